Background: an optimization exercise with open tools, aiming at small area, a short achievable clock period and few clock cycles per item. Do not read the settings as production practice.
In this exercise RTL edits were held to simulation tests only and were not proved equivalent to the original.
Runs are listed by start time; runs that overlapped did not see each other's results, and the first one shown may already differ from the original design.
The series may have gaps, and a smaller design here may also do less where the tests do not look.

[design/flow/run.sh]
#!/bin/bash
# synth_recipe.tcl (not shown) runs the flow's synth.tcl, then flattens the netlist and writes it again
# the make line also repeats each setting of config.mk as NAME=value (left out here)
make -C /OpenROAD-flow-scripts/flow DESIGN_CONFIG=/design/flow/config.mk WORK_HOME=/design/flow/orfs CLKGATE_MAP_FILE= SYNTH_SCRIPT=/design/flow/synth_recipe.tcl finish
[design/flow/config.mk]
export PLATFORM = sky130hd
export DESIGN_NAME = PixelSolver
export DESIGN_NICKNAME = PixelSolver
export VERILOG_FILES = /design/flow/design.v
export SDC_FILE = /design/flow/constraint.sdc
export NUM_CORES = 4
export LEC_CHECK = 0
export CAP_MARGIN = 20
export CORE_MARGIN = 2
export CORE_UTILIZATION = 40
export SLEW_MARGIN = 20
[design/flow/constraint.sdc]
create_clock -name core_clock -period 10.0 [get_ports {clk}]
set_input_delay 2.0000 -clock core_clock [delete_from_list [all_inputs] [get_ports {clk}]]
set_output_delay 2.0000 -clock core_clock [all_outputs]
set_load 0.01 [all_outputs]
[design/flow/design.v]
`timescale 1ns/1ps 
module PixelSolver (
  input               io_cmd_valid,
  output              io_cmd_ready,
  input      [27:0]   io_cmd_payload_x,
  input      [27:0]   io_cmd_payload_y,
  output              io_rsp_valid,
  input               io_rsp_ready,
  output     [5:0]    io_rsp_payload_iteration,
  input               clk,
  input               reset
);
  wire       [2:0]    _zz_Inserter_taskId_valueNext;
  wire       [0:0]    _zz_Inserter_taskId_valueNext_1;
  wire       [35:0]   _zz_Mulstage_output_payload_xx;
  wire       [55:0]   _zz_Mulstage_output_payload_xx_1;
  wire       [35:0]   _zz_Mulstage_output_payload_yy;
  wire       [55:0]   _zz_Mulstage_output_payload_yy_1;
  wire       [35:0]   _zz_Mulstage_output_payload_xy;
  wire       [55:0]   _zz_Mulstage_output_payload_xy_1;
  wire       [27:0]   _zz_AddStage_output_payload_x;
  wire       [28:0]   _zz_AddStage_output_payload_y;
  wire       [28:0]   _zz_AddStage_output_payload_y_1;
  wire       [28:0]   _zz_AddStage_output_payload_y_2;
  wire       [27:0]   _zz_AddStage_output_payload_done;
  wire       [27:0]   _zz_AddStage_output_payload_done_1;
  wire       [5:0]    _zz_AddStage_output_payload_iteration;
  wire       [0:0]    _zz_AddStage_output_payload_iteration_1;
  wire       [2:0]    _zz_Rounter_taskId_valueNext;
  wire       [0:0]    _zz_Rounter_taskId_valueNext_1;
  wire       [2:0]    Inserter_cmdContext_id;
  wire       [27:0]   Inserter_cmdContext_x0;
  wire       [27:0]   Inserter_cmdContext_y0;
  wire       [5:0]    Inserter_cmdContext_iteration;
  wire                Inserter_cmdContext_done;
  wire       [27:0]   Inserter_cmdContext_x;
  wire       [27:0]   Inserter_cmdContext_y;
  wire                Inserter_loopBack_valid;
  wire       [2:0]    Inserter_loopBack_payload_id;
  wire       [27:0]   Inserter_loopBack_payload_x0;
  wire       [27:0]   Inserter_loopBack_payload_y0;
  wire       [5:0]    Inserter_loopBack_payload_iteration;
  wire                Inserter_loopBack_payload_done;
  wire       [27:0]   Inserter_loopBack_payload_x;
  wire       [27:0]   Inserter_loopBack_payload_y;
  wire                Inserter_output_valid;
  reg        [2:0]    Inserter_output_payload_id;
  reg        [27:0]   Inserter_output_payload_x0;
  reg        [27:0]   Inserter_output_payload_y0;
  reg        [5:0]    Inserter_output_payload_iteration;
  reg                 Inserter_output_payload_done;
  reg        [27:0]   Inserter_output_payload_x;
  reg        [27:0]   Inserter_output_payload_y;
  wire                io_cmd_fire;
  reg                 Inserter_taskId_willIncrement;
  wire                Inserter_taskId_willClear;
  reg        [2:0]    Inserter_taskId_valueNext;
  reg        [2:0]    Inserter_taskId_value;
  wire                Inserter_taskId_willOverflowIfInc;
  wire                Inserter_taskId_willOverflow;
  reg                 Mulstage_input_valid;
  reg        [2:0]    Mulstage_input_payload_id;
  reg        [27:0]   Mulstage_input_payload_x0;
  reg        [27:0]   Mulstage_input_payload_y0;
  reg        [5:0]    Mulstage_input_payload_iteration;
  reg                 Mulstage_input_payload_done;
  reg        [27:0]   Mulstage_input_payload_x;
  reg        [27:0]   Mulstage_input_payload_y;
  wire                Mulstage_output_valid;
  wire       [2:0]    Mulstage_output_payload_id;
  wire       [27:0]   Mulstage_output_payload_x0;
  wire       [27:0]   Mulstage_output_payload_y0;
  wire       [5:0]    Mulstage_output_payload_iteration;
  wire                Mulstage_output_payload_done;
  wire       [27:0]   Mulstage_output_payload_xx;
  wire       [27:0]   Mulstage_output_payload_yy;
  wire       [27:0]   Mulstage_output_payload_xy;
  reg                 AddStage_input_valid;
  reg        [2:0]    AddStage_input_payload_id;
  reg        [27:0]   AddStage_input_payload_x0;
  reg        [27:0]   AddStage_input_payload_y0;
  reg        [5:0]    AddStage_input_payload_iteration;
  reg                 AddStage_input_payload_done;
  reg        [27:0]   AddStage_input_payload_xx;
  reg        [27:0]   AddStage_input_payload_yy;
  reg        [27:0]   AddStage_input_payload_xy;
  wire                AddStage_output_valid;
  wire       [2:0]    AddStage_output_payload_id;
  wire       [27:0]   AddStage_output_payload_x0;
  wire       [27:0]   AddStage_output_payload_y0;
  reg        [5:0]    AddStage_output_payload_iteration;
  reg                 AddStage_output_payload_done;
  wire       [27:0]   AddStage_output_payload_x;
  wire       [27:0]   AddStage_output_payload_y;
  reg                 Rounter_input_valid;
  reg        [2:0]    Rounter_input_payload_id;
  reg        [27:0]   Rounter_input_payload_x0;
  reg        [27:0]   Rounter_input_payload_y0;
  reg        [5:0]    Rounter_input_payload_iteration;
  reg                 Rounter_input_payload_done;
  reg        [27:0]   Rounter_input_payload_x;
  reg        [27:0]   Rounter_input_payload_y;
  wire                io_rsp_fire;
  reg                 Rounter_taskId_willIncrement;
  wire                Rounter_taskId_willClear;
  reg        [2:0]    Rounter_taskId_valueNext;
  reg        [2:0]    Rounter_taskId_value;
  wire                Rounter_taskId_willOverflowIfInc;
  wire                Rounter_taskId_willOverflow;
  assign _zz_Inserter_taskId_valueNext_1 = Inserter_taskId_willIncrement;
  assign _zz_Inserter_taskId_valueNext = {2'd0, _zz_Inserter_taskId_valueNext_1};
  assign _zz_Mulstage_output_payload_xx = (_zz_Mulstage_output_payload_xx_1 >>> 20);
  assign _zz_Mulstage_output_payload_xx_1 = ($signed(Mulstage_input_payload_x) * $signed(Mulstage_input_payload_x));
  assign _zz_Mulstage_output_payload_yy = (_zz_Mulstage_output_payload_yy_1 >>> 20);
  assign _zz_Mulstage_output_payload_yy_1 = ($signed(Mulstage_input_payload_y) * $signed(Mulstage_input_payload_y));
  assign _zz_Mulstage_output_payload_xy = (_zz_Mulstage_output_payload_xy_1 >>> 20);
  assign _zz_Mulstage_output_payload_xy_1 = ($signed(Mulstage_input_payload_x) * $signed(Mulstage_input_payload_y));
  assign _zz_AddStage_output_payload_x = ($signed(AddStage_input_payload_xx) - $signed(AddStage_input_payload_yy));
  assign _zz_AddStage_output_payload_y = ($signed(_zz_AddStage_output_payload_y_1) + $signed(_zz_AddStage_output_payload_y_2));
  assign _zz_AddStage_output_payload_y_1 = ({1'd0,AddStage_input_payload_xy} <<< 1);
  assign _zz_AddStage_output_payload_y_2 = {{1{AddStage_input_payload_y0[27]}}, AddStage_input_payload_y0};
  assign _zz_AddStage_output_payload_done = 28'h0400000;
  assign _zz_AddStage_output_payload_done_1 = ($signed(AddStage_input_payload_xx) + $signed(AddStage_input_payload_yy));
  assign _zz_AddStage_output_payload_iteration_1 = (! AddStage_output_payload_done);
  assign _zz_AddStage_output_payload_iteration = {5'd0, _zz_AddStage_output_payload_iteration_1};
  assign _zz_Rounter_taskId_valueNext_1 = Rounter_taskId_willIncrement;
  assign _zz_Rounter_taskId_valueNext = {2'd0, _zz_Rounter_taskId_valueNext_1};
  assign io_cmd_fire = (io_cmd_valid && io_cmd_ready);
  always @(*) begin
    Inserter_taskId_willIncrement = 1'b0;
    if(io_cmd_fire) begin
      Inserter_taskId_willIncrement = 1'b1;
    end
  end
  assign Inserter_taskId_willClear = 1'b0;
  assign Inserter_taskId_willOverflowIfInc = (Inserter_taskId_value == 3'b111);
  assign Inserter_taskId_willOverflow = (Inserter_taskId_willOverflowIfInc && Inserter_taskId_willIncrement);
  always @(*) begin
    Inserter_taskId_valueNext = (Inserter_taskId_value + _zz_Inserter_taskId_valueNext);
    if(Inserter_taskId_willClear) begin
      Inserter_taskId_valueNext = 3'b000;
    end
  end
  assign Inserter_cmdContext_id = Inserter_taskId_value;
  assign Inserter_cmdContext_x0 = io_cmd_payload_x;
  assign Inserter_cmdContext_y0 = io_cmd_payload_y;
  assign Inserter_cmdContext_x = 28'h0;
  assign Inserter_cmdContext_y = 28'h0;
  assign Inserter_cmdContext_iteration = 6'h0;
  assign Inserter_cmdContext_done = 1'b0;
  assign Inserter_output_valid = (io_cmd_valid || Inserter_loopBack_valid);
  always @(*) begin
    if(Inserter_loopBack_valid) begin
      Inserter_output_payload_id = Inserter_loopBack_payload_id;
    end else begin
      Inserter_output_payload_id = Inserter_cmdContext_id;
    end
  end
  always @(*) begin
    if(Inserter_loopBack_valid) begin
      Inserter_output_payload_x0 = Inserter_loopBack_payload_x0;
    end else begin
      Inserter_output_payload_x0 = Inserter_cmdContext_x0;
    end
  end
  always @(*) begin
    if(Inserter_loopBack_valid) begin
      Inserter_output_payload_y0 = Inserter_loopBack_payload_y0;
    end else begin
      Inserter_output_payload_y0 = Inserter_cmdContext_y0;
    end
  end
  always @(*) begin
    if(Inserter_loopBack_valid) begin
      Inserter_output_payload_iteration = Inserter_loopBack_payload_iteration;
    end else begin
      Inserter_output_payload_iteration = Inserter_cmdContext_iteration;
    end
  end
  always @(*) begin
    if(Inserter_loopBack_valid) begin
      Inserter_output_payload_done = Inserter_loopBack_payload_done;
    end else begin
      Inserter_output_payload_done = Inserter_cmdContext_done;
    end
  end
  always @(*) begin
    if(Inserter_loopBack_valid) begin
      Inserter_output_payload_x = Inserter_loopBack_payload_x;
    end else begin
      Inserter_output_payload_x = Inserter_cmdContext_x;
    end
  end
  always @(*) begin
    if(Inserter_loopBack_valid) begin
      Inserter_output_payload_y = Inserter_loopBack_payload_y;
    end else begin
      Inserter_output_payload_y = Inserter_cmdContext_y;
    end
  end
  assign io_cmd_ready = (! Inserter_loopBack_valid);
  assign Mulstage_output_valid = Mulstage_input_valid;
  assign Mulstage_output_payload_id = Mulstage_input_payload_id;
  assign Mulstage_output_payload_x0 = Mulstage_input_payload_x0;
  assign Mulstage_output_payload_y0 = Mulstage_input_payload_y0;
  assign Mulstage_output_payload_iteration = Mulstage_input_payload_iteration;
  assign Mulstage_output_payload_done = Mulstage_input_payload_done;
  assign Mulstage_output_payload_xx = _zz_Mulstage_output_payload_xx[27:0];
  assign Mulstage_output_payload_yy = _zz_Mulstage_output_payload_yy[27:0];
  assign Mulstage_output_payload_xy = _zz_Mulstage_output_payload_xy[27:0];
  assign AddStage_output_valid = AddStage_input_valid;
  assign AddStage_output_payload_id = AddStage_input_payload_id;
  assign AddStage_output_payload_x0 = AddStage_input_payload_x0;
  assign AddStage_output_payload_y0 = AddStage_input_payload_y0;
  always @(*) begin
    AddStage_output_payload_iteration = AddStage_input_payload_iteration;
    AddStage_output_payload_iteration = (AddStage_input_payload_iteration + _zz_AddStage_output_payload_iteration);
  end
  always @(*) begin
    AddStage_output_payload_done = AddStage_input_payload_done;
    AddStage_output_payload_done = ((AddStage_input_payload_done || ($signed(_zz_AddStage_output_payload_done) <= $signed(_zz_AddStage_output_payload_done_1))) || (AddStage_input_payload_iteration == 6'h3f));
  end
  assign AddStage_output_payload_x = ($signed(_zz_AddStage_output_payload_x) + $signed(AddStage_input_payload_x0));
  assign AddStage_output_payload_y = _zz_AddStage_output_payload_y[27:0];
  assign io_rsp_fire = (io_rsp_valid && io_rsp_ready);
  always @(*) begin
    Rounter_taskId_willIncrement = 1'b0;
    if(io_rsp_fire) begin
      Rounter_taskId_willIncrement = 1'b1;
    end
  end
  assign Rounter_taskId_willClear = 1'b0;
  assign Rounter_taskId_willOverflowIfInc = (Rounter_taskId_value == 3'b111);
  assign Rounter_taskId_willOverflow = (Rounter_taskId_willOverflowIfInc && Rounter_taskId_willIncrement);
  always @(*) begin
    Rounter_taskId_valueNext = (Rounter_taskId_value + _zz_Rounter_taskId_valueNext);
    if(Rounter_taskId_willClear) begin
      Rounter_taskId_valueNext = 3'b000;
    end
  end
  assign io_rsp_valid = ((Rounter_input_valid && Rounter_input_payload_done) && (Rounter_taskId_value == Rounter_input_payload_id));
  assign io_rsp_payload_iteration = Rounter_input_payload_iteration;
  assign Inserter_loopBack_valid = (Rounter_input_valid && ((! (Rounter_input_payload_done && (Rounter_taskId_value == Rounter_input_payload_id))) || (! io_rsp_ready)));
  assign Inserter_loopBack_payload_id = Rounter_input_payload_id;
  assign Inserter_loopBack_payload_x0 = Rounter_input_payload_x0;
  assign Inserter_loopBack_payload_y0 = Rounter_input_payload_y0;
  assign Inserter_loopBack_payload_iteration = Rounter_input_payload_iteration;
  assign Inserter_loopBack_payload_done = Rounter_input_payload_done;
  assign Inserter_loopBack_payload_x = Rounter_input_payload_x;
  assign Inserter_loopBack_payload_y = Rounter_input_payload_y;
  always @(posedge clk or posedge reset) begin
    if(reset) begin
      Inserter_taskId_value <= 3'b000;
      Mulstage_input_valid <= 1'b0;
      AddStage_input_valid <= 1'b0;
      Rounter_input_valid <= 1'b0;
      Rounter_taskId_value <= 3'b000;
    end else begin
      Inserter_taskId_value <= Inserter_taskId_valueNext;
      Mulstage_input_valid <= Inserter_output_valid;
      AddStage_input_valid <= Mulstage_output_valid;
      Rounter_input_valid <= AddStage_output_valid;
      Rounter_taskId_value <= Rounter_taskId_valueNext;
    end
  end
  always @(posedge clk) begin
    Mulstage_input_payload_id <= Inserter_output_payload_id;
    Mulstage_input_payload_x0 <= Inserter_output_payload_x0;
    Mulstage_input_payload_y0 <= Inserter_output_payload_y0;
    Mulstage_input_payload_iteration <= Inserter_output_payload_iteration;
    Mulstage_input_payload_done <= Inserter_output_payload_done;
    Mulstage_input_payload_x <= Inserter_output_payload_x;
    Mulstage_input_payload_y <= Inserter_output_payload_y;
    AddStage_input_payload_id <= Mulstage_output_payload_id;
    AddStage_input_payload_x0 <= Mulstage_output_payload_x0;
    AddStage_input_payload_y0 <= Mulstage_output_payload_y0;
    AddStage_input_payload_iteration <= Mulstage_output_payload_iteration;
    AddStage_input_payload_done <= Mulstage_output_payload_done;
    AddStage_input_payload_xx <= Mulstage_output_payload_xx;
    AddStage_input_payload_yy <= Mulstage_output_payload_yy;
    AddStage_input_payload_xy <= Mulstage_output_payload_xy;
    Rounter_input_payload_id <= AddStage_output_payload_id;
    Rounter_input_payload_x0 <= AddStage_output_payload_x0;
    Rounter_input_payload_y0 <= AddStage_output_payload_y0;
    Rounter_input_payload_iteration <= AddStage_output_payload_iteration;
    Rounter_input_payload_done <= AddStage_output_payload_done;
    Rounter_input_payload_x <= AddStage_output_payload_x;
    Rounter_input_payload_y <= AddStage_output_payload_y;
  end
endmodule
==> results.json, run 1 <==
{
  "vias": 52800,
  "drt-pass1-iter-count": 8,
  "yosysTopAreaCell": "fa_1",
  "gp_congestion": 0.880,
  "post-route-period-util_pct": 85.7,
  "fmax_mhz": 117,
  "dieWidth_um": 456,
  "rows": 165,
  "crit_required_ps": 10560,
  "final_common_cell": "inv_1",
  "fin_setup_tns_ps": 0,
  "vias_per_cell": 4.83,
  "synth_top_area_share_pct": 50.8,
  "slew_violations": 0,
  "initialDrtViolationCount": 2207,
  "syn-instance-count": 8376,
  "num-fill-cells": 19600,
  "crit_type": "reg -> reg",
  "die_area_mm2": 0.208,
  "post-route-min-period_ps": 8570,
  "start_util_pct": 40.3,
  "grt_overflow_total": 0,
  "syn_avg_cell_area_um2": 9.76,
  "grt_antenna_before_repair": 7,
  "cts_max_level": 2,
  "endpoint_kind": "flip-flop",
  "cts_made_buffers": 45,
  "fp.dieH_um": 456,
  "ys_warn_count": 1,
  "hold_viol_final": 0,
  "clk_path_buf_depth": 3,
  "drive_above_1_share_pct": 2.88,
  "final_cell_mix": "inv_1 (2251), fa_1 (2074), nand2_1 (981), and2_1 (703), ha_1 (610)",
  "synth_cell_types": 76,
  "outcome": "finished clean",
  "fin_skew_ps": 48.7,
  "coreArea_mm2": 0.203,
  "dp_hpwl_um": 159000,
  "synthesis.area_mm2": 0.0818,
  "cts.hold.buffers_added": 0,
  "async_flop_share_pct": 2.24,
  "synth_seq_area_share_pct": 9.87,
  "hold_class": "reg -> reg",
  "syn_nets": 11100,
  "cts-resized-gates": 0,
  "cts_tree": "yes",
  "path_max_fanout": 21,
  "grt_use_total_pct": 20.0,
  "critPathArrivalTime_ps": 9130,
  "synth-seq-cells": 401,
  "wl_per_cell_um": 18.2,
  "worstSkewPairLatency_ps": 640,
  "rsz0062_at_grt": "false",
  "final-setup-viol-count": 0,
  "synth.area.top_cells": "fa_1 (51%), inv_1 (10%), dfxtp_1 (9.6%)",
  "drv_cap": 0,
  "synth-main-ff-cell": "dfxtp_1",
  "holdWs_ps": 318,
  "grt_max_degree": 69,
  "portBuffers": 67,
  "clkTransAtPathRegs_ps": 70,
  "grt_pass1_vias": 60300,
  "wl_um": 199000,
  "slew_headroom_pct": 26.5,
  "syn2layout_area_growth_pct": 6.06,
  "grt_pass1_wl_um": 328000,
  "cp-start-kind": "flip-flop",
  "ant_nets": 0,
  "clkSinkCount": 401,
  "nNetsFinal": 11000,
  "synth_edf_count": 0,
  "drc": 0,
  "io_pins": 68,
  "cts-root-buf": "clkbuf_16",
  "tightest_slew_ps": 1100,
  "cts_setup_buffers": 0
}
worst max-delay path, stage by stage, from the launching register on:
cell,delay (ps)
dfxtp_1,1050
nand2_1,270
fa_1,610
inv_1,50
fa_1,470
fa_1,520
inv_1,60
fa_1,500
inv_1,50
fa_1,480
fa_1,570
fa_1,410
ha_1,290
ha_1,190
nor4_1,300
o211ai_1,140
o21ai_1,300
a31oi_1,310
o21ai_1,510
a211oi_1,220
a2111oi_4,480
o21ai_2,140
or2_1,260
a21oi_2,150
xnor2_1,120
worst paths after layout:
kind / depth (start not counted) / startpoint / end / slack (ps)
worst max-delay path: 24 / Mulstage_input_payload_y[12] / AddStage_input_payload_yy[26] / 1430
worst min-delay path: 0 / Mulstage_input_payload_y0[9] / AddStage_input_payload_y0[9] / 320
worst max register to register: 24 / Mulstage_input_payload_y[12] / AddStage_input_payload_yy[26] / 1430
worst min register to register: 0 / Mulstage_input_payload_y0[9] / AddStage_input_payload_y0[9] / 320
max in group asynchronous: 2 / reset / Inserter_taskId_value[1] / 8100
min in group asynchronous: 2 / reset / Inserter_taskId_value[0] / 1650
cell families after synthesis:
logic type	after synthesis	synth area share [%]
buffers and inverters	2595	11.9
multiplexers	2	0.0245
AND/OR/NAND/NOR	2055	12.2
adder cells (fa/ha/maj)	2687	60.1
XOR/XNOR	240	2.57
AO/OA/AOI/OAI	396	3.31
flip-flops	401	9.87
sequential cells by signal, summed over array words and instances, names as in the netlist, 6 cells and up:
name / flops
Mulstage_input_payload_iteration: 6
Rounter_input_payload_y0: 27
AddStage_input_payload_xy: 27
Rounter_input_payload_x: 28
Rounter_input_payload_y: 28
Mulstage_input_payload_y: 28
AddStage_input_payload_y0: 28
Mulstage_input_payload_x0: 28
AddStage_input_payload_yy: 28
Rounter_input_payload_iteration: 6
Mulstage_input_payload_y0: 28
Rounter_input_payload_x0: 28
Mulstage_input_payload_x: 28
AddStage_input_payload_xx: 28
AddStage_input_payload_x0: 28
AddStage_input_payload_iteration: 6
area by class of cell:
cell class / instances / area, um2 / share of cell area (%)
clock inverters: 26 / 353 / 0.407
multi-input cells: 5380 / 64000 / 73.8
clock buffers: 52 / 1180 / 1.36
well taps: 2672 / 3340 / 3.85
inverters: 2257 / 8470 / 9.77
repair buffers: 142 / 1250 / 1.44
flip-flops and latches: 401 / 8160 / 9.40
diodes: 4 / 10.0 / 0.0115
metrics by stage:
| stage | utilization (%) | std cells | cell area (um2) | worst slack, ps |
|---|---|---|---|---|
| after CTS | 42.8 | 10900 | 86700 | 1450 |
| final | 42.8 | 10900 | 86700 | 1430 |
| after global placement | 42.0 | 10900 | 85200 | 1620 |
| after detailed placement | 42.0 | 10900 | 85200 | 1490 |
| after global routing | 42.8 | 10900 | 86700 | 1040 |
| after floorplan | - | 8376 | 81800 | 2560 |
per-layer routing:
layer / wire length (um) / part of all wire [%] / global-route usage (%) / vias to the layer above
li1: - / - / - / 23700
met1: 81800 / 41 / 25.4 / 27800
met2: 102000 / 51 / 35.6 / 1044
met3: 7470 / 3.8 / 1.76 / 270
met4: 7920 / 4.0 / 7.01 / 2
met5: 13 / 0.0065 / 0 / -
cells in the mapped netlist (7+ instances only):
cell and count:
a211oi_1 15, a21o_1 69, a21oi_1 111, a31o_2 7
a31oi_1 16, and2_1 703, and3_1 8, buf_1 8
clkbuf_1 330, dfrtp_1 9, dfxtp_1 392, fa_1 2074
ha_1 610, inv_1 2251, nand2_1 981, nand2b_1 34
nand3_1 32, nand4_1 19, nor2_1 163, nor2b_1 64
nor3_1 24, o2111ai_1 8, o211ai_1 8, o21a_1 28
o21ai_0 59, o21bai_1 7, or2_2 7, or3_1 7
xnor2_1 178, xor2_1 62
Testbench counts, summed over its fixed seeds: cycles 333,935, pixels 8,192.
Power of run 1 is left out: the tool's default activity adds up to more than one toggle a clock period on the data nets, which glitch-free logic cannot reach.
## Run 2: large edit since run 1, in outline
design/flow/design.v: 290 -> 3269 lines; modules unchanged: 0
  PixelSolver: edited, 289 -> 3269 lines, shown in part
  code outside the modules changed too, not shown
==> module PixelSolver as of run 2, first 43 of 3269 lines <==
module PixelSolver (
  input               io_cmd_valid,
  output              io_cmd_ready,
  input      [27:0]   io_cmd_payload_x,
  input      [27:0]   io_cmd_payload_y,
  output              io_rsp_valid,
  input               io_rsp_ready,
  output     [5:0]    io_rsp_payload_iteration,
  input               clk,
  input               reset
);
  reg         cb_v;
  reg  [27:0] cb_x, cb_y;
  reg         v1;
  reg  [27:0] x1, y1, x01, y01, ckx1, cky1;
  reg  [5:0]  it1;
  reg  [1:0]  tag1;
  reg         v2;
  reg  [27:0] sxx2, cxx2, syy2, cyy2, sxy2, cxy2;
  reg         cixx2, ciyy2, cixy2;
  reg  [27:0] x02, y02, ckx2, cky2;
  reg  [5:0]  it2;
  reg  [1:0]  tag2;
  reg         per2;
  reg  [3:0]  rob_v;
  reg  [5:0]  rob_d0, rob_d1, rob_d2, rob_d3;
  reg  [2:0]  nseq, head;
  reg         out_v;
  reg  [5:0]  out_d;
  assign io_cmd_ready = !cb_v;
  assign io_rsp_valid = out_v;
  assign io_rsp_payload_iteration = out_d;
  wire pxx_hs1 = x1[13] ^ (x1[0] & x1[25]);
  wire pxx_hc2 = x1[13] & (x1[0] & x1[25]);
  wire pxx_hs3 = (x1[0] & x1[26]) ^ (x1[1] & x1[25]);
  wire pxx_hc4 = (x1[0] & x1[26]) & (x1[1] & x1[25]);
  wire pxx_fs5 = x1[14] ^ 1'b1 ^ (x1[1] & x1[26]);
  wire pxx_fc6 = (x1[14] & 1'b1) | (x1[14] & (x1[1] & x1[26])) | (1'b1 & (x1[1] & x1[26]));
  wire pxx_fs7 = (x1[2] & x1[25]) ^ (x1[3] & x1[24]) ^ (x1[4] & x1[23]);
  wire pxx_fc8 = ((x1[2] & x1[25]) & (x1[3] & x1[24])) | ((x1[2] & x1[25]) & (x1[4] & x1[23])) | ((x1[3] & x1[24]) & (x1[4] & x1[23]));
  wire pxx_fs9 = (x1[2] & x1[26]) ^ (x1[3] & x1[25]) ^ (x1[4] & x1[24]);
  wire pxx_fc10 = ((x1[2] & x1[26]) & (x1[3] & x1[25])) | ((x1[2] & x1[26]) & (x1[4] & x1[24])) | ((x1[3] & x1[25]) & (x1[4] & x1[24]));
  wire pxx_fs11 = x1[15] ^ (x1[3] & x1[26]) ^ (x1[4] & x1[25]);
==> run 2 against run 1 <==
Routed wire length shrank 14%. Via count shrank 18%. Critical path depth shrank 9. Critical endpoint is now cixy2. Sequential cell count grew 164. Die area shrank 18%. Synthesized area shrank 18%. Still clean. Core utilization grew 0.45 points. Cell area shrank 17%. Clock skew shrank 1.3 ps. Count of clock-buffer cells in the layout grew 46. Global-route usage grew 0.89 points.
==> results.json, run 2 <==
{
  "cts_tree": "yes",
  "yosys-top-cells-count": "inv_1 (1983), fa_1 (1375), and2_1 (1103)",
  "drc": 0,
  "startpoint": "y1[14]",
  "wl_um": 172000,
  "yosysTopAreaCell": "fa_1",
  "syn_nets": 8613,
  "drt-pass1-iter-count": 6,
  "synthesis.area_mm2": 0.0673,
  "utilization_pct": 43.2,
  "fp.dieH_um": 414,
  "final_common_cell": "inv_1",
  "clk_path_buf_depth": 3,
  "yosys.area_share.simple_pct": 14.1,
  "dp_hpwl_um": 120000,
  "slew_headroom_pct": 32.7,
  "slew_violations": 0,
  "cts-resized-gates": 0,
  "reg2reg_depth": 15,
  "hp-start": "v1",
  "fmax_mhz": 180,
  "crit_type": "reg -> reg",
  "synth_mux_area_share_pct": 3.29,
  "synth_seq_area_share_pct": 18.2,
  "path_buf_inv": 4,
  "start_util_pct": 40.3,
  "vias_per_cell": 4.79,
  "outcome": "finished clean",
  "syn2layout_area_growth_pct": 7.40,
  "cts_setup_buffers": 0,
  "initialDrtViolationCount": 2556,
  "grt_overflow_total": 0,
  "synth-main-ff-cell": "dfxtp_1",
  "async_flop_share_pct": 2.48,
  "coreArea_mm2": 0.167,
  "critPathArrivalTime_ps": 6090,
  "synth_compound_area_share_pct": 2.77,
  "synth_top_area_share_pct": 40.9,
  "rsz0062_at_grt": "false",
  "ys_warn_count": 1,
  "die_area_mm2": 0.172,
  "placed_cell_area_mm2": 0.0699,
  "cts-root-buf": "clkbuf_16",
  "rows": 150,
  "crit_family": "adder cells",
  "endpoint_kind": "flip-flop",
  "fin_skew_ps": 47.4,
  "portBuffers": 67,
  "grt_antenna_before_repair": 18,
  "syn_avg_cell_area_um2": 9.78,
  "crit_required_ps": 10550,
  "post-route-period-util_pct": 55.4,
  "tightest_slew_ps": 1000,
  "critical_path.max_stage_delay_ps": 830,
  "num-fill-cells": 16100,
  "hold_class": "reg -> reg",
  "syn-instance-count": 6882,
  "synth-seq-cells": 565,
  "seq_area_mm2": 0.0123,
  "clkTransAtPathRegs_ps": 80,
  "multiInputGateArea_mm2": 0.0461,
  "cts_made_buffers": 71,
  "io_pins": 68,
  "grt_pass1_vias": 48200,
  "grt_use_total_pct": 20.9,
  "synth_top_family_by_area": "adder cells",
  "synth_edf_count": 86,
  "cp_cell_sequence": "buf_4 -> nand2_1 -> fa_1 -> fa_1 -> inv_1 -> fa_1 -> inv_1 -> fa_1 -> inv_1 -> fa_1 -> fa_1 -> ha_1 -> o211a_1 -> a221oi_1 -> o21ai_0",
  "synth.area.top_cells": "fa_1 (41%), dfxtp_1 (14%), inv_1 (11%)",
  "holdPathStages": 0,
  "gp_congestion": 0.836,
  "worstSkewPairLatency_ps": 690,
  "cp-start-kind": "flip-flop",
  "vias": 43200,
  "path_max_fanout": 30,
  "wl_per_cell_um": 19.1,
  "clkSinkCount": 565,
  "cts_max_level": 3,
  "hold_viol_final": 0,
  "grt_pass1_wl_um": 278000,
  "design_area_mm2": 0.0723,
  "drv_cap": 0,
  "cts.hold.buffers_added": 0,
  "nNetsFinal": 8472,
  "final_cell_mix": "inv_1 (1982), fa_1 (1375), and2_1 (1103), nand2_1 (463), dfxtp_1 (423)",
  "min_to": "v2",
  "dieWidth_um": 414,
  "drive_above_1_share_pct": 6.03,
  "rr_startpoint": "y1[14]",
  "post-route-min-period_ps": 5540,
  "final-setup-viol-count": 0,
  "yosys.cell_count.top_type": "inv_1",
  "cpMostUsedCell": "fa_1",
  "r2r_end": "cixy2",
  "synth_cell_types": 72,
  "holdWs_ps": 309,
  "synthXorXnorAreaFrac_pct": 1.94,
  "ant_nets": 0,
  "cpMaxStageDelayCell": "dfxtp_2",
  "r2r_slack_ps": 4460,
  "grt_max_degree": 117,
  "synth_adder_area_share_pct": 46.4,
  "fin_setup_tns_ps": 0
}
==> run 2: cell count changes in the layout (fill, tap and decap cells not counted), moves of 80 or more <==
cell	delta
nand2_1	-518
fa_1	-699
inv_1	-269
and2_1	+400
mux2_4	+98
edfxtp_1	+86
ha_1	-314
xnor2_1	-91
dfxtp_1	+80
nor2_1	-106
==> run 2: per-stage QoR <==
step | instances | worst slack [ps]
floorplan | 6882 | 5090
global route | 9002 | 4110
detailed placement | 8872 | 4430
CTS | 9001 | 4380
finish | 9006 | 4460
global placement | 8872 | 4440
==> run 2: worst reg2reg max path, delay by kind of cell, from the launching register on <==
kind,cells,cell delay (ps)
compound gates,3,560
fa+ha+maj,7,3190
flops,1,830
buf+inv,4,690
simple gates,1,150
==> run 2: worst max path at each step <==
stage | end | slack (ps) | cells past startpoint
floorplan | cixy2 | 5090 | 18
global placement | cixy2 | 4440 | 15
detailed placement | cixy2 | 4430 | 15
CTS | cixy2 | 4380 | 15
global route | cixy2 | 4110 | 16
finish | cixy2 | 4460 | 15
==> run 2: cell families (layout without fill, tap and decap cells) <==
logic type / after synthesis / after routing
AO/OA/AOI/OAI: 268 / 268
buffers and inverters: 2336 / 2251
flip-flops: 565 / 565
adder cells (fa/ha/maj): 1671 / 1671
multiplexers: 164 / 164
AND/OR/NAND/NOR: 1729 / 1729
other: 0 / 5
XOR/XNOR: 149 / 149
==> run 2: cell type report <==
type                    count  share of cell area, %
inverters                1983                   10.3
clock buffers              98                   2.78
flip-flops and latches    565                   17.0
well taps                2204                   3.81
repair buffers            139                   1.73
clock inverters            31                  0.531
diodes                      5                 0.0173
multi-input cells        3981                   63.8
==> run 2: layer usage <==
| metal | global-route usage (%) | part of all wire [%] | vias to the layer above |
|---|---|---|---|
| met5 | 0 | 0.015 | - |
| met4 | 4.36 | 2.0 | 4 |
| met3 | 3.23 | 6.0 | 248 |
| met2 | 33.9 | 46 | 1128 |
| met1 | 29.6 | 45 | 22600 |
| li1 | - | - | 19200 |
Testbench counts for the RTL of run 2, summed over its fixed seeds: cycles 256,306, pixels 8,192.
Power of run 2 is left out for the same reason.
==> run 3: too many edits to list; what changed since run 2 <==
design/flow/design.v: 3269 -> 2494 lines; modules unchanged: 0
  PixelSolver: edited, 3269 -> 2494 lines, shown in part
==> module PixelSolver as of run 3, first 46 of 2494 lines <==
module PixelSolver (
  input               io_cmd_valid,
  output              io_cmd_ready,
  input      [27:0]   io_cmd_payload_x,
  input      [27:0]   io_cmd_payload_y,
  output              io_rsp_valid,
  input               io_rsp_ready,
  output     [5:0]    io_rsp_payload_iteration,
  input               clk,
  input               reset
);
  reg         cb_v;
  reg  [27:0] cb_x, cb_y;
  reg         v1;
  reg  [27:0] x1, y1, x01, y01, ckx1, cky1;
  reg  [5:0]  it1;
  reg  [1:0]  tag1;
  reg         v2;
  reg  [27:0] sxx2, cxx2, syy2, cyy2, sxy2, cxy2;
  reg         cixx2, ciyy2, cixy2;
  reg  [13:0] bo1, bt1;
  reg  [27:0] x02, y02, ckx2, cky2;
  reg  [5:0]  it2;
  reg  [1:0]  tag2;
  reg         per2;
  reg  [3:0]  rob_v;
  reg  [5:0]  rob_d0, rob_d1, rob_d2, rob_d3;
  reg  [2:0]  nseq, head;
  reg         out_v;
  reg  [5:0]  out_d;
  assign io_cmd_ready = !cb_v;
  assign io_rsp_valid = out_v;
  assign io_rsp_payload_iteration = out_d;
  wire pxx_hs1 = x1[2] ^ (x1[0] & x1[3]);
  wire pxx_hc2 = x1[2] & (x1[0] & x1[3]);
  wire pxx_hs3 = (x1[0] & x1[4]) ^ (x1[1] & x1[3]);
  wire pxx_hc4 = (x1[0] & x1[4]) & (x1[1] & x1[3]);
  wire pxx_fs5 = x1[3] ^ (x1[0] & x1[5]) ^ (x1[1] & x1[4]);
  wire pxx_fc6 = (x1[3] & (x1[0] & x1[5])) | (x1[3] & (x1[1] & x1[4])) | ((x1[0] & x1[5]) & (x1[1] & x1[4]));
  wire pxx_hs7 = (x1[2] & x1[3]) ^ pxx_hc4;
  wire pxx_hc8 = (x1[2] & x1[3]) & pxx_hc4;
  wire pxx_fs9 = (x1[0] & x1[6]) ^ (x1[1] & x1[5]) ^ (x1[2] & x1[4]);
  wire pxx_fc10 = ((x1[0] & x1[6]) & (x1[1] & x1[5])) | ((x1[0] & x1[6]) & (x1[2] & x1[4])) | ((x1[1] & x1[5]) & (x1[2] & x1[4]));
  wire pxx_hs11 = pxx_fc6 ^ pxx_hc8;
  wire pxx_hc12 = pxx_fc6 & pxx_hc8;
  wire pxx_fs13 = x1[4] ^ (x1[0] & x1[7]) ^ (x1[1] & x1[6]);
==> run 3 against run 2 <==
Critical path depth is the same. Still clean. Setup slack worse by 590 ps. Critical endpoint is now x01[1]. Highest routed layer is now met4. Count of clock-buffer cells in the layout is 8 lower. Sequential share of layout area grew 2.8 points. Non-clock buffer count is 48 higher.
==> results.json, run 3 <==
{
  "clk_path_buf_depth": 3,
  "fin_setup_tns_ps": 0,
  "cts-resized-gates": 0,
  "r2r_slack_ps": 3870,
  "crit_required_ps": 10540,
  "cp_cell_sequence": "fa_1 -> fa_1 -> ha_1 -> nand3_1 -> a211o_1 -> a31oi_1 -> o31ai_2 -> a21o_1 -> a21oi_1 -> mux2i_1 -> o21ai_4 -> buf_4 -> nand2_8 -> buf_4 -> mux2_2",
  "hp-start": "y01[25]",
  "num-fill-cells": 14200,
  "critical_path.max_stage_delay_ps": 780,
  "reg2reg_depth": 15,
  "synth.area.top_cells": "fa_1 (35%), dfxtp_1 (16%), and2_1 (6.3%)",
  "drc": 0,
  "clkTransAtPathRegs_ps": 60,
  "yosys-top-cells-count": "fa_1 (1043), inv_1 (998), and2_1 (607)",
  "dieWidth_um": 391,
  "grt_pass1_vias": 44600,
  "synth_top_area_share_pct": 34.9,
  "post-route-min-period_ps": 6130,
  "cts_made_buffers": 68,
  "cts_max_level": 3,
  "synth_seq_area_share_pct": 21.3,
  "grt_antenna_before_repair": 8,
  "outcome": "finished clean",
  "tightest_slew_ps": 1080,
  "crit_type": "reg -> reg",
  "endpoint_kind": "flip-flop",
  "syn_avg_cell_area_um2": 10.3,
  "hold_class": "reg -> reg",
  "syn2layout_area_growth_pct": 8.04,
  "synth-seq-cells": 592,
  "syn_nets": 7139,
  "ys_warn_count": 1,
  "coreArea_mm2": 0.149,
  "fmax_mhz": 163,
  "start_util_pct": 40.1,
  "dp_hpwl_um": 119000,
  "min_to": "y02[25]",
  "synth-main-ff-cell": "dfxtp_1",
  "io_pins": 68,
  "synth_cell_types": 72,
  "vias": 40800,
  "cts-root-buf": "clkbuf_16",
  "rsz0062_at_grt": "false",
  "grt_overflow_total": 0,
  "portBuffers": 67,
  "drv_cap": 0,
  "post-route-period-util_pct": 61.3,
  "holdPathStages": 0,
  "drt-pass1-iter-count": 6,
  "final_common_cell": "fa_1",
  "critPathArrivalTime_ps": 6680,
  "cts.hold.buffers_added": 0,
  "synthesis.area_mm2": 0.0599,
  "final_cell_mix": "fa_1 (1043), inv_1 (996), and2_1 (606), dfxtp_1 (447), a22oi_1 (363)",
  "cpMaxStageDelayCell": "buf_4",
  "hold_viol_final": 0,
  "cts_setup_buffers": 0,
  "initialDrtViolationCount": 3375,
  "syn-instance-count": 5802,
  "grt_use_total_pct": 23.2,
  "cp-start-kind": "flip-flop",
  "wl_per_cell_um": 22.5,
  "grt_pass1_wl_um": 270000,
  "ant_nets": 0,
  "final-setup-viol-count": 0,
  "yosys.cell_count.top_type": "fa_1",
  "yosysTopAreaCell": "fa_1",
  "cts_tree": "yes",
  "wl_um": 173000,
  "fp.dieH_um": 391,
  "gp_congestion": 0.867,
  "r2r_end": "x01[1]",
  "slew_violations": 0,
  "path_max_fanout": 112,
  "vias_per_cell": 5.33,
  "clkSinkCount": 592,
  "die_area_mm2": 0.153,
  "worstSkewPairLatency_ps": 700,
  "nNetsFinal": 6994,
  "rows": 142,
  "fin_skew_ps": 66.3,
  "slew_headroom_pct": 27.6,
  "grt_max_degree": 113,
  "synth_edf_count": 86,
  "drive_above_1_share_pct": 7.97,
  "async_flop_share_pct": 2.36,
  "rr_startpoint": "sxx2[9]"
}
## run 3: cell count changes after synthesis, moves of 29 or more
cell / previous run / this run
nand2_1: 463 / 246
clkbuf_1: 326 / 285
xnor2_1: 87 / 243
and2_1: 1103 / 607
mux2_4: 98 / 69
o21ai_0: 42 / 82
nor2_1: 57 / 101
xor2_1: 62 / 304
buf_1: 11 / 99
mux2_2: 57 / 92
ha_1: 296 / 234
a22oi_1: 0 / 363
inv_1: 1983 / 998
fa_1: 1375 / 1043
## run 3: layout make-up
type / instances / area [um2] / share of cell area [%]
Tap cell: 1944 / 2430 / 3.76
Timing Repair Buffer: 187 / 1570 / 2.43
Clock inverter: 33 / 459 / 0.709
Antenna cell: 4 / 10.0 / 0.0155
Inverter: 999 / 3750 / 5.80
Multi-Input combinational cell: 3809 / 41800 / 64.6
Clock buffer: 90 / 1850 / 2.85
Sequential cell: 592 / 12800 / 19.8
## run 3: cell families after synthesis
| logic type | count (synthesis) | share of synthesized area [%] |
|---|---|---|
| adder cells (fa/ha/maj) | 1277 | 39.7 |
| flip-flops | 592 | 21.3 |
| buffers and inverters | 1401 | 8.91 |
| AND/OR/NAND/NOR | 1116 | 10.1 |
| multiplexers | 187 | 3.91 |
| AO/OA/AOI/OAI | 682 | 7.98 |
| XOR/XNOR | 547 | 8.00 |
## run 3: critical path, delay by kind of cell (launching register included)
| kind | cells | cell delay (ps) |
|---|---|---|
| adder cells (fa/ha/maj) | 3 | 1340 |
| multiplexers | 2 | 750 |
| buffers and inverters | 2 | 1040 |
| AND/OR/NAND/NOR | 2 | 900 |
| flip-flops | 1 | 340 |
| AO/OA/AOI/OAI | 6 | 1400 |
## run 3: through the flow
stage	setup slack, ps	instances	hold WS, ps	util, %	area, um2
final	3870	7658	322	43.4	64700
after global routing	3680	7654	327	43.4	64700
after CTS	3850	7654	322	43.4	64700
after detailed placement	3870	7531	312	41.8	62400
after floorplan	4950	5802	310	-	59900
after global placement	3920	7531	310	41.8	62400
## run 3: worst max path at each step
stage	startpoint	endpoint	slack [ps]	depth (start not counted)
2_1_floorplan	y1[15]	cixy2	4950	13
3_3_place_gp	sxx2[9]	x01[1]	3920	15
3_5_place_dp	sxx2[9]	x01[0]	3870	15
4_1_cts	sxx2[9]	x01[1]	3850	15
5_1_grt	sxx2[8]	x01[1]	3680	15
6_report	sxx2[9]	x01[1]	3870	15
## run 3: metal layers
metal	vias up	wire length [um]	share of wire (%)	track usage, %
met4	0	5710	3.3	7.46
li1	17600	-	-	-
met5	-	0	0	0
met2	1771	78000	45	36.6
met3	381	15300	8.9	5.37
met1	21000	73500	43	31.3
Testbench counts for the RTL of run 3, summed over its fixed seeds: cycles 256,306, pixels 8,192.
Power of run 3 is left out for the same reason.
==> run 4: too many edits to list; what changed since run 3 <==
design/flow/design.v: 2494 -> 2500 lines; modules unchanged: 0
  PixelSolver: edited, 2494 -> 2500 lines, shown in part
==> module PixelSolver, changes in run 4, first 33 of 880 lines <==
@@ -20,4 +20,6 @@
   reg         cixx2, ciyy2, cixy2;
   reg  [13:0] bo1, bt1;
+  reg  [27:0] x1n;
+  reg  [13:0] bn1n;
   reg  [27:0] x02, y02, ckx2, cky2;
   reg  [5:0]  it2;
@@ -1308,72 +1310,72 @@
   wire [27:0] pyy_hs = pyy_s0[47:20];
   wire [27:0] pyy_hc = pyy_s1[47:20];
-  wire bn0 = y1[1];
-  wire bn1 = y1[3];
-  wire bn2 = y1[5];
-  wire bn3 = y1[7];
-  wire bn4 = y1[9];
-  wire bn5 = y1[11];
-  wire bn6 = y1[13];
-  wire bn7 = y1[15];
-  wire bn8 = y1[17];
-  wire bn9 = y1[19];
-  wire bn10 = y1[21];
-  wire bn11 = y1[23];
-  wire bn12 = y1[25];
-  wire bn13 = y1[27];
-  wire pxy_hs1265 = bn1 ^ (((bo1[0] & x1[2]) | (bt1[0] & x1[1])) ^ bn0);
-  wire pxy_hc1266 = bn1 & (((bo1[0] & x1[2]) | (bt1[0] & x1[1])) ^ bn0);
-  wire pxy_hs1267 = (((bo1[0] & x1[3]) | (bt1[0] & x1[2])) ^ bn0) ^ (((bo1[1] & x1[1]) | (bt1[1] & x1[0])) ^ bn1);
-  wire pxy_hc1268 = (((bo1[0] & x1[3]) | (bt1[0] & x1[2])) ^ bn0) & (((bo1[1] & x1[1]) | (bt1[1] & x1[0])) ^ bn1);
-  wire pxy_fs1269 = bn2 ^ (((bo1[0] & x1[4]) | (bt1[0] & x1[3])) ^ bn0) ^ (((bo1[1] & x1[2]) | (bt1[1] & x1[1])) ^ bn1);
-  wire pxy_fc1270 = (bn2 & (((bo1[0] & x1[4]) | (bt1[0] & x1[3])) ^ bn0)) | (bn2 & (((bo1[1] & x1[2]) | (bt1[1] & x1[1])) ^ bn1)) | ((((bo1[0] & x1[4]) | (bt1[0] & x1[3])) ^ bn0) & (((bo1[1] & x1[2]) | (bt1[1] & x1[1])) ^ bn1));
-  wire pxy_hs1271 = (((bo1[2] & x1[0]) | (bt1[2] & 1'b0)) ^ bn2) ^ pxy_hc1268;
-  wire pxy_hc1272 = (((bo1[2] & x1[0]) | (bt1[2] & 1'b0)) ^ bn2) & pxy_hc1268;
-  wire pxy_fs1273 = (((bo1[0] & x1[5]) | (bt1[0] & x1[4])) ^ bn0) ^ (((bo1[1] & x1[3]) | (bt1[1] & x1[2])) ^ bn1) ^ (((bo1[2] & x1[1]) | (bt1[2] & x1[0])) ^ bn2);
==> run 4 against run 3 <==
Cell area increased by 0.51%. Die area hardly changed. First-iteration DRC count fell by 16%. Clock skew decreased by 26 ps. Hold slack lost 26 ps. Synthesized cell count rose by 0.97%. Global-route usage fell by 0.44 points. Sequential share of layout area grew 1.2 points. Non-clock buffer count decreased by 13. Register-to-register slack better by 160 ps. Largest cell class unchanged.
==> results.json, run 4 <==
{
  "cpMaxStageDelayCell": "a31oi_4",
  "critical_path.max_stage_delay_ps": 880,
  "synth_top_area_share_pct": 34.9,
  "portBuffers": 67,
  "drive_above_1_share_pct": 7.69,
  "coreArea_mm2": 0.149,
  "synth-seq-cells": 634,
  "cts_setup_buffers": 0,
  "drv_cap": 0,
  "initialDrtViolationCount": 2838,
  "async_flop_share_pct": 2.21,
  "synth-main-ff-cell": "dfxtp_1",
  "fin_setup_tns_ps": 0,
  "grt_pass1_vias": 44600,
  "post-route-period-util_pct": 59.7,
  "io_pins": 68,
  "grt_overflow_total": 0,
  "grt_max_degree": 148,
  "path_max_fanout": 147,
  "fin_skew_ps": 40.3,
  "post-route-min-period_ps": 5970,
  "dieWidth_um": 391,
  "cts-resized-gates": 0,
  "wl_per_cell_um": 21.7,
  "clkSinkCount": 634,
  "syn2layout_area_growth_pct": 8.59,
  "hold_class": "reg -> reg",
  "cts_max_level": 3,
  "synth_seq_area_share_pct": 22.7,
  "grt_use_total_pct": 22.7,
  "yosys-top-cells-count": "inv_1 (1045), fa_1 (1043), and2_1 (548)",
  "synth_edf_count": 86,
  "fp.dieH_um": 391,
  "ys_warn_count": 1,
  "preCtsSetupSlack_ps": 4160,
  "final-setup-viol-count": 0,
  "drc": 0,
  "synthesis.area_mm2": 0.0599,
  "final_cell_mix": "inv_1 (1043), fa_1 (1043), and2_1 (548), dfxtp_1 (497), o22ai_1 (363)",
  "syn-instance-count": 5858,
  "crit_type": "reg -> reg",
  "syn_nets": 7195,
  "syn_avg_cell_area_um2": 10.2,
  "slew_violations": 0,
  "crit_required_ps": 10560,
  "nNetsFinal": 7062,
  "num-fill-cells": 14200,
  "cp-start-kind": "flip-flop",
  "synth.area.top_cells": "fa_1 (35%), dfxtp_1 (18%), inv_1 (6.5%)",
  "endpoint_kind": "flip-flop",
  "vias": 40700,
  "reg2reg_depth": 16,
  "gp_congestion": 0.868,
  "yosysTopAreaCell": "fa_1",
  "start_util_pct": 40.1,
  "outcome": "finished clean",
  "rows": 142,
  "grt_pass1_wl_um": 266000,
  "grt_antenna_before_repair": 3,
  "ant_nets": 0,
  "yosys.cell_count.top_type": "inv_1",
  "tightest_slew_ps": 1090,
  "die_area_mm2": 0.153,
  "timing.final.ws_setup_ps": 4030,
  "clkTransAtPathRegs_ps": 70,
  "critPathArrivalTime_ps": 6530,
  "holdPathStages": 0,
  "worstSkewPairLatency_ps": 700,
  "hold_viol_final": 0,
  "fmax_mhz": 167,
  "synth_cell_types": 63,
  "drt-pass1-iter-count": 6,
  "cts.hold.buffers_added": 0,
  "rsz0062_at_grt": "false",
  "cp_cell_sequence": "inv_1 -> fa_1 -> inv_1 -> fa_1 -> ha_1 -> o21ai_0 -> o21ai_0 -> a221oi_1 -> o31a_1 -> nor3_1 -> o32ai_1 -> xnor2_1 -> a41o_1 -> a31oi_4 -> buf_12 -> mux2_2",
  "wl_um": 168000,
  "vias_per_cell": 5.26,
  "dp_hpwl_um": 114000,
  "cts_tree": "yes",
  "cts_made_buffers": 75,
  "cts-root-buf": "clkbuf_16",
  "slew_headroom_pct": 26.8,
  "clk_path_buf_depth": 3
}
==> run 4: changes by cell type after synthesis, moves of 16 or more <==
cell	before	now
mux2_2	92	135
xnor2_1	243	264
dfxtp_1	492	534
a21oi_1	84	100
o22ai_1	0	363
nor2b_1	17	71
mux2_4	69	0
inv_2	1	17
and2_1	607	548
a22oi_1	363	0
inv_1	998	1045
buf_1	99	63
nand3_1	43	17
==> run 4: routing by layer <==
metal	GRT usage [%]	up-vias	wire [um]
met5	0	-	0
met2	37.4	1598	79200
met4	7.28	0	5230
met3	4.29	354	12300
met1	30.1	20900	70900
li1	-	17800	-
==> run 4: path summary, 6_finish.rpt <==
kind / slack (ps) / start / to
max: 4030 / sxx2[1] / y01[27]
min: 300 / x01[17] / x02[17]
max reg2reg: 4030 / sxx2[1] / y01[27]
min reg2reg: 300 / x01[17] / x02[17]
max in group asynchronous: 7890 / reset / v2
min in group asynchronous: 1690 / reset / cb_v
==> run 4: final cells by class <==
class                      instances  area [um2]  area share (%)
antenna                            2        5.00         0.00769
clock buffer                      97        2150            3.31
clock inverter                    39         509           0.783
inverter                        1066        4000            6.15
multi-input combinational       3774       40800            62.7
sequential                       634       13700            21.0
tap                             1944        2430            3.74
timing repair buffer             174        1500            2.30
==> run 4: worst max-delay path: cells and delay by family (launching register included) <==
kind | cells | cell delay [ps]
xor gates and xnor gates | 1 | 120
AOI/OAI and AO/OA | 7 | 2670
and+or+nand+nor | 1 | 90
buffers and inverters | 3 | 740
DFF | 1 | 300
adders and majority gates | 3 | 1280
muxes | 1 | 420
==> run 4: kinds of logic after synthesis <==
family | after synthesis | synth area share (%)
adder cells (fa/ha/maj) | 1277 | 39.7
multiplexers | 159 | 2.96
AND/OR/NAND/NOR | 1084 | 9.85
XOR/XNOR | 554 | 8.10
AO/OA/AOI/OAI | 700 | 7.42
flip-flops | 634 | 22.7
buffers and inverters | 1450 | 9.20
==> run 4: through the flow <==
| step | util, % | hold WS (ps) | instance area (um2) | instances |
|---|---|---|---|---|
| 2_1_floorplan | - | 310 | 59900 | 5858 |
| 3_3_place_gp | 41.8 | 310 | 62400 | 7592 |
| 3_5_place_dp | 41.8 | 312 | 62400 | 7592 |
| 4_1_cts | 43.6 | 300 | 65100 | 7728 |
| 5_1_grt | 43.6 | 305 | 65100 | 7729 |
| 6_report | 43.6 | 296 | 65100 | 7730 |
Testbench counts for the RTL of run 4, summed over its fixed seeds: cycles 256,306, pixels 8,192.
Power of run 4 is left out for the same reason.
==> run 5, diff against run 4 <==
--- a/design/flow/design.v
+++ b/design/flow/design.v
@@ -10,16 +10,18 @@
   input               reset
 );
-  reg         cb_v;
-  reg  [27:0] cb_x, cb_y;
   reg         v1;
   reg  [27:0] x1, y1, x01, y01, ckx1, cky1;
   reg  [5:0]  it1;
   reg  [1:0]  tag1;
+  reg  [13:0] bo1, bt1;      
+  reg  [13:0] bn1n;          
+  reg  [27:0] x1n;           
   reg         v2;
-  reg  [27:0] sxx2, cxx2, syy2, cyy2, sxy2, cxy2;
-  reg         cixx2, ciyy2, cixy2;
-  reg  [13:0] bo1, bt1;
-  reg  [27:0] x1n;
-  reg  [13:0] bn1n;
+  reg  [27:0] sxx2, cxx2;
+  reg         cixx2;
+  reg  [27:0] syy2, cyy2;
+  reg         ciyy2;
+  reg  [27:0] sxy2, cxy2;
+  reg  [19:0] lsxy2, lcxy2;
   reg  [27:0] x02, y02, ckx2, cky2;
   reg  [5:0]  it2;
@@ -31,5 +33,7 @@
   reg         out_v;
   reg  [5:0]  out_d;
-  assign io_cmd_ready = !cb_v;
+  wire [2:0]  outstanding = nseq - head;
+  assign io_cmd_ready = !v1 && !outstanding[2];
+  wire        acc = io_cmd_valid && io_cmd_ready;
   assign io_rsp_valid = out_v;
   assign io_rsp_payload_iteration = out_d;
@@ -2048,10 +2052,12 @@
   wire [47:0] pxy_s0 = {pxy_hc1978, pxy_hs1977, pxy_hc1958, pxy_hs1957, pxy_hc1934, pxy_hs1933, pxy_hc1906, pxy_hs1905, pxy_hc1874, pxy_hs1873, pxy_hc1838, pxy_hs1837, pxy_hc1798, pxy_hs1797, pxy_hc1754, pxy_hs1753, pxy_hc1706, pxy_fc1680, pxy_hc1654, pxy_hc1628, pxy_hc1602, pxy_hc1576, pxy_hc1552, pxy_hc1528, pxy_hc1506, pxy_hc1484, pxy_hc1464, pxy_hc1444, pxy_hc1426, pxy_hc1408, pxy_hc1392, pxy_hc1376, pxy_hc1362, pxy_hc1348, pxy_hc1336, pxy_hc1324, pxy_hc1314, pxy_hc1304, pxy_fs1301, pxy_fs1293, pxy_fs1285, pxy_fs1279, pxy_fs1273, pxy_fs1269, pxy_hc1266, (((bo1[1] & ~x1n[0]) | (bt1[1] & 1'b0)) ^ bn1), (((bo1[0] & ~x1n[1]) | (bt1[0] & ~x1n[0])) ^ bn0), bn0};
   wire [47:0] pxy_s1 = {pxy_fs1985, pxy_fc1968, pxy_fs1967, pxy_fc1946, pxy_fs1945, pxy_fc1920, pxy_fs1919, pxy_fc1890, pxy_fs1889, pxy_fc1856, pxy_fs1855, pxy_fc1818, pxy_fs1817, pxy_fc1776, pxy_fs1775, pxy_fc1730, pxy_fs1729, pxy_hs1705, pxy_fs1679, pxy_hs1653, pxy_hs1627, pxy_hs1601, pxy_hs1575, pxy_hs1551, pxy_hs1527, pxy_hs1505, pxy_hs1483, pxy_hs1463, pxy_hs1443, pxy_hs1425, pxy_hs1407, pxy_hs1391, pxy_hs1375, pxy_hs1361, pxy_hs1347, pxy_hs1335, pxy_hs1323, pxy_hs1313, pxy_hs1303, pxy_hs1295, pxy_hs1287, pxy_hs1281, pxy_hs1275, pxy_hs1271, pxy_hs1267, pxy_hs1265, 1'b0, (((bo1[0] & ~x1n[0]) | (bt1[0] & 1'b0)) ^ bn0)};
-  wire [20:0] pxy_lo = {1'b0, pxy_s0[19:0]} + {1'b0, pxy_s1[19:0]};
-  wire pxy_cy = pxy_lo[20];
+  wire [19:0] pxy_ls = pxy_s0[19:0];
+  wire [19:0] pxy_lc = pxy_s1[19:0];
   wire [27:0] pxy_hs = pxy_s0[47:20];
   wire [27:0] pxy_hc = pxy_s1[47:20];
   wire        per1 = (x1 == ckx1) && (y1 == cky1);
   wire        save1 = (it1[1:0] == 2'b00);
+  wire [20:0] loxy = {1'b0, lsxy2} + {1'b0, lcxy2};
+  wire cixy2 = loxy[20];
   wire nx_fs1987 = sxx2[0] ^ cxx2[0] ^ ~syy2[0];
   wire nx_fc1988 = (sxx2[0] & cxx2[0]) | (sxx2[0] & ~syy2[0]) | (cxx2[0] & ~syy2[0]);
@@ -2398,6 +2404,15 @@
   wire [5:0]  res = per2 ? 6'd63 : it2;
   wire        retire = v2 && last;
-  wire [2:0]  outstanding = nseq - head;
-  wire        ins = cb_v && (!v2 || last) && !outstanding[2];
+  wire [28:0] ny_e = {ny, 1'b0};
+  wire [13:0] ny_bo, ny_bt, ny_bn;
+  genvar gk;
+  generate
+    for (gk = 0; gk < 14; gk = gk + 1) begin : booth_enc
+      assign ny_bo[gk] = ny_e[2*gk+1] ^ ny_e[2*gk];
+      assign ny_bt[gk] = (ny_e[2*gk+2] & ~ny_e[2*gk+1] & ~ny_e[2*gk]) |
+                         (~ny_e[2*gk+2] & ny_e[2*gk+1] & ny_e[2*gk]);
+      assign ny_bn[gk] = ny_e[2*gk+2];
+    end
+  endgenerate
   reg  [5:0]  rob_head;
   always @(*) begin
@@ -2413,5 +2428,4 @@
   always @(posedge clk or posedge reset) begin
     if (reset) begin
-      cb_v <= 1'b0;
       v1 <= 1'b0;
       v2 <= 1'b0;
@@ -2421,9 +2435,7 @@
       out_v <= 1'b0;
     end else begin
-      if (ins) cb_v <= 1'b0;
-      else if (io_cmd_valid) cb_v <= 1'b1;
-      v1 <= ins || (v2 && !last);
-      v2 <= v1;
-      if (ins) nseq <= nseq + 3'd1;
+      v1 <= v2 && !last;
+      v2 <= v1 || acc;
+      if (acc) nseq <= nseq + 3'd1;
       if (pop) head <= head + 3'd1;
       if (out_free) out_v <= rob_v[head[1:0]];
@@ -2431,61 +2443,54 @@
     end
   end
-  wire [27:0] x1_d = ins ? cb_x : nx;
-  wire [27:0] y1_d = ins ? cb_y : ny;
-  wire [28:0] y1_e = {y1_d, 1'b0};
-  wire [13:0] y1_bo, y1_bt;
-  genvar gk;
-  generate
-    for (gk = 0; gk < 14; gk = gk + 1) begin : booth_enc
-      assign y1_bo[gk] = y1_e[2*gk+1] ^ y1_e[2*gk];
-      assign y1_bt[gk] = (y1_e[2*gk+2] & ~y1_e[2*gk+1] & ~y1_e[2*gk]) |
-                         (~y1_e[2*gk+2] & y1_e[2*gk+1] & y1_e[2*gk]);
-    end
-  endgenerate
   always @(posedge clk) begin
-    if (!cb_v) begin
-      cb_x <= io_cmd_payload_x;
-      cb_y <= io_cmd_payload_y;
-    end
-    if (ins) begin
-      x1 <= cb_x;
-      y1 <= cb_y;
-      x01 <= cb_x;
-      y01 <= cb_y;
-      ckx1 <= 28'd0;
-      cky1 <= 28'd0;
-      it1 <= 6'd1;
-      tag1 <= nseq[1:0];
+    x1 <= nx;
+    y1 <= ny;
+    x1n <= ~nx;
+    bo1 <= ny_bo;
+    bt1 <= ny_bt;
+    bn1n <= ~ny_bn;
+    x01 <= x02;
+    y01 <= y02;
+    ckx1 <= ckx2;
+    cky1 <= cky2;
+    it1 <= it2 + 6'd1;
+    tag1 <= tag2;
+    if (v1) begin
+      sxx2 <= pxx_hs;
+      cxx2 <= pxx_hc;
+      cixx2 <= pxx_cy;
+      syy2 <= pyy_hs;
+      cyy2 <= pyy_hc;
+      ciyy2 <= pyy_cy;
+      sxy2 <= pxy_hs;
+      cxy2 <= pxy_hc;
+      lsxy2 <= pxy_ls;
+      lcxy2 <= pxy_lc;
+      x02 <= x01;
+      y02 <= y01;
+      ckx2 <= save1 ? x1 : ckx1;
+      cky2 <= save1 ? y1 : cky1;
+      it2 <= it1;
+      tag2 <= tag1;
+      per2 <= per1;
     end else begin
-      x1 <= nx;
-      y1 <= ny;
-      x01 <= x02;
-      y01 <= y02;
-      ckx1 <= ckx2;
-      cky1 <= cky2;
-      it1 <= it2 + 6'd1;
-      tag1 <= tag2;
+      sxx2 <= 28'd0;
+      cxx2 <= 28'd0;
+      cixx2 <= 1'b0;
+      syy2 <= 28'd0;
+      cyy2 <= 28'd0;
+      ciyy2 <= 1'b0;
+      sxy2 <= 28'd0;
+      cxy2 <= 28'd0;
+      lsxy2 <= 20'd0;
+      lcxy2 <= 20'd0;
+      x02 <= io_cmd_payload_x;
+      y02 <= io_cmd_payload_y;
+      ckx2 <= 28'd0;
+      cky2 <= 28'd0;
+      it2 <= 6'd0;
+      tag2 <= nseq[1:0];
+      per2 <= 1'b0;
     end
-    sxx2 <= pxx_hs;
-    cxx2 <= pxx_hc;
-    cixx2 <= pxx_cy;
-    syy2 <= pyy_hs;
-    cyy2 <= pyy_hc;
-    ciyy2 <= pyy_cy;
-    sxy2 <= pxy_hs;
-    cxy2 <= pxy_hc;
-    cixy2 <= pxy_cy;
-    bo1 <= y1_bo;
-    x1n <= ~x1_d;
-    bn1n <= ~{y1_d[27], y1_d[25], y1_d[23], y1_d[21], y1_d[19], y1_d[17], y1_d[15],
-              y1_d[13], y1_d[11], y1_d[9], y1_d[7], y1_d[5], y1_d[3], y1_d[1]};
-    bt1 <= y1_bt;
-    x02 <= x01;
-    y02 <= y01;
-    ckx2 <= save1 ? x1 : ckx1;
-    cky2 <= save1 ? y1 : cky1;
-    it2 <= it1;
-    tag2 <= tag1;
-    per2 <= per1;
     if (retire) begin
       case (tag2)
==> run 5 against run 4 <==
Still clean. Sequential cell count down 19. Cell area down 0.26%. Global-route usage up 0.079 points. First-iteration DRC count up 6.3%. Critical endpoint is now cxy2[15]. Largest cell class unchanged. Highest routed layer unchanged.
==> results.json, run 5 <==
{
  "outcome": "finished clean",
  "portBuffers": 67,
  "synth_top_family_by_area": "adder cells",
  "synth-seq-cells": 615,
  "synth_mux_area_share_pct": 1.48,
  "drc": 0,
  "ant_nets": 0,
  "final_cell_mix": "inv_1 (1194), fa_1 (1043), and2_1 (739), dfxtp_1 (547), o22ai_1 (366)",
  "grt_overflow_total": 0,
  "antenna_cells": 0,
  "yosys.cell_count.top_type": "inv_1",
  "die_area_mm2": 0.152,
  "fin_setup_tns_ps": 0,
  "synth-main-ff-cell": "dfxtp_1",
  "fp.dieH_um": 390,
  "drt-pass1-iter-count": 6,
  "wl_um": 169000,
  "final-setup-viol-count": 0,
  "tightest_slew_ps": 1170,
  "cts_tree": "yes",
  "slew_violations": 0,
  "hold_class": "reg -> reg",
  "endpoint_kind": "flip-flop",
  "yosys-top-cells-count": "inv_1 (1194), fa_1 (1043), and2_1 (739)",
  "fmax_mhz": 203,
  "wl_per_cell_um": 21.3,
  "syn_nets": 7420,
  "clkTransAtPathRegs_ps": 60,
  "rsz0062_at_grt": "false",
  "hold_viol_final": 0,
  "cts.hold.buffers_added": 0,
  "yosys.area_share.simple_pct": 11.8,
  "synth_seq_area_share_pct": 21.2,
  "syn_avg_cell_area_um2": 9.81,
  "clk_path_buf_depth": 3,
  "drv_cap": 0,
  "grt_max_degree": 113,
  "yosysTopAreaCell": "fa_1",
  "synthesis.area_mm2": 0.0597,
  "holdWs_ps": 315,
  "async_flop_share_pct": 2.11,
  "worstSkewPairLatency_ps": 720,
  "clkSinkCount": 615,
  "fin_skew_ps": 50.3,
  "critPathArrivalTime_ps": 5520,
  "synth_edf_count": 30,
  "path_max_fanout": 16,
  "syn2layout_area_growth_pct": 8.70,
  "final_cells": 7929,
  "nNetsFinal": 7276,
  "post-route-min-period_ps": 4920,
  "ys_warn_count": 1,
  "syn-instance-count": 6083,
  "grt_use_total_pct": 22.8,
  "cts_made_buffers": 75,
  "grt_pass1_vias": 44600,
  "synth_compound_area_share_pct": 7.55,
  "placedCellCount": 7792,
  "slew_headroom_pct": 22.2,
  "crit_required_ps": 10600,
  "cts_max_level": 3,
  "design_area_mm2": 0.0649,
  "gp_congestion": 0.896,
  "cp-start-kind": "flip-flop",
  "drive_above_1_share_pct": 6.18,
  "grt_antenna_before_repair": 2,
  "synth_cell_types": 84,
  "synth_top_area_share_pct": 35.0,
  "cts-root-buf": "clkbuf_16",
  "final_common_cell": "inv_1",
  "crit_type": "reg -> reg",
  "placed_cell_area_mm2": 0.0621,
  "synthXorXnorAreaFrac_pct": 8.01,
  "cts_setup_buffers": 0,
  "rows": 141,
  "initialDrtViolationCount": 3018,
  "vias": 41000,
  "synth_adder_area_share_pct": 39.9,
  "io_pins": 68,
  "grt_pass1_wl_um": 266000,
  "synth.area.top_cells": "fa_1 (35%), dfxtp_1 (19%), and2_1 (7.7%)",
  "dieWidth_um": 390,
  "post-route-period-util_pct": 49.2,
  "coreArea_mm2": 0.148,
  "start_util_pct": 40.3,
  "vias_per_cell": 5.17,
  "dp_hpwl_um": 118000,
  "cts-resized-gates": 0
}
[run 5: changes by cell type after synthesis, moves of 18 or more]
| cell | previous run | this run |
|---|---|---|
| nor2_1 | 100 | 77 |
| and2_1 | 548 | 739 |
| xor2_1 | 290 | 271 |
| nor3_1 | 29 | 8 |
| nand2_1 | 234 | 330 |
| dfxtp_1 | 534 | 572 |
| inv_1 | 1045 | 1194 |
| nor2b_1 | 71 | 13 |
| a21oi_1 | 100 | 68 |
| edfxtp_1 | 86 | 30 |
| mux2_2 | 135 | 61 |
| o21ai_0 | 69 | 39 |
| a21boi_0 | 2 | 58 |
| buf_1 | 63 | 81 |
[run 5: logic make-up (layout without fill, tap and decap cells)]
group                      Yosys count  count (layout)
buffers and inverters             1604            1520
adders and majority gates         1277            1277
muxes                               78              78
and+or+nand+nor                   1287            1287
DFF                                615             615
xor gates and xnor gates           542             542
AOI/OAI and AO/OA                  680             680
[run 5: per-stage QoR]
step	util [%]	setup WS (ps)
floorplan	-	5490
global placement	42.0	5100
detailed placement	42.0	5080
CTS	43.8	5100
global route	43.8	4850
finish	43.8	5080
[run 5: final timing paths]
check / end / slack (ps) / cells past startpoint / start
worst max-delay path: cxy2[15] / 5080 / 14 / bn1n[2]
worst min-delay path: cky1[19] / 310 / 0 / cky2[19]
worst max register to register: cxy2[15] / 5080 / 14 / bn1n[2]
worst min register to register: cky1[19] / 310 / 0 / cky2[19]
max in group asynchronous: v1 / 7990 / 2 / reset
min in group asynchronous: nseq[1] / 1640 / 2 / reset
[run 5: per-layer routing]
metal | track usage [%] | part of all wire [%] | vias to the layer above
li1 | - | - | 18100
met1 | 30.3 | 42 | 21000
met2 | 36.5 | 46 | 1514
met3 | 4.78 | 7.6 | 386
met4 | 8.83 | 4.4 | 0
met5 | 0 | 0 | -
[run 5: final cells by class]
cell class / instances / area, um2
fill: 14200 / 83100
multi-input combinational: 3864 / 41000
sequential: 615 / 12700
inverter: 1220 / 4580
tap: 1930 / 2410
clock buffer: 94 / 2050
timing repair buffer: 163 / 1400
clock inverter: 43 / 723
[run 5: critical path, cell delays in order (launching register included)]
cell and delay (ps):
dfxtp_1 790, inv_1 340, buf_4 340, xnor2_1 490
inv_1 90, ha_1 240, fa_1 480, fa_1 500
inv_1 50, fa_1 500, inv_1 50, fa_1 350
inv_1 70, fa_1 390, and2_1 160
Testbench counts for the RTL of run 5, summed over its fixed seeds: cycles 263,406, pixels 8,192.
Power of run 5 is left out for the same reason.
==> run 6, diff against run 5 <==
==> design/flow/flow/run.sh (new file) <==
#!/bin/bash
# Standard layout, with one extra step between synthesis and floorplan:
# flow/polarity.py removes the inverters that Yosys's adder extraction leaves
# between full adders (full adders are self-dual), choosing each adder's
# signal polarity so that as few inverters as possible remain. Registers and
# every non-inverter cell keep their names and types.
set -euo pipefail
R=orfs/results/${FLOW_PLATFORM}/PixelSolver/base
bash standard.sh synth > synth.log 2>&1
cp "$R/1_2_yosys.v" yosys_standard.v
python3 flow/polarity.py yosys_standard.v polarity.v > polarity.log 2>&1
cp polarity.v "$R/1_2_yosys.v"
rm -f "$R/1_synth.odb"
bash standard.sh finish > finish.log 2>&1
==> design/flow/flow/polarity.py (new file) <==
#!/usr/bin/env python3
"""Inverter-polarity clean-up of a Yosys gate netlist (sky130hd).

Full adders are self-dual: FA(~a,~b,~c) = (~sum, ~cout). Yosys's adder
extraction leaves many inverters between full adders. This pass removes every
inverter that drives only cell pins, then chooses for each full adder whether
it works on true or complemented signals (and swaps and2/nand2, or2/nor2,
xor2/xnor2 where that helps) so that as few inverters as possible are needed,
and puts those back. The function of the netlist is unchanged; registers,
ports and every other cell are untouched.

usage: polarity.py in.v out.v
"""
import re
import sys

INV = {"sky130_fd_sc_hd__inv_1", "sky130_fd_sc_hd__inv_2", "sky130_fd_sc_hd__inv_4",
       "sky130_fd_sc_hd__clkinv_1", "sky130_fd_sc_hd__clkinv_2"}
FA = {"sky130_fd_sc_hd__fa_1", "sky130_fd_sc_hd__fa_2", "sky130_fd_sc_hd__fa_4"}
SWAP = {
    "sky130_fd_sc_hd__and2_1": ("sky130_fd_sc_hd__nand2_1", 6.256, 3.754),
    "sky130_fd_sc_hd__nand2_1": ("sky130_fd_sc_hd__and2_1", 3.754, 6.256),
    "sky130_fd_sc_hd__or2_1": ("sky130_fd_sc_hd__nor2_1", 6.256, 3.754),
    "sky130_fd_sc_hd__nor2_1": ("sky130_fd_sc_hd__or2_1", 3.754, 6.256),
    "sky130_fd_sc_hd__xor2_1": ("sky130_fd_sc_hd__xnor2_1", 8.758, 8.758),
    "sky130_fd_sc_hd__xnor2_1": ("sky130_fd_sc_hd__xor2_1", 8.758, 8.758),
}
OUTPINS = {"X", "Y", "Q", "Q_N", "SUM", "COUT", "HI", "LO"}
INV_AREA = 3.754


def main():
    src = open(sys.argv[1]).read()
    m = re.search(r"^\s*sky130_fd_sc_hd__\w+\s+\S+\s*\(", src, re.M)
    head = src[:m.start()]
    end = src.rindex("endmodule")
    body = src[m.start():end]
    tail = src[end:]
    assert "assign" not in body
    cells = []
    for cm in re.finditer(r"(sky130_fd_sc_hd__\w+)\s+(\\\S+\s|\S+)\s*\((.*?)\);", body, re.S):
        pins = {}
        for pm in re.finditer(r"\.(\w+)\(([^()]*)\)", cm.group(3)):
            pins[pm.group(1)] = pm.group(2).strip()
        cells.append([cm.group(1), cm.group(2).strip(), pins])
    # ports
    outports = set()
    for pm in re.finditer(r"^\s*output\s+(\[(\d+):(\d+)\]\s+)?(\S+);", head, re.M):
        if pm.group(1):
            for i in range(int(pm.group(3)), int(pm.group(2)) + 1):
                outports.add("%s[%d]" % (pm.group(4), i))
        else:
            outports.add(pm.group(4))

    driver = {}
    for ci, (t, n, pins) in enumerate(cells):
        for p, net in pins.items():
            if p in OUTPINS:
                driver[net] = (ci, p)
    removable = set()
    for ci, (t, n, pins) in enumerate(cells):
        if t in INV and pins["Y"] not in outports:
            removable.add(ci)

    def root(net):
        par = 0
        seen = 0
        while net in driver and driver[net][0] in removable:
            net = cells[driver[net][0]][2]["A"]
            par ^= 1
            seen += 1
            assert seen < 100
        return net, par

    # consumers: root -> list of (cell, pin, parity)
    cons = {}
    for ci, (t, n, pins) in enumerate(cells):
        if ci in removable:
            continue
        for p, net in pins.items():
            if p in OUTPINS:
                continue
            r, par = root(net)
            cons.setdefault(r, []).append((ci, p, par))
    # a removed inverter's output that is a register or port name is never used
    # as such here: only cell pins read nets.
    flip = [0] * len(cells)
    flippable = [ci for ci, c in enumerate(cells) if (c[0] in FA or c[0] in SWAP)
                 and not any(c[2][p] in outports for p in c[2] if p in OUTPINS)]

    def phys(r):
        d = driver.get(r)
        return flip[d[0]] if d else 0

    def need(ci, par):
        return par ^ (flip[ci] if cells[ci][0] in FA else 0)

    def net_cost(r):
        ph = phys(r)
        for ci, p, par in cons.get(r, ()):
            if need(ci, par) != ph:
                return INV_AREA
        return 0.0

    def cell_area(ci):
        t = cells[ci][0]
        if t in SWAP:
            return SWAP[t][2] if flip[ci] else SWAP[t][1]
        return 0.0

    def affected(ci):
        t, n, pins = cells[ci]
        rs = set()
        for p, net in pins.items():
            if p in OUTPINS:
                rs.add(net)
            elif t in FA:
                rs.add(root(net)[0])
        return rs

    aff = {ci: affected(ci) for ci in flippable}
    total0 = sum(net_cost(r) for r in cons)
    improved = True
    rounds = 0
    while improved and rounds < 50:
        improved = False
        rounds += 1
        for ci in flippable:
            rs = aff[ci]
            before = sum(net_cost(r) for r in rs) + cell_area(ci)
            flip[ci] ^= 1
            after = sum(net_cost(r) for r in rs) + cell_area(ci)
            if after < before - 1e-9:
                improved = True
            else:
                flip[ci] ^= 1
    # simulated annealing from the greedy result, keeping the best
    import math
    import random
    rng = random.Random(1)
    cur = sum(net_cost(r) for r in cons) + sum(cell_area(ci) for ci in flippable)
    best, best_flip = cur, list(flip)
    steps = 400 * len(flippable)
    for k in range(steps):
        temp = 4.0 * (1 - k / steps) + 0.05
        ci = flippable[rng.randrange(len(flippable))]
        rs = aff[ci]
        before = sum(net_cost(r) for r in rs) + cell_area(ci)
        flip[ci] ^= 1
        after = sum(net_cost(r) for r in rs) + cell_area(ci)
        d = after - before
        if d <= 0 or rng.random() < math.exp(-d / temp):
            cur += d
            if cur < best - 1e-9:
                best, best_flip = cur, list(flip)
        else:
            flip[ci] ^= 1
    flip[:] = best_flip
    total1 = sum(net_cost(r) for r in cons)

    # rebuild
    newwires = []
    ninv = 0
    invnet = {}
    for r, lst in cons.items():
        ph = phys(r)
        for ci, p, par in lst:
            if need(ci, par) != ph:
                if r not in invnet:
                    ninv += 1
                    invnet[r] = "pol_n%d" % ninv
                    newwires.append(invnet[r])
                cells[ci][2][p] = invnet[r]
            else:
                cells[ci][2][p] = r
    out = []
    for ci, (t, n, pins) in enumerate(cells):
        if ci in removable:
            continue
        if t in SWAP and flip[ci]:
            t2 = SWAP[t][0]
            po = "X" if "X" in pins else "Y"
            pn = "Y" if t2.split("__")[1].startswith(("nand", "nor", "xnor")) else "X"
            pins = {(pn if p == po else p): v for p, v in pins.items()}
            t = t2
        out.append("  %s %s (\n%s\n  );\n" % (t, n if not n.startswith("\\") else n + " ",
                                            ",\n".join("    .%s(%s)" % (p, fmt(v)) for p, v in pins.items())))
    for r, w in invnet.items():
        out.append("  sky130_fd_sc_hd__inv_1 %s_i (\n    .A(%s),\n    .Y(%s)\n  );\n" % (w, fmt(r), w))
    head = head + "".join("  wire %s;\n" % w for w in newwires)
    open(sys.argv[2], "w").write(head + "".join(out) + tail)
    nflip_fa = sum(1 for ci in flippable if flip[ci] and cells[ci][0] in FA)
    nflip_g = sum(1 for ci in flippable if flip[ci] and cells[ci][0] in SWAP)
    sys.stderr.write("polarity: removed %d inverters, added %d; flipped %d adders, %d gates;"
                     " inverter+swap cost %.0f -> %.0f after %d rounds\n"
                     % (len(removable), ninv, nflip_fa, nflip_g, total0, total1, rounds))


def fmt(net):
    if net.startswith("\\") and not net.endswith(" "):
        return net + " "
    return net


if __name__ == "__main__":
    main()
==> design/flow/standard.sh (new file) <==
#!/bin/bash
# synth_recipe.tcl (not shown) runs the flow's synth.tcl, then flattens the netlist and writes it again
# the make line also repeats each setting of config.mk as NAME=value (left out here)
make -C /OpenROAD-flow-scripts/flow DESIGN_CONFIG=/design/flow/config.mk WORK_HOME=/design/flow/orfs CLKGATE_MAP_FILE= SYNTH_SCRIPT=/design/flow/synth_recipe.tcl "${@:-finish}"
removed: design/flow/run.sh
==> run 6 against run 5 <==
Synthesized cell count is 13% lower. Cell area is 5.4% lower. Hold slack worse by 0.79 ps. Critical path type unchanged. Global-route usage is 1.0 points higher. Sequential cell count stayed put.
==> results.json, run 6 <==
{
  "outcome": "finished clean",
  "crit_type": "reg -> reg",
  "post-route-period-util_pct": 52.3,
  "dp_hpwl_um": 115000,
  "coreArea_mm2": 0.139,
  "path_max_fanout": 28,
  "die_area_mm2": 0.143,
  "slew_headroom_pct": 19.0,
  "drive_above_1_share_pct": 6.96,
  "vias": 38400,
  "syn_nets": 6599,
  "placed_cell_area_mm2": 0.0586,
  "start_util_pct": 40.2,
  "cts_made_buffers": 77,
  "worstSkewPairLatency_ps": 710,
  "ant_nets": 0,
  "min_to": "cky1[15]",
  "dieWidth_um": 378,
  "rr_startpoint": "bo1[6]",
  "grt_use_total_pct": 23.8,
  "slew_violations": 0,
  "final_cell_mix": "fa_1 (1043), dfxtp_1 (555), nand2_1 (554), and2_1 (515), inv_1 (397)",
  "portBuffers": 67,
  "tightest_slew_ps": 1210,
  "grt_antenna_before_repair": 3,
  "cts-resized-gates": 0,
  "hold_class": "reg -> reg",
  "grt_pass1_wl_um": 257000,
  "syn-instance-count": 5262,
  "wl_um": 166000,
  "post-route-min-period_ps": 5230,
  "placedCellCount": 6937,
  "fin_setup_tns_ps": 0,
  "wl_per_cell_um": 23.4,
  "num-fill-cells": 13100,
  "final_cells": 7081,
  "fp.dieH_um": 378,
  "holdPathStages": 0,
  "initialDrtViolationCount": 2847,
  "clkTransAtPathRegs_ps": 60,
  "final-setup-viol-count": 0,
  "cts.hold.buffers_added": 0,
  "vias_per_cell": 5.42,
  "syn2layout_area_growth_pct": 9.45,
  "crit_required_ps": 10590,
  "hp-start": "cky2[15]",
  "gp_congestion": 0.898,
  "clk_path_buf_depth": 3,
  "drv_cap": 0,
  "rsz0062_at_grt": "false",
  "clkSinkCount": 615,
  "syn_avg_cell_area_um2": 10.7,
  "reg2reg_depth": 13,
  "grt_pass1_vias": 42000,
  "grt_max_degree": 91,
  "ys_warn_count": 1,
  "cp-start-kind": "flip-flop",
  "design_area_mm2": 0.0614,
  "cts_tree": "yes",
  "synthesis.area_mm2": 0.0561,
  "rows": 137,
  "holdWs_ps": 314,
  "final_common_cell": "fa_1",
  "r2r_slack_ps": 4770,
  "cts_max_level": 3,
  "grt_overflow_total": 0,
  "endpoint_kind": "flip-flop",
  "hold_viol_final": 0,
  "drt-pass1-iter-count": 6,
  "fin_skew_ps": 47.8,
  "cts-root-buf": "clkbuf_16",
  "nNetsFinal": 6477,
  "fmax_mhz": 191,
  "r2r_end": "cxy2[9]",
  "critPathArrivalTime_ps": 5820,
  "cts_setup_buffers": 0,
  "drc": 0,
  "io_pins": 68
}
-- run 6: how the worst max path moves through the flow --
stage	end	startpoint	cells past startpoint	slack, ps
after global routing	cxy2[9]	bo1[6]	13	4580
after floorplan	cxy2[9]	bn1n[2]	14	5350
after detailed placement	cxy2[9]	bt1[0]	13	5050
after global placement	cxy2[9]	bt1[0]	13	5050
final	cxy2[9]	bo1[6]	13	4770
after CTS	cxy2[9]	bt1[0]	13	5020
-- run 6: final cells by class --
cell class	instances	area, um2	share of cell area [%]
clock buffers	104	2170	3.53
multi-input cells	3864	40500	65.9
repair buffers	183	1540	2.51
flip-flops and latches	615	12700	20.7
well taps	1876	2350	3.82
inverters	399	1500	2.44
diodes	3	7.51	0.0122
clock inverters	37	641	1.04
-- run 6: metal layers --
layer	GRT usage (%)	vias up	part of all wire, %
met5	0.549	-	0.064
met4	11.9	2	5.7
met3	4.82	449	7.6
met2	38.3	1766	46
met1	30.4	19700	40
li1	-	16500	-
-- run 6: metrics by stage --
step	util (%)	worst slack [ps]
final	44.0	4770
after global routing	44.0	4580
after CTS	44.0	5020
after detailed placement	42.0	5050
after global placement	42.0	5050
after floorplan	-	5350
-- run 6: worst max-delay path: stages, from the launching register on --
cell and delay, ps:
dfxtp_1 330, clkinv_1 840, o22ai_1 540, xnor2_1 140
fa_1 460, fa_1 380, inv_1 90, fa_1 420
fa_1 400, fa_1 460, fa_1 390, fa_1 490
inv_1 40, and2_1 150
Power of run 6 is left out for the same reason.
==> run 7, diff against run 6 <==
--- a/design/flow/flow/run.sh
+++ b/design/flow/flow/run.sh
@@ -5,4 +5,7 @@
 # signal polarity so that as few inverters as possible remain. Registers and
 # every non-inverter cell keep their names and types.
+# The clock period is 10 ns, far above what the design needs, so by default
+# the timing repair steps have nothing to do; a setup margin makes them work
+# towards a shorter achieved period (the constraints themselves are unchanged).
 set -euo pipefail
 R=orfs/results/${FLOW_PLATFORM}/PixelSolver/base
@@ -12,3 +15,3 @@
 cp polarity.v "$R/1_2_yosys.v"
 rm -f "$R/1_synth.odb"
-bash standard.sh finish > finish.log 2>&1
+bash standard.sh SETUP_SLACK_MARGIN=6 finish > finish.log 2>&1
==> run 7 against run 6 <==
Routed wire length up 4.2%. Cell area rose by 8.9%. Synthesized cell count unchanged. Global-route usage fell by 0.054 points. Maximum frequency grew 25%. Sequential cell count unchanged. Cell count grew 2.9%. Register-to-register slack gained 1000 ps. Clock skew is 8.1 ps lower. Critical path depth down 1. Synthesized area did not move. Critical endpoint unchanged.
==> results.json, run 7 <==
{
  "outcome": "finished clean",
  "cts-root-buf": "clkbuf_16",
  "clk_path_buf_depth": 3,
  "cp_cell_sequence": "buf_8 -> xnor2_1 -> fa_2 -> fa_2 -> inv_2 -> fa_1 -> fa_2 -> fa_1 -> fa_2 -> fa_2 -> inv_1 -> and2_1",
  "final_cell_mix": "fa_1 (935), nand2_1 (552), and2_1 (512), dfxtp_1 (497), inv_1 (353)",
  "wl_per_cell_um": 23.7,
  "coreArea_mm2": 0.139,
  "portBuffers": 67,
  "drc": 0,
  "cp-start-kind": "flip-flop",
  "cts_made_buffers": 74,
  "clkTransAtPathRegs_ps": 60,
  "final-setup-viol-count": 0,
  "path_buf_inv": 3,
  "synthesis.area_mm2": 0.0561,
  "slew_headroom_pct": 37.7,
  "initialDrtViolationCount": 4074,
  "vias": 40100,
  "grt_overflow_total": 0,
  "rsz0062_at_grt": "true",
  "ant_nets": 0,
  "crit_family": "adder cells",
  "drt-pass1-iter-count": 9,
  "critical_path.max_stage_delay_ps": 520,
  "wl_um": 173000,
  "rows": 137,
  "post-route-period-util_pct": 41.9,
  "ys_warn_count": 1,
  "fmax_mhz": 239,
  "syn2layout_area_growth_pct": 19.2,
  "critPathArrivalTime_ps": 4760,
  "clkSinkCount": 615,
  "vias_per_cell": 5.50,
  "path_max_fanout": 30,
  "final_common_cell": "fa_1",
  "syn-instance-count": 5262,
  "endpoint_kind": "flip-flop",
  "worstSkewPairLatency_ps": 690,
  "fin_setup_tns_ps": 0,
  "grt_antenna_before_repair": 7,
  "crit_required_ps": 10570,
  "io_pins": 68,
  "drive_above_1_share_pct": 18.0,
  "grt_use_total_pct": 23.7,
  "syn_avg_cell_area_um2": 10.7,
  "hold_viol_final": 0,
  "grt_pass1_wl_um": 259000,
  "slew_violations": 0,
  "start_util_pct": 40.2,
  "cpMostUsedCell": "fa_2",
  "cpMaxStageDelayCell": "fa_2",
  "drv_cap": 0,
  "dieWidth_um": 378,
  "cts_max_level": 3,
  "fp.dieH_um": 378,
  "crit_type": "reg -> reg",
  "post-route-min-period_ps": 4190,
  "tightest_slew_ps": 934,
  "die_area_mm2": 0.143,
  "hold_class": "reg -> reg",
  "grt_max_degree": 107,
  "grt_pass1_vias": 42500,
  "nNetsFinal": 6690,
  "cts_tree": "yes",
  "gp_congestion": 0.880,
  "fin_skew_ps": 39.7,
  "dp_hpwl_um": 111000,
  "syn_nets": 6599
}
run 7: routing by layer:
| metal | part of all wire, % | global-route usage [%] | routed length, um |
|---|---|---|---|
| met1 | 39 | 30.8 | 67800 |
| met5 | 0.035 | 0 | 61 |
| met3 | 9.5 | 5.51 | 16500 |
| met2 | 46 | 38.0 | 79200 |
| met4 | 5.3 | 9.97 | 9180 |
run 7: what timing repair did:
| action | 4_1_cts | 5_1_grt |
|---|---|---|
| hold buffers | 0 | 0 |
| endpoints found under the setup margin | 183 | 127 |
| cloned | 25 | 19 |
| pin swaps | 74 | 123 |
| resized for setup | 393 | 377 |
| setup buffers | 56 | 125 |
run 7: path summary, 6_finish.rpt:
kind / start / endpoint / slack (ps) / cells past startpoint
worst max-delay path: bn1n[7] / cxy2[9] / 5810 / 12
worst min-delay path: cky2[19] / cky1[19] / 300 / 0
worst max register to register: bn1n[7] / cxy2[9] / 5810 / 12
worst min register to register: cky2[19] / cky1[19] / 300 / 0
max in group asynchronous: reset / v1 / 7980 / 2
min in group asynchronous: reset / rob_v[3] / 1650 / 2
run 7: worst register-to-register path: stages, from the launching register on:
cell and delay, ps:
dfxtp_2 330, buf_8 330, xnor2_1 200, fa_2 380
fa_2 400, inv_2 70, fa_1 450, fa_2 390
fa_1 510, fa_2 360, fa_2 520, inv_1 30
and2_1 140
run 7: final cells by class:
type | count | area (um2)
Fill cell | 12400 | 72500
Multi-Input combinational cell | 3864 | 42300
Sequential cell | 615 | 12900
Timing Repair Buffer | 391 | 5060
Tap cell | 1876 | 2350
Clock buffer | 101 | 2150
Inverter | 399 | 1650
Clock inverter | 31 | 377
Timing Repair inverter | 8 | 58.8
Antenna cell | 1 | 2.50
run 7: per-stage QoR:
| stage | util [%] | setup WS (ps) | hold WS [ps] | instances | area, um2 |
|---|---|---|---|---|---|
| after global placement | 42.0 | 5210 | 310 | 6928 | 58600 |
| after detailed placement | 42.0 | 5130 | 312 | 6928 | 58600 |
| final | 48.0 | 5810 | 300 | 7286 | 66800 |
| after floorplan | - | 5980 | 310 | 5262 | 56600 |
| after global routing | 48.0 | 5700 | 311 | 7285 | 66800 |
| after CTS | 45.7 | 5830 | 302 | 7141 | 63700 |
Power of run 7 is left out for the same reason.
==> run 8, diff against run 7 <==
--- a/design/flow/design.v
+++ b/design/flow/design.v
@@ -33,6 +33,6 @@
   reg         out_v;
   reg  [5:0]  out_d;
-  wire [2:0]  outstanding = nseq - head;
-  assign io_cmd_ready = !v1 && !outstanding[2];
+  reg         full;          
+  assign io_cmd_ready = !v1 && !full;
   wire        acc = io_cmd_valid && io_cmd_ready;
   assign io_rsp_valid = out_v;
@@ -2426,4 +2426,6 @@
   wire        out_free = !out_v || io_rsp_ready;
   wire        pop = out_free && rob_v[head[1:0]];
+  wire [2:0]  nseq_next = nseq + {2'd0, acc};
+  wire [2:0]  head_next = head + {2'd0, pop};
   always @(posedge clk or posedge reset) begin
     if (reset) begin
@@ -2433,10 +2435,12 @@
       nseq <= 3'd0;
       head <= 3'd0;
+      full <= 1'b0;
       out_v <= 1'b0;
     end else begin
       v1 <= v2 && !last;
       v2 <= v1 || acc;
-      if (acc) nseq <= nseq + 3'd1;
-      if (pop) head <= head + 3'd1;
+      nseq <= nseq_next;
+      head <= head_next;
+      full <= nseq_next - head_next == 3'd4;
       if (out_free) out_v <= rob_v[head[1:0]];
       rob_v <= (rob_v & ~({3'd0, pop} << head[1:0])) | ({3'd0, retire} << tag2);
--- a/design/flow/flow/run.sh
+++ b/design/flow/flow/run.sh
@@ -15,3 +15,3 @@
 cp polarity.v "$R/1_2_yosys.v"
 rm -f "$R/1_synth.odb"
-bash standard.sh SETUP_SLACK_MARGIN=6 finish > finish.log 2>&1
+bash standard.sh SETUP_SLACK_MARGIN=6.5 finish > finish.log 2>&1
--- a/design/flow/flow/polarity.py
+++ b/design/flow/flow/polarity.py
@@ -28,4 +28,5 @@
 OUTPINS = {"X", "Y", "Q", "Q_N", "SUM", "COUT", "HI", "LO"}
 INV_AREA = 3.754
+FANOUT_MAX = 3
 
 
@@ -62,4 +63,26 @@
         if t in INV and pins["Y"] not in outports:
             removable.add(ci)
+    # Leave high-fanout nets as synthesis buffered them: only inverters whose
+    # whole inverter tree feeds at most FANOUT_MAX cell pins are taken out.
+    sinks = {}
+    for ci, (t, n, pins) in enumerate(cells):
+        for p, net in pins.items():
+            if p not in OUTPINS:
+                sinks[net] = sinks.get(net, 0) + 1
+
+    def tree_root(net):
+        while net in driver and driver[net][0] in removable:
+            net = cells[driver[net][0]][2]["A"]
+        return net
+
+    tree_pins = {}
+    for ci, (t, n, pins) in enumerate(cells):
+        if ci in removable:
+            continue
+        for p, net in pins.items():
+            if p not in OUTPINS:
+                r = tree_root(net)
+                tree_pins[r] = tree_pins.get(r, 0) + 1
+    removable = {ci for ci in removable if tree_pins.get(tree_root(cells[ci][2]["A"]), 0) <= FANOUT_MAX}
 
     def root(net):
@@ -98,7 +121,9 @@
     def net_cost(r):
         ph = phys(r)
-        for ci, p, par in cons.get(r, ()):
+        lst = cons.get(r, ())
+        for ci, p, par in lst:
             if need(ci, par) != ph:
-                return INV_AREA
+                # an inverter on a high-fanout net would be slow: avoid
+                return INV_AREA if len(lst) <= FANOUT_MAX else 50 * INV_AREA
         return 0.0
 
==> run 8 against run 7 <==
Maximum frequency shrank 6.5%. Sequential cell count rose by 1. Hold slack improved by 19 ps. Die area is 0.28% lower. Setup slack lost 290 ps. Via count increased by 5.8%. Largest cell class unchanged.
==> results.json, run 8 <==
{
  "outcome": "finished clean",
  "ys_warn_count": 1,
  "fin_setup_tns_ps": 0,
  "num-fill-cells": 11800,
  "path_max_fanout": 6,
  "post-route-period-util_pct": 44.8,
  "hold_viol_final": 0,
  "syn2layout_area_growth_pct": 29.8,
  "cpMaxStageDelayCell": "fa_1",
  "cts-root-buf": "clkbuf_16",
  "vias_per_cell": 5.63,
  "critPathArrivalTime_ps": 5040,
  "clkTransAtPathRegs_ps": 70,
  "final_common_cell": "fa_1",
  "die_area_mm2": 0.143,
  "ant_nets": 0,
  "grt_use_total_pct": 25.7,
  "synthesis.area_mm2": 0.0559,
  "cp-start-kind": "flip-flop",
  "met2_usage_pct": 40.7,
  "slew_headroom_pct": 28.0,
  "wl_um": 197000,
  "grt_pass1_wl_um": 275000,
  "wl_per_cell_um": 26.1,
  "syn_avg_cell_area_um2": 10.6,
  "cts_made_buffers": 74,
  "grt_antenna_before_repair": 8,
  "post-route-min-period_ps": 4480,
  "grt_max_degree": 88,
  "cts_tree": "yes",
  "crit_required_ps": 10560,
  "final-setup-viol-count": 0,
  "critical_path.max_stage_delay_ps": 530,
  "coreArea_mm2": 0.139,
  "dieWidth_um": 378,
  "fin_skew_ps": 36.7,
  "gp_congestion": 0.892,
  "clkSinkCount": 616,
  "grt_pass1_vias": 43600,
  "drt-pass1-iter-count": 9,
  "cts_max_level": 3,
  "met1_usage_pct": 33.6,
  "busiest_layer": "met2",
  "clk_path_buf_depth": 3,
  "crit_type": "reg -> reg",
  "cpMostUsedCell": "fa_1",
  "fp.dieH_um": 378,
  "final_cell_mix": "fa_1 (661), nand2_1 (610), dfxtp_1 (462), fa_2 (382), and2_1 (364)",
  "endpoint_kind": "flip-flop",
  "rsz0062_at_grt": "true",
  "cp_cell_sequence": "inv_1 -> fa_1 -> fa_1 -> fa_1 -> ha_4 -> and3_1 -> nand2_1 -> nor2_1 -> a211oi_1 -> o31a_1 -> o211ai_1 -> o41a_1 -> buf_4 -> a21o_1 -> a21o_1 -> xor2_1",
  "syn_nets": 6597,
  "vias": 42400,
  "drc": 0,
  "dp_hpwl_um": 111000,
  "initialDrtViolationCount": 4256,
  "start_util_pct": 40.2,
  "fmax_mhz": 223,
  "grt_overflow_total": 0,
  "worstSkewPairLatency_ps": 710,
  "slew_violations": 0,
  "drv_cap": 0,
  "portBuffers": 67,
  "rows": 137,
  "grt_util_met3_pct": 6.75,
  "hold_class": "reg -> reg",
  "cts.hold.buffers_added": 0,
  "io_pins": 68,
  "nNetsFinal": 6939,
  "drive_above_1_share_pct": 32.0,
  "syn-instance-count": 5258,
  "tightest_slew_ps": 1070
}
==> run 8: cell types whose count changed in the layout (fill, tap and decap cells not counted), moves of 30 or more <==
cell / before / now
and2_4: 3 / 65
buf_6: 26 / 113
o22ai_1: 307 / 271
xor2_1: 165 / 135
buf_4: 169 / 264
o22ai_2: 41 / 71
fa_2: 108 / 382
dfxtp_4: 45 / 93
dfxtp_1: 497 / 462
ha_1: 213 / 181
fa_1: 935 / 661
and2_1: 512 / 364
nand2_1: 552 / 610
==> run 8: layer usage <==
metal	share of wire [%]	vias to the layer above	wire, um
met2	45	2603	87700
met1	39	21700	75900
li1	-	17400	-
met4	5.7	4	11200
met5	0.014	-	27
met3	11	702	22100
==> run 8: final cells by class <==
class / instances / area [um2] / share of cell area [%]
multi-input combinational: 3846 / 44200 / 60.9
sequential: 616 / 13100 / 18.0
timing repair buffer: 644 / 8310 / 11.4
tap: 1876 / 2350 / 3.23
clock buffer: 89 / 2000 / 2.76
inverter: 402 / 1860 / 2.56
clock inverter: 45 / 642 / 0.884
timing repair inverter: 16 / 144 / 0.198
antenna: 4 / 10.0 / 0.0138
==> run 8: timing repair <==
item / CTS / global route
endpoints found under the setup margin: 285 / 265
setup buffers: 196 / 254
pin swaps: 178 / 342
gates resized for setup: 619 / 669
gates cloned: 40 / 25
==> run 8: per-stage QoR <==
stage,hold slack [ps],instances,util (%),setup slack (ps),instance area (um2)
after floorplan,310,5258,-,6080,59300
after global placement,310,6885,42.5,5270,59200
after detailed placement,312,6885,42.5,5220,59200
after CTS,318,7255,48.1,5530,67000
after global routing,323,7535,52.1,5370,72600
final,318,7538,52.2,5520,72600
==> run 8: worst paths after layout <==
kind | from | endpoint | slack (ps) | cells after the start
max | syy2[7] | x1[24] | 5520 | 16
min | cky2[5] | cky1[5] | 320 | 0
max reg2reg | syy2[7] | x1[24] | 5520 | 16
min reg2reg | cky2[5] | cky1[5] | 320 | 0
max in group asynchronous | reset | v1 | 7860 | 2
min in group asynchronous | reset | head[0] | 1700 | 2
==> run 8: worst max-delay path, delay by kind of cell (launching register included) <==
family / cells / cell delay [ps]
adders and majority gates: 4 / 1640
and+or+nand+nor: 3 / 360
AOI/OAI and AO/OA: 6 / 1600
DFF: 1 / 360
xor gates and xnor gates: 1 / 160
buffers and inverters: 2 / 220
Testbench counts for the RTL of run 8, summed over its fixed seeds: cycles 263,406, pixels 8,192.
Power of run 8 is left out for the same reason.
==> run 9, diff against run 8 <==
--- a/design/flow/config.mk
+++ b/design/flow/config.mk
@@ -8,4 +8,4 @@
 export CAP_MARGIN = 20
 export CORE_MARGIN = 2
-export CORE_UTILIZATION = 40
+export CORE_UTILIZATION = 55
 export SLEW_MARGIN = 20
==> run 9 against run 8 <==
Cell count down 5.5%. Hold slack lost 6.8 ps. Register-to-register slack gained 190 ps. Still clean on timing, DRC and antenna. Count of clock-buffer cells in the layout rose by 7.
==> results.json, run 9 <==
{
  "outcome": "finished clean",
  "die_area_mm2": 0.104,
  "drt-pass1-iter-count": 9,
  "grt_overflow_total": 0,
  "r2r_slack_ps": 5710,
  "path_buf_inv": 0,
  "critical_path.max_stage_delay_ps": 490,
  "drive_above_1_share_pct": 35.4,
  "gp_congestion": 0.887,
  "cts-root-buf": "clkbuf_16",
  "fp.dieH_um": 323,
  "rsz0062_at_grt": "true",
  "slew_violations": 0,
  "path_max_fanout": 6,
  "grt_pass1_wl_um": 280000,
  "post-route-period-util_pct": 42.9,
  "hold_class": "reg -> reg",
  "grt_antenna_before_repair": 10,
  "crit_type": "reg -> reg",
  "placedCellCount": 6371,
  "grt_use_total_pct": 36.7,
  "portBuffers": 67,
  "cp_cell_sequence": "fa_1 -> fa_1 -> fa_1 -> ha_4 -> a21o_1 -> a21o_1 -> a211oi_2 -> o31a_1 -> o211ai_1 -> o41a_1 -> a211o_1 -> a21oi_2 -> xor2_1",
  "dp_hpwl_um": 109000,
  "wl_per_cell_um": 28.1,
  "post-route-min-period_ps": 4290,
  "fin_setup_tns_ps": 0,
  "cts_max_level": 3,
  "final_cell_mix": "fa_1 (645), nand2_1 (608), dfxtp_1 (441), fa_2 (398), and2_1 (361)",
  "critPathArrivalTime_ps": 4860,
  "io_pins": 68,
  "syn_avg_cell_area_um2": 10.6,
  "fmax_mhz": 233,
  "final_common_cell": "fa_1",
  "hold_viol_final": 0,
  "ant_nets": 0,
  "drc": 0,
  "seq_area_mm2": 0.0131,
  "final_cells": 7121,
  "vias": 43300,
  "final-setup-viol-count": 0,
  "vias_per_cell": 6.08,
  "slew_headroom_pct": 32.4,
  "num-fill-cells": 6927,
  "cpMostUsedCell": "fa_1",
  "endpoint_kind": "flip-flop",
  "rows": 116,
  "cts_tree": "yes",
  "multiInputGateArea_mm2": 0.0449,
  "syn_nets": 6597,
  "initialDrtViolationCount": 4773,
  "ys_warn_count": 1,
  "grt_max_degree": 94,
  "crit_family": "compound AO/OA/AOI/OAI gates",
  "start_util_pct": 55.7,
  "clkTransAtPathRegs_ps": 70,
  "clk_path_buf_depth": 3,
  "grt_pass1_vias": 44200,
  "cts_made_buffers": 75,
  "drv_cap": 0,
  "crit_required_ps": 10570,
  "worstSkewPairLatency_ps": 660,
  "cp-start-kind": "flip-flop",
  "syn-instance-count": 5258,
  "clkSinkCount": 616,
  "wl_um": 200000,
  "nNetsFinal": 7047,
  "syn2layout_area_growth_pct": 31.7,
  "antenna_cells": 0,
  "coreArea_mm2": 0.100,
  "cpMaxStageDelayCell": "fa_1",
  "fin_skew_ps": 35.3,
  "synthesis.area_mm2": 0.0559,
  "tightest_slew_ps": 1010,
  "dieWidth_um": 323
}
[run 9: final timing paths]
path,cells past startpoint,endpoint,startpoint
min in group asynchronous,2,v2,reset
hold reg to reg,0,ckx1[0],ckx2[0]
max in group asynchronous,2,v1,reset
setup reg to reg,13,x1n[26],sxx2[4]
hold / removal,0,ckx1[0],ckx2[0]
setup / recovery,13,x1n[26],sxx2[4]
[run 9: repair_timing]
action                     CTS  global route
hold buffers                 0             0
gates resized for setup    844           650
setup buffers              343           195
cloned                      49            30
pin swaps                  269           316
setup endpoints to repair  277           266
[run 9: final cells by class]
class | count | area share [%]
Multi-Input combinational cell | 3846 | 61.0
Sequential cell | 616 | 17.8
Timing Repair Buffer | 746 | 12.7
Clock buffer | 96 | 2.86
Inverter | 402 | 2.55
Tap cell | 1357 | 2.31
Clock inverter | 37 | 0.532
Timing Repair inverter | 21 | 0.319
[run 9: routing by layer]
layer  part of all wire (%)  global-route usage [%]  routed length (um)
met1                     38                    50.1               75800
met2                     43                    54.8               86500
met3                     13                    11.7               26600
met4                    5.7                    14.4               11300
met5                  0.044                       0                  88
[run 9: metrics by stage]
step | util (%) | setup WS (ps) | hold WS, ps | area, um2
finish | 73.3 | 5710 | 311 | 73700
global route | 73.3 | 5620 | 325 | 73700
CTS | 68.4 | 5730 | 312 | 68700
detailed placement | 58.3 | 5310 | 312 | 58600
global placement | 58.3 | 5330 | 310 | 58600
floorplan | - | 6080 | 310 | 59300
Power of run 9 is left out for the same reason.
==> run 10, diff against run 9 <==
--- a/design/flow/flow/run.sh
+++ b/design/flow/flow/run.sh
@@ -15,3 +15,3 @@
 cp polarity.v "$R/1_2_yosys.v"
 rm -f "$R/1_synth.odb"
-bash standard.sh SETUP_SLACK_MARGIN=6.5 finish > finish.log 2>&1
+bash standard.sh SETUP_SLACK_MARGIN=6 finish > finish.log 2>&1
--- a/design/flow/config.mk
+++ b/design/flow/config.mk
@@ -8,4 +8,4 @@
 export CAP_MARGIN = 20
 export CORE_MARGIN = 2
-export CORE_UTILIZATION = 55
+export CORE_UTILIZATION = 40
 export SLEW_MARGIN = 20
==> run 10 against run 9 <==
Maximum frequency is 0.22% lower. Cell count is 1.4% higher. Count of clock-buffer cells in the layout is 3 higher. Register-to-register slack hardly changed. Critical path depth is 3 higher. Clock skew is 5.9 ps lower. Critical endpoint is now x1[26].
==> results.json, run 10 <==
{
  "outcome": "finished clean",
  "rows": 137,
  "grt_use_total_pct": 24.6,
  "hold_class": "reg -> reg",
  "grt_max_degree": 177,
  "grt_pass1_wl_um": 264000,
  "wl_um": 176000,
  "syn2layout_area_growth_pct": 17.5,
  "drt-pass1-iter-count": 6,
  "r2r_slack_ps": 5700,
  "io_pins": 68,
  "cts_tree": "yes",
  "initialDrtViolationCount": 3517,
  "cts_max_level": 3,
  "cts.hold.buffers_added": 0,
  "grt_pass1_vias": 43000,
  "cts-root-buf": "clkbuf_16",
  "critPathArrivalTime_ps": 4870,
  "startpoint": "cxx2[0]",
  "clkSinkCount": 616,
  "fin_skew_ps": 29.4,
  "coreArea_mm2": 0.139,
  "final_common_cell": "fa_1",
  "path_max_fanout": 3,
  "slew_headroom_pct": 36.9,
  "post-route-min-period_ps": 4300,
  "worstSkewPairLatency_ps": 680,
  "synthesis.area_mm2": 0.0559,
  "wl_per_cell_um": 24.4,
  "final-setup-viol-count": 0,
  "final_cell_mix": "fa_1 (970), nand2_1 (646), dfxtp_1 (503), and2_1 (425), inv_1 (364)",
  "clk_path_buf_depth": 3,
  "clkTransAtPathRegs_ps": 60,
  "post-route-period-util_pct": 43.0,
  "die_area_mm2": 0.143,
  "preCtsSetupSlack_ps": 5160,
  "nNetsFinal": 6624,
  "syn_nets": 6597,
  "design_area_mm2": 0.0657,
  "syn_avg_cell_area_um2": 10.6,
  "portBuffers": 67,
  "min_to": "ckx1[14]",
  "tightest_slew_ps": 939,
  "vias": 39800,
  "num-fill-cells": 12600,
  "vias_per_cell": 5.50,
  "cp-start-kind": "flip-flop",
  "fp.dieH_um": 378,
  "gp_congestion": 0.891,
  "dp_hpwl_um": 113000,
  "rsz0062_at_grt": "true",
  "grt_overflow_total": 0,
  "start_util_pct": 40.2,
  "slew_violations": 0,
  "hold_viol_final": 0,
  "timing.final.ws_setup_ps": 5700,
  "fin_setup_tns_ps": 0,
  "ant_nets": 0,
  "fmax_mhz": 233,
  "cts_made_buffers": 77,
  "drv_cap": 0,
  "reg2reg_depth": 16,
  "syn-instance-count": 5258,
  "rr_startpoint": "cxx2[0]",
  "crit_required_ps": 10570,
  "grt_antenna_before_repair": 7,
  "placed_cell_area_mm2": 0.0583,
  "holdPathStages": 0,
  "r2r_end": "x1[26]",
  "drive_above_1_share_pct": 15.3,
  "hp-start": "ckx2[14]",
  "crit_type": "reg -> reg",
  "drc": 0,
  "dieWidth_um": 378,
  "endpoint_kind": "flip-flop",
  "ys_warn_count": 1
}
-- run 10: worst max-delay path: stages, from the launching register on --
cell and delay (ps):
dfxtp_2 340, fa_1 580, inv_2 50, fa_2 380, fa_1 540, ha_4 230, o21ai_4 70, a21oi_2 80
o21a_1 190, o21ai_2 170, o31a_1 230, o211ai_1 180, o41a_1 430, a211o_1 300, a21oi_2 210, buf_4 150
xnor2_2 50
-- run 10: final cells by class --
type / count / area (um2) / area share, %
Tap cell: 1876 / 2350 / 3.57
Antenna cell: 4 / 10.0 / 0.0152
Timing Repair Buffer: 334 / 4490 / 6.83
Inverter: 402 / 1700 / 2.59
Clock inverter: 38 / 603 / 0.918
Sequential cell: 616 / 12900 / 19.6
Timing Repair inverter: 8 / 51.3 / 0.0780
Clock buffer: 99 / 2120 / 3.23
Multi-Input combinational cell: 3846 / 41500 / 63.2
-- run 10: routing by layer --
metal / wire length (um) / GRT usage [%]
met5: 36 / 0
met4: 10300 / 11.7
met3: 16700 / 6.00
met2: 80500 / 38.6
met1: 68600 / 32.0
-- run 10: worst max path at each step --
stage	end	slack, ps	depth (start not counted)
floorplan	rob_d0[0]	5930	12
CTS	bt1[11]	5560	17
global route	x1n[27]	5580	14
finish	x1[26]	5700	16
global placement	bt1[13]	5250	17
detailed placement	rob_d1[1]	5160	12
-- run 10: timing repair --
item	CTS	global route
pin swaps	80	116
buffers inserted	73	52
cloned	24	17
setup endpoints to repair	194	165
resized for setup	422	241
-- run 10: per-stage QoR --
stage | cells | utilization [%] | hold slack (ps)
6_report | 7223 | 47.2 | 311
5_1_grt | 7219 | 47.2 | 319
4_1_cts | 7150 | 45.9 | 305
3_5_place_dp | 6916 | 41.9 | 312
3_3_place_gp | 6916 | 41.9 | 310
2_1_floorplan | 5258 | - | 310
Power of run 10 is left out for the same reason.
==> run 11, diff against run 10 <==
--- a/design/flow/flow/run.sh
+++ b/design/flow/flow/run.sh
@@ -15,3 +15,3 @@
 cp polarity.v "$R/1_2_yosys.v"
 rm -f "$R/1_synth.odb"
-bash standard.sh SETUP_SLACK_MARGIN=6 finish > finish.log 2>&1
+bash standard.sh SETUP_SLACK_MARGIN=5.5 finish > finish.log 2>&1
==> run 11 against run 10 <==
Still clean. Register-to-register slack worse by 190 ps. Die area unchanged. Global-route usage fell by 1.4 points. Count of clock-buffer cells in the layout fell by 5. Cell count fell by 2.3%. Routed wire length shrank 8.6%. Core utilization shrank 3.1 points. Sequential cell count is the same. Setup slack lost 190 ps. Maximum frequency is 4.2% lower. Synthesized area did not move.
==> results.json, run 11 <==
{
  "worstSkewPairLatency_ps": 690,
  "gp_congestion": 0.918,
  "final-setup-viol-count": 0,
  "worst-path-stages": 11,
  "rr_startpoint": "x1n[17]",
  "busiest_layer": "met2",
  "grt_overflow_total": 0,
  "path_max_fanout": 28,
  "cts-root-buf": "clkbuf_16",
  "post-route-period-util_pct": 44.9,
  "crit_required_ps": 10580,
  "reg2reg_depth": 11,
  "hold_class": "reg -> reg",
  "cpMaxStageDelayCell": "fa_1",
  "vias_per_cell": 5.44,
  "syn-instance-count": 5258,
  "io_pins": 68,
  "grt_pass1_wl_um": 252000,
  "fin_skew_ps": 39.4,
  "drt-pass1-iter-count": 6,
  "slew_headroom_pct": 29.1,
  "final_common_cell": "fa_1",
  "grt_util_met3_pct": 6.28,
  "syn2layout_area_growth_pct": 9.89,
  "portBuffers": 67,
  "crit_family": "adder cells",
  "met1_usage_pct": 30.6,
  "cts_made_buffers": 75,
  "post-route-min-period_ps": 4490,
  "fp.dieH_um": 378,
  "final_cells": 7054,
  "initialDrtViolationCount": 3096,
  "drc": 0,
  "vias": 38400,
  "dp_hpwl_um": 110000,
  "die_area_mm2": 0.143,
  "nNetsFinal": 6462,
  "wl_per_cell_um": 22.8,
  "syn_nets": 6597,
  "drv_cap": 0,
  "outcome": "finished clean",
  "rsz0062_at_grt": "true",
  "cpMostUsedCell": "fa_1",
  "final_cell_mix": "fa_1 (1042), nand2_1 (646), dfxtp_1 (544), and2_1 (429)",
  "preCtsSetupSlack_ps": 4820,
  "hp-start": "cky2[5]",
  "critPathArrivalTime_ps": 5070,
  "grt_antenna_before_repair": 4,
  "rows": 137,
  "cts_tree": "yes",
  "cp-start-kind": "flip-flop",
  "r2r_slack_ps": 5510,
  "placedCellCount": 6905,
  "ant_nets": 0,
  "dieWidth_um": 378,
  "cts_max_level": 3,
  "r2r_end": "cxy2[9]",
  "critical_path.max_stage_delay_ps": 480,
  "tightest_slew_ps": 1060,
  "coreArea_mm2": 0.139,
  "fmax_mhz": 223,
  "holdPathStages": 0,
  "wl_um": 161000,
  "timing.final.ws_setup_ps": 5510,
  "path_buf_inv": 1,
  "drive_above_1_share_pct": 8.54,
  "start_util_pct": 40.2,
  "cp_cell_sequence": "buf_4 -> o22ai_1 -> xnor2_1 -> fa_1 -> fa_1 -> fa_1 -> fa_1 -> fa_1 -> fa_1 -> fa_1 -> and2_1",
  "clkTransAtPathRegs_ps": 70,
  "min_to": "cky1[5]",
  "grt_pass1_vias": 41900,
  "grt_use_total_pct": 23.2,
  "syn_avg_cell_area_um2": 10.6,
  "crit_type": "reg -> reg",
  "met2_usage_pct": 36.9,
  "hold_viol_final": 0,
  "fin_setup_tns_ps": 0,
  "synthesis.area_mm2": 0.0559,
  "clkSinkCount": 616,
  "clk_path_buf_depth": 3,
  "grt_max_degree": 89,
  "ys_warn_count": 1,
  "slew_violations": 0,
  "endpoint_kind": "flip-flop"
}
-- run 11: worst max-delay path by stage --
stage            start   endpoint  slack, ps
2_1_floorplan  bn1n[1]    cxy2[9]       5540
3_3_place_gp   sxx2[6]  rob_d1[0]       4910
3_5_place_dp   sxx2[6]  rob_d1[0]       4820
4_1_cts        sxx2[0]    x1n[27]       5370
5_1_grt        sxx2[0]    x1n[27]       5370
6_report       x1n[17]    cxy2[9]       5510
-- run 11: repair_timing --
item | CTS | global route
buffers inserted | 3 | 12
endpoints found under the setup margin | 85 | 69
hold buffers | 0 | 0
pin swaps | 11 | 24
endpoints found under the hold margin | 0 | 0
resized for setup | 48 | 58
gates cloned | 1 | 1
-- run 11: area by class of cell --
class                           count  area, um2
Antenna cell                        1       2.50
Clock buffer                       94       2040
Clock inverter                     37        556
Fill cell                       13200      77700
Inverter                          402       1550
Multi-Input combinational cell   3846      40600
Sequential cell                   616      12800
Tap cell                         1876       2350
Timing Repair Buffer              181       1560
Timing Repair inverter              1       5.00
-- run 11: metal layers --
layer | up-vias | share of wire [%]
li1 | 16400 | -
met4 | 4 | 3.5
met1 | 19700 | 41
met2 | 1782 | 46
met5 | - | 0.017
met3 | 435 | 9.5
-- run 11: worst reg2reg max path: cells and delay by family (launching register included) --
| family | cells | cell delay [ps] |
|---|---|---|
| AOI/OAI and AO/OA | 1 | 220 |
| xor gates and xnor gates | 1 | 170 |
| adders and majority gates | 7 | 3040 |
| buffers and inverters | 1 | 450 |
| DFF | 1 | 320 |
| and+or+nand+nor | 1 | 160 |
-- run 11: through the flow --
step	cell area [um2]	utilization [%]	hold slack, ps
after floorplan	55900	-	310
after global placement	58200	41.8	310
after detailed placement	58200	41.8	312
after CTS	61100	43.9	304
after global routing	61400	44.1	316
final	61500	44.1	313
Power of run 11 is left out for the same reason.
==> run 12, diff against run 11 <==
--- a/design/flow/flow/run.sh
+++ b/design/flow/flow/run.sh
@@ -15,3 +15,3 @@
 cp polarity.v "$R/1_2_yosys.v"
 rm -f "$R/1_synth.odb"
-bash standard.sh SETUP_SLACK_MARGIN=5.5 finish > finish.log 2>&1
+bash standard.sh SETUP_SLACK_MARGIN=6.5 TNS_END_PERCENT=0 finish > finish.log 2>&1
==> run 12 against run 11 <==
Synthesized area unchanged. Core utilization about the same. Die area unchanged. Via count down 1.4%. Critical path depth down 1.
==> results.json, run 12 <==
{
  "antenna_cells": 0,
  "rows": 137,
  "io_pins": 68,
  "post-route-period-util_pct": 43.7,
  "vias_per_cell": 5.37,
  "cts.hold.buffers_added": 0,
  "clk_path_buf_depth": 3,
  "clkTransAtPathRegs_ps": 60,
  "startpoint": "bo1[1]",
  "syn2layout_area_growth_pct": 9.96,
  "outcome": "finished clean",
  "critPathCapture": "cxy2[9]",
  "ys_warn_count": 1,
  "cts_max_level": 3,
  "dp_hpwl_um": 109000,
  "syn_nets": 6597,
  "path_buf_inv": 1,
  "cts_made_buffers": 74,
  "post-route-min-period_ps": 4370,
  "hold_class": "reg -> reg",
  "worst-path-stages": 10,
  "rsz0062_at_grt": "true",
  "fin_setup_tns_ps": 0,
  "initialDrtViolationCount": 3081,
  "clkSinkCount": 616,
  "cp_cell_sequence": "clkinvlp_4 -> o22ai_1 -> xor2_1 -> fa_1 -> fa_1 -> fa_1 -> fa_1 -> fa_1 -> fa_1 -> and2_1",
  "vias": 37900,
  "hold_viol_final": 0,
  "grt_antenna_before_repair": 3,
  "wl_um": 160000,
  "drive_above_1_share_pct": 8.90,
  "syn-instance-count": 5258,
  "cts-root-buf": "clkbuf_16",
  "fp.dieH_um": 378,
  "grt_use_total_pct": 23.2,
  "slew_violations": 0,
  "path_max_fanout": 13,
  "drc": 0,
  "tightest_slew_ps": 1020,
  "rr_startpoint": "bo1[1]",
  "cpMaxStageDelayCell": "fa_1",
  "grt_pass1_wl_um": 253000,
  "coreArea_mm2": 0.139,
  "start_util_pct": 40.2,
  "drv_cap": 0,
  "drt-pass1-iter-count": 5,
  "die_area_mm2": 0.143,
  "crit_required_ps": 10580,
  "crit_family": "adder cells",
  "dieWidth_um": 378,
  "endpoint_kind": "flip-flop",
  "synthesis.area_mm2": 0.0559,
  "critical_path.max_stage_delay_ps": 540,
  "ant_nets": 0,
  "r2r_slack_ps": 5630,
  "cpMostUsedCell": "fa_1",
  "fmax_mhz": 229,
  "final_cell_mix": "fa_1 (1031), nand2_1 (647), dfxtp_1 (546), and2_1 (429), xnor2_1 (383)",
  "critPathArrivalTime_ps": 4960,
  "final_common_cell": "fa_1",
  "syn_avg_cell_area_um2": 10.6,
  "nNetsFinal": 6463,
  "slew_headroom_pct": 31.9,
  "wl_per_cell_um": 22.7,
  "final-setup-viol-count": 0,
  "portBuffers": 67,
  "gp_congestion": 0.892,
  "reg2reg_depth": 10,
  "cp-start-kind": "flip-flop",
  "r2r_end": "cxy2[9]",
  "worstSkewPairLatency_ps": 710,
  "grt_max_degree": 96,
  "num-fill-cells": 13100,
  "crit_type": "reg -> reg",
  "cts_tree": "yes",
  "grt_overflow_total": 0,
  "grt_pass1_vias": 42200,
  "fin_skew_ps": 48.9
}
## run 12: how the worst min path moves through the flow
stage	start	to	slack (ps)	cells past startpoint
floorplan	ckx2[0]	ckx1[0]	310	0
global placement	ckx2[18]	ckx1[18]	310	0
detailed placement	ckx2[15]	ckx1[15]	310	0
CTS	ckx2[25]	ckx1[25]	300	0
global route	ckx2[25]	ckx1[25]	320	0
finish	ckx2[25]	ckx1[25]	310	0
## run 12: per-layer routing
layer,global-route usage [%],up-vias,wire (um)
met4,6.99,0,5000
met1,30.7,19500,66200
met5,0,-,0
met2,38.1,1610,75800
met3,5.15,356,13400
li1,-,16400,-
## run 12: area by class of cell
cell class / instances / area, um2 / area share [%]
Timing Repair inverter: 4 / 20.0 / 0.0326
Multi-Input combinational cell: 3846 / 40600 / 66.0
Clock inverter: 30 / 499 / 0.812
Clock buffer: 100 / 2120 / 3.46
Tap cell: 1876 / 2350 / 3.82
Timing Repair Buffer: 180 / 1550 / 2.53
Sequential cell: 616 / 12800 / 20.7
Inverter: 402 / 1580 / 2.57
## run 12: stage by stage
step	area, um2	worst slack [ps]	cells	hold slack (ps)	utilization (%)
6_report	61500	5630	7054	307	44.2
5_1_grt	61500	5510	7054	315	44.2
4_1_cts	61100	5500	7036	301	43.9
3_5_place_dp	58300	5200	6897	312	41.9
3_3_place_gp	58300	5190	6897	310	41.9
2_1_floorplan	56500	6080	5258	310	-
## run 12: timing repair
action / CTS / global route
endpoints found under the setup margin: 289 / 300
cloned: 1 / 3
pin swaps: 25 / 36
hold endpoints to repair: 0 / 0
gates resized for setup: 30 / 80
setup buffers: 8 / 15
Power of run 12 is left out for the same reason.
==> run 13: too many edits to list; what changed since run 12 <==
design/flow/design.v: 2509 -> 2563 lines; modules unchanged: 0
  PixelSolver: edited, 2509 -> 2563 lines, shown in part
==> module PixelSolver as of run 13, first 49 of 2563 lines <==
module PixelSolver (
  input               io_cmd_valid,
  output              io_cmd_ready,
  input      [27:0]   io_cmd_payload_x,
  input      [27:0]   io_cmd_payload_y,
  output              io_rsp_valid,
  input               io_rsp_ready,
  output     [5:0]    io_rsp_payload_iteration,
  input               clk,
  input               reset
);
  reg         v1;
  reg  [27:0] x1, y1, x01, y01, ckx1, cky1;
  reg  [5:0]  it1;
  reg  [1:0]  tag1;
  reg  [13:0] bo1, bt1;      
  reg  [13:0] bn1n;          
  reg  [27:0] x1n;           
  reg         v2;
  reg  [27:0] sxx2, cxx2;
  reg         cixx2;
  reg  [27:0] syy2, cyy2;
  reg         ciyy2;
  reg  [27:0] sxy2, cxy2;
  reg  [19:0] lsxy2, lcxy2;
  reg  [27:0] x02, y02, ckx2, cky2;
  reg  [5:0]  it2;
  reg  [1:0]  tag2;
  reg         per2;
  reg  [3:0]  rob_v;
  reg  [5:0]  rob_d0, rob_d1, rob_d2, rob_d3;
  reg  [2:0]  nseq, head;
  reg         out_v;
  reg  [5:0]  out_d;
  reg         full;          
  assign io_cmd_ready = !v1 && !full;
  wire        acc = io_cmd_valid && io_cmd_ready;
  assign io_rsp_valid = out_v;
  assign io_rsp_payload_iteration = out_d;
  wire pxx_hs1 = x1[2] ^ (x1[0] & x1[3]);
  wire pxx_hc2 = x1[2] & (x1[0] & x1[3]);
  wire pxx_hs3 = (x1[0] & x1[4]) ^ (x1[1] & x1[3]);
  wire pxx_hc4 = (x1[0] & x1[4]) & (x1[1] & x1[3]);
  wire pxx_fs5 = x1[3] ^ (x1[0] & x1[5]) ^ (x1[1] & x1[4]);
  wire pxx_fc6 = (x1[3] & (x1[0] & x1[5])) | (x1[3] & (x1[1] & x1[4])) | ((x1[0] & x1[5]) & (x1[1] & x1[4]));
  wire pxx_hs7 = (x1[2] & x1[3]) ^ pxx_hc4;
  wire pxx_hc8 = (x1[2] & x1[3]) & pxx_hc4;
  wire pxx_fs9 = (x1[0] & x1[6]) ^ (x1[1] & x1[5]) ^ (x1[2] & x1[4]);
  wire pxx_fc10 = ((x1[0] & x1[6]) & (x1[1] & x1[5])) | ((x1[0] & x1[6]) & (x1[2] & x1[4])) | ((x1[1] & x1[5]) & (x1[2] & x1[4]));
--- a/design/flow/flow/run.sh
+++ b/design/flow/flow/run.sh
@@ -15,3 +15,3 @@
 cp polarity.v "$R/1_2_yosys.v"
 rm -f "$R/1_synth.odb"
-bash standard.sh SETUP_SLACK_MARGIN=6.5 TNS_END_PERCENT=0 finish > finish.log 2>&1
+bash standard.sh SETUP_SLACK_MARGIN=5.5 finish > finish.log 2>&1
==> run 13 against run 12 <==
Still clean on timing, DRC and antenna. Core utilization is 0.17 points higher. Via count grew 3.1%. Hold slack gained 16 ps. Die area up 0.78%. Maximum frequency decreased by 2.7%. Cell count grew 0.94%. Synthesized cell count is 0.74% higher. Critical path type unchanged. Highest routed layer is now met5.
==> results.json, run 13 <==
{
  "fmax_mhz": 223,
  "startpoint": "sxx2[10]",
  "final-setup-viol-count": 0,
  "grt_overflow_total": 0,
  "cts.hold.buffers_added": 0,
  "grt_max_degree": 230,
  "outcome": "finished clean",
  "drt-pass1-iter-count": 5,
  "seq_area_mm2": 0.0128,
  "slew_violations": 0,
  "grt_use_total_pct": 24.0,
  "grt_antenna_before_repair": 5,
  "fin_skew_ps": 43.8,
  "clk_path_buf_depth": 3,
  "portBuffers": 67,
  "drc": 0,
  "vias": 39000,
  "ys_warn_count": 1,
  "cts_made_buffers": 72,
  "dieWidth_um": 379,
  "r2r_slack_ps": 5510,
  "dp_hpwl_um": 114000,
  "ant_nets": 0,
  "hold_class": "reg -> reg",
  "endpoint_kind": "flip-flop",
  "rsz0062_at_grt": "true",
  "cts_tree": "yes",
  "coreArea_mm2": 0.140,
  "clkTransAtPathRegs_ps": 60,
  "worstSkewPairLatency_ps": 670,
  "synthesis.area_mm2": 0.0564,
  "initialDrtViolationCount": 3552,
  "final_cell_mix": "fa_1 (1063), nand2_1 (680), dfxtp_1 (542), xnor2_1 (406), o22ai_1 (365)",
  "syn-instance-count": 5297,
  "crit_required_ps": 10300,
  "cp-start-kind": "flip-flop",
  "grt_pass1_wl_um": 261000,
  "fp.dieH_um": 379,
  "die_area_mm2": 0.144,
  "fin_setup_tns_ps": 0,
  "path_max_fanout": 7,
  "syn2layout_area_growth_pct": 9.93,
  "r2r_end": "rob_d3[2]",
  "post-route-period-util_pct": 44.9,
  "critPathArrivalTime_ps": 4790,
  "nNetsFinal": 6552,
  "start_util_pct": 40.3,
  "gp_congestion": 0.884,
  "crit_type": "reg -> reg",
  "slew_headroom_pct": 35.0,
  "hp-start": "cky2[8]",
  "cts_max_level": 3,
  "cts-root-buf": "clkbuf_16",
  "holdPathStages": 0,
  "grt_pass1_vias": 42000,
  "min_to": "cky1[8]",
  "clkSinkCount": 616,
  "num-fill-cells": 13000,
  "hold_viol_final": 0,
  "rr_startpoint": "sxx2[10]",
  "post-route-min-period_ps": 4490,
  "final_common_cell": "fa_1",
  "wl_um": 168000,
  "multiInputGateArea_mm2": 0.0410,
  "syn_nets": 6662,
  "tightest_slew_ps": 976,
  "rows": 137,
  "reg2reg_depth": 16,
  "vias_per_cell": 5.48,
  "wl_per_cell_um": 23.6,
  "drv_cap": 0,
  "syn_avg_cell_area_um2": 10.6,
  "drive_above_1_share_pct": 8.51,
  "io_pins": 68
}
[run 13: cell type report]
class / count / share of cell area [%]
clock inverters: 34 / 0.614
well taps: 1876 / 3.79
flip-flops and latches: 616 / 20.6
multi-input cells: 3905 / 66.2
clock buffers: 94 / 3.29
diodes: 3 / 0.0121
repair buffers: 200 / 3.00
inverters: 392 / 2.48
[run 13: critical path: stages (launching register included)]
cell and delay [ps]:
dfxtp_2 330, fa_2 390, fa_1 460, fa_1 540, ha_4 210, a21o_1 150
a21o_1 160, a21o_1 170, a21o_1 180, a21oi_2 120, o211ai_1 220, a2111oi_2 350
a41o_1 180, nor4bb_4 60, buf_6 170, buf_6 130, nor3_4 270
[run 13: worst max-delay path by stage]
stage	to	slack, ps
2_1_floorplan	rob_d0[0]	5360
3_3_place_gp	rob_d0[1]	4560
3_5_place_dp	rob_d0[0]	4520
4_1_cts	rob_d1[3]	5470
5_1_grt	rob_d3[2]	5350
6_report	rob_d3[2]	5510
[run 13: per-layer routing]
metal / routed length [um] / global-route usage [%] / share of wire [%] / vias up
met5: 13 / 0 / 0.0077 / -
met4: 6210 / 8.53 / 3.7 / 2
met2: 74400 / 36.9 / 44 / 1872
li1: - / - / - / 16700
met3: 14900 / 4.92 / 8.9 / 375
met1: 72400 / 33.5 / 43 / 20100
[run 13: timing repair]
action                                  CTS  global route
buffers inserted                         15             9
pin swaps                                10            21
resized for setup                        56            87
endpoints found under the setup margin   67            57
gates cloned                              0             0
[run 13: metrics by stage]
stage / instances / hold WS, ps / utilization (%) / instance area (um2) / setup WS (ps)
2_1_floorplan: 5297 / 310 / - / 56400 / 5360
5_1_grt: 7117 / 330 / 44.3 / 62000 / 5350
6_report: 7120 / 323 / 44.4 / 62000 / 5510
3_3_place_gp: 6964 / 310 / 42.1 / 58800 / 4560
4_1_cts: 7108 / 321 / 44.1 / 61600 / 5470
3_5_place_dp: 6965 / 312 / 42.1 / 58800 / 4520
Testbench counts for the RTL of run 13, summed over its fixed seeds: cycles 263,406, pixels 8,192.
Power of run 13 is left out for the same reason.
==> run 14, diff against run 13 <==
--- a/design/flow/flow/run.sh
+++ b/design/flow/flow/run.sh
@@ -15,3 +15,3 @@
 cp polarity.v "$R/1_2_yosys.v"
 rm -f "$R/1_synth.odb"
-bash standard.sh SETUP_SLACK_MARGIN=5.5 finish > finish.log 2>&1
+bash standard.sh SETUP_SLACK_MARGIN=6.5 TNS_END_PERCENT=0 finish > finish.log 2>&1
--- a/design/flow/config.mk
+++ b/design/flow/config.mk
@@ -9,3 +9,4 @@
 export CORE_MARGIN = 2
 export CORE_UTILIZATION = 40
+export PLACE_DENSITY = 0.8
 export SLEW_MARGIN = 20
==> run 14 against run 13 <==
Still clean on timing, DRC and antenna. Core utilization decreased by 0.29 points. Synthesized cell count is the same. Sequential share of layout area up 0.067 points. Critical endpoint is now cxy2[9].
==> results.json, run 14 <==
{
  "final_cells": 7109,
  "endpoint_kind": "flip-flop",
  "path_max_fanout": 17,
  "initialDrtViolationCount": 4630,
  "ys_warn_count": 1,
  "vias": 40600,
  "holdPathStages": 0,
  "drc": 0,
  "placed_cell_area_mm2": 0.0589,
  "dieWidth_um": 379,
  "cts_max_level": 3,
  "grt_pass1_wl_um": 253000,
  "grt_antenna_before_repair": 5,
  "nNetsFinal": 6545,
  "wl_um": 161000,
  "cpMaxStageDelayCell": "dfxtp_2",
  "post-route-period-util_pct": 45.0,
  "grt_overflow_total": 0,
  "rr_startpoint": "bn1n[8]",
  "cpMostUsedCell": "fa_1",
  "final_cell_mix": "fa_1 (1063), nand2_1 (680), dfxtp_1 (560), xnor2_1 (407), o22ai_1 (366)",
  "tightest_slew_ps": 937,
  "fmax_mhz": 222,
  "crit_family": "adder cells",
  "hp-start": "ckx2[2]",
  "crit_type": "reg -> reg",
  "grt_max_degree": 97,
  "portBuffers": 67,
  "fin_setup_tns_ps": 0,
  "vias_per_cell": 5.72,
  "final-setup-viol-count": 0,
  "worst-path-stages": 10,
  "slew_violations": 0,
  "critPathArrivalTime_ps": 5040,
  "cts-root-buf": "clkbuf_16",
  "grt_pass1_vias": 44100,
  "io_pins": 68,
  "design_area_mm2": 0.0616,
  "min_to": "ckx1[2]",
  "crit_required_ps": 10550,
  "coreArea_mm2": 0.140,
  "clk_path_buf_depth": 3,
  "syn_avg_cell_area_um2": 10.6,
  "path_buf_inv": 1,
  "syn_nets": 6662,
  "fin_skew_ps": 32.1,
  "slew_headroom_pct": 37.1,
  "hold_viol_final": 0,
  "final_common_cell": "fa_1",
  "outcome": "finished clean",
  "cp-start-kind": "flip-flop",
  "grt_use_total_pct": 22.8,
  "critical_path.max_stage_delay_ps": 630,
  "cts_tree": "yes",
  "reg2reg_depth": 10,
  "worstSkewPairLatency_ps": 670,
  "synthesis.area_mm2": 0.0564,
  "drv_cap": 0,
  "cp_cell_sequence": "buf_4 -> xnor2_1 -> fa_1 -> fa_1 -> fa_1 -> fa_1 -> fa_1 -> fa_1 -> fa_1 -> and2_1",
  "utilization_pct": 44.1,
  "dp_hpwl_um": 112000,
  "clkTransAtPathRegs_ps": 70,
  "hold_class": "reg -> reg",
  "r2r_end": "cxy2[9]",
  "wl_per_cell_um": 22.6,
  "fp.dieH_um": 379,
  "drive_above_1_share_pct": 7.78,
  "syn2layout_area_growth_pct": 9.21,
  "die_area_mm2": 0.144,
  "post-route-min-period_ps": 4500,
  "drt-pass1-iter-count": 8,
  "rows": 137,
  "placedCellCount": 6968,
  "rsz0062_at_grt": "true",
  "gp_congestion": 0.935,
  "syn-instance-count": 5297,
  "r2r_slack_ps": 5500,
  "ant_nets": 0,
  "start_util_pct": 40.3,
  "clkSinkCount": 616,
  "cts_made_buffers": 66
}
run 14: metal layers:
layer	vias up	GRT usage, %	part of all wire [%]
met2	2876	35.3	45
met1	20300	28.5	36
met5	-	0	0.024
met4	8	12.8	6.5
met3	755	6.51	12
li1	16700	-	-
run 14: layout make-up:
class                      instances  area, um2
timing repair buffer             198       1710
fill                           12400      78200
clock buffer                      90       1890
sequential                       616      12700
multi-input combinational       3905      41000
inverter                         392       1520
clock inverter                    30        383
timing repair inverter             1       7.51
tap                             1876       2350
antenna                            1       2.50
run 14: repair_timing:
action                                 4_1_cts  5_1_grt
setup buffers                               18        1
setup endpoints to repair                  281      287
cloned                                       1        0
pin swaps                                   11        2
endpoints found under the hold margin        0        0
gates resized for setup                     55        2
hold buffers                                 0        0
run 14: metrics by stage:
step,hold slack [ps],setup slack (ps)
floorplan,310,5820
global placement,310,5050
detailed placement,312,4990
CTS,311,5590
global route,318,5320
finish,317,5500
run 14: worst reg2reg max path: cells and delay by family, from the launching register on:
kind,cells,cell delay (ps)
xor+xnor,1,180
flops,1,630
fa+ha+maj,7,2960
simple gates,1,170
buf+inv,1,450
run 14: worst max-delay path by stage:
stage                   from         to  slack (ps)
finish               bn1n[8]    cxy2[9]        5500
global route        syy2[10]  rob_d0[4]        5320
CTS                 syy2[10]  rob_d1[4]        5590
detailed placement   bn1n[2]    cxy2[9]        4990
global placement     bn1n[2]    cxy2[9]        5050
floorplan           syy2[10]  rob_d0[0]        5820
Power of run 14 is left out for the same reason.
==> run 15, diff against run 14 <==
--- a/design/flow/design.v
+++ b/design/flow/design.v
@@ -34,5 +34,6 @@
   reg  [5:0]  out_d;
   reg         full;          
-  assign io_cmd_ready = !v1 && !full;
+  reg         rdy;           
+  assign io_cmd_ready = rdy;
   wire        acc = io_cmd_valid && io_cmd_ready;
   assign io_rsp_valid = out_v;
@@ -2482,4 +2483,6 @@
   wire [2:0]  nseq_next = nseq + {2'd0, acc};
   wire [2:0]  head_next = head + {2'd0, pop};
+  wire        full_next = nseq_next - head_next == 3'd4;
+  wire        v1_next = v2 && !last;
   always @(posedge clk or posedge reset) begin
     if (reset) begin
@@ -2490,11 +2493,13 @@
       head <= 3'd0;
       full <= 1'b0;
+      rdy <= 1'b1;
       out_v <= 1'b0;
     end else begin
-      v1 <= v2 && !last;
+      v1 <= v1_next;
       v2 <= v1 || acc;
       nseq <= nseq_next;
       head <= head_next;
-      full <= nseq_next - head_next == 3'd4;
+      full <= full_next;
+      rdy <= !v1_next && !full_next;
       if (out_free) out_v <= rob_v[head[1:0]];
       rob_v <= (rob_v & ~({3'd0, pop} << head[1:0])) | ({3'd0, retire} << tag2);
--- a/design/flow/flow/run.sh
+++ b/design/flow/flow/run.sh
@@ -15,3 +15,3 @@
 cp polarity.v "$R/1_2_yosys.v"
 rm -f "$R/1_synth.odb"
-bash standard.sh SETUP_SLACK_MARGIN=6.5 TNS_END_PERCENT=0 finish > finish.log 2>&1
+bash standard.sh SETUP_SLACK_MARGIN=7 TNS_END_PERCENT=0 finish > finish.log 2>&1
--- a/design/flow/config.mk
+++ b/design/flow/config.mk
@@ -9,4 +9,3 @@
 export CORE_MARGIN = 2
 export CORE_UTILIZATION = 40
-export PLACE_DENSITY = 0.8
 export SLEW_MARGIN = 20
==> run 15 against run 14 <==
Still clean on timing, DRC and antenna. Cell area up 0.95%. Non-clock buffer count down 18. Critical path depth up 2. Routed wire length up 5.5%. Hold slack better by 2.7 ps. Highest routed layer unchanged.
==> results.json, run 15 <==
{
  "outcome": "finished clean",
  "rows": 138,
  "io_pins": 68,
  "nNetsFinal": 6574,
  "syn_avg_cell_area_um2": 10.7,
  "fmax_mhz": 214,
  "path_max_fanout": 17,
  "hold_class": "reg -> reg",
  "post-route-min-period_ps": 4670,
  "fp.dieH_um": 381,
  "critPathArrivalTime_ps": 5200,
  "grt_antenna_before_repair": 7,
  "crit_type": "reg -> reg",
  "syn2layout_area_growth_pct": 9.35,
  "crit_required_ps": 10530,
  "slew_violations": 0,
  "cts-root-buf": "clkbuf_16",
  "drive_above_1_share_pct": 8.02,
  "fin_setup_tns_ps": 0,
  "die_area_mm2": 0.145,
  "initialDrtViolationCount": 3284,
  "hold_viol_final": 0,
  "gp_congestion": 0.882,
  "cts.hold.buffers_added": 0,
  "worstSkewPairLatency_ps": 680,
  "vias_per_cell": 5.46,
  "grt_use_total_pct": 23.9,
  "clkSinkCount": 616,
  "cts_tree": "yes",
  "final_cell_mix": "fa_1 (1064), nand2_1 (616), dfxtp_1 (549), and2_1 (398), xnor2_1 (374)",
  "ys_warn_count": 1,
  "post-route-period-util_pct": 46.7,
  "cts_made_buffers": 74,
  "tightest_slew_ps": 1160,
  "wl_per_cell_um": 23.7,
  "final_common_cell": "fa_1",
  "cp-start-kind": "flip-flop",
  "clkTransAtPathRegs_ps": 60,
  "syn_nets": 6700,
  "grt_pass1_wl_um": 265000,
  "portBuffers": 67,
  "rsz0062_at_grt": "true",
  "cts_max_level": 3,
  "synthesis.area_mm2": 0.0568,
  "vias": 39100,
  "fin_skew_ps": 30.7,
  "slew_headroom_pct": 22.6,
  "start_util_pct": 40.2,
  "coreArea_mm2": 0.141,
  "drc": 0,
  "dp_hpwl_um": 120000,
  "drt-pass1-iter-count": 5,
  "final-setup-viol-count": 0,
  "grt_overflow_total": 0,
  "syn-instance-count": 5335,
  "grt_max_degree": 159,
  "grt_pass1_vias": 41900,
  "dieWidth_um": 381,
  "wl_um": 170000,
  "clk_path_buf_depth": 3,
  "drv_cap": 0,
  "ant_nets": 0,
  "endpoint_kind": "flip-flop"
}
[run 15: timing repair]
item                       4_1_cts  5_1_grt
hold endpoints to repair         0        0
setup buffers                    4        2
resized for setup               12       23
setup endpoints to repair      334      337
pin swaps                        3       12
gates cloned                     0        0
[run 15: routing by layer]
metal	vias up	share of wire (%)	track usage, %
li1	16800	-	-
met1	20100	43	34.1
met2	1850	43	35.5
met3	349	9.2	5.52
met4	4	3.9	8.64
met5	-	0.014	0.132
[run 15: per-stage QoR]
step	hold WS (ps)	worst slack (ps)	cell area, um2	std cells	utilization (%)
finish	320	5330	62100	7156	44.0
global route	326	5240	62100	7154	44.0
CTS	316	5370	62000	7152	43.9
detailed placement	312	5110	59300	7017	42.0
global placement	310	5180	59300	7017	42.0
floorplan	310	5810	56900	5335	-
[run 15: worst paths after layout]
path	from	endpoint	slack, ps	cells after the start
max	y1[23]	syy2[14]	5330	12
min	cky2[12]	cky1[12]	320	0
max reg2reg	y1[23]	syy2[14]	5330	12
min reg2reg	cky2[12]	cky1[12]	320	0
max in group asynchronous	reset	v1	7800	2
min in group asynchronous	reset	out_v	1730	2
[run 15: worst max-delay path, stage by stage, from the launching register on]
cell and delay, ps:
dfxtp_1 330, buf_4 360, inv_1 480, or2_1 380
fa_1 500, fa_1 440, fa_1 440, fa_1 400
fa_1 400, fa_1 410, inv_1 80, nand2_1 50
o21ai_0 200
[run 15: layout make-up]
cell class                      count  area [um2]
Antenna cell                        2        5.00
Clock buffer                       96        2070
Sequential cell                   616       12700
Clock inverter                     35         531
Timing Repair Buffer              180        1550
Inverter                          390        1480
Tap cell                         1890        2360
Multi-Input combinational cell   3947       41400
Fill cell                       13300       79100
Testbench counts for the RTL of run 15, summed over its fixed seeds: cycles 263,406, pixels 8,192.
Power of run 15 is left out for the same reason.
## Run 16: large edit since run 15, in outline
design/flow/design.v: 2568 -> 2514 lines; modules unchanged: 0
  PixelSolver: edited, 2568 -> 2514 lines, shown in part
==> module PixelSolver as of run 16, first 50 of 2514 lines <==
module PixelSolver (
  input               io_cmd_valid,
  output              io_cmd_ready,
  input      [27:0]   io_cmd_payload_x,
  input      [27:0]   io_cmd_payload_y,
  output              io_rsp_valid,
  input               io_rsp_ready,
  output     [5:0]    io_rsp_payload_iteration,
  input               clk,
  input               reset
);
  reg         v1;
  reg  [27:0] x1, y1, x01, y01, ckx1, cky1;
  reg  [5:0]  it1;
  reg  [1:0]  tag1;
  reg  [13:0] bo1, bt1;      
  reg  [13:0] bn1n;          
  reg  [27:0] x1n;           
  reg         v2;
  reg  [27:0] sxx2, cxx2;
  reg         cixx2;
  reg  [27:0] syy2, cyy2;
  reg         ciyy2;
  reg  [27:0] sxy2, cxy2;
  reg  [19:0] lsxy2, lcxy2;
  reg  [27:0] x02, y02, ckx2, cky2;
  reg  [5:0]  it2;
  reg  [1:0]  tag2;
  reg         per2;
  reg  [3:0]  rob_v;
  reg  [5:0]  rob_d0, rob_d1, rob_d2, rob_d3;
  reg  [2:0]  nseq, head;
  reg         out_v;
  reg  [5:0]  out_d;
  reg         full;          
  reg         rdy;           
  assign io_cmd_ready = rdy;
  wire        acc = io_cmd_valid && io_cmd_ready;
  assign io_rsp_valid = out_v;
  assign io_rsp_payload_iteration = out_d;
  wire pxx_hs1 = x1[2] ^ (x1[0] & x1[3]);
  wire pxx_hc2 = x1[2] & (x1[0] & x1[3]);
  wire pxx_hs3 = (x1[0] & x1[4]) ^ (x1[1] & x1[3]);
  wire pxx_hc4 = (x1[0] & x1[4]) & (x1[1] & x1[3]);
  wire pxx_fs5 = x1[3] ^ (x1[0] & x1[5]) ^ (x1[1] & x1[4]);
  wire pxx_fc6 = (x1[3] & (x1[0] & x1[5])) | (x1[3] & (x1[1] & x1[4])) | ((x1[0] & x1[5]) & (x1[1] & x1[4]));
  wire pxx_hs7 = (x1[2] & x1[3]) ^ pxx_hc4;
  wire pxx_hc8 = (x1[2] & x1[3]) & pxx_hc4;
  wire pxx_fs9 = (x1[0] & x1[6]) ^ (x1[1] & x1[5]) ^ (x1[2] & x1[4]);
  wire pxx_fc10 = ((x1[0] & x1[6]) & (x1[1] & x1[5])) | ((x1[0] & x1[6]) & (x1[2] & x1[4])) | ((x1[1] & x1[5]) & (x1[2] & x1[4]));
==> run 16 against run 15 <==
Still clean. Clock skew down 4.0 ps. Routed wire length down 5.7%. Global-route usage down 0.70 points. Maximum frequency up 4.0%. Critical path depth up 4. Setup slack better by 180 ps.
==> results.json, run 16 <==
{
  "vias_per_cell": 5.49,
  "critical_path.max_stage_delay_ps": 570,
  "final-setup-viol-count": 0,
  "initialDrtViolationCount": 2999,
  "wl_per_cell_um": 23.0,
  "cts_tree": "yes",
  "fin_skew_ps": 26.6,
  "hold_class": "reg -> reg",
  "crit_family": "adder cells",
  "syn_nets": 6580,
  "cts_max_level": 3,
  "clk_path_buf_depth": 3,
  "cp-start-kind": "flip-flop",
  "preCtsSetupSlack_ps": 4750,
  "path_buf_inv": 1,
  "vias": 38100,
  "cts_made_buffers": 72,
  "die_area_mm2": 0.142,
  "coreArea_mm2": 0.138,
  "slew_headroom_pct": 28.5,
  "path_max_fanout": 2,
  "drt-pass1-iter-count": 6,
  "crit_required_ps": 10560,
  "start_util_pct": 40.4,
  "fin_setup_tns_ps": 0,
  "grt_overflow_total": 0,
  "cts.hold.buffers_added": 0,
  "portBuffers": 67,
  "ant_nets": 0,
  "post-route-period-util_pct": 44.9,
  "outcome": "finished clean",
  "cpMaxStageDelayCell": "fa_1",
  "rsz0062_at_grt": "true",
  "syn-instance-count": 5241,
  "post-route-min-period_ps": 4490,
  "antenna_cells": 0,
  "drc": 0,
  "dp_hpwl_um": 110000,
  "critPathArrivalTime_ps": 5040,
  "clkTransAtPathRegs_ps": 60,
  "final_common_cell": "fa_1",
  "grt_max_degree": 99,
  "dieWidth_um": 377,
  "gp_congestion": 0.889,
  "cpMostUsedCell": "fa_1",
  "synthesis.area_mm2": 0.0556,
  "grt_pass1_vias": 41500,
  "fmax_mhz": 223,
  "nNetsFinal": 6439,
  "drive_above_1_share_pct": 8.05,
  "rows": 136,
  "endpoint_kind": "flip-flop",
  "drv_cap": 0,
  "timing.final.ws_setup_ps": 5510,
  "syn_avg_cell_area_um2": 10.6,
  "worstSkewPairLatency_ps": 690,
  "slew_violations": 0,
  "fp.dieH_um": 377,
  "cts-root-buf": "clkbuf_16",
  "cp_cell_sequence": "inv_1 -> fa_2 -> fa_1 -> fa_1 -> ha_4 -> a21o_1 -> a21oi_2 -> nor2b_2 -> o31ai_4 -> o221ai_4 -> o41ai_4 -> o21a_2 -> nor2_2 -> or3_4 -> and3_4 -> or3_1",
  "final_cell_mix": "fa_1 (1039), nand2_1 (662), dfxtp_1 (546), and2_1 (428), xnor2_1 (387)",
  "grt_pass1_wl_um": 252000,
  "hold_viol_final": 0,
  "grt_antenna_before_repair": 4,
  "io_pins": 68,
  "crit_type": "reg -> reg",
  "syn2layout_area_growth_pct": 9.13,
  "wl_um": 160000,
  "clkSinkCount": 616,
  "tightest_slew_ps": 1070,
  "grt_use_total_pct": 23.2,
  "ys_warn_count": 1
}
run 16: worst register-to-register path: cells and delay by family, from the launching register on:
family                   cells  cell delay [ps]
AO/OA/AOI/OAI                6             1290
flip-flops                   1              330
adder cells (fa/ha/maj)      4             1710
AND/OR/NAND/NOR              5             1000
buffers and inverters        1               60
run 16: routing by layer:
layer / global-route usage (%) / share of wire (%) / vias up / wire length, um
met4: 9.54 / 4.0 / 0 / 6470
met5: 0 / 0 / - / 0
met1: 31.2 / 42 / 19700 / 66500
met3: 4.43 / 8.0 / 380 / 12800
met2: 36.8 / 46 / 1676 / 74000
li1: - / - / 16400 / -
run 16: layout make-up:
type,count,area (um2)
Clock buffer,96,2060
Clock inverter,36,450
Fill cell,12700,77000
Inverter,400,1510
Multi-Input combinational cell,3831,40100
Sequential cell,616,12800
Tap cell,1794,2240
Timing Repair Buffer,179,1520
run 16: final timing paths:
path / start / to / slack (ps) / depth (start not counted)
max: syy2[6] / x1[26] / 5510 / 16
max in group asynchronous: reset / v1 / 7920 / 2
min: cky2[27] / cky1[27] / 310 / 0
min reg2reg: cky2[27] / cky1[27] / 310 / 0
max reg2reg: syy2[6] / x1[26] / 5510 / 16
min in group asynchronous: reset / out_v / 1670 / 2
run 16: metrics by stage:
stage          instance area (um2)  hold slack, ps  util, %  cells
5_1_grt                      60600             322     44.0   6952
2_1_floorplan                55600             310        -   5241
3_5_place_dp                 57800             312     42.0   6814
4_1_cts                      60600             310     44.0   6952
3_3_place_gp                 57800             310     42.0   6814
6_report                     60600             312     44.0   6952
run 16: timing repair:
item | CTS | global route
pin swaps | 16 | 1
gates resized for setup | 51 | 6
setup buffers | 6 | 0
setup endpoints to repair | 325 | 331
Testbench counts for the RTL of run 16, summed over its fixed seeds: cycles 263,406, pixels 8,192.
Power of run 16 is left out for the same reason.
==> run 17, diff against run 16 <==
--- a/design/flow/flow/run.sh
+++ b/design/flow/flow/run.sh
@@ -15,3 +15,3 @@
 cp polarity.v "$R/1_2_yosys.v"
 rm -f "$R/1_synth.odb"
-bash standard.sh SETUP_SLACK_MARGIN=7 TNS_END_PERCENT=0 finish > finish.log 2>&1
+bash standard.sh SETUP_SLACK_MARGIN=6.5 TNS_END_PERCENT=0 finish > finish.log 2>&1
==> run 17 against run 16 <==
Core utilization unchanged. Global-route usage unchanged. Die area is the same. Synthesized area unchanged. Maximum frequency unchanged. Largest cell class unchanged. Via count did not move. Count of clock-buffer cells in the layout unchanged. Non-clock buffer count stayed put. Sequential share of layout area stayed put. Hold slack unchanged. First-iteration DRC count stayed put.
==> results.json, run 17 <==
{
  "fp.dieH_um": 377,
  "syn-instance-count": 5241,
  "cts_made_buffers": 72,
  "final-setup-viol-count": 0,
  "path_max_fanout": 2,
  "die_area_mm2": 0.142,
  "slew_violations": 0,
  "grt_max_degree": 99,
  "syn2layout_area_growth_pct": 9.13,
  "hp-start": "cky2[27]",
  "ant_nets": 0,
  "dieWidth_um": 377,
  "wl_per_cell_um": 23.0,
  "syn_avg_cell_area_um2": 10.6,
  "portBuffers": 67,
  "slew_headroom_pct": 28.5,
  "hold_viol_final": 0,
  "fmax_mhz": 223,
  "syn_nets": 6580,
  "drv_cap": 0,
  "utilization_pct": 44.0,
  "dp_hpwl_um": 110000,
  "rows": 136,
  "cts-root-buf": "clkbuf_16",
  "clkSinkCount": 616,
  "post-route-min-period_ps": 4490,
  "hold_class": "reg -> reg",
  "startpoint": "syy2[6]",
  "crit_type": "reg -> reg",
  "endpoint_kind": "flip-flop",
  "critPathArrivalTime_ps": 5040,
  "antenna_cells": 0,
  "drt-pass1-iter-count": 6,
  "outcome": "finished clean",
  "rr_startpoint": "syy2[6]",
  "grt_pass1_wl_um": 252000,
  "cp-start-kind": "flip-flop",
  "final_common_cell": "fa_1",
  "drc": 0,
  "rsz0062_at_grt": "true",
  "grt_pass1_vias": 41500,
  "drive_above_1_share_pct": 8.05,
  "coreArea_mm2": 0.138,
  "r2r_slack_ps": 5510,
  "grt_use_total_pct": 23.2,
  "critPathCapture": "x1[26]",
  "cts_tree": "yes",
  "clkTransAtPathRegs_ps": 60,
  "vias_per_cell": 5.49,
  "reg2reg_depth": 16,
  "grt_overflow_total": 0,
  "r2r_end": "x1[26]",
  "start_util_pct": 40.4,
  "fin_skew_ps": 26.6,
  "io_pins": 68,
  "tightest_slew_ps": 1070,
  "gp_congestion": 0.889,
  "final_cell_mix": "fa_1 (1039), nand2_1 (662), dfxtp_1 (546), and2_1 (428), xnor2_1 (387)",
  "synthesis.area_mm2": 0.0556,
  "fin_setup_tns_ps": 0,
  "nNetsFinal": 6439,
  "vias": 38100,
  "clk_path_buf_depth": 3,
  "cts.hold.buffers_added": 0,
  "worstSkewPairLatency_ps": 690,
  "cts_max_level": 3,
  "ys_warn_count": 1,
  "initialDrtViolationCount": 2999,
  "wl_um": 160000,
  "post-route-period-util_pct": 44.9,
  "crit_required_ps": 10560,
  "grt_antenna_before_repair": 4
}
==> run 17: critical path, stage by stage, from the launching register on <==
cell and delay [ps]:
dfxtp_2 330, inv_1 60, fa_2 410, fa_1 510, fa_1 570, ha_4 220
a21o_1 190, a21oi_2 140, nor2b_2 70, o31ai_4 270, o221ai_4 170, o41ai_4 290
o21a_2 220, nor2_2 50, or3_4 380, and3_4 160, or3_1 330
==> run 17: worst min-delay path by stage <==
stage	to	slack [ps]	cells after the start
floorplan	ckx1[0]	310	0
global placement	ckx1[24]	310	0
detailed placement	ckx1[20]	310	0
CTS	cky1[27]	310	0
global route	cky1[27]	320	0
finish	cky1[27]	310	0
==> run 17: layout make-up <==
cell class	count	area, um2
clock buffers	96	2060
clock inverters	36	450
fillers	12700	77000
inverters	400	1510
multi-input cells	3831	40100
flip-flops and latches	616	12800
well taps	1794	2240
repair buffers	179	1520
==> run 17: layer usage <==
layer  routed length [um]  GRT usage [%]  vias up  part of all wire [%]
met3                12800           4.43      380                   8.0
met5                    0              0        -                     0
li1                     -              -    16400                     -
met4                 6470           9.54        0                   4.0
met1                66500           31.2    19700                    42
met2                74000           36.8     1676                    46
==> run 17: repair_timing <==
item | CTS | global route
setup buffers | 6 | 0
gates resized for setup | 51 | 6
setup endpoints to repair | 284 | 283
pin swaps | 16 | 1
==> run 17: stage by stage <==
stage                     instance area, um2  setup WS (ps)  std cells  hold slack (ps)
after global placement                 57800           4860       6814              310
after global routing                   60600           5350       6952              322
final                                  60600           5510       6952              312
after floorplan                        55600           5670       5241              310
after detailed placement               57800           4750       6814              312
after CTS                              60600           5510       6952              310
Power of run 17 is left out for the same reason.
==> run 18, diff against run 17 <==
--- a/design/flow/config.mk
+++ b/design/flow/config.mk
@@ -8,4 +8,4 @@
 export CAP_MARGIN = 20
 export CORE_MARGIN = 2
-export CORE_UTILIZATION = 40
+export CORE_UTILIZATION = 50
 export SLEW_MARGIN = 20
==> run 18 against run 17 <==
Register-to-register slack worse by 20 ps. Highest routed layer unchanged. Setup slack worse by 21 ps. Critical path depth is 3 lower. Non-clock buffer count is 8 lower. Hold slack better by 9.9 ps. Sequential cell count stayed put. Maximum frequency is 0.47% lower. Routed wire length is 1.3% lower. Synthesized cell count stayed put. Still clean. Die area is 20% lower. Count of clock-buffer cells in the layout is 2 lower.
==> results.json, run 18 <==
{
  "coreArea_mm2": 0.111,
  "start_util_pct": 50.3,
  "drc": 0,
  "final_common_cell": "fa_1",
  "crit_type": "reg -> reg",
  "dieWidth_um": 337,
  "drive_above_1_share_pct": 8.08,
  "die_area_mm2": 0.114,
  "endpoint_kind": "flip-flop",
  "rsz0062_at_grt": "true",
  "critPathArrivalTime_ps": 5090,
  "holdPathStages": 0,
  "clkSinkCount": 616,
  "drt-pass1-iter-count": 5,
  "antenna_cells": 0,
  "slew_violations": 0,
  "post-route-period-util_pct": 45.1,
  "holdWs_ps": 322,
  "crit_required_ps": 10580,
  "wl_per_cell_um": 23.8,
  "cp-start-kind": "flip-flop",
  "synthesis.area_mm2": 0.0556,
  "cts_made_buffers": 74,
  "fin_setup_tns_ps": 0,
  "num-fill-cells": 9861,
  "wl_um": 158000,
  "cts_max_level": 3,
  "grt_pass1_wl_um": 249000,
  "clk_path_buf_depth": 3,
  "io_pins": 68,
  "startpoint": "sxx2[12]",
  "nNetsFinal": 6434,
  "r2r_slack_ps": 5490,
  "cts-root-buf": "clkbuf_16",
  "grt_use_total_pct": 28.9,
  "cts.hold.buffers_added": 0,
  "outcome": "finished clean",
  "hold_class": "reg -> reg",
  "rr_startpoint": "sxx2[12]",
  "grt_pass1_vias": 41800,
  "cts_tree": "yes",
  "vias": 37900,
  "critical_path.max_stage_delay_ps": 510,
  "fin_skew_ps": 31.7,
  "clkTransAtPathRegs_ps": 60,
  "post-route-min-period_ps": 4510,
  "ys_warn_count": 1,
  "hold_viol_final": 0,
  "slew_headroom_pct": 23.6,
  "cpMaxStageDelayCell": "fa_1",
  "reg2reg_depth": 13,
  "initialDrtViolationCount": 3002,
  "preCtsSetupSlack_ps": 4930,
  "portBuffers": 67,
  "worstSkewPairLatency_ps": 680,
  "final-setup-viol-count": 0,
  "final_cell_mix": "fa_1 (1036), nand2_1 (662), dfxtp_1 (542), and2_1 (428), xnor2_1 (383)",
  "syn-instance-count": 5241,
  "gp_congestion": 0.925,
  "vias_per_cell": 5.71,
  "timing.final.ws_setup_ps": 5490,
  "drv_cap": 0,
  "grt_max_degree": 81,
  "grt_overflow_total": 0,
  "dp_hpwl_um": 109000,
  "path_max_fanout": 5,
  "rows": 122,
  "hp-start": "ckx2[6]",
  "cp_cell_sequence": "fa_1 -> fa_1 -> fa_1 -> ha_1 -> a21o_1 -> nand2b_1 -> a2111o_1 -> o21ai_2 -> o21bai_2 -> a41o_1 -> a41oi_1 -> mux2i_1 -> nand2b_2",
  "syn_avg_cell_area_um2": 10.6,
  "grt_antenna_before_repair": 6,
  "fp.dieH_um": 337,
  "tightest_slew_ps": 1150,
  "cpMostUsedCell": "fa_1",
  "syn2layout_area_growth_pct": 8.40,
  "ant_nets": 0,
  "fmax_mhz": 222,
  "syn_nets": 6580
}
[run 18: cell count changes in the layout (fill, tap and decap cells not counted), sizes merged]
cell      before  now
clkinvlp       2   10
clkbuf        96   94
buf          112  104
inv          402  397
clkinv        27   28
bufinv         5    4
[run 18: repair_timing]
item	CTS	global route
resized for setup	52	29
gates cloned	1	0
pin swaps	10	9
setup buffers	7	3
endpoints found under the setup margin	280	299
[run 18: stage by stage]
| stage | utilization, % | std cells | cell area [um2] |
|---|---|---|---|
| final | 54.5 | 6639 | 60200 |
| after global routing | 54.5 | 6639 | 60200 |
| after CTS | 54.4 | 6636 | 60100 |
| after detailed placement | 51.9 | 6496 | 57400 |
| after global placement | 51.9 | 6496 | 57400 |
| after floorplan | - | 5241 | 55600 |
[run 18: layout make-up]
| class | count | area, um2 | area share (%) |
|---|---|---|---|
| well taps | 1488 | 1860 | 3.09 |
| inverters | 400 | 1540 | 2.56 |
| repair inverters | 1 | 5.00 | 0.00831 |
| multi-input cells | 3831 | 40100 | 66.6 |
| flip-flops and latches | 616 | 12700 | 21.2 |
| clock inverters | 38 | 462 | 0.767 |
| repair buffers | 171 | 1470 | 2.45 |
| clock buffers | 94 | 2040 | 3.39 |
[run 18: path summary, 6_finish.rpt]
check / to
max in group asynchronous: v1
hold / removal: ckx1[6]
hold reg to reg: ckx1[6]
setup / recovery: x1n[27]
min in group asynchronous: rob_v[0]
setup reg to reg: x1n[27]
[run 18: routing by layer]
metal	wire (um)	share of wire [%]	GRT usage (%)	vias up
met5	0	0	0	-
met3	14100	8.9	6.38	421
li1	-	-	-	16300
met1	64900	41	38.3	19400
met4	6300	4.0	11.4	0
met2	72400	46	46.3	1802
[run 18: worst max-delay path, delay by kind of cell, from the launching register on]
| kind | cells | cell delay, ps |
|---|---|---|
| compound gates | 6 | 1630 |
| fa+ha+maj | 4 | 1770 |
| simple gates | 2 | 410 |
| mux | 1 | 250 |
| flops | 1 | 360 |
Power of run 18 is left out for the same reason.
==> run 19: too many edits to list; what changed since run 18 <==
design/flow/design.v: 2514 -> 2554 lines; modules unchanged: 0
  PixelSolver: edited, 2514 -> 2554 lines, shown in part
==> module PixelSolver as of run 19, first 50 of 2554 lines <==
module PixelSolver (
  input               io_cmd_valid,
  output              io_cmd_ready,
  input      [27:0]   io_cmd_payload_x,
  input      [27:0]   io_cmd_payload_y,
  output              io_rsp_valid,
  input               io_rsp_ready,
  output     [5:0]    io_rsp_payload_iteration,
  input               clk,
  input               reset
);
  reg         v1;
  reg  [27:0] x1, y1, x01, y01, ckx1, cky1;
  reg  [5:0]  it1;
  reg  [1:0]  tag1;
  reg  [13:0] bo1, bt1;      
  reg  [13:0] bn1n;          
  reg  [27:0] x1n;           
  reg         v2;
  reg  [27:0] sxx2, cxx2;
  reg         cixx2;
  reg  [27:0] syy2, cyy2;
  reg         ciyy2;
  reg  [27:0] sxy2, cxy2;
  reg  [19:0] lsxy2, lcxy2;
  reg  [27:0] x02, y02, ckx2, cky2;
  reg  [5:0]  it2;
  reg  [1:0]  tag2;
  reg         per2;
  reg  [3:0]  rob_v;
  reg  [5:0]  rob_d0, rob_d1, rob_d2, rob_d3;
  reg  [2:0]  nseq, head;
  reg         out_v;
  reg  [5:0]  out_d;
  reg         full;          
  reg         rdy;           
  assign io_cmd_ready = rdy;
  wire        acc = io_cmd_valid && io_cmd_ready;
  assign io_rsp_valid = out_v;
  assign io_rsp_payload_iteration = out_d;
  wire pxx_hs1 = x1[2] ^ (x1[0] & x1[3]);
  wire pxx_hc2 = x1[2] & (x1[0] & x1[3]);
  wire pxx_hs3 = (x1[0] & x1[4]) ^ (x1[1] & x1[3]);
  wire pxx_hc4 = (x1[0] & x1[4]) & (x1[1] & x1[3]);
  wire pxx_fs5 = x1[3] ^ (x1[0] & x1[5]) ^ (x1[1] & x1[4]);
  wire pxx_fc6 = (x1[3] & (x1[0] & x1[5])) | (x1[3] & (x1[1] & x1[4])) | ((x1[0] & x1[5]) & (x1[1] & x1[4]));
  wire pxx_hs7 = (x1[2] & x1[3]) ^ pxx_hc4;
  wire pxx_hc8 = (x1[2] & x1[3]) & pxx_hc4;
  wire pxx_fs9 = (x1[0] & x1[6]) ^ (x1[1] & x1[5]) ^ (x1[2] & x1[4]);
  wire pxx_fc10 = ((x1[0] & x1[6]) & (x1[1] & x1[5])) | ((x1[0] & x1[6]) & (x1[2] & x1[4])) | ((x1[1] & x1[5]) & (x1[2] & x1[4]));
--- a/design/flow/config.mk
+++ b/design/flow/config.mk
@@ -8,4 +8,4 @@
 export CAP_MARGIN = 20
 export CORE_MARGIN = 2
-export CORE_UTILIZATION = 50
+export CORE_UTILIZATION = 40
 export SLEW_MARGIN = 20
==> run 19 against run 18 <==
Still clean on timing, DRC and antenna. Sequential cell count unchanged. Routed wire length grew 7.1%. Synthesized cell count increased by 3.6%. Die area rose by 28%. First-iteration DRC count grew 4.6%. Sequential share of layout area is 0.72 points lower. Critical path depth unchanged. Count of clock-buffer cells in the layout up 7. Setup slack improved by 3.4 ps. Hold slack about the same. Critical path type unchanged.
==> results.json, run 19 <==
{
  "outcome": "finished clean",
  "syn2layout_area_growth_pct": 9.40,
  "cts_max_level": 3,
  "preCtsSetupSlack_ps": 5010,
  "grt_pass1_vias": 43200,
  "final_common_cell": "fa_1",
  "final-setup-viol-count": 0,
  "dp_hpwl_um": 118000,
  "synthesis.area_mm2": 0.0570,
  "syn_nets": 6786,
  "holdWs_ps": 322,
  "vias": 39600,
  "met2_usage_pct": 37.0,
  "fin_skew_ps": 38.8,
  "rr_startpoint": "x1n[17]",
  "vias_per_cell": 5.46,
  "wl_per_cell_um": 23.3,
  "io_pins": 68,
  "tightest_slew_ps": 1020,
  "clkSinkCount": 616,
  "cts_made_buffers": 73,
  "drv_cap": 0,
  "endpoint_kind": "flip-flop",
  "grt_use_total_pct": 23.7,
  "fp.dieH_um": 381,
  "drive_above_1_share_pct": 7.47,
  "cts.hold.buffers_added": 0,
  "num-fill-cells": 13300,
  "hold_class": "reg -> reg",
  "r2r_end": "cxy2[9]",
  "hold_viol_final": 0,
  "grt_overflow_total": 0,
  "cp-start-kind": "flip-flop",
  "rsz0062_at_grt": "true",
  "grt_util_met3_pct": 4.95,
  "cts_tree": "yes",
  "ys_warn_count": 1,
  "initialDrtViolationCount": 3139,
  "critical_path.max_stage_delay_ps": 490,
  "final_cell_mix": "fa_1 (1062), nand2_1 (635), dfxtp_1 (544), and2_1 (522), inv_1 (408)",
  "grt_pass1_wl_um": 265000,
  "design_area_mm2": 0.0623,
  "worstSkewPairLatency_ps": 670,
  "reg2reg_depth": 13,
  "slew_headroom_pct": 32.1,
  "post-route-min-period_ps": 4510,
  "placed_cell_area_mm2": 0.0595,
  "grt_max_degree": 101,
  "r2r_slack_ps": 5490,
  "drc": 0,
  "wl_um": 169000,
  "crit_required_ps": 10530,
  "path_max_fanout": 28,
  "met1_usage_pct": 32.4,
  "crit_type": "reg -> reg",
  "critPathArrivalTime_ps": 5040,
  "syn-instance-count": 5429,
  "clk_path_buf_depth": 3,
  "clkTransAtPathRegs_ps": 60,
  "critPathCapture": "cxy2[9]",
  "ant_nets": 0,
  "cp_cell_sequence": "buf_4 -> o22ai_1 -> xnor2_1 -> fa_2 -> fa_1 -> inv_1 -> fa_1 -> fa_1 -> fa_1 -> fa_1 -> fa_1 -> inv_1 -> and2_1",
  "fin_setup_tns_ps": 0,
  "cpMaxStageDelayCell": "fa_1",
  "portBuffers": 67,
  "cts-root-buf": "clkbuf_16",
  "start_util_pct": 40.3,
  "grt_antenna_before_repair": 5,
  "nNetsFinal": 6654,
  "startpoint": "x1n[17]",
  "die_area_mm2": 0.145,
  "fmax_mhz": 222,
  "dieWidth_um": 381,
  "busiest_layer": "met2",
  "syn_avg_cell_area_um2": 10.5,
  "gp_congestion": 0.883,
  "slew_violations": 0,
  "cpMostUsedCell": "fa_1",
  "post-route-period-util_pct": 45.1,
  "coreArea_mm2": 0.141,
  "drt-pass1-iter-count": 6,
  "timing.final.ws_setup_ps": 5490,
  "rows": 138,
  "hp-start": "ckx2[26]"
}
-- run 19: cell count changes in the layout (fill, tap and decap cells not counted), moves of 27 or more --
cell	previous run	this run
nor2_1	46	75
and2_1	428	522
mux2_2	58	31
inv_1	376	408
xor2_1	151	238
nand2b_1	20	48
a21oi_1	124	73
a21boi_0	2	58
nand2_1	662	635
xnor2_1	383	299
-- run 19: worst min-delay path by stage --
| stage | endpoint | slack [ps] | depth (start not counted) |
|---|---|---|---|
| after detailed placement | cky1[15] | 310 | 0 |
| after floorplan | ckx1[0] | 310 | 0 |
| final | ckx1[26] | 320 | 0 |
| after global placement | cky1[19] | 310 | 0 |
| after CTS | ckx1[26] | 320 | 0 |
| after global routing | ckx1[26] | 320 | 0 |
-- run 19: worst max-delay path, delay by kind of cell, from the launching register on --
| kind | cells | cell delay [ps] |
|---|---|---|
| xor gates and xnor gates | 1 | 190 |
| adders and majority gates | 7 | 2950 |
| AOI/OAI and AO/OA | 1 | 200 |
| buffers and inverters | 3 | 550 |
| and+or+nand+nor | 1 | 140 |
| DFF | 1 | 330 |
-- run 19: layer usage --
| layer | up-vias | part of all wire [%] |
|---|---|---|
| met5 | - | 0 |
| met4 | 0 | 4.2 |
| met3 | 449 | 8.6 |
| met2 | 1882 | 45 |
| met1 | 20300 | 42 |
| li1 | 16900 | - |
-- run 19: final cells by class --
type / instances / area [um2] / share of cell area [%]
Timing Repair Buffer: 182 / 1570 / 2.51
Sequential cell: 616 / 12700 / 20.4
Clock inverter: 34 / 448 / 0.719
Antenna cell: 4 / 10.0 / 0.0161
Inverter: 434 / 1670 / 2.69
Clock buffer: 101 / 2060 / 3.31
Tap cell: 1890 / 2360 / 3.79
Multi-Input combinational cell: 3990 / 41500 / 66.5
-- run 19: timing repair --
action	4_1_cts	5_1_grt
hold endpoints to repair	0	0
resized for setup	26	42
setup endpoints to repair	277	292
buffers inserted	6	2
pin swaps	15	15
-- run 19: stage by stage --
stage | std cells | utilization (%)
after global placement | 7104 | 42.1
after floorplan | 5429 | -
after global routing | 7250 | 44.1
after CTS | 7245 | 44.0
after detailed placement | 7104 | 42.1
final | 7251 | 44.1
Testbench counts for the RTL of run 19, summed over its fixed seeds: cycles 263,406, pixels 8,192.
Power of run 19 is left out for the same reason.
==> run 20, diff against run 19 <==
==> design/flow/design.v: back to that of run 8 <==
--- a/design/flow/config.mk
+++ b/design/flow/config.mk
@@ -9,3 +9,4 @@
 export CORE_MARGIN = 2
 export CORE_UTILIZATION = 40
+export CTS_BUF_LIST = sky130_fd_sc_hd__clkbuf_8
 export SLEW_MARGIN = 20
==> run 20 against run 19 <==
Largest cell class unchanged. Count of clock-buffer cells in the layout increased by 44. Still clean. Synthesized area is 1.8% lower. Sequential share of layout area is 0.43 points higher.
==> results.json, run 20 <==
{
  "ant_nets": 0,
  "dieWidth_um": 378,
  "drc": 0,
  "grt_pass1_wl_um": 253000,
  "grt_pass1_vias": 42500,
  "slew_headroom_pct": 27.3,
  "tightest_slew_ps": 1090,
  "post-route-min-period_ps": 4470,
  "cts-root-buf": "clkbuf_8",
  "nNetsFinal": 6480,
  "dp_hpwl_um": 109000,
  "rows": 137,
  "portBuffers": 67,
  "syn_avg_cell_area_um2": 10.6,
  "hold_class": "reg -> reg",
  "clkSinkCount": 616,
  "clkTransAtPathRegs_ps": 60,
  "cts_tree": "yes",
  "coreArea_mm2": 0.139,
  "path_max_fanout": 30,
  "final_cells": 7112,
  "reg2reg_depth": 9,
  "post-route-period-util_pct": 44.7,
  "grt_max_degree": 96,
  "placedCellCount": 6897,
  "cpMostUsedCell": "fa_1",
  "slew_violations": 0,
  "critPathArrivalTime_ps": 5170,
  "initialDrtViolationCount": 3010,
  "wl_um": 160000,
  "outcome": "finished clean",
  "drt-pass1-iter-count": 5,
  "syn2layout_area_growth_pct": 9.15,
  "syn_nets": 6597,
  "crit_required_ps": 10710,
  "wl_per_cell_um": 22.5,
  "syn-instance-count": 5258,
  "cts_max_level": 3,
  "holdPathStages": 0,
  "cts_made_buffers": 112,
  "rsz0062_at_grt": "true",
  "cp-start-kind": "flip-flop",
  "fin_setup_tns_ps": 0,
  "crit_type": "reg -> reg",
  "die_area_mm2": 0.143,
  "cp_cell_sequence": "nand2_1 -> fa_1 -> fa_1 -> fa_1 -> fa_1 -> fa_1 -> fa_1 -> inv_1 -> and2_1",
  "holdWs_ps": 311,
  "fp.dieH_um": 378,
  "fin_skew_ps": 71.4,
  "final_cell_mix": "fa_1 (1032), nand2_1 (647), dfxtp_1 (551), and2_1 (429), inv_1 (395)",
  "endpoint_kind": "flip-flop",
  "io_pins": 68,
  "critical_path.max_stage_delay_ps": 1040,
  "ys_warn_count": 1,
  "gp_congestion": 0.892,
  "clk_path_buf_depth": 3,
  "drive_above_1_share_pct": 9.13,
  "start_util_pct": 40.2,
  "grt_overflow_total": 0,
  "worstSkewPairLatency_ps": 850,
  "vias_per_cell": 5.38,
  "cpMaxStageDelayCell": "dfxtp_2",
  "vias": 38200,
  "grt_antenna_before_repair": 5,
  "final_common_cell": "fa_1",
  "synthesis.area_mm2": 0.0559,
  "fmax_mhz": 224,
  "drv_cap": 0,
  "grt_use_total_pct": 23.2,
  "final-setup-viol-count": 0,
  "cts.hold.buffers_added": 0,
  "hold_viol_final": 0
}
## run 20: changes by cell type in the layout (fill, tap and decap cells not counted), moves of 16 or more
| cell | delta |
|---|---|
| nand2b_1 | -31 |
| clkbuf_8 | +134 |
| xnor2_1 | +84 |
| clkbuf_16 | -74 |
| clkbuf_1 | -16 |
| fa_1 | -30 |
| and2_1 | -93 |
| mux2_2 | +27 |
| xor2_1 | -79 |
| a21oi_1 | -22 |
| ha_1 | +18 |
## run 20: area by class of cell
type                            instances  area (um2)
Timing Repair Buffer                  162        1400
Inverter                              402        1550
Multi-Input combinational cell       3846       40500
Tap cell                             1876        2350
Antenna cell                            2        5.00
Clock inverter                         62         551
Fill cell                           13200       78200
Clock buffer                          145        2000
Timing Repair inverter                  1        5.00
Sequential cell                       616       12700
## run 20: what timing repair did
action,in CTS,in global routing
cloned,1,0
resized for setup,39,4
pin swaps,17,4
setup endpoints to repair,287,301
buffers inserted,5,0
## run 20: final timing paths
check | endpoint | from | slack (ps)
max | cxx2[9] | x1[18] | 5530
min | cky1[27] | cky2[27] | 310
max reg2reg | cxx2[9] | x1[18] | 5530
min reg2reg | cky1[27] | cky2[27] | 310
max in group asynchronous | v1 | reset | 7950
min in group asynchronous | out_v | reset | 1580
## run 20: per-stage QoR
step	cell area (um2)	setup WS, ps	util (%)
after global routing	61000	5410	43.9
final	61000	5530	43.9
after detailed placement	58300	5200	41.9
after global placement	58300	5190	41.9
after CTS	61000	5570	43.8
after floorplan	56500	6080	-
## run 20: metal layers
layer	track usage, %	up-vias	part of all wire, %
met1	30.7	19700	41
met3	4.97	347	8.6
li1	-	16500	-
met2	37.8	1718	47
met5	0	-	0
met4	7.57	0	3.0
## run 20: worst max-delay path: cells and delay by family, from the launching register on
kind	cells	cell delay, ps
flip-flops	1	1040
AND/OR/NAND/NOR	2	390
buffers and inverters	1	50
adder cells (fa/ha/maj)	6	2840
Testbench counts for the RTL of run 20, summed over its fixed seeds: cycles 263,406, pixels 8,192.
Power of run 20 is left out for the same reason.
==> run 21, diff against run 20 <==
--- a/design/flow/config.mk
+++ b/design/flow/config.mk
@@ -6,7 +6,6 @@
 export NUM_CORES = 4
 export LEC_CHECK = 0
-export CAP_MARGIN = 20
+export CAP_MARGIN = 10
 export CORE_MARGIN = 2
 export CORE_UTILIZATION = 40
-export CTS_BUF_LIST = sky130_fd_sc_hd__clkbuf_8
-export SLEW_MARGIN = 20
+export SLEW_MARGIN = 10
==> run 21 against run 20 <==
Still clean on timing, DRC and antenna. Count of clock-buffer cells in the layout decreased by 45. Register-to-register slack better by 80 ps. Hold slack got worse by 5.1 ps. Sequential share of layout area is 0.14 points lower. Clock skew shrank 21 ps. Core utilization grew 0.36 points. Maximum frequency is 1.8% higher. Via count fell by 0.26%. Sequential cell count did not move. Global-route usage hardly changed. Synthesized area unchanged. Critical path type unchanged.
==> results.json, run 21 <==
{
  "outcome": "finished clean",
  "path_max_fanout": 13,
  "fin_skew_ps": 50.6,
  "grt_max_degree": 96,
  "antenna_cells": 0,
  "cts_made_buffers": 74,
  "die_area_mm2": 0.143,
  "dp_hpwl_um": 109000,
  "rows": 137,
  "wl_per_cell_um": 22.8,
  "timing.final.ws_setup_ps": 5610,
  "endpoint_kind": "flip-flop",
  "synthesis.area_mm2": 0.0559,
  "cts_max_level": 3,
  "initialDrtViolationCount": 3024,
  "fmax_mhz": 228,
  "post-route-min-period_ps": 4390,
  "final_common_cell": "fa_1",
  "syn-instance-count": 5258,
  "drive_above_1_share_pct": 8.99,
  "clkTransAtPathRegs_ps": 60,
  "syn_avg_cell_area_um2": 10.6,
  "dieWidth_um": 378,
  "cts.hold.buffers_added": 0,
  "cts_tree": "yes",
  "drv_cap": 0,
  "cp-start-kind": "flip-flop",
  "clk_path_buf_depth": 3,
  "worstSkewPairLatency_ps": 710,
  "final-setup-viol-count": 0,
  "placedCellCount": 6897,
  "coreArea_mm2": 0.139,
  "grt_overflow_total": 0,
  "grt_pass1_wl_um": 253000,
  "slew_violations": 0,
  "tightest_slew_ps": 1070,
  "portBuffers": 67,
  "critPathArrivalTime_ps": 4970,
  "gp_congestion": 0.892,
  "preCtsSetupSlack_ps": 5200,
  "ys_warn_count": 1,
  "wl_um": 161000,
  "grt_pass1_vias": 42300,
  "grt_antenna_before_repair": 3,
  "syn_nets": 6597,
  "rsz0062_at_grt": "true",
  "fin_setup_tns_ps": 0,
  "drc": 0,
  "slew_headroom_pct": 28.5,
  "crit_type": "reg -> reg",
  "post-route-period-util_pct": 43.9,
  "cts-root-buf": "clkbuf_16",
  "ant_nets": 0,
  "hold_viol_final": 0,
  "clkSinkCount": 616,
  "final_cell_mix": "fa_1 (1031), nand2_1 (647), dfxtp_1 (545), and2_1 (429), xnor2_1 (383)",
  "vias_per_cell": 5.40,
  "io_pins": 68,
  "start_util_pct": 40.2,
  "drt-pass1-iter-count": 5,
  "nNetsFinal": 6467,
  "design_area_mm2": 0.0615,
  "syn2layout_area_growth_pct": 10.0,
  "crit_required_ps": 10580,
  "fp.dieH_um": 378,
  "grt_use_total_pct": 23.2,
  "vias": 38100,
  "placed_cell_area_mm2": 0.0583,
  "hold_class": "reg -> reg",
  "final_cells": 7058
}
-- run 21: worst paths after layout --
kind                       startpoint        to  slack [ps]  depth (start not counted)
min                          ckx2[25]  ckx1[25]         310                          0
min reg2reg                  ckx2[25]  ckx1[25]         310                          0
max in group asynchronous       reset        v1        7840                          2
min in group asynchronous       reset   head[0]        1670                          2
max                            bo1[1]   cxy2[9]        5610                         10
max reg2reg                    bo1[1]   cxy2[9]        5610                         10
-- run 21: repair_timing --
item | in CTS | in global routing
endpoints found under the setup margin | 291 | 300
cloned | 2 | 3
buffers inserted | 11 | 15
gates resized for setup | 32 | 79
endpoints found under the hold margin | 0 | 0
pin swaps | 25 | 36
-- run 21: area by class of cell --
class,instances,area (um2)
clock buffers,100,2120
clock inverters,30,499
fillers,13100,77700
inverters,402,1580
multi-input cells,3846,40600
flip-flops and latches,616,12800
well taps,1876,2350
repair buffers,183,1590
repair inverters,5,27.5
-- run 21: worst max-delay path: stages (launching register included) --
cell,delay (ps)
dfxtp_1,420
clkinvlp_4,310
o22ai_1,230
xor2_1,240
fa_1,490
fa_1,480
fa_1,510
fa_1,450
fa_1,540
fa_1,420
and2_1,160
-- run 21: metal layers --
layer	track usage, %	vias up	wire length [um]
met1	30.8	19600	66000
met3	5.07	364	13900
met2	37.9	1714	75900
li1	-	16500	-
met5	0	-	0
met4	7.26	0	5140
-- run 21: through the flow --
step | util [%] | hold WS [ps]
after global routing | 44.2 | 315
final | 44.2 | 306
after CTS | 43.9 | 301
after floorplan | - | 310
after global placement | 41.9 | 310
after detailed placement | 41.9 | 312
Power of run 21 is left out for the same reason.

==> afterwards: timing with drivers on the ports <==
The flow's constraints put no driver on any port. The routed layouts listed below were extracted and timed again, unchanged, in two steps.
Step 1 (the two cells are an assumption about what drives the block):
set clk [get_ports {clk}]
set_driving_cell -lib_cell sky130_fd_sc_hd__clkbuf_16 $clk
set_driving_cell -lib_cell sky130_fd_sc_hd__buf_2 [delete_from_list [all_inputs] $clk]
Step 2 moves the port delays by t, midway between the first and last clock arrival at a register: inputs arrive t later, outputs are due t later. That takes back most of the time a late clock gives input paths.
Three values: ideal, step 1, step 2; two values: the first two.
run | t (ns) | setup WS [ns] | worst register clock-pin slew, ns
run 1 | 0.707 | 1.429 / 1.429 / 1.429 | 0.08 / 0.08
run 2 | 0.750 | 4.457 / 4.457 / 4.457 | 0.08 / 0.08
run 3 | 0.747 | 3.867 / 3.867 / 3.867 | 0.07 / 0.07
run 4 | 0.766 | 4.027 / 4.027 / 4.027 | 0.07 / 0.07
run 5 | 0.778 | 5.083 / 5.083 / 5.083 | 0.08 / 0.08
run 6 | 0.757 | 4.770 / 4.770 / 4.770 | 0.06 / 0.06
run 7 | 0.744 | 5.811 / 5.811 / 5.811 | 0.07 / 0.07
run 8 | 0.759 | 5.520 / 5.520 / 5.520 | 0.07 / 0.07
run 9 | 0.716 | 5.709 / 5.709 / 5.709 | 0.08 / 0.08
run 10 | 0.754 | 5.699 / 5.699 / 5.699 | 0.06 / 0.06
run 11 | 0.757 | 5.510 / 5.510 / 5.510 | 0.07 / 0.07
run 12 | 0.754 | 5.626 / 5.626 / 5.626 | 0.08 / 0.08
run 13 | 0.718 | 5.507 / 5.507 / 5.507 | 0.06 / 0.06
run 14 | 0.720 | 5.503 / 5.503 / 5.503 | 0.07 / 0.07
run 15 | 0.740 | 5.331 / 5.331 / 5.331 | 0.08 / 0.08
run 16 | 0.746 | 5.511 / 5.511 / 5.511 | 0.07 / 0.07
run 17 | 0.746 | 5.511 / 5.511 / 5.511 | 0.07 / 0.07
run 18 | 0.735 | 5.489 / 5.489 / 5.489 | 0.07 / 0.07
run 19 | 0.726 | 5.493 / 5.493 / 5.493 | 0.07 / 0.07
run 20 | 0.887 | 5.532 / 5.532 / 5.532 | 0.08 / 0.08
run 21 | 0.755 | 5.613 / 5.613 / 5.613 | 0.08 / 0.08
After both steps every run listed still meets setup and hold.
